This is an optimization exercise on Yosys and OpenROAD, whose aim is small area, not a production implementation.
RTL that was checked went through simulation tests only; none was proved equivalent to the original.
The runs stand in the order in which they began. Some may have run side by side, so a run need not build on the results above it, and the first need not be the original design.
Some runs may be left out. An edit can pass the tests and still lose a function that they never use.
Only the layout flow was run in runs 3 to 5 and 9 to 12; the RTL was not checked for function there.
Power and IR drop assume default switching activity.

[design/flow/run.sh]
#!/bin/bash
# synth_recipe.tcl (not shown) runs the flow's synth.tcl, then flattens the netlist and writes it again
# the make line also repeats each setting of config.mk as NAME=value (left out here)
make -C /OpenROAD-flow-scripts/flow DESIGN_CONFIG=/design/flow/config.mk WORK_HOME=/design/flow/orfs CLKGATE_MAP_FILE= SYNTH_SCRIPT=/design/flow/synth_recipe.tcl finish
[design/flow/config.mk]
export PLATFORM = sky130hd
export DESIGN_NAME = miniCPU
export DESIGN_NICKNAME = miniCPU
export VERILOG_FILES = /design/flow/design.v
export SDC_FILE = /design/flow/constraint.sdc
export NUM_CORES = 4
export LEC_CHECK = 0
export CAP_MARGIN = 20
export CORE_MARGIN = 2
export CORE_UTILIZATION = 40
export SLEW_MARGIN = 20
[design/flow/constraint.sdc]
create_clock -name core_clock -period 20.0 [get_ports {clk}]
set_input_delay 4.0000 -clock core_clock [delete_from_list [all_inputs] [get_ports {clk}]]
set_output_delay 4.0000 -clock core_clock [all_outputs]
set_load 0.01 [all_outputs]
[design/flow/design.v]
module aluCPU(
    input [15:0] data1,  
    input [15:0] data2,  
    input [1:0] sel,  
    output reg [15:0] result
); 
    parameter [1:0] 
        SUM = 2'b00,
        SUB = 2'b01,
        MUL = 2'b10;
    reg [31:0] mul_full;  
    always @(*) begin
        case(sel)
            SUM: begin
                result = data1 + data2;
            end
            SUB: begin
                result = data1 - data2;
            end
            MUL: begin
                mul_full = $signed(data1) * $signed(data2);  
                result = mul_full[15:0];  
            end
            default: result = 16'd0;  
        endcase 
    end 
endmodule 
module memoryCPU (
    input clock,
    input reset,  
    input regWrite,               
    input [3:0] write_reg_addr,   
    input [15:0] write_data,      
    input [3:0] read_reg_addr_1, 
    input [3:0] read_reg_addr_2, 
    output [15:0] read_data_1,    
    output [15:0] read_data_2     
);
    reg [15:0] register [0:15];  
    integer i;
    always @ (posedge clock or negedge reset) begin
        if (~reset) begin
            for (i = 0; i < 16; i = i + 1) begin
                register[i] <= 16'd0;
            end
        end
        else if (regWrite) begin   
            register[write_reg_addr] <= write_data;
        end
    end
    assign read_data_1 = register[read_reg_addr_1]; 
    assign read_data_2 = register[read_reg_addr_2];
endmodule
module lcd_controller (
    input clk,
    input reset_n,           
    input rst_n,             
    input start,            
    input [2:0] opcode,     
    input [3:0] reg_idx,    
    input signed [15:0] value, 
    output reg [7:0] lcd_data,
    output reg lcd_rs,      
    output wire lcd_rw,      
    output reg lcd_en,      
    output wire lcd_on,     
    output wire lcd_blon    
);
    assign lcd_rw = 1'b0; 
    assign lcd_on   = (state != STATE_IDLE);
    assign lcd_blon = (state != STATE_IDLE);
    localparam STATE_IDLE = 0, STATE_INIT = 1, STATE_READY = 2, 
               STATE_WRITE_LINE1 = 3, STATE_LINE2_ADDR = 4, STATE_WRITE_LINE2 = 5;
    reg [3:0] state; 
    reg [5:0] char_index; 
    reg [19:0] counter;
    reg wait_flag;
    reg [2:0] op_store;
    reg [3:0] reg_store;
    reg signed [15:0] val_store;
    reg first_boot; 
    reg [15:0] unsigned_val;
    reg is_negative;
    reg [3:0] digit_10000, digit_1000, digit_100, digit_10, digit_1;
    reg prev_reset_n;        
    reg system_active;       
    function [7:0] init_cmds(input [5:0] idx);
        case(idx)
            6'd0: init_cmds = 8'h38;
            6'd1: init_cmds = 8'h38;
            6'd2: init_cmds = 8'h0C;
            6'd3: init_cmds = 8'h01;
            6'd4: init_cmds = 8'h06;
            default: init_cmds = 8'h00;
        endcase
    endfunction
    function [39:0] get_op_string(input [2:0] op);
        case(op)
            3'b000: get_op_string = "LOAD ";
            3'b001: get_op_string = "ADD  ";
            3'b010: get_op_string = "ADDI ";
            3'b011: get_op_string = "SUB  ";
            3'b100: get_op_string = "SUBI ";
            3'b101: get_op_string = "MUL  ";
            3'b110: get_op_string = "CLEAR";
            3'b111: get_op_string = "DPL  ";
            default: get_op_string = "ERR  ";
        endcase
    endfunction
    always @(posedge clk) begin
      if (!rst_n) begin
        system_active <= 0;
        prev_reset_n <= 1;
        state <= STATE_IDLE;
        lcd_en <= 0;
      end else begin
        prev_reset_n <= reset_n;
        if (prev_reset_n == 1'b1 && reset_n == 1'b0) begin
            system_active <= ~system_active; 
        end
        if (system_active == 1'b0) begin
            state <= STATE_IDLE;
            lcd_en <= 0;
            wait_flag <= 0;
            counter <= 0;
            char_index <= 0;
            first_boot <= 1;  
        end 
        else begin
            if (state == STATE_IDLE) begin
                state <= STATE_INIT;
                char_index <= 0;
                wait_flag <= 0;
                first_boot <= 1;
            end
            else if (wait_flag) begin
                if (counter < 20'd2000) begin 
                    counter <= counter + 1;
                    if (counter == 20'd40) lcd_en <= 0; 
                end else begin
                    wait_flag <= 0;
                    counter <= 0;
                end
            end else begin
                case (state)
                    STATE_INIT: begin
                        lcd_rs <= 0;
                        lcd_data <= init_cmds(char_index);
                        lcd_en <= 1; 
                        wait_flag <= 1;
                        if (char_index < 4) 
                            char_index <= char_index + 1;
                        else begin
                            char_index <= 0;
                            op_store <= 3'b000;
                            reg_store <= 4'b0000;
                            val_store <= 16'd0;
                            unsigned_val <= 16'd0;
                            is_negative <= 0;
                            state <= STATE_WRITE_LINE1; 
                        end
                    end
                    STATE_READY: begin
                        if (start) begin
                            op_store <= opcode;
                            reg_store <= reg_idx;
                            val_store <= value;
                            if (value < 0) begin
                                is_negative <= 1;
                                unsigned_val <= -value;
                            end else begin
                                is_negative <= 0;
                                unsigned_val <= value;
                            end
                            lcd_rs <= 0;
                            lcd_data <= 8'h01; 
                            lcd_en <= 1;
                            wait_flag <= 1;
                            state <= STATE_WRITE_LINE1;
                            char_index <= 0;
                        end
                    end
                    STATE_WRITE_LINE1: begin
                        digit_10000 <= (unsigned_val / 10000) % 10;
                        digit_1000  <= (unsigned_val / 1000) % 10;
                        digit_100   <= (unsigned_val / 100) % 10;
                        digit_10    <= (unsigned_val / 10) % 10;
                        digit_1     <= (unsigned_val) % 10;
                        lcd_rs <= 1;
                        lcd_en <= 1;
                        wait_flag <= 1;
                        if (char_index < 5) begin
                            if (first_boot)
                                lcd_data <= " "; 
                            else
                                lcd_data <= get_op_string(op_store) >> (8 * (4 - char_index));
                        end 
                        else begin
                            if (op_store == 3'b110 && !first_boot) begin
                                lcd_data <= " ";
                            end else begin
                                if (char_index == 5) lcd_data <= " ";
                                else if (char_index == 6) lcd_data <= "[";
                                else if (char_index >= 7 && char_index <= 10) 
                                    lcd_data <= reg_store[10 - char_index] ? "1" : "0";
                                else if (char_index == 11) lcd_data <= "]";
                            end
                        end
                        if (char_index < 11)
                            char_index <= char_index + 1;
                        else begin
                            char_index <= 0;
                            if (op_store == 3'b110 && !first_boot) begin
                                state <= STATE_READY;
                            end else begin
                                state <= STATE_LINE2_ADDR;
                            end
                        end
                    end
                    STATE_LINE2_ADDR: begin
                        lcd_rs <= 0;
                        lcd_data <= 8'hC0;
                        lcd_en <= 1;
                        wait_flag <= 1;
                        state <= STATE_WRITE_LINE2;
                    end
                    STATE_WRITE_LINE2: begin
                        lcd_rs <= 1;
                        lcd_en <= 1;
                        wait_flag <= 1;
                        case(char_index)
                            0: lcd_data <= is_negative ? "-" : "+";
                            1: lcd_data <= 8'h30 + digit_10000;
                            2: lcd_data <= 8'h30 + digit_1000;
                            3: lcd_data <= 8'h30 + digit_100;
                            4: lcd_data <= 8'h30 + digit_10;
                            5: lcd_data <= 8'h30 + digit_1;
                        endcase
                        if (char_index < 5)
                            char_index <= char_index + 1;
                        else begin
                            first_boot <= 0;
                            state <= STATE_READY;
                        end
                    end
                endcase
            end
        end
      end
    end
endmodule
module miniCPU (
    input [17:0] switches,  
    input ligar,       
    input enviar,      
    input clk,         
    input rst_n,       
    output [7:0] LCD_DATA,
    output LCD_RS,
    output LCD_RW,
    output LCD_EN,
    output LCD_ON,
    output LCD_BLON
);
    wire [2:0] opcode = switches [17:15];
    wire [3:0] reg_dest = switches [14:11];
    wire [3:0] reg_input1 = switches[10:7];
    wire [3:0] reg_input2 = switches [6:3];
    wire signal = switches[6];
    wire [15:0] imediato_module = {10'd0, switches[5:0]};
    wire [15:0] imediato = (signal) ? (-imediato_module) : imediato_module;
    wire [15:0] mem_read_data1;
    wire [15:0] mem_read_data2;
    wire [15:0] alu_result;
    reg write_enable;
    reg [15:0] mem_write;
    reg [1:0] alu_selector;
    reg [15:0] alu_input_2;
    reg soft_reset; 
    wire memory_reset_signal = ligar & ~soft_reset;  
    parameter [2:0] LOAD = 3'b000, ADD = 3'b001, ADDI = 3'b010, SUB = 3'b011,
                    SUBI = 3'b100, MUL = 3'b101, CLEAR = 3'b110, DISPLAY = 3'b111;                   
    memoryCPU Memo (
        .clock(clk),
        .reset(memory_reset_signal),
        .regWrite(write_enable),
        .write_reg_addr(reg_dest),
        .write_data(mem_write),
        .read_reg_addr_1(reg_input1),
        .read_reg_addr_2(reg_input2),
        .read_data_1(mem_read_data1),
        .read_data_2(mem_read_data2)
    );
    aluCPU ALU (
        .data1(mem_read_data1),
        .data2(alu_input_2),
        .sel(alu_selector),
        .result(alu_result)
    );
    reg lcd_start_signal;
    reg [15:0] lcd_value_reg;
    reg [3:0] lcd_reg_idx;
    wire [3:0] current_lcd_reg_idx = (opcode == DISPLAY) ? reg_input1 : reg_dest;
    reg [15:0] current_lcd_value;
    lcd_controller LCD (
        .clk(clk),
        .reset_n(ligar),
        .rst_n(rst_n),
        .start(lcd_start_signal),
        .opcode(opcode),
        .reg_idx(lcd_reg_idx),   
        .value(lcd_value_reg),  
        .lcd_data(LCD_DATA),
        .lcd_rs(LCD_RS),
        .lcd_rw(LCD_RW),
        .lcd_en(LCD_EN),
        .lcd_on(LCD_ON),
        .lcd_blon(LCD_BLON)
    );
    always @(*) begin
        if (opcode == LOAD)
            current_lcd_value = imediato;
        else if (opcode == DISPLAY)
            current_lcd_value = mem_read_data1;
        else
            current_lcd_value = alu_result;
    end
    reg [2:0] state;
    parameter [2:0] IDLE = 3'd0, EXECUTE = 3'd1, WRITE = 3'd2, WAIT_RELEASE = 3'd3;                 
    always @(posedge clk or negedge ligar) begin 
        if (~ligar) begin
            state <= IDLE;
            write_enable <= 0;
            soft_reset <= 0;
            lcd_start_signal <= 0;
        end
        else begin
            case(state)
                IDLE: begin  
                    write_enable <= 0;
                    soft_reset <= 0;
                    lcd_start_signal <= 0;  
                    if (!enviar) begin
                        state <= EXECUTE;
                    end
                end
                EXECUTE: begin  
                    state <= WRITE;
                end
                WRITE: begin  
                    lcd_start_signal <= 1;  
                    if (opcode == CLEAR) begin
                        soft_reset <= 1;
                        write_enable <= 0;
                    end
                    else if (opcode != DISPLAY) begin
                        write_enable <= 1;
                    end
                    state <= WAIT_RELEASE;
                end
                WAIT_RELEASE: begin  
                    write_enable <= 0;  
                    soft_reset <= 0;  
                    lcd_start_signal <= 0;  
                    if (enviar) begin  
                        state <= IDLE;  
                    end
                end
            endcase
        end
    end
    always @(posedge clk) begin
        if (state == EXECUTE) begin
            case(opcode)
                ADD: begin alu_selector <= 2'b00; alu_input_2 <= mem_read_data2; end
                ADDI: begin alu_selector <= 2'b00; alu_input_2 <= imediato; end
                SUB: begin alu_selector <= 2'b01; alu_input_2 <= mem_read_data2; end
                SUBI: begin alu_selector <= 2'b01; alu_input_2 <= imediato; end
                MUL: begin alu_selector <= 2'b10; alu_input_2 <= imediato; end
                default: begin alu_selector <= 2'b00; alu_input_2 <= 16'd0; end
            endcase
        end
        if (state == WRITE) begin
            lcd_reg_idx <= current_lcd_reg_idx;
            lcd_value_reg <= current_lcd_value;
            if (opcode != CLEAR && opcode != DISPLAY) begin
                if (opcode == LOAD)
                    mem_write <= imediato;
                else
                    mem_write <= alu_result;
            end
        end
    end
endmodule
==> metrics list, run 1 <==
* Row cnt: 108
* Flip-flop count of the largest register, all copies and words added: between 200 and 300
- Cell internal power dissipation: about 2.7 mW
* Die width: 300 µm
- The average instance in the mapped netlist occupies between 9 and 10 µm².
- The number of antenna diodes in the final layout is 0.
* Number of top-level design ports: 35
- The analysis attributes to net switching a power of about 2.1 mW.
* Final design utilization: 0.439
- Clk latency of the worst-skew pair: 630 ps
- The filler cells instantiated in the layout total 8398.
- Clock tree synthesis found a total of 419 sinks.
* Via count: between 30000 and 40000
- The share of total power dissipated in the clock network is 0.178.
- Area delta synth->final: 8.83%
- Sort of element at the start of the critical path: flip-flop
- Floorplan Core Area: 86900 µm²
* # DRC: 0
- In this design, the critical path's most frequently occurring cell is nand3_1.
* Status: no timing/DRC/antenna violations
* Synth top area cells: dfrtp_1, edfxtp_1, mux2_2
* Final setup slack of the worst path: about 8000 ps
- Total negative slack: 0 ps
- Cell type of the slowest stage on the worst timing path: and3_1
- Relative max-transition margin: 0.141
* Pin slew with the least headroom to its limit: around 1300 ps
- Global-route wire length before repair: between 150 and 200 mm
- Largest reg by FF count: Memo.register
- Buffers plus inverters on the worst setup path: 2
- Unrepaired setup endpoints after global routing: false
- Between clock sinks in the finished design, the worst skew comes to 49.7 ps.
* Minimum clock period after layout: ~12000 ps
* Ys flop type: dfrtp_1
- Pwr Total: ~4.8 mW
* Worst slack on hold paths: approximately 460 ps
- The count of nets left with antenna violations once routing finished came out at 0.
* Flop pwr share: 0.332
* Endpoints failing hold: 0
* Via density per instance: about 6.3
- Max-cap violations in this run came to 0.
* CTS tree: built
- On the critical path the largest part of the delay comes from compound AO/OA/AOI/OAI gates.
* Tightest Hold Check Type: flip-flop to flip-flop
- Commonest cells post-synth: nor2_1, nand2_1, mux2_2, dfrtp_1, a21oi_1
- Cell Area, Synth: 35100 µm²
* P per Cell Area: 126 nW/µm²
* Largest net degree at the start of global routing: 178
- Share of synthesized flip-flops with an asynchronous set or reset: 0.623
- The routed design has 117 mm of wire.
* Library cell used as clock root buffer: clkbuf_16
- In the final design database the tool counted about 4000 nets.
- Number of enable flip-flop cells after synthesis: 134
- The first detailed-routing pass ran for 9 iterations.
- Wire length per cell after detailed routing: ~23 µm
* Area enclosed by the die boundary: approximately 90000 µm²
- In the final layout, the share of cells above drive strength 1 is 0.143.
- Post-route cell area: ~38000 µm²
- Total grt overflow: 0
- Of the total power, combinational logic draws 0.490.
- In this run, CTS created clock tree buffers numbering between 40 and 50.
* Overall global routing resource usage: 0.254
* Netlist cell types: 131
- STA classifies the critical path endpoint as a flip-flop.
* Post-CTS Resized: 0
- IR Drop Worst-Case VDD: roughly 0.00017 V
- Of the post-synthesis cell area, the dominant cell type holds 0.186.
- Registers with the most flip-flops: Memo.register (256), LCD.counter (20)
- Data arrival time of the worst path: approximately 12000 ps
- Port buffering added 33 buffers.
* Maximum achievable frequency: about 0.083 GHz
- The setup path with the least slack is of type flip-flop to flip-flop.
- Initial antenna violation count: 2
* Detailed-placement wirelength estimate: just over 80 mm
- Via count of the first global-routing pass: between 30000 and 40000
- Of the synthesized area, sequential elements account for 0.315.
- In this design, the stage delay of the slowest critical-path cell is 820 ps.
- The clock passes through at most 3 buffers.
- In this run the static leakage power is ~15 nW.
- The number of setup buffers added after CTS is 0.
- Number of H-tree levels: 2
- The max-slew violation count came to 0.
- The number of placed instances, taps included, is approximately 4900.
- Worst EP required: a little over 20000 ps
- Effective utilization at floorplan: 0.404
* Yosys reg bits: 419
* Clock slew at the register clock pins of the worst setup and hold paths: 60 ps
- DRC marker count from the first detailed-route iteration: about 3700
- In this run the cell area measured after placement is 36700 µm².
- Switching portion of total power: 0.435
- The count of cells in the finished layout, fillers not included, comes to roughly 5000.
* Maximum fanout encountered on the critical timing path: 23
* Most common cell in the netlist: nor2_1
- Post-Synthesis Cells: between 3000 and 4000
- The largest total area in the synthesized netlist belongs to dfrtp_1.
- Of the available clock period, the critical path in the final layout requires 0.603.
- Post-placement worst setup slack: 7500 ps
- Measured along the y axis, the die boundary spans about 300 µm.
- Placer Congestion: between 0.9 and 1
- Yosys printed 5 warnings.
* Setup-violating endpoint count in the final report: 0
- For this design, the CTS-stage hold fixing added 0 buffers.
cell type report:
cell class	count	area (µm²)	share of cell area
multi-input combinational	3055	22500	0.589
sequential	419	11000	0.289
tap	1155	1450	0.0378
clock buffer	66	1310	0.0342
timing repair buffer	116	986	0.0258
inverter	190	713	0.0187
clock inverter	15	193	0.00505
power groups by stage:
stage | clock [mW] | sequential, mW | combinational, mW
2_1_floorplan | 0 | 1.39 | 1.86
3_3_place_gp | 0 | 1.59 | 2.30
3_5_place_dp | 0 | 1.59 | 2.34
4_1_cts | 0.868 | 1.58 | 2.35
5_1_grt | 0.903 | 1.63 | 2.63
6_report | 0.856 | 1.59 | 2.35
path summary, 6_finish.rpt:
path / startpoint / end / slack (ps) / cells after the start
setup / recovery: LCD.unsigned_val[14] / LCD.digit_10[3] / 7950 / 34
hold / removal: LCD.unsigned_val[0] / LCD.digit_1[0] / 460 / 0
setup reg to reg: LCD.unsigned_val[14] / LCD.digit_10[3] / 7950 / 34
hold reg to reg: LCD.unsigned_val[0] / LCD.digit_1[0] / 460 / 0
max in group asynchronous: ligar / Memo.register[13][10] / 14660 / 3
min in group asynchronous: soft_reset / Memo.register[4][15] / 580 / 2
cell usage in the layout (no fill, tap or decap), types with 81 or more instances in the layout:
master and count:
nor2_1 299, o21ai_0 181, a22oi_1 197, a21oi_1 242, dfrtp_1 261, nand2_1 288
mux2_2 264, xnor2_1 137, ha_1 112, nand3_1 102, and2_1 100, edfxtp_1 134
inv_1 180, buf_4 81
kinds of logic (layout without fill, tap and decap cells):
group           count (synthesis)  count (layout)  share of synthesized area
flops                         419             419                      0.315
fa+ha+maj                     208             208                     0.0903
compound gates               1122            1122                      0.226
xor+xnor                      190             190                     0.0483
other cells                     1              10                   0.000107
mux                           298             298                     0.0953
simple gates                 1227            1227                      0.176
buf+inv                       427             387                     0.0486
per-layer routing:
metal  wire (µm)  share of wire  GRT usage  vias up
met2       51300           0.44      0.394     1549
li1            -              -          -    14300
met5          29        0.00025          0        -
met3       10800          0.092     0.0520      391
met1       49800           0.43      0.349    15500
met4        5010          0.043     0.0945        4
worst register-to-register path: cells and delay by family, from the launching register on:
| family | cells | cell delay [ps] |
|---|---|---|
| XOR/XNOR | 2 | 320 |
| flip-flops | 1 | 360 |
| AND/OR/NAND/NOR | 13 | 4770 |
| buffers and inverters | 2 | 320 |
| AO/OA/AOI/OAI | 16 | 5640 |
| adder cells (fa/ha/maj) | 1 | 360 |
==> inputs of run 2 (changes only) <==
==> design/flow/design.v (replaced) <==
module aluCPU(
    input [15:0] data1,
    input [15:0] data2,
    input [1:0] sel,
    output [15:0] result
);
    wire mul = sel[1];
    wire sub = ~sel[1] & sel[0];
    wire [15:0] r0 = data1 & {16{~mul | data2[0]}};
    wire [15:0] r1 = mul ? ({data1[14:0], 1'b0} & {16{data2[1]}}) : (data2 ^ {16{sub}});
    wire [15:0] r2 = {data1[13:0], 2'b0} & {16{mul & data2[2]}};
    wire [15:0] r3 = {data1[12:0], 3'b0} & {16{mul & data2[3]}};
    wire [15:0] r4 = {data1[11:0], 4'b0} & {16{mul & data2[4]}};
    wire [15:0] r5 = {data1[10:0], 5'b0} & {16{mul & data2[5]}};
    wire neg = mul & data2[6];
    wire [15:0] r6 = {~data1[9:0] & {10{neg}}, 6'b0};
    wire [15:0] r7 = {9'd0, neg, 5'd0, sub};
    function [31:0] csa(input [15:0] a, input [15:0] b, input [15:0] c);
        reg [15:0] s, k;
        begin
            s = a ^ b ^ c;
            k = (a & b) | (a & c) | (b & c);
            csa = {k[14:0], 1'b0, s};
        end
    endfunction
    wire [31:0] l1a = csa(r0, r1, r2);
    wire [31:0] l1b = csa(r3, r4, r5);
    wire [31:0] l2a = csa(l1a[15:0], l1a[31:16], l1b[15:0]);
    wire [31:0] l2b = csa(l1b[31:16], r6, r7);
    wire [31:0] l3 = csa(l2a[15:0], l2a[31:16], l2b[15:0]);
    wire [31:0] l4 = csa(l3[15:0], l3[31:16], l2b[31:16]);
    wire [15:0] x = l4[15:0], y = l4[31:16];
    wire [16:0] c;
    assign c[0] = 1'b0;
    genvar g;
    generate
        for (g = 0; g < 16; g = g + 1) begin : rca
            assign result[g] = x[g] ^ y[g] ^ c[g];
            assign c[g+1] = (x[g] & y[g]) | (x[g] & c[g]) | (y[g] & c[g]);
        end
    endgenerate
endmodule
module memoryCPU (
    input clock,
    input clear,
    input regWrite,
    input [3:0] write_reg_addr,
    input [15:0] write_data,
    input [3:0] read_reg_addr,
    output reg [15:0] read_data
);
    reg [15:0] register [0:15];
    wire [15:0] wdata = write_data & {16{~clear}};
    integer i;
    always @(posedge clock) begin
        for (i = 0; i < 16; i = i + 1)
            if (clear | (regWrite & (write_reg_addr == i)))
                register[i] <= wdata;
    end
    always @(*) begin
        read_data = 16'd0;
        for (i = 0; i < 16; i = i + 1)
            read_data = read_data | (register[i] & {16{read_reg_addr == i}});
    end
endmodule
module lcd_controller (
    input clk,
    input reset_n,           
    input rst_n,             
    input start,
    input [2:0] opcode,
    input load,
    input [3:0] reg_idx,
    input [15:0] value,
    output reg [7:0] lcd_data,
    output reg lcd_rs,
    output wire lcd_rw,
    output reg lcd_en,
    output wire lcd_on,
    output wire lcd_blon
);
    localparam [2:0] STATE_IDLE = 0, STATE_INIT = 1, STATE_READY = 2,
                     STATE_WRITE_LINE1 = 3, STATE_LINE2_ADDR = 4, STATE_WRITE_LINE2 = 5;
    reg [2:0] state;
    reg [3:0] char_index;
    reg [10:0] counter;       
    reg wait_flag;
    reg [2:0] op_store;
    reg [3:0] reg_store;
    reg [15:0] val;           
    reg first_boot;
    reg prev_reset_n;
    reg system_active;
    assign lcd_rw = 1'b0;
    assign lcd_on = (state != STATE_IDLE);
    assign lcd_blon = (state != STATE_IDLE);
    function [7:0] init_cmds(input [3:0] idx);
        case (idx)
            4'd0: init_cmds = 8'h38;
            4'd1: init_cmds = 8'h38;
            4'd2: init_cmds = 8'h0C;
            4'd3: init_cmds = 8'h01;
            default: init_cmds = 8'h06;
        endcase
    endfunction
    function [39:0] get_op_string(input [2:0] op);
        case (op)
            3'b000: get_op_string = "LOAD ";
            3'b001: get_op_string = "ADD  ";
            3'b010: get_op_string = "ADDI ";
            3'b011: get_op_string = "SUB  ";
            3'b100: get_op_string = "SUBI ";
            3'b101: get_op_string = "MUL  ";
            3'b110: get_op_string = "CLEAR";
            default: get_op_string = "DPL  ";
        endcase
    endfunction
    wire val_neg = val[15];
    reg [15:0] step_k;
    always @(*) begin
        case ({val_neg, char_index[2:0]})
            4'b0001: step_k = -16'd10000;
            4'b0010: step_k = -16'd1000;
            4'b0011: step_k = -16'd100;
            4'b0100: step_k = -16'd10;
            4'b1001: step_k = 16'd10000;
            4'b1010: step_k = 16'd1000;
            4'b1011: step_k = 16'd100;
            4'b1100: step_k = 16'd10;
            4'b1101: step_k = 16'd1;
            default: step_k = -16'd1;
        endcase
    end
    wire [15:0] step_sum;
    wire [16:0] step_c;
    assign step_c[0] = 1'b0;
    genvar g;
    generate
        for (g = 0; g < 16; g = g + 1) begin : rca
            assign step_sum[g] = val[g] ^ step_k[g] ^ step_c[g];
            assign step_c[g+1] = (val[g] & step_k[g]) | (val[g] & step_c[g]) | (step_k[g] & step_c[g]);
        end
    endgenerate
    wire step_ok = val_neg ? (step_sum[15] | (step_sum == 16'd0)) : ~step_sum[15];
    wire extracting = (state == STATE_WRITE_LINE2) && wait_flag && !lcd_en && (char_index != 4'd0);
    wire is_clear = (op_store == 3'b110) && !first_boot;
    wire [39:0] op_str = get_op_string(op_store);
    always @(posedge clk) begin
        if (load && state == STATE_READY) begin
            reg_store <= reg_idx;
            val <= value;
        end else if (extracting && step_ok) begin
            val <= step_sum;
        end
        if (!rst_n) begin
            system_active <= 0;
            prev_reset_n <= 1;
            state <= STATE_IDLE;
            lcd_en <= 0;
        end else begin
            prev_reset_n <= reset_n;
            if (prev_reset_n == 1'b1 && reset_n == 1'b0)
                system_active <= ~system_active;
            if (system_active == 1'b0) begin
                state <= STATE_IDLE;
                lcd_en <= 0;
                wait_flag <= 0;
                counter <= 0;
                char_index <= 0;
                first_boot <= 1;
            end else if (state == STATE_IDLE) begin
                state <= STATE_INIT;
                char_index <= 0;
                wait_flag <= 0;
                first_boot <= 1;
            end else if (wait_flag) begin
                if (counter != 11'd935) begin
                    counter <= {counter[9:0], ~(counter[10] ^ counter[8])};
                    if (counter == 11'd1648) begin
                        lcd_en <= 0;
                        lcd_data[3:0] <= 4'd0;
                    end
                end else begin
                    wait_flag <= 0;
                    counter <= 0;
                end
                if (extracting && step_ok)
                    lcd_data[3:0] <= lcd_data[3:0] + 1'b1;
            end else begin
                case (state)
                    STATE_INIT: begin
                        lcd_rs <= 0;
                        lcd_data <= init_cmds(char_index);
                        lcd_en <= 1;
                        wait_flag <= 1;
                        if (char_index != 4'd4)
                            char_index <= char_index + 1'b1;
                        else begin
                            char_index <= 0;
                            state <= STATE_WRITE_LINE1;
                        end
                    end
                    STATE_READY: begin
                        if (start) begin
                            op_store <= opcode;
                            lcd_rs <= 0;
                            lcd_data <= 8'h01;
                            lcd_en <= 1;
                            wait_flag <= 1;
                            state <= STATE_WRITE_LINE1;
                            char_index <= 0;
                        end
                    end
                    STATE_WRITE_LINE1: begin
                        lcd_rs <= 1;
                        lcd_en <= 1;
                        wait_flag <= 1;
                        if (char_index < 5) begin
                            if (first_boot)
                                lcd_data <= " ";
                            else
                                lcd_data <= op_str >> (8 * (4 - char_index));
                        end else if (is_clear) begin
                            lcd_data <= " ";
                        end else begin
                            case (char_index)
                                4'd5: lcd_data <= " ";
                                4'd6: lcd_data <= "[";
                                4'd11: lcd_data <= "]";
                                default: lcd_data <= (reg_store[10 - char_index] && !first_boot) ? "1" : "0";
                            endcase
                        end
                        if (char_index != 4'd11)
                            char_index <= char_index + 1'b1;
                        else begin
                            char_index <= 0;
                            if (is_clear)
                                state <= STATE_READY;
                            else
                                state <= STATE_LINE2_ADDR;
                        end
                    end
                    STATE_LINE2_ADDR: begin
                        lcd_rs <= 0;
                        lcd_data <= 8'hC0;
                        lcd_en <= 1;
                        wait_flag <= 1;
                        state <= STATE_WRITE_LINE2;
                    end
                    STATE_WRITE_LINE2: begin
                        lcd_rs <= 1;
                        lcd_en <= 1;
                        wait_flag <= 1;
                        if (char_index == 4'd0)
                            lcd_data <= (val_neg && !first_boot) ? "-" : "+";
                        else
                            lcd_data <= {4'h3, first_boot ? 4'd0 : lcd_data[3:0]};
                        if (char_index != 4'd5)
                            char_index <= char_index + 1'b1;
                        else begin
                            first_boot <= 0;
                            state <= STATE_READY;
                        end
                    end
                    default: ;
                endcase
            end
        end
    end
endmodule
module miniCPU (
    input [17:0] switches,
    input ligar,
    input enviar,
    input clk,
    input rst_n,
    output [7:0] LCD_DATA,
    output LCD_RS,
    output LCD_RW,
    output LCD_EN,
    output LCD_ON,
    output LCD_BLON
);
    wire [2:0] opcode = switches[17:15];
    wire [3:0] reg_dest = switches[14:11];
    wire [3:0] reg_input1 = switches[10:7];
    wire [3:0] reg_input2 = switches[6:3];
    wire signal = switches[6];
    wire [15:0] imediato_module = {10'd0, switches[5:0]};
    wire [15:0] imediato = signal ? -imediato_module : imediato_module;
    localparam [2:0] LOAD = 3'b000, ADD = 3'b001, ADDI = 3'b010, SUB = 3'b011,
                     SUBI = 3'b100, MUL = 3'b101, CLEAR = 3'b110, DISPLAY = 3'b111;
    localparam [1:0] IDLE = 2'd0, EXECUTE = 2'd1, WRITE = 2'd2, WAIT_RELEASE = 2'd3;
    reg [1:0] state;
    reg write_enable;
    reg soft_reset;
    reg lcd_start_signal;
    reg [15:0] work;
    reg [1:0] alu_selector;
    wire [15:0] mem_read_data;
    wire [15:0] alu_result;
    reg ligar_high;
    always @(posedge clk or negedge ligar)
        if (~ligar) ligar_high <= 1'b0;
        else ligar_high <= 1'b1;
    wire memory_clear = ~ligar_high | soft_reset;
    wire [3:0] read_addr = (state == EXECUTE) ? reg_input2 : reg_input1;
    memoryCPU Memo (
        .clock(clk),
        .clear(memory_clear),
        .regWrite(write_enable),
        .write_reg_addr(reg_dest),
        .write_data(work),
        .read_reg_addr(read_addr),
        .read_data(mem_read_data)
    );
    aluCPU ALU (
        .data1(mem_read_data),
        .data2(work),
        .sel(alu_selector),
        .result(alu_result)
    );
    wire [3:0] current_lcd_reg_idx = (opcode == DISPLAY) ? reg_input1 : reg_dest;
    reg [15:0] current_lcd_value;
    always @(*) begin
        if (opcode == LOAD)
            current_lcd_value = imediato;
        else if (opcode == DISPLAY)
            current_lcd_value = mem_read_data;
        else
            current_lcd_value = alu_result;
    end
    lcd_controller LCD (
        .clk(clk),
        .reset_n(ligar),
        .rst_n(rst_n),
        .start(lcd_start_signal),
        .opcode(opcode),
        .load(state == WRITE),
        .reg_idx(current_lcd_reg_idx),
        .value(current_lcd_value),
        .lcd_data(LCD_DATA),
        .lcd_rs(LCD_RS),
        .lcd_rw(LCD_RW),
        .lcd_en(LCD_EN),
        .lcd_on(LCD_ON),
        .lcd_blon(LCD_BLON)
    );
    always @(posedge clk or negedge ligar) begin
        if (~ligar) begin
            state <= IDLE;
            write_enable <= 0;
            soft_reset <= 0;
            lcd_start_signal <= 0;
        end else begin
            case (state)
                IDLE: begin
                    write_enable <= 0;
                    soft_reset <= 0;
                    lcd_start_signal <= 0;
                    if (!enviar) state <= EXECUTE;
                end
                EXECUTE: state <= WRITE;
                WRITE: begin
                    lcd_start_signal <= 1;
                    if (opcode == CLEAR) begin
                        soft_reset <= 1;
                        write_enable <= 0;
                    end else if (opcode != DISPLAY) begin
                        write_enable <= 1;
                    end
                    state <= WAIT_RELEASE;
                end
                WAIT_RELEASE: begin
                    write_enable <= 0;
                    soft_reset <= 0;
                    lcd_start_signal <= 0;
                    if (enviar) state <= IDLE;
                end
            endcase
        end
    end
    always @(posedge clk) begin
        if (state == EXECUTE) begin
            case (opcode)
                ADD: begin alu_selector <= 2'b00; work <= mem_read_data; end
                ADDI: begin alu_selector <= 2'b00; work <= imediato; end
                SUB: begin alu_selector <= 2'b01; work <= mem_read_data; end
                SUBI: begin alu_selector <= 2'b01; work <= imediato; end
                MUL: begin alu_selector <= 2'b10; work <= imediato; end
                default: begin alu_selector <= 2'b00; work <= 16'd0; end
            endcase
        end else if (state == WRITE) begin
            work <= current_lcd_value;
        end
    end
endmodule
--- a/design/flow/config.mk
+++ b/design/flow/config.mk
@@ -7,2 +7,3 @@
 export LEC_CHECK = 0
+export ABC_AREA = 1
 export CAP_MARGIN = 20
==> metrics list, run 2 <==
- Library cell used as clock root buffer: clkbuf_16
- Via density per instance: 5.42 (-14%)
* Worst r2r src: LCD.char_index[0]
* Cell Area, Synth: 18500 µm² (-47%)
* Share of synthesized flip-flops with an asynchronous set or reset: 0.0179 (-0.605)
- In this run the worst hold path is classified as flip-flop to flip-flop.
- The summed negative setup slack over all endpoints is 0 ps (unchanged).
* Area delta synth->final: 11.8%
- The die extent in y came to 219 µm (-27%).
- Most common library cell in the layout ignoring fill and taps: nand2_1
- Netlist cell types: 58 (-56%)
- In the final layout, the registers with the most flip-flops are Memo.register (256), LCD.val (16), work (16).
* Longest Clk Path Bufs: 3 (unchanged)
* Minimum setup slack among reg-to-reg paths: 9020 ps (+1070 ps)
- IR Drop Worst-Case VDD: 0.000101 V (-39%)
- The row count was 78 (-28%).
- Startpoint-to-endpoint class of the critical path: input pin to flip-flop
* Final WL: 50.2 mm (-57%)
- The count of instances resized after the clock tree is built came to 0 (unchanged).
- P per Cell Area: 186 nW/µm² (+48%)
* DRC marker count from the first detailed-route iteration: 1252 (-66%)
- Sink of the worst hold path: LCD.system_active
* Effective utilization at floorplan: 0.406 (+0.00263)
- The horizontal die dimension is 219 µm (-27%).
- The per-instance average area after synthesis was 10.5 µm² (+17%).
- Endpoints failing hold: 0 (unchanged)
- Flip-flop count of the largest register, all copies and words added: 256 (unchanged)
* Nets: 1945 (-52%)
- Category of the worst setup path capture point: flip-flop
* Delay of the slowest critical-path stage: 700 ps (-120 ps)
* Max-slew violation total from the final report: 0 (unchanged)
- The length of the first detailed-routing pass in iterations came to 6 (-3).
- The clock-pin transition on the worst setup and hold timing paths is 60 ps (about the same).
- Number of top-level design ports: 35 (unchanged)
* RR Endpoint: LCD.val[9]
- Layout Skew: 35.8 ps (-13.9 ps)
- The clock latency at the later pin of the worst-skew pair is 560 ps (-70 ps).
- The wire length of the first global-routing pass is 76.5 mm (-58%).
- The area enclosed by the die boundary came to 48000 µm² (-47%).
- Post-placement worst setup slack: 6400 ps (-1100 ps)
* Number of warnings reported in the yosys synthesis log: 5 (unchanged)
- The highest net fanout along the worst path is 16 (-30%).
- Data arrival time of the worst path: 13360 ps (+980 ps)
- Clock network fraction of design power: 0.174 (-0.004)
- The worst hold path stage count came to 2 (+2).
- The quantity of I/O buffers inserted on ports is 33 (unchanged).
- Via count: 13200 (-59%)
- The core box area is 45600 µm² (-48%).
* Pin slew with the least headroom to its limit: 1110 ps (-176 ps)
* Post-Synthesis Cells: 1763 (-55%)
- Status: no timing/DRC/antenna violations
* Synth top area share: 0.524 (+0.337)
- CTS tree: built
* Antenna cells: 0 (unchanged)
- Sinks on the clock net: 335 (-20%)
- The number of global-route vias before repair was 12900 (-57%).
- Worst EP required: 20310 ps (about the same)
- Share of the clock period used by the worst path after layout: 0.652 (+0.0498)
- The number of levels the H-tree was split into is 2 (unchanged).
- The overall fraction of global-route tracks in use was 0.212 (-0.0421).
- Largest reg by FF count: Memo.register
- The number of setup violations in the final report is 0 (unchanged).
- The final routed DRC violation total is 0 (unchanged).
* Flop pwr share: 0.292 (-0.040)
- Sorting the synthesized cells by area gives the leading types as edfxtp_1, fa_1, nand2_1.
* Largest net degree at the start of global routing: 27 (-85%)
* Setup fix buffers added after clock tree synthesis: 0 (unchanged)
- Wire length per cell after detailed routing: 20.7 µm (-11%)
- Placer Congestion: 0.912 (-1.4%)
- Layout fillers: 4226 (-50%)
- Most common cell in the netlist: nand2_1
- The final worst hold slack was 475 ps (+19.3 ps).
* Antenna violation net count after detailed routing: 0 (unchanged)
- Switching Power: 1.72 mW (-17%)
* Max-cap violations: 0 (unchanged)
* Sort of element at the start of the critical path: input pin
* Commonest cells post-synth: nand2_1, edfxtp_1, inv_1, nor2_1, o21ai_0
- The worst setup slack after layout came to 6950 ps (-997 ps).
* Clock buffers created by TritonCTS: 38 (-14%)
- Minimum clock period after layout: 13050 ps (+997 ps)
* Yosys reg bits: 335 (-20%)
* Largest area contributor in the synthesized netlist: edfxtp_1
- The total chip power was 3.86 mW (-20%).
- Hold-fix buffers at CTS: 0 (unchanged)
* Ys flop type: edfxtp_1
- The overflow left after global routing is 0 (unchanged).
* Gate power share: 0.534 (+0.044)
- The critical path buffer and inverter count is 9 (+7).
- Most frequent cells in the layout: nand2_1, edfxtp_1, inv_1, nor2_1, a21oi_1
- Unrepaired setup endpoints after global routing: false
- Cell repeated most along the worst path: fa_1
* Switching portion of total power: 0.447 (+0.0118)
- The slowest stage of the critical path belongs to the cell clkdlybuf4s50_1.
- The cell count of the worst reg-to-reg path was 26 (-24%).
- The internal portion of total power is 2.14 mW (-21%).
* Fraction of layout cells with a size suffix above 1: 0.0941 (-0.0491)
* Top Family by Delay on Critical Path: adder cells
- The achievable frequency is 0.0766 GHz (-7.6%).
- Relative max-transition margin: 0.261 (+0.120)
- The half-perimeter wire length of the detailed placement result was 34.3 mm (-58%).
* Min-delay src: LCD.prev_reset_n
- The number of antenna violations at the first check in global routing came to 0 (-2).
- The sequential cell area fraction in the yosys report was 0.538 (+0.224).
- Number of enable flip-flop cells after synthesis: 323 (+140%)
* Multi-input combinational cell area: 7430 µm² (-67%)
- Sequential cell area: 9970 µm² (-9.7%)
- The static power due to leakage was 8.41 nW (-46%).
run 2: cell count changes after synthesis, sizes merged, moves of 67 or more:
cell,delta
mux2,-266
dfrtp,-255
a22oi,-190
edfxtp,+189
a21oi,-161
clkbuf,-158
xnor2,-139
nor2,-108
o21ai,-108
nand2,+102
and2,-101
nor3,-86
ha,-67
run 2: final cells by class:
type / instances / share of cell area
Clock buffer: 47 / 0.0475
Multi-Input combinational cell: 1130 / 0.359
Clock inverter: 20 / 0.00960
Inverter: 246 / 0.0448
Tap cell: 600 / 0.0362
Timing Repair Buffer: 49 / 0.0219
Sequential cell: 335 / 0.481
run 2: power groups by stage:
stage / sequential, mW / combinational, mW / clock [mW]
after floorplan: 1.11 / 1.36 / 0
after global placement: 1.14 / 2.01 / 0
after detailed placement: 1.14 / 2.04 / 0
after CTS: 1.13 / 2.05 / 0.678
after global routing: 1.14 / 2.30 / 0.706
final: 1.13 / 2.06 / 0.671
run 2: how the worst max path moves through the flow:
stage          cells after the start     endpoint        start  slack [ps]
2_1_floorplan                     46     work[15]  switches[6]        7740
3_3_place_gp                      47  LCD.val[15]  switches[6]        6640
3_5_place_dp                      47  LCD.val[15]  switches[6]        6400
4_1_cts                           47     work[15]  switches[6]        6980
5_1_grt                           47     work[15]  switches[6]        6260
6_report                          47     work[15]  switches[6]        6950
run 2: kinds of logic after synthesis:
group,Yosys count,share of synthesized area
buffers and inverters,298,0.0680
and+or+nand+nor,693,0.167
AOI/OAI and AO/OA,285,0.0984
adders and majority gates,123,0.115
DFF,335,0.538
muxes,14,0.00757
xor gates and xnor gates,13,0.00615
other,2,0.000405
run 2: per-stage QoR:
| step | cell area, µm² | instances | util |
|---|---|---|---|
| finish | 20700 | 2427 | 0.454 |
| floorplan | 18500 | 1763 | - |
| global route | 20700 | 2427 | 0.454 |
| CTS | 20700 | 2427 | 0.454 |
| detailed placement | 19500 | 2360 | 0.428 |
| global placement | 19500 | 2359 | 0.428 |
run 2: routing by layer:
layer / share of wire / track usage
met2: 0.48 / 0.354
met3: 0.067 / 0.0276
met4: 0.028 / 0.0658
met1: 0.43 / 0.288
met5: 0 / 0
run 2: tightest hold or removal path, stage by stage, from the launching register on:
cell and delay, ps:
dfxtp_1 300, nand2_1 70, a21oi_1 60
==> inputs of run 3 (changes only) <==
--- a/design/flow/design.v
+++ b/design/flow/design.v
@@ -3,9 +3,14 @@
     input [15:0] data2,
-    input [1:0] sel,
+    input [15:0] imm,
+    input pass,
+    input use_imm,
+    input add,
+    input sub,
+    input mul,
     output [15:0] result
 );
-    wire mul = sel[1];
-    wire sub = ~sel[1] & sel[0];
-    wire [15:0] r0 = data1 & {16{~mul | data2[0]}};
-    wire [15:0] r1 = mul ? ({data1[14:0], 1'b0} & {16{data2[1]}}) : (data2 ^ {16{sub}});
+    wire [15:0] r0 = data1 & {16{pass | add | sub | (mul & data2[0])}};
+    wire [15:0] r1 = (imm & {16{use_imm}})
+                   | ((data2 ^ {16{sub}}) & {16{add | sub}})
+                   | ({data1[14:0], 1'b0} & {16{mul & data2[1]}});
     wire [15:0] r2 = {data1[13:0], 2'b0} & {16{mul & data2[2]}};
@@ -293,2 +298,3 @@
     localparam [1:0] IDLE = 2'd0, EXECUTE = 2'd1, WRITE = 2'd2, WAIT_RELEASE = 2'd3;
+    localparam [1:0] SEL_ADD = 2'b00, SEL_SUB = 2'b01, SEL_MUL = 2'b10, SEL_PASS = 2'b11;
     reg [1:0] state;
@@ -306,3 +312,5 @@
     wire memory_clear = ~ligar_high | soft_reset;
-    wire [3:0] read_addr = (state == EXECUTE) ? reg_input2 : reg_input1;
+    wire executing = (state == EXECUTE);
+    wire writing = (state == WRITE);
+    wire [3:0] read_addr = executing ? reg_input2 : reg_input1;
     memoryCPU Memo (
@@ -316,2 +324,11 @@
     );
+    wire op_rr = (opcode == ADD) | (opcode == SUB);
+    wire w_load = (opcode == LOAD);
+    wire w_pass = (opcode == DISPLAY) | (alu_selector == SEL_PASS);
+    wire w_op = ~w_load & ~w_pass;
+    wire m_pass = executing ? op_rr : (~w_load & w_pass);
+    wire m_imm = executing ? ~op_rr : w_load;
+    wire m_add = ~executing & w_op & (alu_selector == SEL_ADD);
+    wire m_sub = ~executing & w_op & (alu_selector == SEL_SUB);
+    wire m_mul = ~executing & w_op & (alu_selector == SEL_MUL);
     aluCPU ALU (
@@ -319,3 +336,8 @@
         .data2(work),
-        .sel(alu_selector),
+        .imm(imediato),
+        .pass(m_pass),
+        .use_imm(m_imm),
+        .add(m_add),
+        .sub(m_sub),
+        .mul(m_mul),
         .result(alu_result)
@@ -323,11 +345,2 @@
     wire [3:0] current_lcd_reg_idx = (opcode == DISPLAY) ? reg_input1 : reg_dest;
-    reg [15:0] current_lcd_value;
-    always @(*) begin
-        if (opcode == LOAD)
-            current_lcd_value = imediato;
-        else if (opcode == DISPLAY)
-            current_lcd_value = mem_read_data;
-        else
-            current_lcd_value = alu_result;
-    end
     lcd_controller LCD (
@@ -338,5 +351,5 @@
         .opcode(opcode),
-        .load(state == WRITE),
+        .load(writing),
         .reg_idx(current_lcd_reg_idx),
-        .value(current_lcd_value),
+        .value(alu_result),
         .lcd_data(LCD_DATA),
@@ -383,14 +396,12 @@
     always @(posedge clk) begin
-        if (state == EXECUTE) begin
+        if (executing) begin
             case (opcode)
-                ADD: begin alu_selector <= 2'b00; work <= mem_read_data; end
-                ADDI: begin alu_selector <= 2'b00; work <= imediato; end
-                SUB: begin alu_selector <= 2'b01; work <= mem_read_data; end
-                SUBI: begin alu_selector <= 2'b01; work <= imediato; end
-                MUL: begin alu_selector <= 2'b10; work <= imediato; end
-                default: begin alu_selector <= 2'b00; work <= 16'd0; end
+                ADD, ADDI: alu_selector <= SEL_ADD;
+                SUB, SUBI: alu_selector <= SEL_SUB;
+                MUL: alu_selector <= SEL_MUL;
+                default: alu_selector <= SEL_PASS;
             endcase
-        end else if (state == WRITE) begin
-            work <= current_lcd_value;
         end
+        if (executing | writing)
+            work <= alu_result;
     end
==> design/flow/flow/run.sh (new file) <==
#!/bin/bash
# Standard synthesis, then a stronger ABC area pass over the combinational
# logic only (flip-flops, adders and tie cells are kept as they are, with
# their names), then the standard layout from that netlist.
set -euo pipefail
WORK=$(pwd)
R=$WORK/orfs/results/${FLOW_PLATFORM}/miniCPU/base
LIB=$FLOW_HOME/platforms/${FLOW_PLATFORM}/lib/sky130_fd_sc_hd__tt_025C_1v80.lib

bash standard.sh synth > synth_standard.log 2>&1
cp "$R/1_2_yosys.v" "$WORK/1_2_yosys.standard.v"

DU=$(sed -n '/DONT_USE_CELLS/,/^$/p' "$FLOW_HOME/platforms/${FLOW_PLATFORM}/config.mk" | tr -d '\\' \
     | grep -o 'sky130_fd_sc_hd__[a-z0-9_]*' | sed 's/^/-dont_use /' | tr '\n' ' ')
cp "$WORK/flow/reopt.abc" "$WORK/reopt.abc"
cat > "$WORK/reopt.ys" <<EOY
read_liberty -wb -ignore_miss_func $LIB
read_verilog $WORK/1_2_yosys.standard.v
hierarchy -top $FLOW_TOP
blackbox =sky130_fd_sc_hd__*df* =sky130_fd_sc_hd__fa_* =sky130_fd_sc_hd__ha_* =sky130_fd_sc_hd__conb_*
flatten -wb
opt_clean
abc -liberty $LIB $DU -script $WORK/reopt.abc
opt_clean -purge
read_liberty -lib -overwrite $LIB
hierarchy -top $FLOW_TOP
splitnets
opt_clean -purge
hilomap -singleton -hicell sky130_fd_sc_hd__conb_1 HI -locell sky130_fd_sc_hd__conb_1 LO
insbuf -buf sky130_fd_sc_hd__buf_4 A X
opt_clean -purge
check -assert -mapped
stat -liberty $LIB
write_verilog -noattr -nohex -nodec $WORK/1_2_yosys.reopt.v
EOY
yosys -s "$WORK/reopt.ys" > reopt.log 2>&1
cp "$WORK/1_2_yosys.reopt.v" "$R/1_2_yosys.v"
rm -f "$R/1_synth.odb" "$R/1_synth.sdc"
bash standard.sh finish > layout.log 2>&1
==> design/flow/flow/reopt.abc (new file) <==
strash;&get -n;&deepsyn -T 60;&put;&get -n;&dch -f;&nf -R 1000;&put
==> design/flow/standard.sh (new file) <==
#!/bin/bash
# synth_recipe.tcl (not shown) runs the flow's synth.tcl, then flattens the netlist and writes it again
# the make line also repeats each setting of config.mk as NAME=value (left out here)
make -C /OpenROAD-flow-scripts/flow DESIGN_CONFIG=/design/flow/config.mk WORK_HOME=/design/flow/orfs CLKGATE_MAP_FILE= SYNTH_SCRIPT=/design/flow/synth_recipe.tcl "${@:-finish}"
removed: design/flow/run.sh
==> metrics list, run 3 <==
- The flow ran to the end and the layout has no timing, DRC or antenna violations.
* Maximum achievable frequency: 0.0740 GHz (-3.5%)
- The cell count after placement came to 1831 (-22%).
- Clock buffers created by TritonCTS: 34 (-11%)
- The worst endpoint data arrival time was 13780 ps (+420 ps).
- P per Cell Area: 151 nW/µm² (-19%)
- Relative max-transition margin: 0.250 (-0.0112)
- By instance count, the cell type seen most on the critical path is fa_1.
- The area enclosed by the die boundary was 43200 µm² (-10%).
* Wire length per cell after detailed routing: 23.9 µm (+16%)
- The overflow left after global routing is 0 (unchanged).
- Post-CTS Resized: 0 (unchanged)
- The clock latency at the later pin of the worst-skew pair is 540 ps (-20 ps).
* Most common library cell in the layout ignoring fill and taps: edfxtp_1
* Sort of element at the start of the critical path: input pin
* Tightest Hold Check Type: flip-flop to flip-flop
- Maximum fanout encountered on the critical timing path: 16 (unchanged)
- Total negative slack: 0 ps (unchanged)
- Largest reg by FF count: Memo.register
- Flip-flop count of the largest register, all copies and words added: 256 (unchanged)
* Post-Synthesis Mean Instance Area: 13.5 µm² (+28%)
* Routing usage on met2: 0.348 (-0.00643)
- The largest stage delay on the critical path was 650 ps (-50 ps).
* Pre-Repair DR Iteration Count: 6 (unchanged)
- PortBufs: 33 (unchanged)
- Die width: 208 µm (-5.2%)
* Clock slew at the register clock pins of the worst setup and hold paths: 60 ps (about the same)
- The number of setup violations in the final report is 0 (unchanged).
- Effective utilization at floorplan: 0.406 (-0.000488)
- Worst EP required: 20260 ps (-50 ps)
- Antenna cells: 0 (unchanged)
- Placer Congestion: 0.955 (+4.7%)
- The critical path buffer and inverter count is 9 (unchanged).
- DRC marker count from the first detailed-route iteration: 1123 (-10%)
- Via density per instance: 5.89 (+8.6%)
- The final number of hold-violating endpoints came to 0 (unchanged).
- Number of H-tree levels: 2 (unchanged)
- Final design utilization: 0.463 (+0.00886)
- The overall routed net length was 45.2 mm (-9.8%).
* Number of warnings reported in the yosys synthesis log: 5 (unchanged)
* Sinks on the clock net: 335 (unchanged)
- Via count: 11100 (-15%)
- The static power due to leakage came to 6.46 nW (-23%).
- Clock tree synthesis selected as its root buffer the cell clkbuf_16.
* Nets: 1482 (-24%)
* Top Family by Delay on Critical Path: adder cells
- The maximum ir drop on the vdd rail came to 0.0000907 V (-9.9%).
* Area delta synth->final: 14.1%
- Overall global routing resource usage: 0.208 (-0.00356)
* Most frequent cells in the layout: edfxtp_1, clkinv_1, nand2_1, fa_1, nor2_1
* Category of the worst setup path capture point: flip-flop
- The max-capacitance violation count is 0 (unchanged).
- The fraction of final layout cells with drive strength greater than 1 is 0.0751 (-0.0191).
* Longest Clk Path Bufs: 3 (unchanged)
* CTS tree: built
- The number of global-route vias before repair was 11200 (-13%).
* Layout Skew: 22.0 ps (-13.9 ps)
- Post-placement worst setup slack: 5900 ps (-503 ps)
- Setup repair after global routing left no endpoint under its margin.
* Layout fillers: 3664 (-13%)
* Detailed-placement wirelength estimate: 29.7 mm (-13%)
- The worst setup slack after layout is 6480 ps (-469 ps).
- The mapped cell area was 16600 µm² (-10%).
* Floorplan Core Area: 40900 µm² (-10%)
* Number of top-level design ports: 35 (unchanged)
* Setup fix buffers added after clock tree synthesis: 0 (unchanged)
- The share of the clock period used by the worst path is 0.676 (+0.0234).
- The die extent in y came to 208 µm (-5.2%).
* Startpoint-to-endpoint class of the critical path: input pin to flip-flop
* Max-slew violation total from the final report: 0 (unchanged)
- Minimum clock period after layout: 13520 ps (+469 ps)
- The measured slew at the worst slew-check pin is 1130 ps (+16.9 ps).
* Row cnt: 74 (-5.1%)
- # DRC: 0 (unchanged)
* Antenna violation net count after detailed routing: 0 (unchanged)
- In this run the most used layer during global routing was met2.
* Post-Synthesis Cells: 1233 (-30%)
- Met1 Track Usage GR: 0.278 (-0.0104)
* Largest net degree at the start of global routing: 33 (+22%)
* Registers with the most flip-flops: Memo.register (256), LCD.val (16), work (16)
* Initial antenna violation count: 0 (unchanged)
- Count of non-filler cells in the finished layout: 1891 (-22%)
- Cell type of the slowest stage on the worst timing path: clkdlybuf4s50_1
* Hold-fix buffers at CTS: 0 (unchanged)
- The wire length of the first global-routing pass came to 68.4 mm (-11%).
- The final worst hold slack was 508 ps (+33.5 ps).
- Met3 track demand over resource in global routing: 0.0309 (+0.00328)
## run 3: worst paths after layout
check                                        from          endpoint  slack, ps  depth (start not counted)
worst max-delay path                  switches[6]       LCD.val[15]       6480                         39
worst min-delay path             lcd_start_signal  lcd_start_signal        510                          2
worst max register to register  LCD.char_index[0]   LCD.lcd_data[3]       9210                         26
worst min register to register   lcd_start_signal  lcd_start_signal        510                          2
max in group asynchronous                   ligar        soft_reset      15980                          1
min in group asynchronous                   ligar          state[0]       3750                          1
## run 3: through the flow
step | power, mW | cell area (µm²)
2_1_floorplan | 1.85 | 16600
5_1_grt | 3.04 | 19000
3_3_place_gp | 2.25 | 17900
3_5_place_dp | 2.27 | 17900
4_1_cts | 2.88 | 19000
6_report | 2.87 | 19000
## run 3: where the power goes
group	internal (mW)	switching, mW	total (mW)
Combinational	0.373	0.691	1.06
Sequential	1.10	0.0939	1.19
Clock	0.343	0.264	0.607
## run 3: worst reg2reg max path: stages (launching register included)
cell       delay [ps]
edfxtp_1          750
clkinv_1          500
ha_1              480
clkinv_1          130
ha_1              320
o22ai_1           140
a21oi_1           150
ha_1              160
clkinv_1           80
fa_1              430
fa_1              430
fa_1              430
fa_1              450
fa_1              440
fa_1              430
fa_1              430
fa_1              420
fa_1              420
fa_1              430
fa_1              430
fa_1              420
fa_1              420
fa_1              570
nand4b_1          110
nor4_1            610
o2111ai_1         370
a31oi_1           500
## run 3: layer usage
metal	vias to the layer above	wire, µm
met3	106	3410
met1	5628	18500
li1	4892	-
met4	0	1530
met2	511	21800
met5	-	0
## run 3: final cells by class
class | count | area (µm²) | share of cell area
clock buffers | 44 | 888 | 0.0468
clock inverters | 16 | 153 | 0.00805
inverters | 110 | 413 | 0.0218
multi-input cells | 783 | 6260 | 0.330
flip-flops and latches | 335 | 9970 | 0.526
well taps | 532 | 666 | 0.0351
repair buffers | 71 | 616 | 0.0325
==> inputs of run 4 (changes only) <==
--- a/design/flow/design.v
+++ b/design/flow/design.v
@@ -54,17 +54,40 @@
     input [3:0] read_reg_addr,
-    output reg [15:0] read_data
+    output [15:0] read_data
 );
-    reg [15:0] register [0:15];
-    wire [15:0] wdata = write_data & {16{~clear}};
+    reg phase;
+    reg write_d;
+    reg [3:0] addr_d;
+    reg clear_d;
+    reg [7:0] ring_a [0:15];
+    reg [7:0] ring_b [0:15];
+    always @(posedge clock) begin
+        phase <= ~phase;
+        write_d <= regWrite;
+        addr_d <= write_reg_addr;
+        clear_d <= clear;
+    end
+    wire clr = clear | clear_d;
+    wire [3:0] waddr = regWrite ? write_reg_addr : addr_d;
+    wire wen = regWrite | write_d;
+    wire [7:0] wbits = (phase ? write_data[7:0] : write_data[15:8]) & {8{~clr}};
     integer i;
     always @(posedge clock) begin
-        for (i = 0; i < 16; i = i + 1)
-            if (clear | (regWrite & (write_reg_addr == i)))
-                register[i] <= wdata;
+        for (i = 0; i < 16; i = i + 1) begin
+            ring_b[i] <= ring_a[i];
+            if (clr | (wen & (waddr == i)))
+                ring_a[i] <= wbits;
+            else
+                ring_a[i] <= ring_b[i];
+        end
     end
+    reg [7:0] rd_a, rd_b;
     always @(*) begin
-        read_data = 16'd0;
-        for (i = 0; i < 16; i = i + 1)
-            read_data = read_data | (register[i] & {16{read_reg_addr == i}});
+        rd_a = 8'd0;
+        rd_b = 8'd0;
+        for (i = 0; i < 16; i = i + 1) begin
+            rd_a = rd_a | (ring_a[i] & {8{read_reg_addr == i}});
+            rd_b = rd_b | (ring_b[i] & {8{read_reg_addr == i}});
+        end
     end
+    assign read_data = (phase ? {rd_a, rd_b} : {rd_b, rd_a}) & {16{~clear_d}};
 endmodule
@@ -80,3 +103,3 @@
     output reg [7:0] lcd_data,
-    output reg lcd_rs,
+    output wire lcd_rs,
     output wire lcd_rw,
@@ -89,3 +112,3 @@
     reg [2:0] state;
-    reg [3:0] char_index;
+    reg [3:0] char_index;     
     reg [10:0] counter;       
@@ -95,2 +118,3 @@
     reg [15:0] val;           
+    reg [3:0] digit;          
     reg first_boot;
@@ -101,11 +125,2 @@
     assign lcd_blon = (state != STATE_IDLE);
-    function [7:0] init_cmds(input [3:0] idx);
-        case (idx)
-            4'd0: init_cmds = 8'h38;
-            4'd1: init_cmds = 8'h38;
-            4'd2: init_cmds = 8'h0C;
-            4'd3: init_cmds = 8'h01;
-            default: init_cmds = 8'h06;
-        endcase
-    endfunction
     function [39:0] get_op_string(input [2:0] op);
@@ -149,5 +164,42 @@
     wire step_ok = val_neg ? (step_sum[15] | (step_sum == 16'd0)) : ~step_sum[15];
-    wire extracting = (state == STATE_WRITE_LINE2) && wait_flag && !lcd_en && (char_index != 4'd0);
+    wire extracting = (state == STATE_WRITE_LINE2) && wait_flag && !lcd_en &&
+                      (char_index != 4'd0) && !first_boot;
     wire is_clear = (op_store == 3'b110) && !first_boot;
     wire [39:0] op_str = get_op_string(op_store);
+    wire [3:0] ci_prev = char_index - 1'b1;
+    always @(*) begin
+        lcd_data = 8'hxx;
+        case (state)
+            STATE_INIT:
+                case (char_index)
+                    4'd1, 4'd2: lcd_data = 8'h38;
+                    4'd3: lcd_data = 8'h0C;
+                    default: lcd_data = 8'h01;
+                endcase
+            STATE_WRITE_LINE1:
+                if (char_index == 4'd0)
+                    lcd_data = first_boot ? 8'h06 : 8'h01;
+                else if (ci_prev < 5)
+                    lcd_data = first_boot ? " " : op_str >> (8 * (4 - ci_prev));
+                else if (is_clear || ci_prev == 4'd5)
+                    lcd_data = " ";
+                else if (ci_prev == 4'd6)
+                    lcd_data = "[";
+                else
+                    lcd_data = (reg_store[10 - ci_prev] && !first_boot) ? "1" : "0";
+            STATE_LINE2_ADDR:
+                lcd_data = "]";
+            STATE_WRITE_LINE2:
+                if (char_index == 4'd0)
+                    lcd_data = 8'hC0;
+                else if (char_index == 4'd1)
+                    lcd_data = (val_neg && !first_boot) ? "-" : "+";
+                else
+                    lcd_data = {4'h3, digit};
+            default:  
+                lcd_data = is_clear ? " " : {4'h3, digit};
+        endcase
+    end
+    assign lcd_rs = ((char_index != 4'd0) && (state == STATE_WRITE_LINE1 || state == STATE_WRITE_LINE2))
+                  || state == STATE_LINE2_ADDR || state == STATE_READY;
     always @(posedge clk) begin
@@ -185,3 +237,3 @@
                         lcd_en <= 0;
-                        lcd_data[3:0] <= 4'd0;
+                        digit <= 4'd0;
                     end
@@ -192,3 +244,3 @@
                 if (extracting && step_ok)
-                    lcd_data[3:0] <= lcd_data[3:0] + 1'b1;
+                    digit <= digit + 1'b1;
             end else begin
@@ -196,4 +248,2 @@
                     STATE_INIT: begin
-                        lcd_rs <= 0;
-                        lcd_data <= init_cmds(char_index);
                         lcd_en <= 1;
@@ -204,2 +254,3 @@
                             char_index <= 0;
+                            op_store <= 3'b000;
                             state <= STATE_WRITE_LINE1;
@@ -210,4 +261,2 @@
                             op_store <= opcode;
-                            lcd_rs <= 0;
-                            lcd_data <= 8'h01;
                             lcd_en <= 1;
@@ -219,20 +268,4 @@
                     STATE_WRITE_LINE1: begin
-                        lcd_rs <= 1;
                         lcd_en <= 1;
                         wait_flag <= 1;
-                        if (char_index < 5) begin
-                            if (first_boot)
-                                lcd_data <= " ";
-                            else
-                                lcd_data <= op_str >> (8 * (4 - char_index));
-                        end else if (is_clear) begin
-                            lcd_data <= " ";
-                        end else begin
-                            case (char_index)
-                                4'd5: lcd_data <= " ";
-                                4'd6: lcd_data <= "[";
-                                4'd11: lcd_data <= "]";
-                                default: lcd_data <= (reg_store[10 - char_index] && !first_boot) ? "1" : "0";
-                            endcase
-                        end
                         if (char_index != 4'd11)
@@ -248,4 +281,2 @@
                     STATE_LINE2_ADDR: begin
-                        lcd_rs <= 0;
-                        lcd_data <= 8'hC0;
                         lcd_en <= 1;
@@ -255,9 +286,4 @@
                     STATE_WRITE_LINE2: begin
-                        lcd_rs <= 1;
                         lcd_en <= 1;
                         wait_flag <= 1;
-                        if (char_index == 4'd0)
-                            lcd_data <= (val_neg && !first_boot) ? "-" : "+";
-                        else
-                            lcd_data <= {4'h3, first_boot ? 4'd0 : lcd_data[3:0]};
                         if (char_index != 4'd5)
==> design/flow/run.sh (new file) <==
#!/bin/bash
# synth_recipe.tcl (not shown) runs the flow's synth.tcl, then flattens the netlist and writes it again
# the make line also repeats each setting of config.mk as NAME=value (left out here)
make -C /OpenROAD-flow-scripts/flow DESIGN_CONFIG=/design/flow/config.mk WORK_HOME=/design/flow/orfs CLKGATE_MAP_FILE= SYNTH_SCRIPT=/design/flow/synth_recipe.tcl finish
--- a/design/flow/config.mk
+++ b/design/flow/config.mk
@@ -11,2 +11,4 @@
 export CORE_UTILIZATION = 40
+export CTS_CLUSTER_DIAMETER = 60
+export CTS_CLUSTER_SIZE = 20
 export SLEW_MARGIN = 20
removed: design/flow/flow/run.sh
removed: design/flow/flow/reopt.abc
removed: design/flow/standard.sh
==> metrics list, run 4 <==
- Status: no timing/DRC/antenna violations
- Most common library cell in the layout ignoring fill and taps: nand2_1
- Category of the worst setup path capture point: flip-flop
- Total grt overflow: 0 (unchanged)
* Number of top-level design ports: 35 (unchanged)
- Number of H-tree levels: 1 (-1)
* Post-Synth Simple-Gate Area: 0.250
- Worst EP required: 20350 ps (+90 ps)
- By instance count, the leading cell after synthesis is nand2_1.
* Portion of the post-synthesis area used by sequential elements: 0.431
* Delay of the slowest critical-path stage: 610 ps (-40 ps)
- Sort of element at the start of the critical path: input pin
- The final standard cell utilization of the core is 0.449 (-0.0139).
- Detailed-placement wirelength estimate: 39.6 mm (+33%)
- Clock slew at the register clock pins of the worst setup and hold paths: 80 ps (+20 ps)
* Yosys reg bits: between 300 and 400
- The maximum ir drop on the vdd rail was 0.0000688 V (-24%).
- The largest registers in the layout are Memo.ring_a (128), Memo.ring_b (128).
- Most frequent cells in the layout: nand2_1, dfxtp_1, inv_1, o21ai_0, nor2_1
- Layout fillers: 4243 (+16%)
- The area of all sequential standard cells came to 7400 µm² (-26%).
* Floorplan Core Area: 42100 µm² (+3.0%)
* Multi-input combinational cell area: 8430 µm² (+35%)
- The number of buffers created by CTS came to 28 (-18%).
* Row cnt: 75 (+1.4%)
- After synthesis, the share of cell area in mux cells is 0.000583.
* Tightest Hold Check Type: flip-flop to flip-flop
- Sinks on the clock net: 337 (+0.60%)
- Arithmetic-cell share of the synthesized area counting full adders, half adders and majority gates: 0.124
- By area, the combinational part of the netlist is dominated by simple AND/OR/NAND/NOR gates.
* Via count of the first global-routing pass: 13900 (+24%)
* Unrepaired setup endpoints after global routing: false
- For this design, the slowest cell found on the critical path is clkdlybuf4s50_1.
* Initial antenna violation count: 9 (+9)
- For this run, asynchronously set or reset flops after synthesis account for 0.0178.
- P per Cell Area: 134 nW/µm² (-11%)
- Static Leak: 8.15 nW (+26%)
- Relative to the synthesized area, the layout overhead comes to 10.3%.
* Compound-gate portion of the synthesized area: 0.100
- The setup path with the least slack is of type input pin to flip-flop.
- Pre-Repair DR Iteration Count: 5 (-1)
- The measured slew at the worst slew-check pin was 1120 ps (-6.22 ps).
- Ys flop type: dfxtp_1
- Max-slew violation total from the final report: 0 (unchanged)
- Nets: 2302 (+55%)
- The average via count per standard cell came to 5.14 (-13%).
* Layout Skew: 40.2 ps (+18.3 ps)
- The final routed DRC violation total was 0 (unchanged).
- CTS tree: built
* Global-route wire length before repair: 80.3 mm (+18%)
- The normalized max-slew margin came to 0.244 (-0.00532).
- Number of warnings reported in the yosys synthesis log: 6 (+1)
* Endpoints failing hold: 0 (unchanged)
- The largest net degree at the start of global routing came to 37 (+12%).
- PortBufs: 33 (unchanged)
- Die Y-Extent: 211 µm (+1.6%)
- The per-instance average area after synthesis is 8.01 µm² (-41%).
- The number of setup violations in the final report came to 0 (unchanged).
- Hold-fix buffers at CTS: 0 (unchanged)
- The final antenna-violating net count came to 0 (unchanged).
- The total chip power came to 2.54 mW (-11%).
- The netlist uses 58 different library cells.
* Wire length per cell after detailed routing: 18.9 µm (-21%)
- Number of enable flip-flop cells after synthesis: 62
* Library cell used as clock root buffer: clkbuf_16
- The worst endpoint data arrival time came to 13730 ps (-50 ps).
- Placer Congestion: 0.944 (-1.1%)
- Area enclosed by the die boundary: 44600 µm² (+3.3%)
* Fraction of layout cells with a size suffix above 1: 0.0584 (-0.0166)
- Longest Clk Path Bufs: 3 (unchanged)
- The worst slack after detailed placement came to 5960 ps (+66.0 ps).
- Of the total synthesized cell area, the portion taken by XOR and XNOR cells is 0.0133.
- The highest net fanout along the worst path was 16 (unchanged).
* Overall global routing resource usage: 0.234 (+0.0259)
* Commonest cells post-synth: nand2_1, dfxtp_1, inv_1, o21ai_0, nor2_1
- Effective utilization at floorplan: 0.407 (+0.00147)
- In the post-synthesis netlist, the biggest area contributors are dfxtp_1, nand2_1, edfxtp_1.
* Die width: 211 µm (+1.6%)
* Total negative slack: 0 ps (unchanged)
- Clk latency of the worst-skew pair: 610 ps (+70 ps)
- The max-capacitance violation count was 0 (unchanged).
* Minimum clock period after layout: 13380 ps (-132 ps)
- The worst setup slack after layout was 6620 ps (+132 ps).
- Share of the clock period used by the worst path after layout: 0.669 (-0.00661)
- The via count is 14000 (+25%).
- The achievable frequency was 0.0747 GHz (+0.99%).
* Post-Synthesis Cells: 2142 (+74%)
* DRC marker count from the first detailed-route iteration: 1170 (+4.2%)
- The mapped cell area was 17200 µm² (+3.3%).
* Synth top area share: 0.314
* Cell repeated most along the worst path: fa_1
- Setup fix buffers added after clock tree synthesis: 0 (unchanged)
* Worst slack on hold paths: 347 ps (-161 ps)
- The count of instances resized after the clock tree is built was 0 (unchanged).
- Largest area contributor in the synthesized netlist: dfxtp_1
- The overall routed net length came to 51.4 mm (+14%).
## run 4: cell types whose count changed in the layout (fill, tap and decap cells not counted), moves of 22 or more
| cell | before | now |
|---|---|---|
| a22oi_1 | 34 | 0 |
| a221oi_1 | 25 | 3 |
| o21ai_0 | 44 | 185 |
| a222oi_1 | 37 | 0 |
| dfxtp_1 | 6 | 269 |
| and2_0 | 36 | 0 |
| nand3_1 | 27 | 57 |
| nor2_1 | 78 | 180 |
| nor2b_1 | 28 | 0 |
| buf_4 | 38 | 15 |
| edfxtp_1 | 323 | 62 |
| nand2_1 | 101 | 669 |
| inv_1 | 0 | 261 |
| clkinv_1 | 115 | 2 |
## run 4: power breakdown
group	internal, mW	switching [mW]	total [mW]
Sequential	0.878	0.0951	0.973
Clock	0.292	0.294	0.586
Combinational	0.322	0.660	0.982
Total	1.49	1.05	2.54
## run 4: critical path, delay by kind of cell
kind | cells | cell delay (ps)
simple gates | 20 | 2240
fa+ha+maj | 16 | 6170
buf+inv | 7 | 990
compound gates | 1 | 330
## run 4: area by class of cell
class / count / area share
sequential: 337 / 0.391
timing repair buffer: 48 / 0.0234
tap: 539 / 0.0356
inverter: 269 / 0.0534
clock buffer: 31 / 0.0381
multi-input combinational: 1472 / 0.445
clock inverter: 17 / 0.0133
antenna: 4 / 0.000529
## run 4: layer usage
layer	wire length [µm]	GRT usage
met5	81	0
met4	1490	0.0622
met3	3070	0.0366
met2	23900	0.397
met1	22800	0.312
## run 4: kinds of logic after synthesis
group	Yosys count
buffers and inverters	333
adder cells (fa/ha/maj)	124
flip-flops	337
other	2
AND/OR/NAND/NOR	1014
AO/OA/AOI/OAI	305
multiplexers	1
XOR/XNOR	26
## run 4: stage by stage
step	instances	area, µm²
3_3_place_gp	2665	17900
2_1_floorplan	2142	17200
3_5_place_dp	2665	17900
6_report	2717	18900
5_1_grt	2714	18900
4_1_cts	2713	18900
## run 4: final timing paths
kind | startpoint | slack, ps | to | cells past startpoint
worst min register to register | Memo.ring_a[6][5] | 350 | Memo.ring_b[6][5] | 0
min in group asynchronous | ligar | 3720 | state[1] | 1
max in group asynchronous | ligar | 15960 | write_enable | 1
worst min-delay path | Memo.ring_a[6][5] | 350 | Memo.ring_b[6][5] | 0
worst max-delay path | switches[6] | 6620 | LCD.val[15] | 44
worst max register to register | LCD.char_index[0] | 9290 | LCD.digit[2] | 26
==> inputs of run 5 (changes only) <==
==> design/flow/flow/run.sh (new file) <==
#!/bin/bash
# Standard synthesis, then a stronger ABC area pass over the combinational
# logic only (flip-flops, adders and tie cells are kept as they are, with
# their names), then the standard layout from that netlist with the extra
# make settings in flow/params.sh (clock-tree and port-buffer options).
set -euo pipefail
WORK=$(pwd)
R=$WORK/orfs/results/${FLOW_PLATFORM}/miniCPU/base
LIB=$FLOW_HOME/platforms/${FLOW_PLATFORM}/lib/sky130_fd_sc_hd__tt_025C_1v80.lib
source "$WORK/flow/params.sh"

bash standard.sh synth > synth_standard.log 2>&1
cp "$R/1_2_yosys.v" "$WORK/1_2_yosys.standard.v"

DU=$(sed -n '/DONT_USE_CELLS/,/^$/p' "$FLOW_HOME/platforms/${FLOW_PLATFORM}/config.mk" | tr -d '\\' \
     | grep -o 'sky130_fd_sc_hd__[a-z0-9_]*' | sed 's/^/-dont_use /' | tr '\n' ' ')
cp "$WORK/flow/reopt.abc" "$WORK/reopt.abc"
cat > "$WORK/reopt.ys" <<EOY
read_liberty -wb -ignore_miss_func $LIB
read_verilog $WORK/1_2_yosys.standard.v
hierarchy -top $FLOW_TOP
blackbox =sky130_fd_sc_hd__*df* =sky130_fd_sc_hd__fa_* =sky130_fd_sc_hd__ha_* =sky130_fd_sc_hd__conb_*
flatten -wb
opt_clean
abc -liberty $LIB $DU -script $WORK/reopt.abc
opt_clean -purge
read_liberty -lib -overwrite $LIB
hierarchy -top $FLOW_TOP
splitnets
opt_clean -purge
hilomap -singleton -hicell sky130_fd_sc_hd__conb_1 HI -locell sky130_fd_sc_hd__conb_1 LO
insbuf -buf sky130_fd_sc_hd__buf_4 A X
opt_clean -purge
check -assert -mapped
stat -liberty $LIB
write_verilog -noattr -nohex -nodec $WORK/1_2_yosys.reopt.v
EOY
yosys -s "$WORK/reopt.ys" > reopt.log 2>&1
cp "$WORK/1_2_yosys.reopt.v" "$R/1_2_yosys.v"
rm -f "$R/1_synth.odb" "$R/1_synth.sdc"
bash standard.sh "${LAYOUT_VARS[@]}" finish > layout.log 2>&1
==> design/flow/flow/params.sh (new file) <==
# extra make settings for the layout steps
LAYOUT_VARS=(
  "CTS_ARGS=-sink_clustering_enable -repair_clock_nets -dont_use_dummy_load -sink_clustering_size 16 -sink_clustering_max_diameter 60"
  "BUFFER_PORTS_ARGS=-buffer_cell sky130_fd_sc_hd__buf_1"
)
==> design/flow/flow/reopt.abc (new file) <==
strash;&get -n;&deepsyn -T 60;&put;&get -n;&dch -f;&nf -R 1000;&put
==> design/flow/standard.sh (new file) <==
#!/bin/bash
# synth_recipe.tcl (not shown) runs the flow's synth.tcl, then flattens the netlist and writes it again
# the make line also repeats each setting of config.mk as NAME=value (left out here)
make -C /OpenROAD-flow-scripts/flow DESIGN_CONFIG=/design/flow/config.mk WORK_HOME=/design/flow/orfs CLKGATE_MAP_FILE= SYNTH_SCRIPT=/design/flow/synth_recipe.tcl "${@:-finish}"
--- a/design/flow/config.mk
+++ b/design/flow/config.mk
@@ -11,4 +11,2 @@
 export CORE_UTILIZATION = 40
-export CTS_CLUSTER_DIAMETER = 60
-export CTS_CLUSTER_SIZE = 20
 export SLEW_MARGIN = 20
removed: design/flow/run.sh
==> metrics list, run 5 <==
- The overall fraction of global-route tracks in use was 0.219 (-0.0151).
- Number of top-level design ports: 35 (unchanged)
- Post-Synthesis Cells: 1570 (-27%)
* Delay of the slowest critical-path stage: 500 ps (-110 ps)
- Crit path launch: switches[3]
* Cell Area, Synth: 15400 µm² (-10%)
* Via density per instance: 5.61 (+9.2%)
* Maximum achievable frequency: 0.0718 GHz (-4.0%)
- In this design, the critical path's most frequently occurring cell is fa_1.
- Sinks on the clock net: 337 (unchanged)
- Worst EP required: 20270 ps (-80 ps)
- The combinational fraction of design power was 0.355 (-0.031).
* Startpoint-to-endpoint class of the critical path: input pin to flip-flop
- The per-instance average area after synthesis is 9.83 µm² (+23%).
- Wire length per cell after detailed routing: 20.3 µm (+7.5%)
* Placer Congestion: 0.899 (-4.8%)
* Floorplan Core Area: 37800 µm² (-10%)
* CTS tree: built
- The initial core utilization was 0.408 (about the same).
- Registers with the most flip-flops: Memo.ring_a (128), Memo.ring_b (128)
* Hold-fix buffers at CTS: 0 (unchanged)
* Switching Power: 946 µW (-9.8%)
- The number of global-route vias before repair came to 12300 (-12%).
* Antenna violation net count after detailed routing: 0 (unchanged)
* Final WL: 44.2 mm (-14%)
- The clock-pin transition on the worst setup and hold timing paths came to 70 ps (about the same).
* Switching portion of total power: 0.389 (-0.0242)
- Flop pwr share: 0.444 (+0.061)
- The final routed DRC violation total came to 0 (unchanged).
- The summed negative setup slack over all endpoints was 0 ps (unchanged).
- PortBufs: 33 (unchanged)
- The largest net degree at the start of global routing was 23 (-38%).
- The count of instances resized after the clock tree is built was 0 (unchanged).
- Data arrival time of the worst path: 14210 ps (+480 ps)
* Longest Clk Path Bufs: 3 (unchanged)
- The length of the first detailed-routing pass in iterations was 6 (+1).
- The number of warnings printed during yosys synthesis came to 6 (unchanged).
- Initial antenna violation count: 0 (-9)
- DRC marker count from the first detailed-route iteration: 1436 (+23%)
- The post-CTS setup buffer count was 0 (unchanged).
- Worst hold stages: 0 (unchanged)
- Setup repair after global routing left no endpoint under its margin.
- The number of buffers created by CTS was 29 (+3.6%).
* Share of the clock period used by the worst path after layout: 0.697 (+0.0276)
- Maximum fanout encountered on the critical timing path: 16 (unchanged)
- From synthesis to final layout, the design area changed by 11.3%.
- Worst slack on hold paths: 307 ps (-40.1 ps)
- Cell internal power dissipation: 1.49 mW (-0.26%)
- Minimum setup slack among reg-to-reg paths: 8790 ps (-500 ps)
- Endpoints failing hold: 0 (unchanged)
- The worst register-to-register path begins at state[1].
- Cell type of the slowest stage on the worst timing path: fa_1
- Most frequent cells in the layout: dfxtp_1, nand2_1, nor2_1, clkinv_1, o21ai_0
- Die width: 200 µm (-5.1%)
- In this run the critical register-to-register path is captured at LCD.val[15].
- Pin slew with the least headroom to its limit: 1090 ps (-28.2 ps)
* Pwr Total: 2.43 mW (-4.2%)
* Most common library cell in the layout ignoring fill and taps: dfxtp_1
* Via count: 12200 (-13%)
* Clock network fraction of design power: 0.201 (-0.030)
- The antenna diode count is 0 (-4).
- The maximum ir drop on the vdd rail came to 0.0000861 V (+25%).
* Capturing element of the worst setup path: LCD.val[15]
- The wire length of the first global-routing pass came to 69.7 mm (-13%).
- The final-stage net count came to 1813 (-21%).
- Number of H-tree levels: 1 (unchanged)
- Max-cap violations: 0 (unchanged)
* Category of the worst setup path capture point: flip-flop
* Layout Skew: 78.8 ps (+38.6 ps)
* Die Y-Extent: 200 µm (-5.1%)
- The cell count of the worst reg-to-reg path was 40 (+54%).
- The tree is rooted in a clkbuf_16.
* Layout fillers: 3678 (-13%)
* Tightest Hold Check Type: flip-flop to flip-flop
- Max-slew violation total from the final report: 0 (unchanged)
* Sort of element at the start of the critical path: input pin
* Status: no timing/DRC/antenna violations
- The number of setup violations in the final report came to 0 (unchanged).
- The fraction of final layout cells with drive strength greater than 1 is 0.0384 (-0.0200).
- P per Cell Area: 142 nW/µm² (+5.7%)
* Clk latency of the worst-skew pair: 590 ps (-20 ps)
* Area enclosed by the die boundary: 40200 µm² (-9.9%)
* Row cnt: 71 (-5.3%)
- Relative max-transition margin: 0.265 (+0.0206)
- The clock period minus worst slack is 13940 ps (+551 ps).
- The half-perimeter wire length of the detailed placement result was 32.0 mm (-19%).
- The overflow left after global routing was 0 (unchanged).
- Static Leak: 6.35 nW (-22%)
[run 5: per-layer routing]
layer  global-route usage  vias to the layer above  wire length, µm
li1                     -                     5747                -
met1                0.295                     5967            19400
met2                0.354                      390            20200
met3               0.0292                      106             2650
met4               0.0966                        0             2070
met5                    0                        -                0
[run 5: power by group through the flow]
stage	Clock (mW)	Sequential (mW)	Combinational, mW
floorplan	0	1.03	0.568
global placement	0	1.09	0.847
detailed placement	0	1.09	0.861
CTS	0.497	1.08	0.863
global route	0.522	1.10	0.965
finish	0.489	1.08	0.865
[run 5: worst min path at each step]
stage | start | slack, ps | to
after floorplan | Memo.ring_a[10][1] | 330 | Memo.ring_b[10][1]
after global placement | Memo.ring_a[13][5] | 330 | Memo.ring_b[13][5]
after detailed placement | Memo.ring_a[1][6] | 340 | Memo.ring_b[1][6]
after CTS | Memo.ring_a[2][7] | 300 | Memo.ring_b[2][7]
after global routing | Memo.ring_a[2][7] | 320 | Memo.ring_b[2][7]
final | Memo.ring_a[2][7] | 310 | Memo.ring_b[2][7]
[run 5: cell type report]
class / instances / area, µm² / area share
sequential: 337 / 7400 / 0.431
multi-input combinational: 1108 / 7560 / 0.441
tap: 511 / 639 / 0.0372
timing repair buffer: 67 / 379 / 0.0221
inverter: 124 / 465 / 0.0271
clock buffer: 29 / 726 / 0.0423
[run 5: through the flow]
stage                     cells  cell area, µm²  worst slack, ps  utilization
after floorplan            1570           15400             6530            -
after global placement     2147           16400             5710        0.434
after detailed placement   2147           16400             5560        0.435
after CTS                  2176           17200             6130        0.454
after global routing       2176           17200             5560        0.454
final                      2176           17200             6060        0.454
[run 5: worst max-delay path: cells and delay by family]
kind	cells	cell delay [ps]
buffers and inverters	6	760
adders and majority gates	16	6150
xor gates and xnor gates	6	960
AOI/OAI and AO/OA	5	1560
and+or+nand+nor	6	760
==> inputs of run 6 (changes only) <==
--- a/design/flow/design.v
+++ b/design/flow/design.v
@@ -57,11 +57,12 @@
     reg phase;
-    reg write_d;
-    reg [3:0] addr_d;
+    reg pending;
+    reg [2:0] pair_d;
     reg clear_d;
-    reg [7:0] ring_a [0:15];
-    reg [7:0] ring_b [0:15];
+    reg [15:0] slot_p [0:7];
+    reg [15:0] slot_q [0:7];
+    wire write_now = regWrite & (write_reg_addr[0] != phase);
     always @(posedge clock) begin
         phase <= ~phase;
-        write_d <= regWrite;
-        addr_d <= write_reg_addr;
+        pending <= regWrite & (write_reg_addr[0] == phase);
+        pair_d <= write_reg_addr[3:1];
         clear_d <= clear;
@@ -69,25 +70,23 @@
     wire clr = clear | clear_d;
-    wire [3:0] waddr = regWrite ? write_reg_addr : addr_d;
-    wire wen = regWrite | write_d;
-    wire [7:0] wbits = (phase ? write_data[7:0] : write_data[15:8]) & {8{~clr}};
+    wire [15:0] wdata = write_data & {16{~clr}};
     integer i;
     always @(posedge clock) begin
-        for (i = 0; i < 16; i = i + 1) begin
-            ring_b[i] <= ring_a[i];
-            if (clr | (wen & (waddr == i)))
-                ring_a[i] <= wbits;
+        for (i = 0; i < 8; i = i + 1) begin
+            slot_q[i] <= slot_p[i];
+            if (clr | (write_now & (write_reg_addr[3:1] == i)) | (pending & (pair_d == i)))
+                slot_p[i] <= wdata;
             else
-                ring_a[i] <= ring_b[i];
+                slot_p[i] <= slot_q[i];
         end
     end
-    reg [7:0] rd_a, rd_b;
+    wire [3:0] slot = {read_reg_addr[3:1], read_reg_addr[0] ^ phase};  
+    reg [15:0] rd;
     always @(*) begin
-        rd_a = 8'd0;
-        rd_b = 8'd0;
-        for (i = 0; i < 16; i = i + 1) begin
-            rd_a = rd_a | (ring_a[i] & {8{read_reg_addr == i}});
-            rd_b = rd_b | (ring_b[i] & {8{read_reg_addr == i}});
+        rd = 16'd0;
+        for (i = 0; i < 8; i = i + 1) begin
+            rd = rd | (slot_p[i] & {16{slot == {i[2:0], 1'b0}}});
+            rd = rd | (slot_q[i] & {16{slot == {i[2:0], 1'b1}}});
         end
     end
-    assign read_data = (phase ? {rd_a, rd_b} : {rd_b, rd_a}) & {16{~clear_d}};
+    assign read_data = rd & {16{~clear_d}};
 endmodule
==> metrics list, run 6 <==
* Initial antenna violation count: 1 (+1)
- Worst hold stages: 0 (unchanged)
- The gate count after technology mapping is 1363 (-13%).
- The number of buffers created by CTS is 28 (-3.4%).
* Most common library cell in the layout ignoring fill and taps: dfxtp_1
- Total grt overflow: 0 (unchanged)
- Among cell families on the critical path, the largest total delay comes from adder cells.
* Buffers plus inverters on the worst setup path: 4 (-2)
* Floorplan Core Area: 37500 µm² (-0.94%)
* Max-cap violations: 0 (unchanged)
- Layout fillers: 3497 (-4.9%)
- Maximum fanout encountered on the critical timing path: 16 (unchanged)
- The worst slack after detailed placement was 5720 ps (+159 ps).
- The worst hold path terminates at Memo.slot_q[0][1].
- STA classifies the critical path startpoint as an input pin.
- Worst r2r src: state[1]
- Library cell used as clock root buffer: clkbuf_16
* Cell Area, Synth: 15100 µm² (-2.0%)
- Tightest Hold Check Type: flip-flop to flip-flop
- The maximum count of clock buffers along a single path is 3 (unchanged).
* Via count: 11700 (-4.6%)
* Final WL: 43.9 mm (-0.76%)
- Status: no timing/DRC/antenna violations
- The clock-pin transition on the worst setup and hold timing paths is 70 ps (about the same).
- The total chip power is 2.10 mW (-14%).
* Share of the clock period used by the worst path after layout: 0.687 (-0.00993)
- The count of instances resized after the clock tree is built was 0 (unchanged).
* Min-delay src: Memo.slot_p[0][1]
* Die Y-Extent: 198 µm (-0.99%)
- The clock period minus worst slack is 13740 ps (-199 ps).
* Final setup slack of the worst path: 6260 ps (+199 ps)
- DRC marker count from the first detailed-route iteration: 1387 (-3.4%)
* Path depth of the worst reg2reg path: 37 (-7.5%)
* Number of warnings reported in the yosys synthesis log: 6 (unchanged)
- Fraction of layout cells with a size suffix above 1: 0.0487 (+0.0103)
- The routability congestion estimate is 0.855 (-4.9%).
- Setup-violating endpoint count in the final report: 0 (unchanged)
* Total negative slack: 0 ps (unchanged)
* Largest net degree at the start of global routing: 23 (unchanged)
* Pin slew with the least headroom to its limit: 1110 ps (+15.0 ps)
- The post-route cell area is 16900 µm² (-1.7%).
- For this design, the slowest cell found on the critical path is fa_1.
- The normalized max-slew margin was 0.260 (-0.00505).
- The horizontal die dimension is 198 µm (-0.99%).
* Area enclosed by the die boundary: 39400 µm² (-2.0%)
- The average via count per standard cell was 5.92 (+5.4%).
- Setup repair after global routing left no endpoint under its margin.
- The number of global-route vias before repair was 11500 (-6.0%).
- The largest stage delay on the critical path was 510 ps (about the same).
- The number of placed I/O pins was 35 (unchanged).
* Cell repeated most along the worst path: fa_1
* PortBufs: 33 (unchanged)
- The total number of cells along the worst setup path was 36 (-7.7%).
* Hold-fix buffers at CTS: 0 (unchanged)
* Final design utilization: 0.450 (-0.00328)
- The top cell types in the final layout, fill and taps aside, are dfxtp_1, a22o_1, nand2_1, clkinv_1, nor2_1.
* Antenna violation net count after detailed routing: 0 (unchanged)
- Nets: 1607 (-11%)
- The required arrival time at the worst endpoint was 20220 ps (-50 ps).
- Maximum achievable frequency: 0.0728 GHz (+1.4%)
- Clk latency of the worst-skew pair: 610 ps (+20 ps)
* Wire length per cell after detailed routing: 22.3 µm (+9.7%)
* Category of the worst setup path capture point: flip-flop
- Layout Skew: 123 ps (+43.9 ps)
- Pre-Repair DR Iteration Count: 8 (+2)
- IR Drop Worst-Case VDD: 0.0000722 V (-16%)
- Number of H-tree levels: 1 (unchanged)
* Effective utilization at floorplan: 0.403 (-0.00438)
- The static power due to leakage is 6.08 nW (-4.2%).
* Detailed-placement wirelength estimate: 30.0 mm (-6.2%)
- The power density over cell area came to 124 nW/µm² (-12%).
* Startpoint-to-endpoint class of the critical path: input pin to flip-flop
- # DRC: 0 (unchanged)
- The slack of the worst reg-to-reg path is 8850 ps (+60 ps).
- The final number of hold-violating endpoints is 0 (unchanged).
- Area delta synth->final: 11.7%
- TritonCTS built the clock tree.
- RR Endpoint: LCD.val[15]
* Global-route wire length before repair: 68.4 mm (-1.9%)
- Registers with the most flip-flops: Memo.slot_p (128), Memo.slot_q (128)
- The overall fraction of global-route tracks in use came to 0.226 (+0.00694).
- The worst endpoint data arrival time is 13960 ps (-250 ps).
- The number of sinks driven by the clock tree came to 336 (-0.30%).
- Antenna cells: 0 (unchanged)
* Post-Synthesis Mean Instance Area: 11.1 µm² (+13%)
* Setup fix buffers added after clock tree synthesis: 0 (unchanged)
- Max-slew violation total from the final report: 0 (unchanged)
- The row count is 71 (unchanged).
- The cell area after placement was 16200 µm² (-1.6%).
## run 6: how the worst max path moves through the flow
stage	to	from	slack (ps)
final	LCD.val[15]	switches[3]	6260
after global routing	LCD.val[15]	switches[3]	5510
after CTS	LCD.val[15]	switches[3]	6240
after floorplan	LCD.val[15]	switches[3]	6390
after global placement	LCD.val[15]	switches[3]	5890
after detailed placement	LCD.val[15]	switches[3]	5720
## run 6: stage by stage
stage,instances,hold slack (ps)
floorplan,1363,330
global placement,1941,337
detailed placement,1941,336
CTS,1969,273
global route,1969,286
finish,1969,269
## run 6: final cells by class
class                   instances  area [µm²]  area share
multi-input cells             925        7400       0.438
inverters                     101         379      0.0225
clock buffers                  28         701      0.0415
flip-flops and latches        336        7380       0.437
well taps                     511         639      0.0379
repair buffers                 68         387      0.0229
## run 6: where the power goes
| group | switching, mW | internal, mW |
|---|---|---|
| sequential | 0.157 | 0.871 |
| clock | 0.232 | 0.244 |
| combinational | 0.374 | 0.221 |
## run 6: routing by layer
metal	GRT usage	vias to the layer above	wire length, µm
li1	-	5272	-
met1	0.333	5699	19700
met2	0.342	601	18900
met3	0.0390	76	4270
met4	0.0633	2	1000
met5	0	-	13
==> inputs of run 7 (changes only) <==
==> design/flow/flow/params.sh (replaced) <==
# extra make settings for the layout steps
LAYOUT_VARS=(
  "CTS_ARGS=-sink_clustering_enable -repair_clock_nets -dont_use_dummy_load -sink_clustering_size 24 -sink_clustering_max_diameter 80"
  "BUFFER_PORTS_ARGS=-buffer_cell sky130_fd_sc_hd__buf_1"
)
--- a/design/flow/config.mk
+++ b/design/flow/config.mk
@@ -10,3 +10,3 @@
 export CORE_MARGIN = 2
-export CORE_UTILIZATION = 40
+export CORE_UTILIZATION = 55
 export SLEW_MARGIN = 20
==> metrics list, run 7 <==
* Status: no timing/DRC/antenna violations
- Largest net degree at the start of global routing: 25 (+8.7%)
- The worst endpoint data arrival time came to 14010 ps (+50 ps).
- Most common library cell in the layout ignoring fill and taps: dfxtp_1
- Clock buffers created by TritonCTS: 19 (-32%)
- IR Drop Worst-Case VDD: 0.0000737 V (+2.1%)
- The core box area was 27000 µm² (-28%).
- The number of antenna violations at the first check in global routing was 0 (-1).
- Delay of the slowest critical-path stage: 470 ps (-40 ps)
* Die width: 170 µm (-14%)
- In this run the worst hold path is classified as flip-flop to flip-flop.
- The row count was 60 (-15%).
* Post-Synthesis Mean Instance Area: 11.1 µm² (unchanged)
- The top cell types in the final layout, fill and taps aside, are dfxtp_1, a22o_1, nand2_1, clkinv_1, nor2_1.
- Nets: 1599 (-0.50%)
- The number of sinks driven by the clock tree was 336 (unchanged).
* Worst EP required: 20270 ps (+50 ps)
* Final design utilization: 0.611 (+0.160)
- PortBufs: 33 (unchanged)
- The share of the clock period used by the worst path was 0.687 (about the same).
- Layout Skew: 51.2 ps (-71.5 ps)
- Relative max-transition margin: 0.267 (+0.00714)
- Global-route wire length before repair: 67.9 mm (-0.78%)
* P per Cell Area: 122 nW/µm² (-2.3%)
* Maximum fanout encountered on the critical timing path: 16 (unchanged)
- Effective utilization at floorplan: 0.561 (+0.158)
* Endpoints failing hold: 0 (unchanged)
- Clk latency of the worst-skew pair: 530 ps (-80 ps)
- The max-slew violation count was 0 (unchanged).
- Total grt overflow: 0 (unchanged)
- The max-capacitance violation count was 0 (unchanged).
- Detailed-placement wirelength estimate: 30.4 mm (+1.3%)
* Number of H-tree levels: 1 (unchanged)
- The via count is 11500 (-1.2%).
* Placer Congestion: 0.914 (+6.9%)
* Hold-fix buffers at CTS: 0 (unchanged)
* Total negative slack: 0 ps (unchanged)
* Category of the worst setup path capture point: flip-flop
- The maximum count of clock buffers along a single path is 3 (unchanged).
* Overall global routing resource usage: 0.309 (+0.0824)
- Die Y-Extent: 170 µm (-14%)
- Fraction of layout cells with a size suffix above 1: 0.0434 (-0.00525)
* Sort of element at the start of the critical path: input pin
- By startpoint and endpoint, the worst setup path is classified as input pin to flip-flop.
- The static power due to leakage came to 5.97 nW (-1.8%).
* Clock slew at the register clock pins of the worst setup and hold paths: 90 ps (+20 ps)
- Library cell used as clock root buffer: clkbuf_16
- The final antenna-violating net count came to 0 (unchanged).
- Area enclosed by the die boundary: 28800 µm² (-27%)
- The routed length per instance is 24.4 µm (+9.4%).
- The achievable frequency is 0.0728 GHz (about the same).
* # DRC: 0 (unchanged)
* Worst slack on hold paths: 333 ps (+64.1 ps)
* Cell type of the slowest stage on the worst timing path: fa_1
- Post-Synthesis Cells: 1363 (unchanged)
- The mapped cell area came to 15100 µm² (unchanged).
- From synthesis to final layout, the design area changed by 8.84%.
- The number of global-route vias before repair came to 11400 (-0.79%).
* Minimum clock period after layout: 13740 ps (+4.01 ps)
- Setup-violating endpoint count in the final report: 0 (unchanged)
- Pre-Repair DR Iteration Count: 6 (-2)
- Unrepaired setup endpoints after global routing: false
- Registers with the most flip-flops: Memo.slot_p (128), Memo.slot_q (128)
- Via density per instance: 6.42 (+8.5%)
- The count of instances resized after the clock tree is built came to 0 (unchanged).
- The post-CTS setup buffer count came to 0 (unchanged).
* Number of warnings reported in the yosys synthesis log: 6 (unchanged)
* Cell repeated most along the worst path: fa_1
- Final WL: 43.7 mm (-0.43%)
- DRC marker count from the first detailed-route iteration: 1315 (-5.2%)
- Number of top-level design ports: 35 (unchanged)
- The measured slew at the worst slew-check pin is 1100 ps (-10.7 ps).
- TritonCTS built the clock tree.
-- run 7: worst paths after layout --
path	startpoint	to	slack, ps	depth (start not counted)
setup / recovery	switches[3]	LCD.val[15]	6260	36
hold / removal	Memo.slot_p[3][2]	Memo.slot_q[3][2]	330	0
setup reg to reg	state[1]	LCD.val[15]	8920	37
hold reg to reg	Memo.slot_p[3][2]	Memo.slot_q[3][2]	330	0
max in group asynchronous	ligar	soft_reset	16300	1
min in group asynchronous	ligar	ligar_high	3380	1
-- run 7: power by group --
group / internal, mW / leakage [nW] / total [mW] / switching (mW)
Combinational: 0.219 / 2.88 / 0.586 / 0.367
Clock: 0.170 / 0.234 / 0.381 / 0.211
Sequential: 0.870 / 2.86 / 1.03 / 0.162
-- run 7: metal layers --
| layer | wire (µm) | vias up | track usage |
|---|---|---|---|
| met5 | 0 | - | 0 |
| met4 | 1530 | 0 | 0.0985 |
| met3 | 4160 | 92 | 0.0637 |
| met2 | 18800 | 532 | 0.464 |
| met1 | 19200 | 5643 | 0.448 |
| li1 | - | 5242 | - |
-- run 7: area by class of cell --
cell class,instances,area [µm²]
clock buffer,19,475
antenna,1,2.50
fill,2259,10500
timing repair buffer,69,394
multi-input combinational,925,7400
tap,341,427
inverter,101,379
sequential,336,7380
-- run 7: worst max-delay path: cells and delay by family --
kind / cells / cell delay [ps]
adder cells (fa/ha/maj): 16 / 6540
XOR/XNOR: 5 / 760
buffers and inverters: 5 / 650
AND/OR/NAND/NOR: 5 / 930
multiplexers: 1 / 180
AO/OA/AOI/OAI: 4 / 930
-- run 7: per-stage QoR --
stage	power (mW)	instance area [µm²]	cells	worst slack (ps)
2_1_floorplan	1.35	15100	1363	6390
3_3_place_gp	1.61	16000	1772	5940
3_5_place_dp	1.62	16000	1772	5690
4_1_cts	2.00	16500	1791	6260
5_1_grt	2.10	16500	1791	5540
6_report	2.00	16500	1792	6260
==> inputs of run 8 (changes only) <==
==> design/flow/flow/params.sh (replaced) <==
# extra make settings for the layout steps
LAYOUT_VARS=(
  "CTS_ARGS=-sink_clustering_enable -repair_clock_nets -dont_use_dummy_load -sink_clustering_size 12 -sink_clustering_max_diameter 50 -buf_list sky130_fd_sc_hd__clkbuf_8"
  "BUFFER_PORTS_ARGS=-buffer_cell sky130_fd_sc_hd__buf_1"
)
--- a/design/flow/config.mk
+++ b/design/flow/config.mk
@@ -10,3 +10,3 @@
 export CORE_MARGIN = 2
-export CORE_UTILIZATION = 55
+export CORE_UTILIZATION = 40
 export SLEW_MARGIN = 20
==> metrics list, run 8 <==
- Row cnt: 71 (+18%)
- The largest net degree at the start of global routing came to 23 (-8.0%).
* Cell Area, Synth: 15100 µm² (unchanged)
- Data arrival time of the worst path: 13930 ps (-80 ps)
- The achievable frequency was 0.0730 GHz (+0.28%).
- Area enclosed by the die boundary: 39400 µm² (+37%)
* Layout fillers: 3529 (+56%)
- The run finished with no timing, DRC or antenna violations.
- Setup-violating endpoint count in the final report: 0 (unchanged)
- The summed negative setup slack over all endpoints is 0 ps (unchanged).
* Post-CTS Resized: 0 (unchanged)
- Layout Skew: 87.1 ps (+35.9 ps)
- Post-placement worst setup slack: 5720 ps (+28.3 ps)
- Registers with the most flip-flops: Memo.slot_p (128), Memo.slot_q (128)
- Static Leak: 6.00 nW (+0.46%)
- The largest stage delay on the critical path was 460 ps (about the same).
* Placer Congestion: 0.855 (-6.5%)
- The overall fraction of global-route tracks in use came to 0.228 (-0.0807).
* Startpoint-to-endpoint class of the critical path: input pin to flip-flop
* Number of warnings reported in the yosys synthesis log: 6 (unchanged)
- Library cell used as clock root buffer: clkbuf_8
- The half-perimeter wire length of the detailed placement result was 30.0 mm (-1.3%).
- The number of placed I/O pins came to 35 (unchanged).
* Via count: 11700 (+1.6%)
* Wire length per cell after detailed routing: 22.2 µm (-8.8%)
* Setup fix buffers added after clock tree synthesis: 0 (unchanged)
- Effective utilization at floorplan: 0.403 (-0.158)
- The number of global-route vias before repair came to 11600 (+1.2%).
- Maximum fanout encountered on the critical timing path: 16 (unchanged)
- Worst slack on hold paths: 316 ps (-17.2 ps)
- The final number of hold-violating endpoints was 0 (unchanged).
- Longest Clk Path Bufs: 3 (unchanged)
- The clock latency at the later pin of the worst-skew pair is 580 ps (+50 ps).
* Share of the clock period used by the worst path after layout: 0.685 (-0.00192)
- IR Drop Worst-Case VDD: 0.0000470 V (-36%)
* PortBufs: 33 (unchanged)
- CTS tree: built
* # placed instances: 1941 (+9.5%)
- The startpoint identified for the worst register-to-register timing path is state[1].
- Among all stages on the critical path, the largest delay is contributed by fa_1.
- The gate count after technology mapping was 1363 (unchanged).
* Floorplan Core Area: 37500 µm² (+39%)
- The post-route cell area was 16700 µm² (+1.4%).
* Unrepaired setup endpoints after global routing: false
- The normalized max-slew margin was 0.231 (-0.0365).
* Area delta synth->final: 10.4%
- The number of levels the H-tree was split into came to 2 (+1).
* Max-slew violation total from the final report: 0 (unchanged)
* Most common library cell in the layout ignoring fill and taps: dfxtp_1
- The iteration-0 DRC count of the detailed router came to 1382 (+5.1%).
- The measured slew at the worst slew-check pin was 1150 ps (+54.6 ps).
- Fraction of layout cells with a size suffix above 1: 0.0545 (+0.0111)
* Tightest Hold Check Type: flip-flop to flip-flop
- Category of the worst setup path capture point: flip-flop
- The hold buffer count at cts is 0 (unchanged).
- The wire length of the first global-routing pass was 68.7 mm (+1.2%).
* Max-cap violations: 0 (unchanged)
- Count of non-filler cells in the finished layout: 1978 (+10%)
* # DRC: 0 (unchanged)
* Instance area at placement: 16200 µm² (+1.3%)
- Clock buffers created by TritonCTS: 37 (+18)
- The worst setup slack after layout came to 6300 ps (+38.3 ps).
- The area of combinational cells with multiple inputs came to 7400 µm² (unchanged).
- The number of sinks driven by the clock tree came to 336 (unchanged).
* Total grt overflow: 0 (unchanged)
* Antenna cells: 0 (-1)
- The clock-pin transition on the worst setup and hold timing paths came to 80 ps (about the same).
* Min-delay src: Memo.slot_p[0][1]
- Counting stages on the worst path, the most repeated cell is fa_1.
* P per Cell Area: 120 nW/µm² (-0.88%)
- The die extent in y came to 198 µm (+17%).
* Crit path launch: switches[3]
* Sequential cell area: 7380 µm² (unchanged)
- Pre-Repair DR Iteration Count: 6 (unchanged)
- The required arrival time at the worst endpoint came to 20230 ps (-40 ps).
- Sort of element at the start of the critical path: input pin
- The clock period minus worst slack is 13700 ps (-38.3 ps).
- Post-Synthesis Mean Instance Area: 11.1 µm² (unchanged)
- Die width: 198 µm (+17%)
* Final WL: 44.0 mm (+0.64%)
- Antenna violation net count after detailed routing: 0 (unchanged)
- Via density per instance: 5.91 (-7.9%)
- Nets: 1616 (+1.1%)
- Initial antenna violation count: 1 (+1)
- In the layout the commonest cells are dfxtp_1, a22o_1, nand2_1, clkinv_1, nor2_1.
==> run 8: cell type report <==
type | count | area share
Multi-Input combinational cell | 925 | 0.443
Sequential cell | 336 | 0.442
Tap cell | 511 | 0.0383
Clock buffer | 37 | 0.0305
Timing Repair Buffer | 68 | 0.0232
Inverter | 101 | 0.0227
==> run 8: final timing paths <==
check / cells past startpoint / end / slack [ps]
hold / removal: 0 / Memo.slot_q[0][1] / 320
max in group asynchronous: 1 / state[0] / 16300
hold reg to reg: 0 / Memo.slot_q[0][1] / 320
min in group asynchronous: 1 / soft_reset / 3370
setup / recovery: 36 / LCD.val[15] / 6300
setup reg to reg: 37 / LCD.val[15] / 8860
==> run 8: power by group <==
part | internal [mW] | leakage, nW | switching [mW]
clock | 0.165 | 0.266 | 0.224
sequential | 0.871 | 2.86 | 0.157
combinational | 0.221 | 2.87 | 0.373
total | 1.26 | 6.00 | 0.754
==> run 8: stage by stage <==
stage / power, mW / util
final: 2.01 / 0.445
after global routing: 2.12 / 0.445
after CTS: 2.01 / 0.445
after detailed placement: 1.62 / 0.432
after global placement: 1.62 / 0.432
after floorplan: 1.35 / -
==> run 8: critical path: cells and delay by family <==
kind | cells | cell delay (ps)
adder cells (fa/ha/maj) | 16 | 6520
XOR/XNOR | 5 | 720
buffers and inverters | 5 | 560
AO/OA/AOI/OAI | 4 | 970
AND/OR/NAND/NOR | 5 | 870
multiplexers | 1 | 270
==> run 8: per-layer routing <==
metal / vias up / GRT usage / routed length [µm]
met3: 84 / 0.0420 / 4190
met1: 5761 / 0.335 / 19800
met2: 570 / 0.341 / 19000
met4: 2 / 0.0663 / 1060
met5: - / 0 / 13
li1: 5279 / - / -
==> inputs of run 9 (changes only) <==
--- a/design/flow/design.v
+++ b/design/flow/design.v
@@ -4,2 +4,3 @@
     input [15:0] imm,
+    input imm_cin,
     input pass,
@@ -21,4 +22,4 @@
     wire [15:0] r6 = {~data1[9:0] & {10{neg}}, 6'b0};
-    wire [15:0] r7 = {9'd0, neg, 5'd0, sub};
-    function [31:0] csa(input [15:0] a, input [15:0] b, input [15:0] c);
+    wire [15:0] r7 = {9'd0, neg, 5'd0, sub | (use_imm & imm_cin)};
+    function [31:0] csa_n(input [15:0] a, input [15:0] b, input [15:0] c);
         reg [15:0] s, k;
@@ -27,14 +28,15 @@
             k = (a & b) | (a & c) | (b & c);
-            csa = {k[14:0], 1'b0, s};
+            csa_n = {k[14:0], 1'b1, s};
         end
     endfunction
-    wire [31:0] l1a = csa(r0, r1, r2);
-    wire [31:0] l1b = csa(r3, r4, r5);
-    wire [31:0] l2a = csa(l1a[15:0], l1a[31:16], l1b[15:0]);
-    wire [31:0] l2b = csa(l1b[31:16], r6, r7);
-    wire [31:0] l3 = csa(l2a[15:0], l2a[31:16], l2b[15:0]);
-    wire [31:0] l4 = csa(l3[15:0], l3[31:16], l2b[31:16]);
+    wire [31:0] l1a = csa_n(~r0, ~r1, ~r2);
+    wire [31:0] l1b = csa_n(~r3, ~r4, ~r5);
+    wire [31:0] l2a = csa_n(l1a[15:0], l1a[31:16], l1b[15:0]);
+    wire [31:0] l2b = csa_n(l1b[31:16], ~r6, ~r7);
+    wire [31:0] l3 = csa_n(l2a[15:0], l2a[31:16], l2b[15:0]);
+    wire [31:0] l4 = csa_n(l3[15:0], l3[31:16], l2b[31:16]);
     wire [15:0] x = l4[15:0], y = l4[31:16];
+    wire [15:0] result_n;
     wire [16:0] c;
-    assign c[0] = 1'b0;
+    assign c[0] = 1'b1;
     genvar g;
@@ -42,3 +44,3 @@
         for (g = 0; g < 16; g = g + 1) begin : rca
-            assign result[g] = x[g] ^ y[g] ^ c[g];
+            assign result_n[g] = x[g] ^ y[g] ^ c[g];
             assign c[g+1] = (x[g] & y[g]) | (x[g] & c[g]) | (y[g] & c[g]);
@@ -46,2 +48,3 @@
     endgenerate
+    assign result = ~result_n;
 endmodule
@@ -100,3 +103,6 @@
     input [3:0] reg_idx,
-    input [15:0] value,
+    input [15:0] value,      
+    input step_free,         
+    output [15:0] val_out,
+    output [15:0] step_out,
     output reg [7:0] lcd_data,
@@ -152,15 +158,8 @@
     end
-    wire [15:0] step_sum;
-    wire [16:0] step_c;
-    assign step_c[0] = 1'b0;
-    genvar g;
-    generate
-        for (g = 0; g < 16; g = g + 1) begin : rca
-            assign step_sum[g] = val[g] ^ step_k[g] ^ step_c[g];
-            assign step_c[g+1] = (val[g] & step_k[g]) | (val[g] & step_c[g]) | (step_k[g] & step_c[g]);
-        end
-    endgenerate
+    assign val_out = val;
+    assign step_out = step_k;
+    wire [15:0] step_sum = value;
     wire step_ok = val_neg ? (step_sum[15] | (step_sum == 16'd0)) : ~step_sum[15];
     wire extracting = (state == STATE_WRITE_LINE2) && wait_flag && !lcd_en &&
-                      (char_index != 4'd0) && !first_boot;
+                      (char_index != 4'd0) && !first_boot && step_free;
     wire is_clear = (op_store == 3'b110) && !first_boot;
@@ -318,12 +317,12 @@
     wire signal = switches[6];
-    wire [15:0] imediato_module = {10'd0, switches[5:0]};
-    wire [15:0] imediato = signal ? -imediato_module : imediato_module;
+    wire [15:0] imm_ones = {{10{signal}}, switches[5:0] ^ {6{signal}}};
     localparam [2:0] LOAD = 3'b000, ADD = 3'b001, ADDI = 3'b010, SUB = 3'b011,
                      SUBI = 3'b100, MUL = 3'b101, CLEAR = 3'b110, DISPLAY = 3'b111;
-    localparam [1:0] IDLE = 2'd0, EXECUTE = 2'd1, WRITE = 2'd2, WAIT_RELEASE = 2'd3;
+    localparam [2:0] IDLE = 3'b000, EXECUTE = 3'b001, WRITE = 3'b010, WAIT_MORE = 3'b011,
+                     W1_NONE = 3'b100, W1_WRITE = 3'b101, W1_CLEAR = 3'b110;
     localparam [1:0] SEL_ADD = 2'b00, SEL_SUB = 2'b01, SEL_MUL = 2'b10, SEL_PASS = 2'b11;
-    reg [1:0] state;
-    reg write_enable;
-    reg soft_reset;
-    reg lcd_start_signal;
+    reg [2:0] state;
+    wire lcd_start_signal = state[2];
+    wire write_enable = state[2] & state[0];
+    wire soft_reset = state[2] & state[1];
     reg [15:0] work;
@@ -353,11 +352,15 @@
     wire w_op = ~w_load & ~w_pass;
-    wire m_pass = executing ? op_rr : (~w_load & w_pass);
-    wire m_imm = executing ? ~op_rr : w_load;
-    wire m_add = ~executing & w_op & (alu_selector == SEL_ADD);
-    wire m_sub = ~executing & w_op & (alu_selector == SEL_SUB);
-    wire m_mul = ~executing & w_op & (alu_selector == SEL_MUL);
+    wire cpu_alu = executing | writing;
+    wire ext = ~cpu_alu;
+    wire m_pass = ext | (executing ? op_rr : (~w_load & w_pass));
+    wire m_imm = ext | (executing ? ~op_rr : w_load);
+    wire m_add = writing & w_op & (alu_selector == SEL_ADD);
+    wire m_sub = writing & w_op & (alu_selector == SEL_SUB);
+    wire m_mul = writing & w_op & (alu_selector == SEL_MUL);
+    wire [15:0] lcd_val, lcd_step;
     aluCPU ALU (
-        .data1(mem_read_data),
+        .data1(ext ? lcd_val : mem_read_data),
         .data2(work),
-        .imm(imediato),
+        .imm(ext ? lcd_step : imm_ones),
+        .imm_cin(~ext & signal),
         .pass(m_pass),
@@ -379,2 +382,5 @@
         .value(alu_result),
+        .step_free(ext),
+        .val_out(lcd_val),
+        .step_out(lcd_step),
         .lcd_data(LCD_DATA),
@@ -389,30 +395,17 @@
             state <= IDLE;
-            write_enable <= 0;
-            soft_reset <= 0;
-            lcd_start_signal <= 0;
         end else begin
             case (state)
-                IDLE: begin
-                    write_enable <= 0;
-                    soft_reset <= 0;
-                    lcd_start_signal <= 0;
-                    if (!enviar) state <= EXECUTE;
-                end
+                IDLE: if (!enviar) state <= EXECUTE;
                 EXECUTE: state <= WRITE;
                 WRITE: begin
-                    lcd_start_signal <= 1;
-                    if (opcode == CLEAR) begin
-                        soft_reset <= 1;
-                        write_enable <= 0;
-                    end else if (opcode != DISPLAY) begin
-                        write_enable <= 1;
-                    end
-                    state <= WAIT_RELEASE;
+                    if (opcode == CLEAR)
+                        state <= W1_CLEAR;
+                    else if (opcode == DISPLAY)
+                        state <= W1_NONE;
+                    else
+                        state <= W1_WRITE;
                 end
-                WAIT_RELEASE: begin
-                    write_enable <= 0;
-                    soft_reset <= 0;
-                    lcd_start_signal <= 0;
+                default:  
                     if (enviar) state <= IDLE;
-                end
+                    else state <= WAIT_MORE;
             endcase
==> design/flow/flow/params.sh (replaced) <==
# extra make settings for the layout steps
LAYOUT_VARS=(
  "CTS_ARGS=-sink_clustering_enable -repair_clock_nets -dont_use_dummy_load -sink_clustering_size 30 -sink_clustering_max_diameter 100"
  "BUFFER_PORTS_ARGS=-buffer_cell sky130_fd_sc_hd__buf_1"
)
--- a/design/flow/config.mk
+++ b/design/flow/config.mk
@@ -10,3 +10,3 @@
 export CORE_MARGIN = 2
-export CORE_UTILIZATION = 40
+export CORE_UTILIZATION = 55
 export SLEW_MARGIN = 20
==> metrics list, run 9 <==
- Leaving out fill and tap cells, the most frequent cell in the layout is dfxtp_1.
- The measured slew at the worst slew-check pin was 1150 ps (+2.08 ps).
- Setup fix buffers added after clock tree synthesis: 0 (unchanged)
- The gate count after technology mapping was 1287 (-5.6%).
* Clock slew at the register clock pins of the worst setup and hold paths: 110 ps (+30 ps)
* Antenna violation net count after detailed routing: 0 (unchanged)
* Relative max-transition margin: 0.229 (-0.00139)
- In this run the clock root is driven by a clkbuf_16.
- The worst endpoint data arrival time came to 15120 ps (+1190 ps).
- Layout Skew: 54.6 ps (-32.5 ps)
- STA classifies the critical path endpoint as a flip-flop.
* Minimum setup slack among reg-to-reg paths: 7720 ps (-1140 ps)
* Unrepaired setup endpoints after global routing: false
* Placer Congestion: 0.895 (+4.7%)
- The final worst hold slack was 358 ps (+41.9 ps).
- The number of antenna violations at the first check in global routing is 0 (-1).
- The number of cells in the finished layout apart from fillers is 1709 (-14%).
- Row cnt: 59 (-17%)
- In this design, the largest share of critical-path delay is due to adder cells.
- Post-CTS Resized: 0 (unchanged)
- CTS tree: built
- Via density per instance: 6.67 (+13%)
* Status: no timing/DRC/antenna violations
* P per Cell Area: 166 nW/µm² (+38%)
* # placed instances: 1694 (-13%)
* Delay of the slowest critical-path stage: 530 ps (+70 ps)
- # DRC: 0 (unchanged)
- Final setup slack of the worst path: 4970 ps (-1320 ps)
- The highest net fanout along the worst path was 16 (unchanged).
- The area growth from synthesis to layout is 8.81%.
- Number of top-level design ports: 35 (unchanged)
* Cell repeated most along the worst path: fa_1
- The wire length of the first global-routing pass was 69.2 mm (+0.71%).
* Total grt overflow: 0 (unchanged)
- The routed length per instance is 26.2 µm (+18%).
- Setup-violating endpoint count in the final report: 0 (unchanged)
* Pre-Repair DR Iteration Count: 10 (+4)
* Antenna cells: 0 (unchanged)
* Pwr Total: 2.61 mW (+30%)
- The max-capacitance violation count is 0 (unchanged).
- Startpoint-to-endpoint class of the critical path: input pin to flip-flop
* Post-Synthesis Mean Instance Area: 11.2 µm² (+1.4%)
- The overall fraction of global-route tracks in use is 0.324 (+0.0959).
- The mapped cell area was 14500 µm² (-4.3%).
- Area enclosed by the die boundary: 27600 µm² (-30%)
- Minimum clock period after layout: 15030 ps (+1320 ps)
* Largest net degree at the start of global routing: 34 (+48%)
- The hold buffer count at cts came to 0 (unchanged).
- Floorplan Core Area: 25900 µm² (-31%)
* Clk latency of the worst-skew pair: 510 ps (-70 ps)
- The number of buffers created by CTS came to 15 (-59%).
* Cell type of the slowest stage on the worst timing path: fa_1
* Nets: 1501 (-7.1%)
- The path class of the tightest hold or removal check is flip-flop to flip-flop.
- The max-slew violation count was 0 (unchanged).
- STA classifies the critical path startpoint as an input pin.
- The maximum ir drop on the vdd rail is 0.000146 V (+210%).
- In the layout the commonest cells are dfxtp_1, a22o_1, nand2_1, nor2_1, clkinv_1.
- Number of warnings reported in the yosys synthesis log: 6 (unchanged)
- The quantity of I/O buffers inserted on ports is 33 (unchanged).
- The horizontal die dimension was 166 µm (-16%).
- Total negative slack: 0 ps (unchanged)
* Via count: 11400 (-2.6%)
* Fraction of layout cells with a size suffix above 1: 0.0473 (-0.00723)
- Maximum achievable frequency: 0.0665 GHz (-8.8%)
- Registers with the most flip-flops: Memo.slot_p (128), Memo.slot_q (128)
- Sinks on the clock net: 334 (-0.60%)
- The required arrival time at the worst endpoint was 20100 ps (-130 ps).
* Final WL: 44.8 mm (+1.9%)
- Via count of the first global-routing pass: 11400 (-1.7%)
- The share of the clock period used by the worst path is 0.751 (+0.0662).
- Static Leak: 5.86 nW (-2.4%)
- DRC marker count from the first detailed-route iteration: 1615 (+17%)
- Effective utilization at floorplan: 0.559 (+0.155)
- Buffers plus inverters on the worst setup path: 4 (-1)
- The number of levels the H-tree was split into is 1 (-1).
- Endpoints failing hold: 0 (unchanged)
- The die extent in y came to 166 µm (-16%).
* Longest Clk Path Bufs: 3 (unchanged)
- The worst slack after detailed placement came to 4530 ps (-1190 ps).
- The half-perimeter wire length of the detailed placement result came to 29.8 mm (-0.67%).
==> run 9: report_power, final <==
group	leakage [nW]	internal [mW]	total (mW)	switching (mW)
registers	2.84	0.911	1.06	0.148
logic	2.83	0.455	1.22	0.762
clock network	0.185	0.136	0.337	0.201
==> run 9: final timing paths <==
check / from / end / cells after the start
min reg2reg: Memo.slot_p[3][11] / Memo.slot_q[3][11] / 0
max in group asynchronous: ligar / ligar_high / 1
max: switches[5] / LCD.digit[2] / 34
max reg2reg: state[2] / LCD.digit[2] / 36
min: Memo.slot_p[3][11] / Memo.slot_q[3][11] / 0
min in group asynchronous: ligar / state[1] / 1
==> run 9: per-layer routing <==
layer	track usage	routed length, µm	vias up
met5	0	0	-
met4	0.0956	1470	0
met3	0.0338	3670	112
met2	0.535	20600	575
met1	0.455	19000	5680
li1	-	-	5027
==> run 9: layout make-up <==
| class | count | area, µm² |
|---|---|---|
| multi-input cells | 879 | 6930 |
| flip-flops and latches | 334 | 7330 |
| clock buffers | 15 | 375 |
| repair buffers | 73 | 424 |
| fillers | 2235 | 10200 |
| inverters | 73 | 274 |
| well taps | 335 | 419 |
==> run 9: per-stage QoR <==
step	utilization	cell area [µm²]
global route	0.608	15700
floorplan	-	14500
global placement	0.593	15400
CTS	0.607	15700
detailed placement	0.593	15400
finish	0.608	15700
==> inputs of run 10 (changes only) <==
==> design/flow/flow/params.sh (replaced) <==
# extra make settings for the layout steps
LAYOUT_VARS=(
  "CTS_ARGS=-sink_clustering_enable -repair_clock_nets -dont_use_dummy_load -sink_clustering_size 24 -sink_clustering_max_diameter 80"
  "BUFFER_PORTS_ARGS=-buffer_cell sky130_fd_sc_hd__buf_1"
)
--- a/design/flow/config.mk
+++ b/design/flow/config.mk
@@ -8,5 +8,5 @@
 export ABC_AREA = 1
-export CAP_MARGIN = 20
+export CAP_MARGIN = 0
 export CORE_MARGIN = 2
-export CORE_UTILIZATION = 55
-export SLEW_MARGIN = 20
+export CORE_UTILIZATION = 65
+export SLEW_MARGIN = 0
==> metrics list, run 10 <==
- The die extent in y was 153 µm (-7.8%).
- Nets: 1503 (+0.13%)
* DRC marker count from the first detailed-route iteration: 1474 (-8.7%)
- The routed length per instance came to 26.0 µm (-0.85%).
* Antenna cells: 0 (unchanged)
* Post-CTS Resized: 0 (unchanged)
* Relative max-transition margin: 0.197 (-0.0317)
- The layout filler cell count was 1608 (-28%).
- The clock period minus worst slack was 14830 ps (-201 ps).
* Max-slew violation total from the final report: 0 (unchanged)
* Longest Clk Path Bufs: 3 (unchanged)
- The share of the clock period used by the worst path came to 0.741 (-0.0101).
- The post-route cell area was 15800 µm² (about the same).
* Fraction of layout cells with a size suffix above 1: 0.0472 (-0.0000688)
* Clock slew at the register clock pins of the worst setup and hold paths: 100 ps (about the same)
* Instance area at placement: 15300 µm² (-0.58%)
- Setup fix buffers added after clock tree synthesis: 0 (unchanged)
- The final number of hold-violating endpoints is 0 (unchanged).
* Tightest Hold Check Type: flip-flop to flip-flop
- Top Family by Delay on Critical Path: adder cells
- Registers with the most flip-flops: Memo.slot_p (128), Memo.slot_q (128)
- The horizontal die dimension was 153 µm (-7.8%).
* Startpoint-to-endpoint class of the critical path: input pin to flip-flop
- Setup repair after global routing left no endpoint under its margin.
* Area enclosed by the die boundary: 23500 µm² (-15%)
- Via count of the first global-routing pass: 11500 (+1.2%)
- The worst-case clock skew is 71.8 ps (+17.2 ps).
- Clk latency of the worst-skew pair: 530 ps (+20 ps)
* Sort of element at the start of the critical path: input pin
- The critical path buffer and inverter count is 4 (unchanged).
* Global-route wire length before repair: 66.5 mm (-3.9%)
- Cell type of the slowest stage on the worst timing path: nand2_1
- TritonCTS built the clock tree.
- The area added between synthesis and finish came to 8.83% (about the same).
- Status: no timing/DRC/antenna violations
- Maximum fanout encountered on the critical timing path: 16 (unchanged)
- The summed negative setup slack over all endpoints came to 0 ps (unchanged).
* Pre-Repair DR Iteration Count: 8 (-2)
- The library cell used most frequently in the layout, excluding fill and tap cells, is dfxtp_1.
- Cell Area, Synth: 14500 µm² (unchanged)
- The achievable frequency was 0.0675 GHz (+1.4%).
- Post-Synthesis Cells: 1287 (unchanged)
- Hold-fix buffers at CTS: 0 (unchanged)
- Library cell used as clock root buffer: clkbuf_16
- Overall global routing resource usage: 0.366 (+0.0422)
* Most frequent cells in the layout: dfxtp_1, a22o_1, nand2_1, nor2_1, clkinv_1
- Max-cap violations: 0 (unchanged)
- Setup-violating endpoint count in the final report: 0 (unchanged)
* Pin slew with the least headroom to its limit: 1200 ps (+49.3 ps)
- The number of placed I/O pins is 35 (unchanged).
- Delay of the slowest critical-path stage: 680 ps (+150 ps)
- Data arrival time of the worst path: 14920 ps (-200 ps)
- The static power due to leakage was 5.89 nW (+0.64%).
* Worst slack on hold paths: 302 ps (-55.5 ps)
- Final WL: 43.0 mm (-3.9%)
* Post-Synthesis Mean Instance Area: 11.2 µm² (unchanged)
- IR Drop Worst-Case VDD: 0.000170 V (+16%)
- The required arrival time at the worst endpoint came to 20090 ps (about the same).
- Category of the worst setup path capture point: flip-flop
- The slack of the worst reg-to-reg path came to 7250 ps (-470 ps).
- Effective utilization at floorplan: 0.663 (+0.105)
- The final routed DRC violation total was 0 (unchanged).
* Cell repeated most along the worst path: fa_1
* Via count: 11400 (+0.32%)
- Clock buffers created by TritonCTS: 19 (+4)
- Floorplan Core Area: 21800 µm² (-16%)
- Number of H-tree levels: 1 (unchanged)
* Via density per instance: 6.90 (+3.5%)
- Initial antenna violation count: 1 (+1)
- The half-perimeter wire length of the detailed placement result was 29.1 mm (-2.5%).
- Antenna violation net count after detailed routing: 0 (unchanged)
- The overflow left after global routing is 0 (unchanged).
* Largest net degree at the start of global routing: 34 (unchanged)
- The power density over cell area came to 167 nW/µm² (+0.62%).
- PortBufs: 33 (unchanged)
- Row cnt: 54 (-8.5%)
* Sinks on the clock net: 334 (unchanged)
* Number of warnings reported in the yosys synthesis log: 6 (unchanged)
- The routability congestion estimate was 0.997 (+11%).
run 10: cell count changes in the layout (fill, tap and decap cells not counted):
cell / delta
a311oi_2: +1
a311oi_4: -1
a41oi_1: +1
a41oi_2: -1
buf_4: -2
clkbuf_16: +4
nor3b_2: -1
nor3b_4: +1
o31a_1: +1
o31a_2: -1
run 10: final timing paths:
| path | from | endpoint | cells past startpoint |
|---|---|---|---|
| max | switches[6] | LCD.val[2] | 34 |
| min | Memo.slot_p[7][2] | Memo.slot_q[7][2] | 0 |
| max reg2reg | state[2] | LCD.val[2] | 34 |
| min reg2reg | Memo.slot_p[7][2] | Memo.slot_q[7][2] | 0 |
| max in group asynchronous | ligar | state[0] | 1 |
| min in group asynchronous | ligar | state[2] | 1 |
run 10: area by class of cell:
type                    count  area, µm²  area share
flip-flops and latches    334       7330       0.465
multi-input cells         879       6910       0.439
clock buffers              19        475      0.0302
repair buffers             71        409      0.0260
well taps                 280        350      0.0222
inverters                  73        274      0.0174
run 10: layer usage:
| metal | GRT usage | share of wire | routed length [µm] |
|---|---|---|---|
| met4 | 0.141 | 0.042 | 1810 |
| met2 | 0.596 | 0.46 | 19900 |
| met3 | 0.0655 | 0.099 | 4250 |
| met5 | 0 | 0.00028 | 12 |
| met1 | 0.492 | 0.40 | 17100 |
run 10: worst reg2reg max path: cells and delay by family, from the launching register on:
family	cells	cell delay (ps)
buf+inv	3	390
simple gates	10	3330
mux	1	220
compound gates	5	1800
xor+xnor	1	310
fa+ha+maj	14	5850
flops	1	460
run 10: per-stage QoR:
step / power [mW] / setup WS [ps] / std cells / util
after CTS: 2.60 / 5240 / 1656 / 0.722
after global routing: 2.78 / 4630 / 1656 / 0.722
after global placement: 2.19 / 5050 / 1637 / 0.700
after detailed placement: 2.22 / 4770 / 1637 / 0.700
final: 2.63 / 5170 / 1656 / 0.722
after floorplan: 1.79 / 5840 / 1287 / -
run 10: where the power goes:
group,internal (mW),switching (mW),total [mW]
Clock,0.170,0.206,0.376
Sequential,0.911,0.149,1.06
Combinational,0.447,0.745,1.19
==> inputs of run 11 (changes only) <==
==> design/flow/flow/params.sh (replaced) <==
# extra make settings for the layout steps
LAYOUT_VARS=(
  "CTS_ARGS=-sink_clustering_enable -repair_clock_nets -dont_use_dummy_load -sink_clustering_size 26 -sink_clustering_max_diameter 90"
  "BUFFER_PORTS_ARGS=-buffer_cell sky130_fd_sc_hd__buf_1"
)
--- a/design/flow/config.mk
+++ b/design/flow/config.mk
@@ -8,5 +8,6 @@
 export ABC_AREA = 1
-export CAP_MARGIN = 0
+export CAP_MARGIN = 20
 export CORE_MARGIN = 2
-export CORE_UTILIZATION = 65
-export SLEW_MARGIN = 0
+export CORE_UTILIZATION = 55
+export GPL_TIMING_DRIVEN = 0
+export SLEW_MARGIN = 20
==> metrics list, run 11 <==
* Number of top-level design ports: 35 (unchanged)
* Post-Synthesis Cells: 1287 (unchanged)
* Startpoint-to-endpoint class of the critical path: input pin to flip-flop
* Global-route wire length before repair: 67.6 mm (+1.7%)
* Cell type of the slowest stage on the worst timing path: a31oi_1
- Clk latency of the worst-skew pair: 530 ps (about the same)
* Sort of element at the start of the critical path: input pin
* Overall global routing resource usage: 0.318 (-0.0480)
- Antenna violation net count after detailed routing: 0 (unchanged)
- IR Drop Worst-Case VDD: 0.000181 V (+6.8%)
* Hold-fix buffers at CTS: 0 (unchanged)
* Category of the worst setup path capture point: flip-flop
- Status: no timing/DRC/antenna violations
- Detailed-placement wirelength estimate: 30.8 mm (+6.0%)
* Post-CTS Resized: 0 (unchanged)
- The number of warnings printed during yosys synthesis came to 6 (unchanged).
- The worst slack after detailed placement came to 3190 ps (-1580 ps).
- The maximum count of clock buffers along a single path came to 3 (unchanged).
- Placer Congestion: 0.892 (-11%)
- Most common library cell in the layout ignoring fill and taps: dfxtp_1
* Setup-violating endpoint count in the final report: 0 (unchanged)
- The iteration-0 DRC count of the detailed router was 1371 (-7.0%).
- Crit path launch: switches[6]
* Cell repeated most along the worst path: fa_1
* Fraction of layout cells with a size suffix above 1: 0.0566 (+0.00934)
- Setup repair after global routing left no endpoint under its margin.
* Cell Area, Synth: 14500 µm² (unchanged)
- Worst slack on hold paths: 319 ps (+17.1 ps)
- The overall routed net length was 44.2 mm (+2.8%).
* PortBufs: 33 (unchanged)
- Clock buffers created by TritonCTS: 17 (-2)
- Data arrival time of the worst path: 16570 ps (+1650 ps)
- The share of the clock period used by the worst path came to 0.823 (+0.0815).
- Relative max-transition margin: 0.209 (+0.0117)
- Delay of the slowest critical-path stage: 750 ps (+70 ps)
* Library cell used as clock root buffer: clkbuf_16
- Buffers plus inverters on the worst setup path: 4 (unchanged)
- Wire length per cell after detailed routing: 26.1 µm (+0.35%)
* Pre-Repair DR Iteration Count: 6 (-2)
- Area delta synth->final: 10.5%
- CTS tree: built
- Total grt overflow: 0 (unchanged)
- The die extent in y is 166 µm (+8.5%).
- Worst r2r src: state[2]
- The initial core utilization was 0.559 (-0.105).
- Floorplan Core Area: 25900 µm² (+19%)
- Worst EP required: 20110 ps (+20 ps)
- Min-delay src: Memo.slot_p[6][10]
- Static Leak: 5.85 nW (-0.69%)
- Layout Skew: 69.1 ps (-2.62 ps)
- The highest net fanout along the worst path is 16 (unchanged).
- Row cnt: 59 (+9.3%)
- Maximum achievable frequency: 0.0608 GHz (-9.9%)
- The final-stage net count is 1488 (-1.0%).
- The area enclosed by the die boundary came to 27600 µm² (+18%).
- The max-capacitance violation count was 0 (unchanged).
* Post-route cell area: 16000 µm² (+1.5%)
* Instance area at placement: 15600 µm² (+1.9%)
* Final setup slack of the worst path: 3550 ps (-1630 ps)
- The summed negative setup slack over all endpoints was 0 ps (unchanged).
* Tightest Hold Check Type: flip-flop to flip-flop
- Sinks on the clock net: 334 (unchanged)
- The number of global-route vias before repair came to 11100 (-3.3%).
- Endpoints failing hold: 0 (unchanged)
- # DRC: 0 (unchanged)
- Via density per instance: 6.71 (-2.7%)
- The per-instance average area after synthesis came to 11.2 µm² (unchanged).
- Number of H-tree levels: 1 (unchanged)
- Largest net degree at the start of global routing: 27 (-21%)
- The via count is 11400 (-0.37%).
- The final standard cell utilization of the core came to 0.617 (-0.105).
- Die width: 166 µm (+8.5%)
- Top Family by Delay on Critical Path: adder cells
- P per Cell Area: 167 nW/µm² (-0.25%)
- Max-slew violation total from the final report: 0 (unchanged)
* Registers with the most flip-flops: Memo.slot_p (128), Memo.slot_q (128)
* Pin slew with the least headroom to its limit: 1190 ps (-14.9 ps)
* Minimum clock period after layout: 16450 ps (+1630 ps)
* Clock slew at the register clock pins of the worst setup and hold paths: 100 ps (about the same)
* Antenna cells: 0 (unchanged)
- The library cells used most frequently in the layout, excluding fill and tap cells, are dfxtp_1, a22o_1, nand2_1, clkinv_1, nor2_1.
- Setup fix buffers added after clock tree synthesis: 0 (unchanged)
- Initial antenna violation count: 0 (-1)
## run 11: through the flow
| step | instances | power (mW) |
|---|---|---|
| finish | 1696 | 2.66 |
| global route | 1696 | 2.82 |
| CTS | 1696 | 2.66 |
| detailed placement | 1679 | 2.29 |
| global placement | 1655 | 2.23 |
| floorplan | 1287 | 1.79 |
## run 11: worst reg2reg max path: cells and delay by family, from the launching register on
kind            cells  cell delay [ps]
flops               1              480
buf+inv             2              160
compound gates      5             2160
mux                 1              320
xor+xnor            1              200
simple gates       11             3760
fa+ha+maj          14             6010
## run 11: where the power goes
| part | total (mW) | switching (mW) | internal [mW] |
|---|---|---|---|
| registers | 1.05 | 0.142 | 0.911 |
| logic | 1.25 | 0.784 | 0.468 |
| clock network | 0.359 | 0.205 | 0.153 |
| total | 2.66 | 1.13 | 1.53 |
## run 11: final cells by class
class,instances,area (µm²)
Fill cell,2171,9920
Clock buffer,17,425
Timing Repair Buffer,57,433
Tap cell,335,419
Multi-Input combinational cell,879,7100
Inverter,73,274
Sequential cell,334,7330
Buffer,1,7.51
## run 11: path summary, 6_finish.rpt
kind	endpoint	slack, ps	cells after the start
worst min-delay path	Memo.slot_q[6][10]	320	0
max in group asynchronous	state[0]	16310	1
worst max-delay path	LCD.digit[0]	3550	34
worst min register to register	Memo.slot_q[6][10]	320	0
worst max register to register	LCD.digit[0]	6540	34
min in group asynchronous	state[2]	3390	1
## run 11: metal layers
layer	global-route usage	wire, µm	up-vias
li1	-	-	5023
met5	0	0	-
met2	0.517	20300	583
met1	0.442	18700	5689
met3	0.0484	3840	93
met4	0.0990	1440	0
==> inputs of run 12 (changes only) <==
--- a/design/flow/flow/run.sh
+++ b/design/flow/flow/run.sh
@@ -31,3 +31,3 @@
 hilomap -singleton -hicell sky130_fd_sc_hd__conb_1 HI -locell sky130_fd_sc_hd__conb_1 LO
-insbuf -buf sky130_fd_sc_hd__buf_4 A X
+insbuf -buf sky130_fd_sc_hd__buf_1 A X
 opt_clean -purge
==> design/flow/flow/params.sh (replaced) <==
# extra make settings for the layout steps
LAYOUT_VARS=(
  "CTS_ARGS=-sink_clustering_enable -repair_clock_nets -dont_use_dummy_load -sink_clustering_size 26 -sink_clustering_max_diameter 90 -buf_list {sky130_fd_sc_hd__clkbuf_8 sky130_fd_sc_hd__clkbuf_16}"
  "BUFFER_PORTS_ARGS=-buffer_cell sky130_fd_sc_hd__buf_1"
)
--- a/design/flow/config.mk
+++ b/design/flow/config.mk
@@ -11,2 +11,3 @@
 export CORE_UTILIZATION = 55
+export GPL_ROUTABILITY_DRIVEN = 0
 export GPL_TIMING_DRIVEN = 0
==> metrics list, run 12 <==
- The post-CTS setup buffer count is 0 (unchanged).
- The number of setup violations in the final report came to 0 (unchanged).
- The number of buffers created by CTS is 17 (unchanged).
- Switching Power: 1.13 mW (+0.11%)
- The antenna diode count is 0 (unchanged).
* Via count of the first global-routing pass: 11300 (+1.3%)
- The number of cells in the finished layout apart from fillers came to 1701 (+0.29%).
- The clock share of power is 0.136 (about the same).
- Static Leak: 5.88 nW (+0.51%)
* Registers with the most flip-flops: Memo.slot_p (128), Memo.slot_q (128)
- Post-CTS Resized: 0 (unchanged)
- The initial core utilization came to 0.558 (about the same).
- The largest net degree at the start of global routing is 27 (unchanged).
- Post-Synthesis Cells: 1287 (unchanged)
- The worst endpoint data arrival time is 16110 ps (-460 ps).
- Minimum clock period after layout: 16000 ps (-454 ps)
- The share of the clock period used by the worst path came to 0.800 (-0.0227).
- The via count was 11400 (-0.14%).
* Flop pwr share: 0.395 (about the same)
* Worst EP required: 20110 ps (about the same)
* Wire length per cell after detailed routing: 26.3 µm (+0.82%)
* # placed instances: 1684 (+0.30%)
* Max-cap violations: 0 (unchanged)
- Switching portion of total power: 0.425 (about the same)
* Hold-fix buffers at CTS: 0 (unchanged)
* Total negative slack: 0 ps (unchanged)
* Gate power share: 0.469 (about the same)
- Unrepaired setup endpoints after global routing: false
* Number of H-tree levels: 1 (unchanged)
- Detailed-placement wirelength estimate: 31.4 mm (+2.0%)
- The mapped cell area is 14500 µm² (about the same).
- Die width: 166 µm (about the same)
- Die Y-Extent: 166 µm (about the same)
- The total chip power came to 2.67 mW (+0.15%).
- The slowest stage of the critical path belongs to the cell a31oi_1.
- The number of warnings printed during yosys synthesis is 6 (unchanged).
* Layout Skew: 80.2 ps (+11.1 ps)
- Cell repeated most along the worst path: fa_1
* Maximum fanout encountered on the critical timing path: 9 (-7)
* Top Family by Delay on Critical Path: adder cells
- Overall global routing resource usage: 0.321 (+0.00295)
* Sinks on the clock net: 334 (unchanged)
- Antenna violation net count after detailed routing: 0 (unchanged)
- Clock slew at the register clock pins of the worst setup and hold paths: 100 ps (about the same)
- Leaving out fill and tap cells, the most frequent cells in the layout are dfxtp_1, a22o_1, nand2_1, clkinv_1, nor2_1.
- The quantity of I/O buffers inserted on ports came to 33 (unchanged).
- The per-instance average area after synthesis was 11.2 µm² (about the same).
- The path class of the tightest hold or removal check is flip-flop to flip-flop.
- Most common library cell in the layout ignoring fill and taps: dfxtp_1
- Maximum achievable frequency: 0.0625 GHz (+2.8%)
- The row count is 59 (unchanged).
* Startpoint-to-endpoint class of the critical path: input pin to flip-flop
* Total grt overflow: 0 (unchanged)
* Via density per instance: 6.69 (-0.43%)
- Sort of element at the start of the critical path: input pin
- TritonCTS built the clock tree.
- Cell internal power dissipation: 1.53 mW (+0.18%)
- P per Cell Area: 166 nW/µm² (-0.15%)
- The largest stage delay on the critical path is 740 ps (about the same).
* Relative max-transition margin: 0.237 (+0.0279)
- The cell sitting at the root of the clock tree is a clkbuf_16.
* Pre-Repair DR Iteration Count: 6 (unchanged)
* Clk latency of the worst-skew pair: 540 ps (about the same)
* Number of top-level design ports: 35 (unchanged)
* Global-route wire length before repair: 68.2 mm (+0.89%)
- Endpoints failing hold: 0 (unchanged)
- Floorplan Core Area: 25900 µm² (unchanged)
- The layout filler cell count came to 2128 (-2.0%).
- Max-slew violation total from the final report: 0 (unchanged)
- The overall routed net length was 44.7 mm (+1.1%).
* Initial antenna violation count: 0 (unchanged)
- The final-stage net count came to 1493 (+0.34%).
* Area enclosed by the die boundary: 27600 µm² (about the same)
* DRC marker count from the first detailed-route iteration: 1584 (+16%)
- The area growth from synthesis to layout is 10.8%.
* Buffers plus inverters on the worst setup path: 5 (+1)
- The maximum count of clock buffers along a single path is 3 (unchanged).
- # DRC: 0 (unchanged)
- The run finished with no timing, DRC or antenna violations.
* Fraction of layout cells with a size suffix above 1: 0.0608 (+0.00419)
* IR Drop Worst-Case VDD: 0.000183 V (+0.78%)
- Category of the worst setup path capture point: flip-flop
* Pin slew with the least headroom to its limit: 1140 ps (-47.2 ps)
run 12: cell types whose count changed in the layout (fill, tap and decap cells not counted), sizes merged:
cell	change
buf	+5
run 12: metal layers:
| layer | wire, µm | up-vias | GRT usage |
|---|---|---|---|
| met4 | 1430 | 0 | 0.0941 |
| met5 | 0 | - | 0 |
| li1 | - | 5019 | - |
| met3 | 3650 | 105 | 0.0493 |
| met1 | 19000 | 5674 | 0.446 |
| met2 | 20600 | 574 | 0.524 |
run 12: final timing paths:
check / start / end / slack (ps) / cells past startpoint
min: Memo.slot_p[3][10] / Memo.slot_q[3][10] / 310 / 0
max in group asynchronous: ligar / ligar_high / 16330 / 1
min reg2reg: Memo.slot_p[3][10] / Memo.slot_q[3][10] / 310 / 0
min in group asynchronous: ligar / state[1] / 3390 / 1
max: switches[6] / LCD.digit[3] / 4000 / 33
max reg2reg: state[2] / LCD.digit[3] / 6590 / 34
run 12: layout make-up:
| class | count | area [µm²] | share of cell area |
|---|---|---|---|
| Tap cell | 335 | 419 | 0.0261 |
| Multi-Input combinational cell | 879 | 7090 | 0.442 |
| Sequential cell | 334 | 7330 | 0.457 |
| Buffer | 1 | 3.75 | 0.000234 |
| Inverter | 73 | 274 | 0.0171 |
| Clock buffer | 17 | 425 | 0.0265 |
| Timing Repair Buffer | 62 | 500 | 0.0312 |
run 12: per-stage QoR:
step / cell area [µm²] / util / worst slack, ps / hold slack, ps
floorplan: 14500 / - / 5840 / 330
global route: 16000 / 0.619 / 3540 / 327
global placement: 15000 / 0.579 / 2810 / 334
CTS: 16000 / 0.619 / 4020 / 318
finish: 16000 / 0.619 / 4000 / 314
detailed placement: 15600 / 0.602 / 3580 / 336
run 12: power by group through the flow:
stage               Combinational [mW]  Clock (mW)  Sequential (mW)
floorplan                        0.785           0             1.00
global placement                  1.17           0             1.06
detailed placement                1.23           0             1.06
CTS                               1.25       0.365             1.05
global route                      1.37       0.386             1.07
finish                            1.25       0.362             1.05
==> inputs of run 13 (changes only) <==
--- a/design/flow/design.v
+++ b/design/flow/design.v
@@ -89,7 +89,7 @@
         for (i = 0; i < 8; i = i + 1) begin
-            rd = rd | (slot_p[i] & {16{slot == {i[2:0], 1'b0}}});
-            rd = rd | (slot_q[i] & {16{slot == {i[2:0], 1'b1}}});
+            rd = rd | (slot_p[i] & {16{(slot == {i[2:0], 1'b0}) & ~clear_d}});
+            rd = rd | (slot_q[i] & {16{(slot == {i[2:0], 1'b1}) & ~clear_d}});
         end
     end
-    assign read_data = rd & {16{~clear_d}};
+    assign read_data = rd;
 endmodule
==> design/flow/flow/params.sh (replaced) <==
# extra make settings for the layout steps
LAYOUT_VARS=(
  "CTS_ARGS=-sink_clustering_enable -repair_clock_nets -dont_use_dummy_load -sink_clustering_size 28 -sink_clustering_max_diameter 100"
  "BUFFER_PORTS_ARGS=-buffer_cell sky130_fd_sc_hd__buf_1"
)
--- a/design/flow/config.mk
+++ b/design/flow/config.mk
@@ -11,4 +11,2 @@
 export CORE_UTILIZATION = 55
-export GPL_ROUTABILITY_DRIVEN = 0
-export GPL_TIMING_DRIVEN = 0
 export SLEW_MARGIN = 20
==> metrics list, run 13 <==
- Post-Synthesis Mean Instance Area: 11.2 µm² (-0.75%)
- The critical path buffer and inverter count was 4 (-1).
* Setup-violating endpoint count in the final report: 0 (unchanged)
- Initial antenna violation count: 0 (unchanged)
* Worst r2r src: state[2]
* # DRC: 0 (unchanged)
- Endpoints failing hold: 0 (unchanged)
- Top Family by Delay on Critical Path: adder cells
- By instance count, the cell type seen most on the critical path is fa_1.
* Overall global routing resource usage: 0.326 (+0.00474)
- Min-delay src: Memo.slot_p[0][1]
- Clock buffers created by TritonCTS: 17 (unchanged)
* Most common library cell in the layout ignoring fill and taps: dfxtp_1
* Tightest Hold Check Type: flip-flop to flip-flop
- Floorplan Core Area: 25900 µm² (unchanged)
- IR Drop Worst-Case VDD: 0.000143 V (-22%)
* Final setup slack of the worst path: 5320 ps (+1320 ps)
- Largest net degree at the start of global routing: 37 (+37%)
- The post-CTS setup buffer count is 0 (unchanged).
* Area enclosed by the die boundary: 27600 µm² (about the same)
* Post-placement worst setup slack: 4860 ps (+1290 ps)
- The layout filler cell count is 2159 (+1.5%).
* Relative max-transition margin: 0.372 (+0.135)
- The worst setup path is of the input pin to flip-flop kind.
* Share of the clock period used by the worst path after layout: 0.734 (-0.0661)
- Multi-input combinational cell area: 6870 µm² (-3.0%)
- The power density over cell area came to 174 nW/µm² (+4.7%).
- The final-stage net count is 1512 (+1.3%).
* Static Leak: 5.88 nW (about the same)
* Cell Area, Synth: 14500 µm² (about the same)
- Via density per instance: 6.59 (-1.4%)
* Effective utilization at floorplan: 0.558 (about the same)
- The half-perimeter wire length of the detailed placement result came to 30.0 mm (-4.6%).
* Longest Clk Path Bufs: 3 (unchanged)
* Fraction of layout cells with a size suffix above 1: 0.0469 (-0.0138)
- CTS tree: built
- The length of the first detailed-routing pass in iterations is 7 (+1).
* Global-route wire length before repair: 69.1 mm (+1.3%)
- The largest stage delay on the critical path came to 730 ps (about the same).
- Maximum fanout encountered on the critical timing path: 16 (+7)
- The worst endpoint data arrival time was 14700 ps (-1410 ps).
- Max-cap violations: 0 (unchanged)
* Category of the worst setup path capture point: flip-flop
- The via count is 11300 (-0.27%).
- The worst-case clock skew came to 85.5 ps (+5.33 ps).
- Hold-fix buffers at CTS: 0 (unchanged)
- Number of warnings reported in the yosys synthesis log: 6 (unchanged)
- The quantity of I/O buffers inserted on ports was 33 (unchanged).
- Total grt overflow: 0 (unchanged)
- Unrepaired setup endpoints after global routing: false
- DRC marker count from the first detailed-route iteration: 1267 (-20%)
- Die Y-Extent: 166 µm (about the same)
- Registers with the most flip-flops: Memo.slot_p (128), Memo.slot_q (128)
* Sinks on the clock net: 334 (unchanged)
- The library cells used most frequently in the layout, excluding fill and tap cells, are dfxtp_1, a22o_1, nand2_1, nor2_1, clkinv_1.
- Cell type of the slowest stage on the worst timing path: a21oi_1
* Antenna cells: 0 (unchanged)
- The row count was 59 (unchanged).
- The summed negative setup slack over all endpoints is 0 ps (unchanged).
- Pin slew with the least headroom to its limit: 942 ps (-197 ps)
- The number of global-route vias before repair is 11300 (+0.24%).
- The max-slew violation count was 0 (unchanged).
- Status: no timing/DRC/antenna violations
- Maximum achievable frequency: 0.0681 GHz (+9.0%)
- The gate count after technology mapping was 1296 (+0.70%).
- Clock slew at the register clock pins of the worst setup and hold paths: 110 ps (about the same)
- Compared with the post-synthesis result, the final layout area differs by 9.03%.
- Sequential cell area: 7330 µm² (unchanged)
- The final antenna-violating net count was 0 (unchanged).
- The worst setup path is launched from an input pin.
- The horizontal die dimension came to 166 µm (about the same).
- Routability-driven placement finished with a final weighted congestion of a little under 0.9.
- Clk latency of the worst-skew pair: 530 ps (about the same)
* Final WL: 45.2 mm (+1.1%)
- The count of instances resized after the clock tree is built is 0 (unchanged).
- The required arrival time at the worst endpoint came to 20020 ps (-90 ps).
* Crit path launch: switches[6]
- Minimum clock period after layout: 14680 ps (-1320 ps)
- The number of levels the H-tree was split into is 1 (unchanged).
- Wire length per cell after detailed routing: 26.3 µm (about the same)
* Number of top-level design ports: 35 (unchanged)
- In this run the clock root is driven by a clkbuf_16.
==> run 13: path summary, 6_finish.rpt <==
check	end	slack (ps)	cells past startpoint
max in group asynchronous	state[2]	16470	1
hold reg to reg	Memo.slot_q[0][1]	340	0
setup / recovery	LCD.val[15]	5320	36
min in group asynchronous	ligar_high	3320	1
hold / removal	Memo.slot_q[0][1]	340	0
setup reg to reg	LCD.val[15]	7930	37
==> run 13: cell type report <==
class                      count  area share
sequential                   334       0.465
inverter                      79      0.0188
multi-input combinational    882       0.436
timing repair buffer          73      0.0269
tap                          335      0.0266
clock buffer                  17      0.0270
==> run 13: layer usage <==
metal | GRT usage | up-vias | routed length (µm)
met2 | 0.542 | 518 | 21300
met5 | 0 | - | 0
li1 | - | 5066 | -
met1 | 0.430 | 5637 | 18700
met4 | 0.126 | 0 | 1910
met3 | 0.0510 | 120 | 3330
==> run 13: report_power, final <==
| part | switching (mW) | internal [mW] | leakage, nW | total [mW] |
|---|---|---|---|---|
| clock | 0.205 | 0.153 | 0.209 | 0.358 |
| sequential | 0.135 | 0.928 | 2.83 | 1.06 |
| combinational | 0.817 | 0.506 | 2.84 | 1.32 |
| total | 1.16 | 1.59 | 5.88 | 2.74 |
==> run 13: per-stage QoR <==
stage                     std cells  utilization  power (mW)  area, µm²  hold WS [ps]
after floorplan                1296            -        1.92      14500           330
after global placement         1703        0.592        2.36      15300           334
after detailed placement       1703        0.592        2.38      15300           336
after CTS                      1720        0.608        2.74      15800           340
after global routing           1720        0.608        2.94      15800           341
final                          1720        0.608        2.74      15800           336
==> inputs of run 14 (changes only) <==
==> design/flow/flow/params.sh (replaced) <==
# extra make settings for the layout steps
LAYOUT_VARS=(
  "CTS_ARGS=-sink_clustering_enable -repair_clock_nets -dont_use_dummy_load -sink_clustering_size 28 -sink_clustering_max_diameter 100"
  "BUFFER_PORTS_ARGS=-buffer_cell sky130_fd_sc_hd__buf_2"
)
==> metrics list, run 14 <==
* Antenna violation net count after detailed routing: 0 (unchanged)
* Max-slew violation total from the final report: 0 (unchanged)
- The worst-case clock skew is 65.6 ps (-19.9 ps).
- The mapped cell area is 14500 µm² (unchanged).
* Registers with the most flip-flops: Memo.slot_p (128), Memo.slot_q (128)
- The core box area came to 25900 µm² (unchanged).
* Min-delay src: Memo.slot_p[0][1]
* Worst r2r src: state[2]
- Via density per instance: 6.54 (-0.82%)
- The maximum ir drop on the vdd rail was 0.000169 V (+18%).
* Die width: 166 µm (unchanged)
- The hold buffer count at cts was 0 (unchanged).
- The normalized max-slew margin came to 0.351 (-0.0217).
- Area enclosed by the die boundary: 27600 µm² (unchanged)
* Area delta synth->final: 9.39%
- The worst register-to-register path ends at LCD.val[15].
- Post-Synthesis Cells: 1296 (unchanged)
- The final number of hold-violating endpoints is 0 (unchanged).
- The overall routed net length was 44.7 mm (-1.2%).
* Path depth of the worst reg2reg path: 37 (unchanged)
* Data arrival time of the worst path: 14660 ps (-40 ps)
* Effective utilization at floorplan: 0.558 (unchanged)
* Cell repeated most along the worst path: fa_1
- PortBufs: 33 (unchanged)
- The met1 usage came to 0.433 (+0.00215).
- The largest stage delay on the critical path came to 650 ps (-80 ps).
- The count of instances resized after the clock tree is built was 0 (unchanged).
- The total chip power is 2.77 mW (+0.89%).
- The number of buffers created by CTS is 17 (unchanged).
- Number of H-tree levels: 1 (unchanged)
- The global routing usage on met2 came to 0.532 (-0.00992).
- Overall global routing resource usage: 0.323 (-0.00257)
- The highest net fanout along the worst path came to 16 (unchanged).
- The slack of the worst reg-to-reg path was 7690 ps (-240 ps).
- The worst hold path stage count was 0 (unchanged).
- Library cell used as clock root buffer: clkbuf_16
- The area of combinational cells with multiple inputs is 6870 µm² (unchanged).
- The number of global-route vias before repair came to 11400 (+1.1%).
- Largest net degree at the start of global routing: 36 (-2.7%)
- The min-delay analysis places its worst path in the category flip-flop to flip-flop.
- The required arrival time at the worst endpoint is 20070 ps (+50 ps).
* Minimum clock period after layout: 14580 ps (-96.5 ps)
- Sequential cell area: 7330 µm² (unchanged)
* # DRC: 0 (unchanged)
* Pin slew with the least headroom to its limit: 974 ps (+32.6 ps)
- The routability congestion estimate was 0.898 (+2.2%).
* Met3 track demand over resource in global routing: 0.0408 (-0.0102)
- Static Leak: 5.99 nW (+1.8%)
* Longest Clk Path Bufs: 3 (unchanged)
- Clock slew at the register clock pins of the worst setup and hold paths: 100 ps (about the same)
- Cell type of the slowest stage on the worst timing path: nand2_1
- The number of antenna violations at the first check in global routing was 0 (unchanged).
- The length of the first detailed-routing pass in iterations is 9 (+2).
* Share of the clock period used by the worst path after layout: 0.729 (-0.00482)
* Post-Synthesis Mean Instance Area: 11.2 µm² (unchanged)
- STA classifies the critical path startpoint as an input pin.
* Status: no timing/DRC/antenna violations
* Layout fillers: 2173 (+0.65%)
* Sinks on the clock net: 334 (unchanged)
- Maximum achievable frequency: 0.0686 GHz (+0.66%)
- Setup fix buffers added after clock tree synthesis: 0 (unchanged)
- The library cell used most frequently in the layout, excluding fill and tap cells, is dfxtp_1.
- CTS tree: built
- Most frequent cells in the layout: dfxtp_1, a22o_1, nand2_1, nor2_1, clkinv_1
* Max-cap violations: 0 (unchanged)
- Nets: 1513 (+0.066%)
* Detailed-placement wirelength estimate: 30.3 mm (+1.0%)
- Total negative slack: 0 ps (unchanged)
* Sink of the worst hold path: Memo.slot_q[0][1]
- The iteration-0 DRC count of the detailed router was 1652 (+30%).
- The routed length per instance was 25.9 µm (-1.4%).
- Via count: 11300 (-0.71%)
- After global routing, the most crowded layer is met2.
- The worst setup path is captured at a flip-flop.
* Global-route wire length before repair: 68.7 mm (-0.57%)
- Setup repair after global routing left no endpoint under its margin.
* P per Cell Area: 175 nW/µm² (+0.56%)
* Clk latency of the worst-skew pair: 530 ps (about the same)
- The row count was 59 (unchanged).
- The fraction of final layout cells with drive strength greater than 1 is 0.0714 (+0.0245).
- Setup-violating endpoint count in the final report: 0 (unchanged)
- Startpoint-to-endpoint class of the critical path: input pin to flip-flop
- The number of warnings printed during yosys synthesis came to 6 (unchanged).
- Number of top-level design ports: 35 (unchanged)
- The overflow left after global routing came to 0 (unchanged).
* Die Y-Extent: 166 µm (unchanged)
run 14: layout make-up:
type / instances / share of cell area
diodes: 1 / 0.000158
well taps: 335 / 0.0265
clock buffers: 17 / 0.0269
flip-flops and latches: 334 / 0.463
multi-input cells: 882 / 0.435
inverters: 79 / 0.0187
repair buffers: 74 / 0.0299
run 14: how the worst max path moves through the flow:
stage	cells after the start	slack [ps]	start	end
after floorplan	36	6080	switches[6]	LCD.val[0]
after global placement	37	5160	switches[3]	LCD.val[11]
after detailed placement	37	4890	switches[3]	LCD.val[12]
after CTS	36	5380	switches[3]	LCD.val[10]
after global routing	38	4750	switches[3]	LCD.val[15]
final	37	5420	switches[3]	LCD.val[15]
run 14: per-layer routing:
metal / wire length [µm] / part of all wire
met2: 20500 / 0.46
met1: 18500 / 0.41
met3: 3430 / 0.077
met5: 0 / 0
met4: 2280 / 0.051
run 14: metrics by stage:
| stage | utilization | instance area, µm² | setup slack, ps | instances | hold slack (ps) |
|---|---|---|---|---|---|
| floorplan | - | 14500 | 6080 | 1296 | 330 |
| global placement | 0.594 | 15400 | 5160 | 1704 | 333 |
| detailed placement | 0.594 | 15400 | 4890 | 1704 | 336 |
| CTS | 0.610 | 15800 | 5380 | 1721 | 302 |
| global route | 0.610 | 15800 | 4750 | 1721 | 295 |
| finish | 0.610 | 15800 | 5420 | 1722 | 305 |
run 14: critical path: cells and delay by family:
family	cells	cell delay, ps
buf+inv	6	820
xor+xnor	7	1070
fa+ha+maj	14	5570
simple gates	6	1600
compound gates	3	1370
mux	1	180
run 14: power breakdown:
part           internal (mW)  switching, mW
registers              0.929          0.146
clock network          0.153          0.207
logic                  0.510          0.824
==> inputs of run 15 (changes only) <==
--- a/design/flow/design.v
+++ b/design/flow/design.v
@@ -202,2 +202,7 @@
                   || state == STATE_LINE2_ADDR || state == STATE_READY;
+    always @(posedge clk)
+        if (rst_n && system_active && state != STATE_IDLE && wait_flag && counter != 11'd935)
+            counter <= {counter[9:0], ~(counter[10] ^ counter[8])};
+        else
+            counter <= 11'd0;
     always @(posedge clk) begin
@@ -222,3 +227,2 @@
                 wait_flag <= 0;
-                counter <= 0;
                 char_index <= 0;
@@ -232,3 +236,2 @@
                 if (counter != 11'd935) begin
-                    counter <= {counter[9:0], ~(counter[10] ^ counter[8])};
                     if (counter == 11'd1648) begin
@@ -239,3 +242,2 @@
                     wait_flag <= 0;
-                    counter <= 0;
                 end
@@ -414,10 +416,8 @@
     always @(posedge clk) begin
-        if (executing) begin
-            case (opcode)
-                ADD, ADDI: alu_selector <= SEL_ADD;
-                SUB, SUBI: alu_selector <= SEL_SUB;
-                MUL: alu_selector <= SEL_MUL;
-                default: alu_selector <= SEL_PASS;
-            endcase
-        end
+        case (opcode)
+            ADD, ADDI: alu_selector <= SEL_ADD;
+            SUB, SUBI: alu_selector <= SEL_SUB;
+            MUL: alu_selector <= SEL_MUL;
+            default: alu_selector <= SEL_PASS;
+        endcase
         if (executing | writing)
--- a/design/flow/flow/run.sh
+++ b/design/flow/flow/run.sh
@@ -24,3 +24,3 @@
 opt_clean
-abc -liberty $LIB $DU -script $WORK/reopt.abc
+abc -D 20000 -liberty $LIB $DU -script $WORK/reopt.abc
 opt_clean -purge
==> design/flow/flow/params.sh (replaced) <==
# extra make settings for the layout steps
LAYOUT_VARS=(
  "CTS_ARGS=-sink_clustering_enable -repair_clock_nets -dont_use_dummy_load -sink_clustering_size 28 -sink_clustering_max_diameter 100"
  "BUFFER_PORTS_ARGS=-buffer_cell sky130_fd_sc_hd__buf_1"
)
==> design/flow/flow/reopt.abc (replaced) <==
strash;&get -n;&deepsyn -T 60;&put;&get -n;&dch -f;&nf -R 1000;&put;topo;stime -c;buffer -c -N 10;upsize -c;dnsize -c
==> metrics list, run 15 <==
- The horizontal die dimension was 167 µm (+0.59%).
* Startpoint-to-endpoint class of the critical path: input pin to flip-flop
- Leaving out fill and tap cells, the most frequent cell in the layout is dfxtp_1.
- The final antenna-violating net count was 0 (unchanged).
- The clock period minus worst slack was 13900 ps (-680 ps).
* Area enclosed by the die boundary: 27900 µm² (+1.2%)
* Number of top-level design ports: 35 (unchanged)
* Clock buffers created by TritonCTS: 16 (-1)
- Cell repeated most along the worst path: fa_1
- Status: no timing/DRC/antenna violations
* Data arrival time of the worst path: 14030 ps (-630 ps)
- Global-route wire length before repair: 68.9 mm (+0.36%)
* Hold-fix buffers at CTS: 0 (unchanged)
- The switching share of power was 0.431 (+0.00548).
- Tightest Hold Check Type: flip-flop to flip-flop
- For this design, the slowest cell found on the critical path is a31oi_1.
* Setup-violating endpoint count in the final report: 0 (unchanged)
* # DRC: 0 (unchanged)
- Via density per instance: 6.62 (+1.2%)
- The overall fraction of global-route tracks in use was 0.320 (-0.00326).
- Maximum fanout encountered on the critical timing path: 16 (unchanged)
- Total grt overflow: 0 (unchanged)
- The worst hold path begins at Memo.slot_p[2][2].
- The length of the first detailed-routing pass in iterations was 8 (-1).
- The required arrival time at the worst endpoint came to 20120 ps (+50 ps).
- Pin slew with the least headroom to its limit: 1140 ps (+170 ps)
- The most critical setup path has its startpoint at switches[3].
- The share of the clock period used by the worst path came to 0.695 (-0.0340).
- The antenna diode count came to 0 (-1).
- Static Leak: 6.20 nW (+3.6%)
* Area delta synth->final: 7.07%
- The number of warnings printed during yosys synthesis is 6 (unchanged).
- The clock latency at the later pin of the worst-skew pair is 510 ps (-20 ps).
* Gate power share: 0.490 (+0.008)
* DRC marker count from the first detailed-route iteration: 1424 (-14%)
- The layout filler cell count is 2208 (+1.6%).
- Nets: 1519 (+0.40%)
- The per-instance average area after synthesis is 10.8 µm² (-3.6%).
- The row count came to 59 (unchanged).
- The initial core utilization is 0.562 (+0.00361).
- Initial antenna violation count: 2 (+2)
- Largest net degree at the start of global routing: 41 (+14%)
- Setup repair after global routing left no endpoint under its margin.
- P per Cell Area: 179 nW/µm² (+2.0%)
- The die extent in y is 167 µm (+0.59%).
- Via count of the first global-routing pass: 11400 (+0.0088%)
* PortBufs: 33 (unchanged)
- Flop pwr share: 0.384 (-0.004)
- The number of levels the H-tree was split into came to 1 (unchanged).
* IR Drop Worst-Case VDD: 0.000195 V (+15%)
- The internal portion of total power was 1.59 mW (+0.14%).
* Registers with the most flip-flops: Memo.slot_p (128), Memo.slot_q (128)
- TritonCTS built the clock tree.
- The clock share of power was 0.126 (-0.004).
* Switching Power: 1.21 mW (+2.4%)
- The max-capacitance violation count came to 0 (unchanged).
* Max-slew violation total from the final report: 0 (unchanged)
- The core box area was 26100 µm² (+0.57%).
* Setup fix buffers added after clock tree synthesis: 0 (unchanged)
* Post-Synthesis Cells: 1361 (+5.0%)
* Total negative slack: 0 ps (unchanged)
- STA classifies the critical path startpoint as an input pin.
- Sinks on the clock net: 334 (unchanged)
* Detailed-placement wirelength estimate: 30.3 mm (-0.13%)
- The via count came to 11400 (+1.5%).
* Final design utilization: 0.601 (-0.00908)
- Cell Area, Synth: 14600 µm² (+1.2%)
- The maximum count of clock buffers along a single path came to 3 (unchanged).
- The routability congestion estimate was 0.903 (+0.58%).
- Layout Skew: 52.0 ps (-13.6 ps)
* Endpoints failing hold: 0 (unchanged)
* Worst r2r src: state[1]
- The largest stage delay on the critical path is 840 ps (+190 ps).
* Maximum achievable frequency: 0.0719 GHz (+4.9%)
- The count of instances resized after the clock tree is built is 0 (unchanged).
- Final WL: 45.0 mm (+0.65%)
- The routed length per instance was 26.0 µm (+0.36%).
* Relative max-transition margin: 0.234 (-0.117)
- Most frequent cells in the layout: dfxtp_1, a22o_1, nand2_1, nor2_1, inv_1
- Fraction of layout cells with a size suffix above 1: 0.0589 (-0.0125)
- The tree is rooted in a clkbuf_16.
- The clock-pin transition on the worst setup and hold timing paths was 100 ps (about the same).
* Category of the worst setup path capture point: flip-flop
-- run 15: layout make-up --
type	count	area, µm²	share of cell area
sequential	334	7200	0.459
multi-input combinational	897	6980	0.445
tap	335	419	0.0267
clock buffer	16	400	0.0255
timing repair buffer	69	394	0.0251
inverter	76	285	0.0182
-- run 15: stage by stage --
step,cells,hold WS [ps],setup slack (ps),total power [mW],instance area [µm²]
after detailed placement,1711,335,5600,2.44,15300
after CTS,1727,331,6100,2.79,15700
after global placement,1711,332,5750,2.42,15300
final,1727,332,6100,2.80,15700
after global routing,1727,334,5510,2.99,15700
after floorplan,1361,326,6700,1.94,14600
-- run 15: final timing paths --
path | endpoint | slack (ps) | depth (start not counted)
max | LCD.val[15] | 6100 | 35
min | Memo.slot_q[2][2] | 330 | 0
max reg2reg | LCD.val[15] | 8710 | 32
min reg2reg | Memo.slot_q[2][2] | 330 | 0
max in group asynchronous | state[1] | 16400 | 1
min in group asynchronous | state[2] | 3350 | 1
-- run 15: routing by layer --
layer  global-route usage  vias to the layer above  wire length (µm)
met2                0.521                      567             20600
met1                0.437                     5663             18800
li1                     -                     5075                 -
met4                0.127                        4              2020
met5                    0                        -                27
met3               0.0411                      122              3550
-- run 15: power by group through the flow --
stage               logic, mW  registers, mW  clock network [mW]
floorplan               0.918           1.02                   0
global placement         1.33           1.09                   0
detailed placement       1.36           1.08                   0
CTS                      1.37           1.07               0.355
global route             1.53           1.09               0.376
finish                   1.37           1.08               0.352
-- run 15: worst max-delay path: cells and delay by family --
| family | cells | cell delay [ps] |
|---|---|---|
| multiplexers | 2 | 330 |
| buffers and inverters | 6 | 660 |
| AND/OR/NAND/NOR | 8 | 1830 |
| adder cells (fa/ha/maj) | 13 | 5490 |
| XOR/XNOR | 1 | 150 |
| AO/OA/AOI/OAI | 5 | 1550 |
==> inputs of run 16 (changes only) <==
--- a/design/flow/flow/run.sh
+++ b/design/flow/flow/run.sh
@@ -24,3 +24,3 @@
 opt_clean
-abc -D 20000 -liberty $LIB $DU -script $WORK/reopt.abc
+abc -liberty $LIB $DU -script $WORK/reopt.abc
 opt_clean -purge
==> design/flow/flow/reopt.abc (replaced) <==
strash;&get -n;&deepsyn -T 60;&put;&get -n;&dch -f;&nf -R 1000;&put
==> metrics list, run 16 <==
- The worst endpoint data arrival time came to 14270 ps (+240 ps).
* Path depth of the worst reg2reg path: 28 (-13%)
- In this run the critical register-to-register path is captured at LCD.val[10].
* Via count: 11400 (-0.41%)
- The final routed DRC violation total came to 0 (unchanged).
- Worst hold stages: 0 (unchanged)
* Number of warnings reported in the yosys synthesis log: 6 (unchanged)
* Via density per instance: 6.59 (-0.41%)
- The final antenna-violating net count is 0 (unchanged).
- Flop pwr share: 0.382 (-0.002)
* P per Cell Area: 180 nW/µm² (+0.67%)
- The library cell used most frequently in the layout, excluding fill and tap cells, is dfxtp_1.
* Registers with the most flip-flops: Memo.slot_p (128), Memo.slot_q (128)
* Area enclosed by the die boundary: 27400 µm² (-1.8%)
- Fraction of layout cells with a size suffix above 1: 0.0445 (-0.0144)
- The normalized max-slew margin is 0.286 (+0.0527).
- The switching share of power came to 0.430 (-0.000504).
- Cell Area, Synth: 14400 µm² (-1.9%)
- Post-Synthesis Mean Instance Area: 11.0 µm² (+2.1%)
* Instance area at placement: 15200 µm² (-0.32%)
* Hold-fix buffers at CTS: 0 (unchanged)
- The summed negative setup slack over all endpoints is 0 ps (unchanged).
- Die Y-Extent: 166 µm (-0.92%)
* Antenna cells: 0 (unchanged)
- Worst EP required: 20140 ps (+20 ps)
- Startpoint-to-endpoint class of the critical path: input pin to flip-flop
- CTS tree: built
* Maximum fanout encountered on the critical timing path: 16 (unchanged)
* # placed instances: 1711 (unchanged)
- The iteration-0 DRC count of the detailed router was 1577 (+11%).
- Static Leak: 5.87 nW (-5.4%)
- The worst hold path terminates at Memo.slot_q[1][2].
- Total grt overflow: 0 (unchanged)
- The number of buffers created by CTS came to 16 (unchanged).
* Overall global routing resource usage: 0.329 (+0.00904)
- The number of cells in the finished layout apart from fillers is 1727 (unchanged).
- The horizontal die dimension was 166 µm (-0.92%).
- Status: no timing/DRC/antenna violations
- The final-stage net count came to 1519 (unchanged).
- Clock tree synthesis selected as its root buffer the cell clkbuf_16.
- Maximum achievable frequency: 0.0708 GHz (-1.6%)
- Tightest Hold Check Type: flip-flop to flip-flop
* Endpoints failing hold: 0 (unchanged)
- Clk latency of the worst-skew pair: 520 ps (about the same)
- Clock slew at the register clock pins of the worst setup and hold paths: 110 ps (about the same)
- The wire length of the first global-routing pass was 67.5 mm (-2.0%).
- Unrepaired setup endpoints after global routing: false
- The routed length per instance came to 25.6 µm (-1.5%).
- The maximum count of clock buffers along a single path came to 3 (unchanged).
- Switching Power: 1.21 mW (+0.24%)
- Max-slew violation total from the final report: 0 (unchanged)
- The routability congestion estimate is 0.950 (+5.2%).
- Max-cap violations: 0 (unchanged)
- Setup-violating endpoint count in the final report: 0 (unchanged)
* Cell repeated most along the worst path: fa_1
- Multi-input combinational cell area: 6930 µm² (-0.70%)
- Worst r2r src: state[1]
- Pin slew with the least headroom to its limit: 1070 ps (-78.6 ps)
- The largest net degree at the start of global routing came to 38 (-7.3%).
* PortBufs: 33 (unchanged)
* Clock network fraction of design power: 0.124 (-0.002)
- The core box area is 25800 µm² (-0.85%).
- Number of H-tree levels: 1 (unchanged)
- Compared with the post-synthesis result, the final layout area differs by 8.78%.
- Minimum clock period after layout: 14130 ps (+227 ps)
* Post-route cell area: 15600 µm² (-0.31%)
* Initial antenna violation count: 0 (-2)
- Pwr Total: 2.81 mW (+0.36%)
- Sinks on the clock net: 334 (unchanged)
- Share of the clock period used by the worst path after layout: 0.706 (+0.0113)
- The worst hold path begins at Memo.slot_p[1][2].
- Delay of the slowest critical-path stage: 760 ps (-80 ps)
- The area of all sequential standard cells was 7200 µm² (unchanged).
- On the critical path, the stage with the largest delay is an instance of and2_0.
* Layout Skew: 64.3 ps (+12.3 ps)
- Final WL: 44.3 mm (-1.5%)
- The combinational fraction of design power was 0.494 (+0.004).
* Via count of the first global-routing pass: 11300 (-1.0%)
- Layout fillers: 2230 (+1.0%)
- IR Drop Worst-Case VDD: 0.000185 V (-5.2%)
- Cell internal power dissipation: 1.60 mW (+0.44%)
- The worst setup path is captured at a flip-flop.
- The length of the first detailed-routing pass in iterations was 6 (-2).
- The gate count after technology mapping came to 1308 (-3.9%).
* Row cnt: 59 (unchanged)
- The half-perimeter wire length of the detailed placement result came to 29.8 mm (-1.6%).
- Number of top-level design ports: 35 (unchanged)
- The initial core utilization was 0.556 (-0.00584).
- The library cells used most frequently in the layout, excluding fill and tap cells, are dfxtp_1, a22o_1, nand2_1, nor2_1, clkinv_1.
- STA classifies the critical path startpoint as an input pin.
- Setup fix buffers added after clock tree synthesis: 0 (unchanged)
- Post-CTS Resized: 0 (unchanged)
- Minimum setup slack among reg-to-reg paths: 8460 ps (-250 ps)
==> run 16: layout make-up <==
| type | count | share of cell area |
|---|---|---|
| repair buffers | 69 | 0.0252 |
| clock buffers | 16 | 0.0256 |
| well taps | 335 | 0.0268 |
| flip-flops and latches | 334 | 0.461 |
| multi-input cells | 897 | 0.443 |
| inverters | 76 | 0.0183 |
==> run 16: per-layer routing <==
| metal | vias up | track usage | part of all wire |
|---|---|---|---|
| li1 | 5076 | - | - |
| met1 | 5589 | 0.461 | 0.43 |
| met2 | 600 | 0.518 | 0.45 |
| met3 | 119 | 0.0569 | 0.093 |
| met4 | 0 | 0.109 | 0.034 |
| met5 | - | 0 | 0 |
==> run 16: critical path, delay by kind of cell <==
family                   cells  cell delay (ps)
AND/OR/NAND/NOR              9             3700
buffers and inverters        4              400
multiplexers                 1              170
AO/OA/AOI/OAI                1              170
adder cells (fa/ha/maj)     14             5830
==> run 16: worst max path at each step <==
stage,startpoint,end,slack (ps),cells after the start
6_report,switches[17],LCD.val[10],5870,29
2_1_floorplan,switches[7],LCD.val[0],6540,32
5_1_grt,switches[3],LCD.val[10],5330,34
3_3_place_gp,switches[16],LCD.val[8],5260,29
4_1_cts,switches[3],LCD.val[10],5970,34
3_5_place_dp,switches[3],LCD.val[14],5460,34
==> run 16: per-stage QoR <==
step / hold slack (ps) / worst slack (ps) / utilization
2_1_floorplan: 326 / 6540 / -
3_3_place_gp: 333 / 5260 / 0.589
3_5_place_dp: 336 / 5460 / 0.589
4_1_cts: 341 / 5970 / 0.605
5_1_grt: 344 / 5330 / 0.605
6_report: 345 / 5870 / 0.605
==> run 16: power groups by stage <==
stage | Clock [mW] | Combinational [mW] | Sequential (mW)
after detailed placement | 0 | 1.38 | 1.08
after global routing | 0.376 | 1.55 | 1.09
after floorplan | 0 | 0.932 | 1.02
after CTS | 0.354 | 1.39 | 1.07
after global placement | 0 | 1.35 | 1.08
final | 0.349 | 1.39 | 1.07
==> inputs of run 17 (changes only) <==
--- a/design/flow/design.v
+++ b/design/flow/design.v
@@ -114,6 +114,5 @@
 );
-    localparam [2:0] STATE_IDLE = 0, STATE_INIT = 1, STATE_READY = 2,
-                     STATE_WRITE_LINE1 = 3, STATE_LINE2_ADDR = 4, STATE_WRITE_LINE2 = 5;
-    reg [2:0] state;
-    reg [3:0] char_index;     
+    localparam [1:0] STATE_IDLE = 2'd0, STATE_RUN = 2'd1, STATE_READY = 2'd2;
+    reg [1:0] state;
+    reg [4:0] pos;
     reg [10:0] counter;       
@@ -145,12 +144,12 @@
     always @(*) begin
-        case ({val_neg, char_index[2:0]})
-            4'b0001: step_k = -16'd10000;
-            4'b0010: step_k = -16'd1000;
-            4'b0011: step_k = -16'd100;
-            4'b0100: step_k = -16'd10;
-            4'b1001: step_k = 16'd10000;
-            4'b1010: step_k = 16'd1000;
-            4'b1011: step_k = 16'd100;
-            4'b1100: step_k = 16'd10;
-            4'b1101: step_k = 16'd1;
+        case ({val_neg, pos})
+            {1'b0, 5'd20}: step_k = -16'd10000;
+            {1'b0, 5'd21}: step_k = -16'd1000;
+            {1'b0, 5'd22}: step_k = -16'd100;
+            {1'b0, 5'd23}: step_k = -16'd10;
+            {1'b1, 5'd20}: step_k = 16'd10000;
+            {1'b1, 5'd21}: step_k = 16'd1000;
+            {1'b1, 5'd22}: step_k = 16'd100;
+            {1'b1, 5'd23}: step_k = 16'd10;
+            {1'b1, 5'd24}: step_k = 16'd1;
             default: step_k = -16'd1;
@@ -162,42 +161,41 @@
     wire step_ok = val_neg ? (step_sum[15] | (step_sum == 16'd0)) : ~step_sum[15];
-    wire extracting = (state == STATE_WRITE_LINE2) && wait_flag && !lcd_en &&
-                      (char_index != 4'd0) && !first_boot && step_free;
+    wire in_line2_digits = (pos >= 5'd20) && (pos <= 5'd24);
+    wire extracting = (state == STATE_RUN) && wait_flag && !lcd_en &&
+                      in_line2_digits && !first_boot && step_free;
     wire is_clear = (op_store == 3'b110) && !first_boot;
     wire [39:0] op_str = get_op_string(op_store);
-    wire [3:0] ci_prev = char_index - 1'b1;
+    wire [4:0] l1 = pos - 5'd7;    
     always @(*) begin
-        lcd_data = 8'hxx;
-        case (state)
-            STATE_INIT:
-                case (char_index)
-                    4'd1, 4'd2: lcd_data = 8'h38;
-                    4'd3: lcd_data = 8'h0C;
-                    default: lcd_data = 8'h01;
-                endcase
-            STATE_WRITE_LINE1:
-                if (char_index == 4'd0)
-                    lcd_data = first_boot ? 8'h06 : 8'h01;
-                else if (ci_prev < 5)
-                    lcd_data = first_boot ? " " : op_str >> (8 * (4 - ci_prev));
-                else if (is_clear || ci_prev == 4'd5)
-                    lcd_data = " ";
-                else if (ci_prev == 4'd6)
-                    lcd_data = "[";
-                else
-                    lcd_data = (reg_store[10 - ci_prev] && !first_boot) ? "1" : "0";
-            STATE_LINE2_ADDR:
+        lcd_data = 8'h00;
+        if (state == STATE_RUN) begin
+            if (pos == 5'd1 || pos == 5'd2)
+                lcd_data = 8'h38;
+            else if (pos == 5'd3)
+                lcd_data = 8'h0C;
+            else if (pos == 5'd4)
+                lcd_data = 8'h01;
+            else if (pos == 5'd6)
+                lcd_data = first_boot ? 8'h06 : 8'h01;
+            else if (pos <= 5'd11)
+                lcd_data = first_boot ? " " : op_str >> (8 * (4 - l1[2:0]));
+            else if (pos == 5'd12 || (is_clear && pos <= 5'd17))
+                lcd_data = " ";
+            else if (pos == 5'd13)
+                lcd_data = "[";
+            else if (pos <= 5'd17)
+                lcd_data = (reg_store[10 - l1[3:0]] && !first_boot) ? "1" : "0";
+            else if (pos == 5'd18)
                 lcd_data = "]";
-            STATE_WRITE_LINE2:
-                if (char_index == 4'd0)
-                    lcd_data = 8'hC0;
-                else if (char_index == 4'd1)
-                    lcd_data = (val_neg && !first_boot) ? "-" : "+";
-                else
-                    lcd_data = {4'h3, digit};
-            default:  
-                lcd_data = is_clear ? " " : {4'h3, digit};
-        endcase
+            else if (pos == 5'd19)
+                lcd_data = 8'hC0;
+            else if (pos == 5'd20)
+                lcd_data = (val_neg && !first_boot) ? "-" : "+";
+            else
+                lcd_data = {4'h3, digit};
+        end else begin  
+            lcd_data = is_clear ? " " : {4'h3, digit};
+        end
     end
-    assign lcd_rs = ((char_index != 4'd0) && (state == STATE_WRITE_LINE1 || state == STATE_WRITE_LINE2))
-                  || state == STATE_LINE2_ADDR || state == STATE_READY;
+    assign lcd_rs = (state != STATE_RUN) ||
+                    (pos >= 5'd7 && pos <= 5'd18) || (pos >= 5'd20);
     always @(posedge clk)
@@ -227,7 +225,7 @@
                 wait_flag <= 0;
-                char_index <= 0;
+                pos <= 0;
                 first_boot <= 1;
             end else if (state == STATE_IDLE) begin
-                state <= STATE_INIT;
-                char_index <= 0;
+                state <= STATE_RUN;
+                pos <= 0;
                 wait_flag <= 0;
@@ -245,54 +243,24 @@
                     digit <= digit + 1'b1;
-            end else begin
-                case (state)
-                    STATE_INIT: begin
-                        lcd_en <= 1;
-                        wait_flag <= 1;
-                        if (char_index != 4'd4)
-                            char_index <= char_index + 1'b1;
-                        else begin
-                            char_index <= 0;
-                            op_store <= 3'b000;
-                            state <= STATE_WRITE_LINE1;
-                        end
-                    end
-                    STATE_READY: begin
-                        if (start) begin
-                            op_store <= opcode;
-                            lcd_en <= 1;
-                            wait_flag <= 1;
-                            state <= STATE_WRITE_LINE1;
-                            char_index <= 0;
-                        end
-                    end
-                    STATE_WRITE_LINE1: begin
-                        lcd_en <= 1;
-                        wait_flag <= 1;
-                        if (char_index != 4'd11)
-                            char_index <= char_index + 1'b1;
-                        else begin
-                            char_index <= 0;
-                            if (is_clear)
-                                state <= STATE_READY;
-                            else
-                                state <= STATE_LINE2_ADDR;
-                        end
-                    end
-                    STATE_LINE2_ADDR: begin
-                        lcd_en <= 1;
-                        wait_flag <= 1;
-                        state <= STATE_WRITE_LINE2;
-                    end
-                    STATE_WRITE_LINE2: begin
-                        lcd_en <= 1;
-                        wait_flag <= 1;
-                        if (char_index != 4'd5)
-                            char_index <= char_index + 1'b1;
-                        else begin
-                            first_boot <= 0;
-                            state <= STATE_READY;
-                        end
-                    end
-                    default: ;
-                endcase
+            end else if (state == STATE_READY) begin
+                if (start) begin
+                    op_store <= opcode;
+                    lcd_en <= 1;
+                    wait_flag <= 1;
+                    state <= STATE_RUN;
+                    pos <= 5'd6;
+                end
+            end else begin  
+                lcd_en <= 1;
+                wait_flag <= 1;
+                if (pos == 5'd4) begin
+                    op_store <= 3'b000;
+                    pos <= 5'd6;
+                end else if (pos == 5'd17 && is_clear) begin
+                    state <= STATE_READY;
+                end else if (pos == 5'd24) begin
+                    first_boot <= 0;
+                    state <= STATE_READY;
+                end else begin
+                    pos <= pos + 1'b1;
+                end
             end
==> metrics list, run 17 <==
- The run finished with no timing, DRC or antenna violations.
- The number of buffers created by CTS was 16 (unchanged).
* Longest Clk Path Bufs: 3 (unchanged)
- Unrepaired setup endpoints after global routing: false
- The row count was 59 (unchanged).
* Final WL: 45.5 mm (+2.8%)
- Global-route wire length before repair: 68.6 mm (+1.6%)
* Relative max-transition margin: 0.309 (+0.0225)
* Post-CTS Resized: 0 (unchanged)
* Most frequent cells in the layout: dfxtp_1, a22o_1, nand2_1, nor2_1, clkinv_1
- Data arrival time of the worst path: 14990 ps (+720 ps)
- The worst-case clock skew is 59.3 ps (-5.00 ps).
- The hold buffer count at cts came to 0 (unchanged).
* Cell type of the slowest stage on the worst timing path: a31oi_1
- # DRC: 0 (unchanged)
- Tightest Hold Check Type: flip-flop to flip-flop
- The final-stage net count was 1512 (-0.46%).
* Antenna cells: 0 (unchanged)
- The power density over cell area is 193 nW/µm² (+7.2%).
* Total negative slack: 0 ps (unchanged)
* Instance area at placement: 15200 µm² (about the same)
- PortBufs: 33 (unchanged)
* Endpoints failing hold: 0 (unchanged)
* Via count of the first global-routing pass: 11100 (-2.1%)
- Placer Congestion: 0.896 (-5.8%)
* Via density per instance: 6.64 (+0.71%)
- The area added between synthesis and finish came to 8.87% (about the same).
* Gate power share: 0.518 (+0.024)
- The routed length per instance is 26.4 µm (+2.9%).
- Detailed-placement wirelength estimate: 30.5 mm (+2.4%)
* Sort of element at the start of the critical path: input pin
- The length of the first detailed-routing pass in iterations is 7 (+1).
- The clock share of power is 0.117 (-0.007).
- The maximum ir drop on the vdd rail is 0.000191 V (+3.2%).
- The via count is 11500 (+0.60%).
- The required arrival time at the worst endpoint was 20100 ps (-40 ps).
- Static Leak: 5.79 nW (-1.3%)
- CTS tree: built
* Cell Area, Synth: 14300 µm² (-0.14%)
* Overall global routing resource usage: 0.336 (+0.00728)
* Pin slew with the least headroom to its limit: 1040 ps (-29.4 ps)
* Minimum clock period after layout: 14890 ps (+765 ps)
- The fraction of final layout cells with drive strength greater than 1 is 0.0439 (-0.000655).
- The post-route cell area came to 15600 µm² (about the same).
- The number of warnings printed during yosys synthesis was 6 (unchanged).
- Die width: 165 µm (about the same)
- Leaving out fill and tap cells, the most frequent cell in the layout is dfxtp_1.
- The most numerous cell type found on the critical path is fa_1.
* Registers with the most flip-flops: Memo.slot_p (128), Memo.slot_q (128)
- Number of top-level design ports: 35 (unchanged)
- The tree is rooted in a clkbuf_16.
- The switching share of power was 0.439 (+0.00886).
* Total grt overflow: 0 (unchanged)
* Startpoint-to-endpoint class of the critical path: input pin to flip-flop
- Area enclosed by the die boundary: 27400 µm² (-0.14%)
- Post-Synthesis Cells: 1305 (-0.23%)
- Setup fix buffers added after clock tree synthesis: 0 (unchanged)
- Sinks on the clock net: 334 (unchanged)
- The share of the clock period used by the worst path came to 0.745 (+0.0382).
* Max-cap violations: 0 (unchanged)
- Max-slew violation total from the final report: 0 (unchanged)
* Category of the worst setup path capture point: flip-flop
* Largest net degree at the start of global routing: 36 (-5.3%)
- Cell internal power dissipation: 1.69 mW (+5.5%)
* Delay of the slowest critical-path stage: 680 ps (-80 ps)
- The number of levels the H-tree was split into was 1 (unchanged).
- The core box area is 25800 µm² (unchanged).
* Die Y-Extent: 165 µm (about the same)
- Switching Power: 1.32 mW (+9.4%)
- Post-Synthesis Mean Instance Area: 11.0 µm² (about the same)
* Setup-violating endpoint count in the final report: 0 (unchanged)
* Initial antenna violation count: 0 (unchanged)
- Maximum fanout encountered on the critical timing path: 16 (unchanged)
- Maximum achievable frequency: 0.0671 GHz (-5.1%)
* DRC marker count from the first detailed-route iteration: 1840 (+17%)
* Antenna violation net count after detailed routing: 0 (unchanged)
* Clk latency of the worst-skew pair: 520 ps (about the same)
* Clock slew at the register clock pins of the worst setup and hold paths: 100 ps (about the same)
* Flop pwr share: 0.365 (-0.017)
* Effective utilization at floorplan: 0.555 (-0.000775)
* Layout fillers: 2247 (+0.76%)
[run 17: critical path, delay by kind of cell]
kind	cells	cell delay, ps
simple gates	8	2900
fa+ha+maj	14	5840
compound gates	4	1270
buf+inv	5	700
mux	1	290
[run 17: through the flow]
stage          std cells  setup WS, ps  hold slack [ps]  power (mW)   util
3_5_place_dp        1709          4600              337        2.65  0.589
2_1_floorplan       1305          6130              330        2.10      -
5_1_grt             1725          4500              320        3.23  0.604
6_report            1725          5110              313        3.01  0.604
4_1_cts             1725          5150              311        3.00  0.604
3_3_place_gp        1709          4890              331        2.63  0.589
[run 17: path summary, 6_finish.rpt]
kind / start / to / slack [ps] / cells after the start
worst max-delay path: switches[6] / LCD.val[9] / 5110 / 32
worst min-delay path: Memo.slot_p[5][1] / Memo.slot_q[5][1] / 310 / 0
worst max register to register: state[2] / LCD.val[9] / 7660 / 32
worst min register to register: Memo.slot_p[5][1] / Memo.slot_q[5][1] / 310 / 0
max in group asynchronous: ligar / state[0] / 16470 / 1
min in group asynchronous: ligar / ligar_high / 3320 / 1
[run 17: area by class of cell]
class,instances,area (µm²),area share
inverters,76,285,0.0183
flip-flops and latches,334,7210,0.462
well taps,335,419,0.0268
clock buffers,16,400,0.0256
multi-input cells,894,6900,0.442
repair buffers,70,402,0.0257
[run 17: layer usage]
metal,global-route usage,up-vias,share of wire
met5,0,-,0
met4,0.115,0,0.038
met3,0.0465,127,0.084
met2,0.553,631,0.47
met1,0.458,5635,0.41
li1,-,5059,-
[run 17: power by group through the flow]
stage	clock network (mW)	registers (mW)	logic, mW
after floorplan	0	1.05	1.05
after global placement	0	1.11	1.52
after detailed placement	0	1.11	1.55
after CTS	0.354	1.09	1.55
after global routing	0.375	1.11	1.74
final	0.352	1.10	1.56
==> inputs of run 18 (changes only) <==
--- a/design/flow/flow/run.sh
+++ b/design/flow/flow/run.sh
@@ -2,3 +2,3 @@
 # Standard synthesis, then a stronger ABC area pass over the combinational
-# logic only (flip-flops, adders and tie cells are kept as they are, with
+# logic only (flip-flops, full adders and tie cells are kept as they are, with
 # their names), then the standard layout from that netlist with the extra
@@ -21,3 +21,3 @@
 hierarchy -top $FLOW_TOP
-blackbox =sky130_fd_sc_hd__*df* =sky130_fd_sc_hd__fa_* =sky130_fd_sc_hd__ha_* =sky130_fd_sc_hd__conb_*
+blackbox =sky130_fd_sc_hd__*df* =sky130_fd_sc_hd__fa_* =sky130_fd_sc_hd__conb_*
 flatten -wb
==> design/flow/flow/reopt.abc (replaced) <==
strash;&get -n;&deepsyn -T 60;&put;&get -n;&dch -f;&nf -R 1000;&put;&get -n;&dch -f;&nf -R 1000;&put
==> metrics list, run 18 <==
- The clock period minus worst slack is 14310 ps (-589 ps).
- The total chip power was 3.01 mW (about the same).
- The routability congestion estimate was 0.920 (+2.7%).
- The cell count after placement came to 1661 (-2.8%).
- Maximum fanout encountered on the critical timing path: 11 (-5)
- Gate power share: 0.513 (-0.005)
- TritonCTS built the clock tree.
- Total negative slack: 0 ps (unchanged)
- Setup-violating endpoint count in the final report: 0 (unchanged)
* Max-cap violations: 0 (unchanged)
- The row count is 58 (-1.7%).
- The number of global-route vias before repair is 10900 (-1.7%).
- Longest Clk Path Bufs: 3 (unchanged)
* Nets: 1435 (-5.1%)
- In the layout the commonest cells are dfxtp_1, a22o_1, nand2_1, nor2_1, fa_1.
- Delay of the slowest critical-path stage: 620 ps (-60 ps)
- The maximum ir drop on the vdd rail was 0.000234 V (+22%).
- The die extent in y was 163 µm (-1.5%).
* Library cell used as clock root buffer: clkbuf_16
- The run finished with no timing, DRC or antenna violations.
* Switching portion of total power: 0.433 (-0.00603)
* Final design utilization: 0.608 (+0.00365)
- Antenna cells: 0 (unchanged)
* Via density per instance: 6.62 (-0.21%)
- The quantity of I/O buffers inserted on ports came to 33 (unchanged).
* Unrepaired setup endpoints after global routing: false
* Post-Synthesis Cells: 1260 (-3.4%)
- Clock slew at the register clock pins of the worst setup and hold paths: 110 ps (about the same)
- Pre-Repair DR Iteration Count: 9 (+2)
- Detailed-placement wirelength estimate: 28.5 mm (-6.5%)
- The count of instances resized after the clock tree is built came to 0 (unchanged).
- Most common library cell in the layout ignoring fill and taps: dfxtp_1
- The final number of hold-violating endpoints came to 0 (unchanged).
- The largest registers in the layout are Memo.slot_p (128), Memo.slot_q (128).
- Via count: 11100 (-3.0%)
* Floorplan Core Area: 25000 µm² (-3.4%)
- Clk latency of the worst-skew pair: 520 ps (about the same)
- Wire length per cell after detailed routing: 25.5 µm (-3.2%)
* P per Cell Area: 198 nW/µm² (+2.8%)
- The share of the clock period used by the worst path came to 0.715 (-0.0295).
- Clock network fraction of design power: 0.117 (about the same)
- Clock buffers created by TritonCTS: 16 (unchanged)
- The internal portion of total power is 1.71 mW (+1.0%).
- Effective utilization at floorplan: 0.557 (+0.00183)
- The wire length of the first global-routing pass was 65.8 mm (-4.0%).
- The critical path buffer and inverter count was 5 (unchanged).
- Post-Synthesis Mean Instance Area: 11.0 µm² (+0.40%)
- Hold-fix buffers at CTS: 0 (unchanged)
* DRC marker count from the first detailed-route iteration: 1488 (-19%)
- The path class of the tightest hold or removal check is flip-flop to flip-flop.
* Sinks on the clock net: 334 (unchanged)
- The overall fraction of global-route tracks in use was 0.327 (-0.00906).
- Fraction of layout cells with a size suffix above 1: 0.0475 (+0.00363)
- The worst-case clock skew came to 50.8 ps (-8.43 ps).
- The number of warnings printed during yosys synthesis was 6 (unchanged).
* Static Leak: 5.42 nW (-6.4%)
* Relative max-transition margin: 0.300 (-0.00912)
- Cell Area, Synth: 13900 µm² (-3.1%)
* Count of non-filler cells in the finished layout: 1677 (-2.8%)
* Setup fix buffers added after clock tree synthesis: 0 (unchanged)
- The number of placed I/O pins is 35 (unchanged).
* Data arrival time of the worst path: 14420 ps (-570 ps)
- Final WL: 42.8 mm (-5.9%)
* Cell type of the slowest stage on the worst timing path: a21oi_1
* # DRC: 0 (unchanged)
- The required arrival time at the worst endpoint is 20120 ps (+20 ps).
- The overflow left after global routing is 0 (unchanged).
- By instance count, the cell type seen most on the critical path is fa_1.
- The switching component of the power came to 1.30 mW (-1.4%).
- Category of the worst setup path capture point: flip-flop
* Area delta synth->final: 9.17%
* Startpoint-to-endpoint class of the critical path: input pin to flip-flop
* Antenna violation net count after detailed routing: 0 (unchanged)
* Sort of element at the start of the critical path: input pin
- Top Family by Delay on Critical Path: adder cells
- The layout filler cell count came to 2191 (-2.5%).
* Flop pwr share: 0.370 (+0.005)
- The measured slew at the worst slew-check pin came to 1050 ps (+10.4 ps).
- Max-slew violation total from the final report: 0 (unchanged)
- The area enclosed by the die boundary came to 26600 µm² (-3.0%).
- Number of H-tree levels: 1 (unchanged)
- The number of antenna violations at the first check in global routing is 0 (unchanged).
* Maximum achievable frequency: 0.0699 GHz (+4.1%)
* Die width: 163 µm (-1.5%)
- The largest net degree at the start of global routing is 35 (-2.8%).
==> run 18: stage by stage <==
step / hold slack (ps) / cell area [µm²] / setup WS (ps)
finish: 341 / 15200 / 5690
global route: 359 / 15200 / 4940
CTS: 345 / 15200 / 5690
detailed placement: 335 / 14800 / 5210
global placement: 332 / 14800 / 5470
floorplan: 326 / 13900 / 6160
==> run 18: power groups by stage <==
stage          Combinational [mW]  Sequential [mW]  Clock [mW]
2_1_floorplan                1.09             1.06           0
3_3_place_gp                 1.52             1.12           0
3_5_place_dp                 1.54             1.12           0
4_1_cts                      1.55             1.11       0.353
5_1_grt                      1.74             1.13       0.374
6_report                     1.54             1.11       0.352
==> run 18: per-layer routing <==
layer  global-route usage  wire (µm)
met4                0.106       1440
met5                    0          0
met1                0.447      18100
met3               0.0504       3410
met2                0.537      19900
==> run 18: worst register-to-register path, delay by kind of cell (launching register included) <==
kind / cells / cell delay [ps]
compound gates: 5 / 1490
xor+xnor: 6 / 1100
fa+ha+maj: 13 / 5300
buf+inv: 4 / 600
flops: 1 / 470
mux: 1 / 180
simple gates: 8 / 2060
==> run 18: worst paths after layout <==
kind,end,startpoint,cells past startpoint,slack [ps]
worst min register to register,Memo.slot_q[7][0],Memo.slot_p[7][0],0,340
max in group asynchronous,state[2],ligar,1,16460
worst max register to register,LCD.digit[1],state[2],37,8420
worst min-delay path,Memo.slot_q[7][0],Memo.slot_p[7][0],0,340
worst max-delay path,LCD.digit[1],switches[5],36,5690
min in group asynchronous,state[1],ligar,1,3330
==> run 18: layout make-up <==
class | count | area [µm²] | share of cell area
inverters | 60 | 225 | 0.0148
clock buffers | 16 | 400 | 0.0264
multi-input cells | 865 | 6520 | 0.429
well taps | 330 | 413 | 0.0272
repair buffers | 72 | 417 | 0.0275
flip-flops and latches | 334 | 7210 | 0.475
==> inputs of run 19 (changes only) <==
==> design/flow/flow/params.sh (replaced) <==
# extra make settings for the layout steps
LAYOUT_VARS=(
  "CTS_ARGS=-sink_clustering_enable -repair_clock_nets -dont_use_dummy_load -sink_clustering_size 32 -sink_clustering_max_diameter 110"
  "BUFFER_PORTS_ARGS=-buffer_cell sky130_fd_sc_hd__buf_1"
)
--- a/design/flow/config.mk
+++ b/design/flow/config.mk
@@ -10,3 +10,3 @@
 export CORE_MARGIN = 2
-export CORE_UTILIZATION = 55
+export CORE_UTILIZATION = 60
 export SLEW_MARGIN = 20
==> metrics list, run 19 <==
- The run finished with no timing, DRC or antenna violations.
- The antenna diode count came to 0 (unchanged).
- Total negative slack: 0 ps (unchanged)
- The wire length of the first global-routing pass was 64.3 mm (-2.3%).
* Final setup slack of the worst path: 5960 ps (+261 ps)
- The number of setup violations in the final report came to 0 (unchanged).
* Initial antenna violation count: 0 (unchanged)
* Post-Synthesis Mean Instance Area: 11.0 µm² (unchanged)
* CTS tree: built
- The measured slew at the worst slew-check pin came to 1050 ps (+0.000656 ps).
- The worst slack after detailed placement was 5400 ps (+194 ps).
* Antenna violation net count after detailed routing: 0 (unchanged)
* Most frequent cells in the layout: dfxtp_1, a22o_1, nand2_1, nor2_1, fa_1
- The clock period minus worst slack was 14040 ps (-261 ps).
* Number of warnings reported in the yosys synthesis log: 6 (unchanged)
* Overall global routing resource usage: 0.347 (+0.0197)
- Row cnt: 55 (-5.2%)
- The static power due to leakage came to 5.40 nW (-0.38%).
- Among cell families on the critical path, the largest total delay comes from adder cells.
- The initial core utilization is 0.612 (+0.0553).
- Worst EP required: 20130 ps (about the same)
- The critical path buffer and inverter count is 4 (-1).
* Relative max-transition margin: 0.300 (unchanged)
- The horizontal die dimension was 156 µm (-4.2%).
- PortBufs: 33 (unchanged)
- Share of the clock period used by the worst path after layout: 0.702 (-0.0131)
- IR Drop Worst-Case VDD: 0.000222 V (-4.9%)
* Area enclosed by the die boundary: 24400 µm² (-8.1%)
* Count of non-filler cells in the finished layout: 1631 (-2.7%)
* Number of H-tree levels: 1 (unchanged)
- Setup fix buffers added after clock tree synthesis: 0 (unchanged)
- Max-slew violation total from the final report: 0 (unchanged)
- Delay of the slowest critical-path stage: 560 ps (-60 ps)
- The worst endpoint data arrival time was 14180 ps (-240 ps).
- Final WL: 41.3 mm (-3.5%)
- The number of sinks driven by the clock tree came to 334 (unchanged).
- Maximum fanout encountered on the critical timing path: 16 (+5)
* Tightest Hold Check Type: flip-flop to flip-flop
- The final-stage net count came to 1434 (-0.070%).
* Maximum achievable frequency: 0.0712 GHz (+1.9%)
- Via count of the first global-routing pass: 10900 (+0.52%)
* Clk latency of the worst-skew pair: 510 ps (about the same)
* Unrepaired setup endpoints after global routing: false
- Post-CTS Resized: 0 (unchanged)
* Layout fillers: 1850 (-16%)
- Clock buffers created by TritonCTS: 14 (-2)
- The half-perimeter wire length of the detailed placement result was 27.6 mm (-3.2%).
- The maximum count of clock buffers along a single path is 3 (unchanged).
- The area growth from synthesis to layout is 8.46%.
- Library cell used as clock root buffer: clkbuf_16
- Most common library cell in the layout ignoring fill and taps: dfxtp_1
- Cell Area, Synth: 13900 µm² (unchanged)
- Fraction of layout cells with a size suffix above 1: 0.0468 (-0.000708)
- Endpoints failing hold: 0 (unchanged)
- Sort of element at the start of the critical path: input pin
- In the final layout, the registers with the most flip-flops are Memo.slot_p (128), Memo.slot_q (128).
- The die extent in y was 156 µm (-4.2%).
- Via count: 11000 (-0.76%)
* Hold-fix buffers at CTS: 0 (unchanged)
- The final routed DRC violation total is 0 (unchanged).
- The worst-case clock skew came to 30.4 ps (-20.4 ps).
- The core box area came to 22700 µm² (-9.0%).
* Largest net degree at the start of global routing: 37 (+5.7%)
- Max-cap violations: 0 (unchanged)
- Cell repeated most along the worst path: fa_1
- Clock slew at the register clock pins of the worst setup and hold paths: 110 ps (about the same)
- Number of top-level design ports: 35 (unchanged)
* Cell type of the slowest stage on the worst timing path: a21boi_0
- The cell count after placement came to 1617 (-2.6%).
* P per Cell Area: 199 nW/µm² (+0.44%)
- Total grt overflow: 0 (unchanged)
- Category of the worst setup path capture point: flip-flop
* Post-Synthesis Cells: 1260 (unchanged)
- The routed length per instance came to 25.3 µm (-0.79%).
* DRC marker count from the first detailed-route iteration: 1411 (-5.2%)
- Placer Congestion: 0.903 (-1.8%)
- Via density per instance: 6.76 (+2.0%)
* Startpoint-to-endpoint class of the critical path: input pin to flip-flop
- The length of the first detailed-routing pass in iterations came to 6 (-3).
-- run 19: power by group --
group,total (mW),switching [mW],internal (mW)
Sequential,1.11,0.144,0.969
Combinational,1.56,0.969,0.595
Clock,0.326,0.198,0.128
Total,3.00,1.31,1.69
-- run 19: per-layer routing --
metal | vias to the layer above | track usage | wire, µm
met1 | 5424 | 0.467 | 16900
met2 | 548 | 0.567 | 18900
met5 | - | 0 | 0
met4 | 0 | 0.134 | 1700
li1 | 4936 | - | -
met3 | 118 | 0.0562 | 3810
-- run 19: worst register-to-register path, delay by kind of cell (launching register included) --
family / cells / cell delay [ps]
AOI/OAI and AO/OA: 5 / 1240
xor gates and xnor gates: 7 / 1400
and+or+nand+nor: 8 / 1680
buffers and inverters: 6 / 1050
adders and majority gates: 13 / 5240
DFF: 1 / 490
-- run 19: area by class of cell --
cell class	instances	area (µm²)	share of cell area
Sequential cell	334	7210	0.478
Multi-Input combinational cell	865	6520	0.432
Timing Repair Buffer	73	424	0.0281
Tap cell	285	357	0.0236
Clock buffer	14	350	0.0232
Inverter	60	225	0.0149
-- run 19: final timing paths --
check,from,slack [ps],endpoint,cells past startpoint
setup / recovery,switches[3],5960,LCD.digit[0],41
hold / removal,Memo.slot_p[6][2],350,Memo.slot_q[6][2],0
setup reg to reg,state[2],8520,LCD.digit[0],39
hold reg to reg,Memo.slot_p[6][2],350,Memo.slot_q[6][2],0
max in group asynchronous,ligar,16430,state[2],1
min in group asynchronous,ligar,3330,state[0],1
-- run 19: per-stage QoR --
step | cell area (µm²) | util | hold slack (ps) | total power, mW
after CTS | 15100 | 0.664 | 344 | 2.99
after detailed placement | 14700 | 0.649 | 337 | 2.67
after floorplan | 13900 | - | 326 | 2.16
after global routing | 15100 | 0.664 | 357 | 3.24
final | 15100 | 0.664 | 346 | 3.00
after global placement | 14700 | 0.649 | 333 | 2.65
==> inputs of run 20 (changes only) <==
--- a/design/flow/flow/run.sh
+++ b/design/flow/flow/run.sh
@@ -3,3 +3,4 @@
 # logic only (flip-flops, full adders and tie cells are kept as they are, with
-# their names), then the standard layout from that netlist with the extra
+# their names), a larger drive strength for the drivers of high-fanout nets,
+# then the standard layout from that netlist with the extra
 # make settings in flow/params.sh (clock-tree and port-buffer options).
@@ -38,3 +39,4 @@
 yosys -s "$WORK/reopt.ys" > reopt.log 2>&1
-cp "$WORK/1_2_yosys.reopt.v" "$R/1_2_yosys.v"
+python3 "$WORK/flow/upsize.py" "$LIB" "$WORK/1_2_yosys.reopt.v" "$WORK/1_2_yosys.upsized.v" 14 $DU > upsize.log 2>&1
+cp "$WORK/1_2_yosys.upsized.v" "$R/1_2_yosys.v"
 rm -f "$R/1_synth.odb" "$R/1_synth.sdc"
==> design/flow/flow/params.sh (replaced) <==
# extra make settings for the layout steps
LAYOUT_VARS=(
  "CTS_ARGS=-sink_clustering_enable -repair_clock_nets -dont_use_dummy_load -sink_clustering_size 28 -sink_clustering_max_diameter 100"
  "BUFFER_PORTS_ARGS=-buffer_cell sky130_fd_sc_hd__buf_1"
)
==> design/flow/flow/upsize.py (new file) <==
#!/usr/bin/env python3
"""Give the combinational drivers of high-fanout nets the next drive strength
(X_0/X_1 -> X_2, same pins), so that placement repair needs fewer buffers.
usage: upsize.py liberty netlist_in netlist_out min_fanout"""
import re, sys

lib, src, dst, min_fanout = sys.argv[1], sys.argv[2], sys.argv[3], int(sys.argv[4])
cells = set(re.findall(r'^\s*cell\s*\(\s*"?(sky130_fd_sc_hd__\w+)"?\s*\)', open(lib).read(), re.M))
dont_use = set(sys.argv[5:])
txt = open(src).read()
inst = re.compile(r'(sky130_fd_sc_hd__\w+)(\s+\S+\s*\()(.*?)(\);)', re.S)
outs = ('X', 'Y')
fanout, driver = {}, {}
for m in inst.finditer(txt):
    for p, n in re.findall(r'\.(\w+)\(([^)]*)\)', m.group(3)):
        n = n.strip()
        if p in outs:
            driver[n] = m.group(1)
        else:
            fanout[n] = fanout.get(n, 0) + 1
big = {n for n, f in fanout.items() if f >= min_fanout}

def repl(m):
    typ, body = m.group(1), m.group(3)
    if re.search(r'__(df|edf|sdf|dl|fa_|ha_|conb)', typ):
        return m.group(0)
    pins = dict(re.findall(r'\.(\w+)\(([^)]*)\)', body))
    o = [pins[p].strip() for p in outs if p in pins]
    base = re.match(r'(sky130_fd_sc_hd__\w+?)_(\d+)$', typ)
    if o and o[0] in big and base and int(base.group(2)) < 2:
        new = base.group(1) + '_2'
        if new in cells and new not in dont_use:
            return new + m.group(2) + body + m.group(4)
    return m.group(0)

open(dst, 'w').write(inst.sub(repl, txt))
--- a/design/flow/config.mk
+++ b/design/flow/config.mk
@@ -10,3 +10,3 @@
 export CORE_MARGIN = 2
-export CORE_UTILIZATION = 60
+export CORE_UTILIZATION = 55
 export SLEW_MARGIN = 20
==> metrics list, run 20 <==
- The run finished with no timing, DRC or antenna violations.
- The setup path with the least slack is of type input pin to flip-flop.
- The cell count after placement came to 1647 (+1.9%).
- The library cell used most frequently in the layout, excluding fill and tap cells, is dfxtp_1.
- The initial core utilization was 0.559 (-0.0535).
- Antenna cells: 0 (unchanged)
* Top Family by Delay on Critical Path: adder cells
- The normalized max-slew margin came to 0.210 (-0.0902).
- The largest net degree at the start of global routing is 37 (unchanged).
* Delay of the slowest critical-path stage: 910 ps (+350 ps)
- Maximum fanout encountered on the critical timing path: 16 (unchanged)
- Most frequent cells in the layout: dfxtp_1, a22o_1, nand2_1, nor2_1, fa_1
* Sort of element at the start of the critical path: input pin
- Setup fix buffers added after clock tree synthesis: 0 (unchanged)
- Sink of the worst hold path: Memo.slot_q[1][3]
- The worst slack after detailed placement came to 4890 ps (-505 ps).
* Buffers plus inverters on the worst setup path: 3 (-1)
* Registers with the most flip-flops: Memo.slot_p (128), Memo.slot_q (128)
- The number of setup violations in the final report is 0 (unchanged).
- Post-Synthesis Mean Instance Area: 11.1 µm² (+0.90%)
- Data arrival time of the worst path: 14820 ps (+640 ps)
- The routability congestion estimate is 0.931 (+3.1%).
* Minimum setup slack among reg-to-reg paths: 8050 ps (-470 ps)
- Switching portion of total power: 0.436 (-0.00101)
- Number of warnings reported in the yosys synthesis log: 6 (unchanged)
- Hold-fix buffers at CTS: 0 (unchanged)
- Overall global routing resource usage: 0.329 (-0.0180)
- The static power due to leakage was 5.36 nW (-0.68%).
- The routed length per instance came to 26.2 µm (+3.5%).
- The cell area after placement came to 14800 µm² (+0.21%).
- The mapped cell area is 14000 µm² (+0.90%).
- Clock network fraction of design power: 0.115 (+0.006)
* Post-route cell area: 15200 µm² (+0.57%)
* IR Drop Worst-Case VDD: 0.000234 V (+5.3%)
- Max-slew violation total from the final report: 0 (unchanged)
- The cell count of the worst reg-to-reg path came to 40 (+2.6%).
- Flop pwr share: 0.367 (-0.004)
* Clock buffers created by TritonCTS: 16 (+2)
* # DRC: 0 (unchanged)
- The number of cells in the finished layout apart from fillers came to 1663 (+2.0%).
- Number of top-level design ports: 35 (unchanged)
* Clk latency of the worst-skew pair: 510 ps (about the same)
- Pre-Repair DR Iteration Count: 7 (+1)
- The switching component of the power came to 1.32 mW (+0.92%).
* Initial antenna violation count: 0 (unchanged)
- Detailed-placement wirelength estimate: 28.5 mm (+3.2%)
- Post-CTS Resized: 0 (unchanged)
- Antenna violation net count after detailed routing: 0 (unchanged)
- Tightest Hold Check Type: flip-flop to flip-flop
- Category of the worst setup path capture point: flip-flop
- The fraction of final layout cells with drive strength greater than 1 came to 0.0623 (+0.0155).
- The required arrival time at the worst endpoint came to 20100 ps (-30 ps).
- Die width: 164 µm (+4.8%)
- Unrepaired setup endpoints after global routing: false
- Library cell used as clock root buffer: clkbuf_16
- Worst hold stages: 0 (unchanged)
- Worst r2r src: state[2]
- Endpoints failing hold: 0 (unchanged)
- The total chip power came to 3.04 mW (+1.2%).
- RR Endpoint: LCD.digit[0]
* Share of the clock period used by the worst path after layout: 0.736 (+0.0337)
- The layout filler cell count was 2154 (+16%).
- Longest Clk Path Bufs: 3 (unchanged)
- The internal portion of total power was 1.71 mW (+1.3%).
- Sinks on the clock net: 334 (unchanged)
- The final-stage net count was 1421 (-0.91%).
- Clock slew at the register clock pins of the worst setup and hold paths: 110 ps (about the same)
- Final setup slack of the worst path: 5280 ps (-674 ps)
- Gate power share: 0.518 (-0.003)
- Row cnt: 58 (+5.5%)
* Cell repeated most along the worst path: fa_1
* Total negative slack: 0 ps (unchanged)
* Total grt overflow: 0 (unchanged)
- Layout Skew: 55.8 ps (+25.4 ps)
- The achievable frequency came to 0.0679 GHz (-4.6%).
- The via count came to 11200 (+1.4%).
- CTS tree: built
* Area delta synth->final: 8.11%
- Min-delay src: Memo.slot_p[1][3]
- The die extent in y came to 164 µm (+4.8%).
- Post-Synthesis Cells: 1260 (unchanged)
- The core box area is 25100 µm² (+11%).
- The average via count per standard cell came to 6.72 (-0.56%).
- The quantity of I/O buffers inserted on ports was 33 (unchanged).
- The power density over cell area came to 200 nW/µm² (+0.58%).
- The area enclosed by the die boundary was 26800 µm² (+9.8%).
- Max-cap violations: 0 (unchanged)
* DRC marker count from the first detailed-route iteration: 1344 (-4.7%)
- Via count of the first global-routing pass: 11000 (+0.57%)
* Cell type of the slowest stage on the worst timing path: nor2_2
- Final WL: 43.6 mm (+5.5%)
- The number of levels the H-tree was split into came to 1 (unchanged).
* Minimum clock period after layout: 14720 ps (+674 ps)
- Pin slew with the least headroom to its limit: 1180 ps (+138 ps)
- Global-route wire length before repair: 66.3 mm (+3.1%)
[run 20: cell count changes in the layout (fill, tap and decap cells not counted), sizes merged]
cell,before,now
buf,73,58
clkbuf,14,16
[run 20: worst max-delay path by stage]
| stage | slack [ps] | to | startpoint | cells past startpoint |
|---|---|---|---|---|
| finish | 5280 | LCD.digit[0] | switches[4] | 39 |
| CTS | 5280 | LCD.digit[0] | switches[4] | 39 |
| floorplan | 6520 | LCD.digit[0] | switches[7] | 39 |
| global placement | 5160 | LCD.digit[0] | switches[3] | 40 |
| global route | 4610 | LCD.digit[3] | switches[3] | 40 |
| detailed placement | 4890 | LCD.digit[0] | switches[4] | 39 |
[run 20: layout make-up]
| type | count | area (µm²) | area share |
|---|---|---|---|
| well taps | 330 | 413 | 0.0272 |
| repair buffers | 58 | 312 | 0.0205 |
| flip-flops and latches | 334 | 7210 | 0.475 |
| clock buffers | 16 | 400 | 0.0264 |
| multi-input cells | 865 | 6610 | 0.436 |
| inverters | 60 | 226 | 0.0149 |
[run 20: stage by stage]
step / util / hold slack (ps)
2_1_floorplan: - / 326
3_3_place_gp: 0.588 / 333
3_5_place_dp: 0.588 / 336
4_1_cts: 0.604 / 352
5_1_grt: 0.604 / 361
6_report: 0.604 / 340
[run 20: power groups by stage]
stage               logic (mW)  clock network, mW  registers [mW]
global route              1.76              0.373            1.13
detailed placement        1.57                  0            1.12
CTS                       1.58              0.350            1.11
floorplan                 1.10                  0            1.06
finish                    1.57              0.349            1.11
global placement          1.53                  0            1.12
[run 20: routing by layer]
layer / global-route usage / share of wire
met1: 0.438 / 0.41
met2: 0.544 / 0.46
met3: 0.0535 / 0.081
met4: 0.120 / 0.046
met5: 0 / 0
==> inputs of run 21 (changes only) <==
--- a/design/flow/design.v
+++ b/design/flow/design.v
@@ -22,3 +22,4 @@
     wire [15:0] r6 = {~data1[9:0] & {10{neg}}, 6'b0};
-    wire [15:0] r7 = {9'd0, neg, 5'd0, sub | (use_imm & imm_cin)};
+    wire [15:0] r7 = {9'd0, neg, 6'd0};
+    wire cin = sub | (use_imm & imm_cin);    
     function [31:0] csa_n(input [15:0] a, input [15:0] b, input [15:0] c);
@@ -40,3 +41,3 @@
     wire [16:0] c;
-    assign c[0] = 1'b1;
+    assign c[0] = ~cin;
     genvar g;
==> design/flow/flow/params.sh (replaced) <==
# extra make settings for the layout steps
LAYOUT_VARS=(
  "CTS_ARGS=-sink_clustering_enable -repair_clock_nets -dont_use_dummy_load -sink_clustering_size 30 -sink_clustering_max_diameter 105"
  "BUFFER_PORTS_ARGS=-buffer_cell sky130_fd_sc_hd__buf_1"
)
--- a/design/flow/config.mk
+++ b/design/flow/config.mk
@@ -10,3 +10,3 @@
 export CORE_MARGIN = 2
-export CORE_UTILIZATION = 55
+export CORE_UTILIZATION = 60
 export SLEW_MARGIN = 20
==> metrics list, run 21 <==
- Post-Synthesis Mean Instance Area: 11.2 µm² (+0.24%)
- The quantity of I/O buffers inserted on ports was 33 (unchanged).
- The static power due to leakage came to 5.41 nW (+0.79%).
* Longest Clk Path Bufs: 3 (unchanged)
- Buffers plus inverters on the worst setup path: 4 (+1)
* Via count: 11100 (-1.1%)
- IR Drop Worst-Case VDD: 0.000168 V (-28%)
- The clock latency at the later pin of the worst-skew pair is 520 ps (about the same).
- The final worst hold slack was 341 ps (+1.32 ps).
- The mapped cell area came to 14000 µm² (-0.31%).
- Final WL: 42.4 mm (-2.9%)
- Antenna violation net count after detailed routing: 0 (unchanged)
* Via count of the first global-routing pass: 11000 (+0.036%)
- Tightest Hold Check Type: flip-flop to flip-flop
- CTS tree: built
* Row cnt: 55 (-5.2%)
* P per Cell Area: 200 nW/µm² (-0.19%)
* Number of H-tree levels: 1 (unchanged)
* Max-slew violation total from the final report: 0 (unchanged)
* Total negative slack: 0 ps (unchanged)
- Effective utilization at floorplan: 0.614 (+0.0552)
- The path with the worst hold slack has its endpoint at Memo.slot_q[1][13].
* Min-delay src: Memo.slot_p[1][13]
- The largest registers in the layout are Memo.slot_p (128), Memo.slot_q (128).
* Overall global routing resource usage: 0.350 (+0.0209)
- Clock slew at the register clock pins of the worst setup and hold paths: 120 ps (about the same)
- The horizontal die dimension is 157 µm (-4.3%).
- Clock network fraction of design power: 0.112 (-0.003)
* Area enclosed by the die boundary: 24500 µm² (-8.4%)
- Post-CTS Resized: 0 (unchanged)
- The final routed DRC violation total is 0 (unchanged).
* Final setup slack of the worst path: 5110 ps (-169 ps)
- Final design utilization: 0.664 (+0.0600)
- The max-capacitance violation count is 0 (unchanged).
* Switching Power: 1.32 mW (-0.41%)
- The cell sitting at the root of the clock tree is a clkbuf_16.
- Minimum setup slack among reg-to-reg paths: 7750 ps (-300 ps)
- Data arrival time of the worst path: 15010 ps (+190 ps)
- The routability congestion estimate is 0.891 (-4.4%).
* Total grt overflow: 0 (unchanged)
- The run finished with no timing, DRC or antenna violations.
- The total chip power came to 3.02 mW (-0.47%).
- The achievable frequency is 0.0672 GHz (-1.1%).
- DRC marker count from the first detailed-route iteration: 1491 (+11%)
- Minimum clock period after layout: 14890 ps (+169 ps)
- The number of cells in the finished layout apart from fillers is 1643 (-1.2%).
- STA classifies the critical path endpoint as a flip-flop.
* Sort of element at the start of the critical path: input pin
- The cell family contributing the most delay on the critical path is adder cells.
- Crit path launch: switches[6]
* Layout Skew: 47.2 ps (-8.67 ps)
* Pin slew with the least headroom to its limit: 1220 ps (+31.7 ps)
* Hold-fix buffers at CTS: 0 (unchanged)
- Pre-Repair DR Iteration Count: 8 (+1)
- Delay of the slowest critical-path stage: 680 ps (-230 ps)
* Cell type of the slowest stage on the worst timing path: a21oi_1
- Via density per instance: 6.73 (+0.10%)
- The core box area is 22800 µm² (-9.3%).
- The cell count of the worst reg-to-reg path came to 35 (-13%).
* Post-route cell area: 15100 µm² (-0.27%)
* Post-Synthesis Cells: 1253 (-0.56%)
- Largest net degree at the start of global routing: 38 (+2.7%)
* Startpoint-to-endpoint class of the critical path: input pin to flip-flop
- Initial antenna violation count: 0 (unchanged)
* Die Y-Extent: 157 µm (-4.3%)
* RR Endpoint: LCD.digit[0]
- Fraction of layout cells with a size suffix above 1: 0.0647 (+0.00240)
- Most common library cell in the layout ignoring fill and taps: dfxtp_1
- Cell internal power dissipation: 1.71 mW (-0.51%)
- Setup repair after global routing left no endpoint under its margin.
- The cell count after placement was 1627 (-1.2%).
- The number of setup violations in the final report came to 0 (unchanged).
- The cell area after placement was 14700 µm² (-0.21%).
- The area added between synthesis and finish was 8.15% (about the same).
* Cell repeated most along the worst path: fa_1
- Switching portion of total power: 0.436 (about the same)
- The highest net fanout along the worst path is 16 (unchanged).
* Endpoints failing hold: 0 (unchanged)
- Sinks on the clock net: 334 (unchanged)
- Global-route wire length before repair: 64.9 mm (-2.1%)
- Number of warnings reported in the yosys synthesis log: 6 (unchanged)
* Worst EP required: 20130 ps (+30 ps)
* Flop pwr share: 0.367 (about the same)
- Nets: 1418 (-0.21%)
* Wire length per cell after detailed routing: 25.8 µm (-1.7%)
- The share of the clock period used by the worst path came to 0.744 (+0.00844).
* Worst r2r src: state[2]
* Relative max-transition margin: 0.188 (-0.0211)
- The worst hold path stage count is 0 (unchanged).
- The number of buffers created by CTS is 15 (-1).
- The combinational fraction of design power came to 0.521 (+0.003).
- Post-placement worst setup slack: 4760 ps (-137 ps)
* Setup fix buffers added after clock tree synthesis: 0 (unchanged)
- Most frequent cells in the layout: dfxtp_1, a22o_1, nand2_1, nor2_1, fa_1
* Detailed-placement wirelength estimate: 27.6 mm (-3.0%)
- The antenna diode count was 0 (unchanged).
- The number of placed I/O pins was 35 (unchanged).
## run 21: area by class of cell
class,count,area [µm²]
clock buffer,15,375
multi-input combinational,866,6580
timing repair buffer,63,372
inverter,52,196
tap,313,392
sequential,334,7210
fill,1836,7650
## run 21: worst reg2reg max path, delay by kind of cell (launching register included)
family          cells  cell delay, ps
fa+ha+maj          13            5420
compound gates      8            2960
simple gates       10            2330
buf+inv             3             510
flops               1             500
xor+xnor            1             220
## run 21: worst max path at each step
stage / endpoint / slack [ps] / cells past startpoint
2_1_floorplan: LCD.digit[0] / 5800 / 35
3_3_place_gp: LCD.digit[1] / 4970 / 35
3_5_place_dp: LCD.digit[3] / 4760 / 35
4_1_cts: LCD.digit[0] / 5240 / 35
5_1_grt: LCD.digit[0] / 4490 / 35
6_report: LCD.digit[0] / 5110 / 34
## run 21: power by group through the flow
stage / Clock [mW] / Combinational [mW] / Sequential [mW]
finish: 0.337 / 1.58 / 1.11
global route: 0.362 / 1.74 / 1.13
floorplan: 0 / 1.09 / 1.06
CTS: 0.339 / 1.56 / 1.10
global placement: 0 / 1.51 / 1.12
detailed placement: 0 / 1.55 / 1.12
## run 21: routing by layer
metal,up-vias,track usage,wire length (µm),part of all wire
met4,0,0.121,1600,0.038
li1,4906,-,-,-
met2,614,0.591,19900,0.47
met1,5409,0.467,17200,0.41
met5,-,0,0,0
met3,127,0.0435,3690,0.087
==> inputs of run 22 (changes only) <==
--- a/design/flow/config.mk
+++ b/design/flow/config.mk
@@ -10,3 +10,3 @@
 export CORE_MARGIN = 2
-export CORE_UTILIZATION = 60
+export CORE_UTILIZATION = 70
 export SLEW_MARGIN = 20
==> metrics list, run 22 <==
- Startpoint-to-endpoint class of the critical path: input pin to flip-flop
- The power density over cell area was 202 nW/µm² (+1.3%).
- Number of warnings reported in the yosys synthesis log: 6 (unchanged)
- Placer Congestion: 0.972 (+9.1%)
- The max-slew violation count was 0 (unchanged).
- The number of antenna violations at the first check in global routing was 0 (unchanged).
- Count of non-filler cells in the finished layout: 1591 (-3.2%)
- The share of the clock period used by the worst path came to 0.745 (+0.000827).
- The tree is rooted in a clkbuf_16.
* Via count of the first global-routing pass: 11100 (+0.95%)
* Met3 track demand over resource in global routing: 0.0674 (+0.0239)
- Most frequent cells in the layout: dfxtp_1, a22o_1, nand2_1, nor2_1, fa_1
- The global routing usage on met2 was 0.614 (+0.0231).
- The final-stage net count was 1414 (-0.28%).
* Antenna cells: 0 (unchanged)
- The final worst hold slack was 300 ps (-41.2 ps).
- The total chip power was 3.04 mW (+0.49%).
- Wire length per cell after detailed routing: 25.8 µm (+0.13%)
* Number of H-tree levels: 1 (unchanged)
- Pin slew with the least headroom to its limit: 1230 ps (+9.55 ps)
- Layout Skew: 63.2 ps (+16.1 ps)
* Clock buffers created by TritonCTS: 15 (unchanged)
* Clock slew at the register clock pins of the worst setup and hold paths: 110 ps (about the same)
- DRC marker count from the first detailed-route iteration: 1588 (+6.5%)
* Relative max-transition margin: 0.182 (-0.00637)
* Worst hold stages: 0 (unchanged)
- Largest net degree at the start of global routing: 38 (unchanged)
- The overflow left after global routing came to 0 (unchanged).
- Area enclosed by the die boundary: 21100 µm² (-14%)
- The half-perimeter wire length of the detailed placement result came to 26.8 mm (-3.1%).
- TritonCTS built the clock tree.
- Hold-fix buffers at CTS: 0 (unchanged)
- The max-capacitance violation count is 0 (unchanged).
* Global route hottest layer: met2
- The row count was 51 (-7.3%).
- The cell that appears most often on the critical path is fa_1.
- Post-CTS Resized: 0 (unchanged)
- Static Leak: 5.38 nW (-0.52%)
- The cell count after placement is 1576 (-3.1%).
* Buffers plus inverters on the worst setup path: 4 (unchanged)
* Floorplan Core Area: 19500 µm² (-14%)
- Sinks on the clock net: 334 (unchanged)
- Fraction of layout cells with a size suffix above 1: 0.0618 (-0.00282)
* Worst r2r src: state[2]
- Setup repair after global routing left no endpoint under its margin.
- The post-CTS setup buffer count is 0 (unchanged).
- The clock period minus worst slack was 14900 ps (+16.5 ps).
- The highest net fanout along the worst path came to 16 (unchanged).
- The final antenna-violating net count was 0 (unchanged).
* Tightest Hold Check Type: flip-flop to flip-flop
- Cell Area, Synth: 14000 µm² (unchanged)
- The horizontal die dimension is 145 µm (-7.2%).
* # DRC: 0 (unchanged)
- Via count: 11300 (+2.2%)
- Cell type of the slowest stage on the worst timing path: nor2_2
- Maximum achievable frequency: 0.0671 GHz (-0.11%)
- STA classifies the critical path startpoint as an input pin.
* Post-Synthesis Mean Instance Area: 11.2 µm² (unchanged)
- The largest registers in the layout are Memo.slot_p (128), Memo.slot_q (128).
- Post-route cell area: 15000 µm² (-0.78%)
- RR Endpoint: LCD.digit[3]
* Endpoints failing hold: 0 (unchanged)
- The maximum count of clock buffers along a single path is 3 (unchanged).
- Most common library cell in the layout ignoring fill and taps: dfxtp_1
- The gate count after technology mapping is 1253 (unchanged).
- Min-delay src: Memo.slot_p[4][2]
* Setup-violating endpoint count in the final report: 0 (unchanged)
- The number of placed I/O pins is 35 (unchanged).
- The slack of the worst reg-to-reg path was 7800 ps (+50 ps).
- The required arrival time at the worst endpoint came to 20100 ps (-30 ps).
* Die Y-Extent: 145 µm (-7.2%)
* Global-route wire length before repair: 63.7 mm (-1.8%)
* Instance area at placement: 14600 µm² (-0.66%)
- PortBufs: 33 (unchanged)
* Sink of the worst hold path: Memo.slot_q[4][2]
- The overall fraction of global-route tracks in use came to 0.385 (+0.0358).
* Effective utilization at floorplan: 0.716 (+0.102)
* Clk latency of the worst-skew pair: 520 ps (about the same)
- Grouping stages by cell kind, the critical path spends the most delay in adder cells.
- STA classifies the critical path endpoint as a flip-flop.
- The summed negative setup slack over all endpoints was 0 ps (unchanged).
* Area delta synth->final: 7.31%
* Status: no timing/DRC/antenna violations
- Data arrival time of the worst path: 15000 ps (about the same)
- The average via count per standard cell was 7.10 (+5.5%).
- Path depth of the worst reg2reg path: 36 (+2.9%)
- The largest stage delay on the critical path was 890 ps (+210 ps).
- IR Drop Worst-Case VDD: 0.000229 V (+36%)
- The length of the first detailed-routing pass in iterations is 8 (unchanged).
- Met1 Track Usage GR: 0.524 (+0.0578)
* Final WL: 41.1 mm (-3.0%)
## run 22: cell count changes in the layout (fill, tap and decap cells not counted), sizes merged
cell	delta
buf	-4
## run 22: layout make-up
class	count	area, µm²
clock buffers	15	375
fillers	1372	4520
inverters	52	196
multi-input cells	866	6580
flip-flops and latches	334	7210
well taps	265	332
repair buffers	59	319
## run 22: per-layer routing
metal  up-vias  wire (µm)  share of wire
li1       4894          -              -
met2       791      18700           0.46
met5         -          0              0
met3       167       4870           0.12
met1      5448      15300           0.37
met4         0       2160          0.052
## run 22: worst max path at each step
stage,slack (ps),depth (start not counted),from,to
finish,5100,34,switches[3],LCD.digit[3]
global route,4370,37,switches[6],LCD.digit[3]
CTS,5210,34,switches[3],LCD.digit[3]
detailed placement,4760,35,switches[6],LCD.digit[3]
global placement,5050,40,switches[5],LCD.digit[0]
floorplan,5800,35,switches[10],LCD.digit[0]
## run 22: power breakdown
part / leakage, nW / switching, mW / internal [mW]
clock: 0.185 / 0.197 / 0.136
combinational: 2.39 / 0.992 / 0.603
sequential: 2.80 / 0.144 / 0.966
total: 5.38 / 1.33 / 1.71
## run 22: metrics by stage
step                      utilization  worst slack, ps
after detailed placement        0.749             4760
after global routing            0.768             4370
after CTS                       0.768             5210
final                           0.768             5100
after global placement          0.749             5050
after floorplan                     -             5800
==> inputs of run 23 (changes only) <==
--- a/design/flow/config.mk
+++ b/design/flow/config.mk
@@ -10,3 +10,4 @@
 export CORE_MARGIN = 2
-export CORE_UTILIZATION = 70
+export CORE_UTILIZATION = 60
+export PLACE_DENSITY = 0.8
 export SLEW_MARGIN = 20
==> metrics list, run 23 <==
- The post-CTS setup buffer count is 0 (unchanged).
- The mapped cell area was 14000 µm² (unchanged).
- Nets: 1411 (-0.21%)
- Via count of the first global-routing pass: 10900 (-1.6%)
* Cell repeated most along the worst path: fa_1
- Effective utilization at floorplan: 0.614 (-0.102)
* Largest net degree at the start of global routing: 38 (unchanged)
- The root buffer cell chosen for the clock tree is clkbuf_16.
* Most frequent cells in the layout: dfxtp_1, a22o_1, nand2_1, nor2_1, fa_1
- Endpoints failing hold: 0 (unchanged)
- Share of the clock period used by the worst path after layout: 0.776 (+0.0308)
* Cell type of the slowest stage on the worst timing path: nor2_2
* Setup-violating endpoint count in the final report: 0 (unchanged)
- Number of H-tree levels: 1 (unchanged)
- The gate count after technology mapping came to 1253 (unchanged).
- Min-delay src: Memo.slot_p[0][7]
- DRC marker count from the first detailed-route iteration: 1618 (+1.9%)
* RR Endpoint: LCD.digit[1]
- The hold buffer count at cts came to 0 (unchanged).
* Detailed-placement wirelength estimate: 26.4 mm (-1.2%)
- Antenna violation net count after detailed routing: 0 (unchanged)
- Minimum setup slack among reg-to-reg paths: 7140 ps (-660 ps)
* Via density per instance: 6.87 (-3.2%)
- The number of warnings printed during yosys synthesis was 6 (unchanged).
- Buffers plus inverters on the worst setup path: 4 (unchanged)
- The largest registers in the layout are Memo.slot_p (128), Memo.slot_q (128).
- The final routed DRC violation total came to 0 (unchanged).
* Most common library cell in the layout ignoring fill and taps: dfxtp_1
- Row cnt: 55 (+7.8%)
- The via count came to 11200 (-0.50%).
- Post-Synthesis Mean Instance Area: 11.2 µm² (unchanged)
* Worst hold stages: 0 (unchanged)
* Post-CTS Resized: 0 (unchanged)
* Tightest Hold Check Type: flip-flop to flip-flop
- Clk latency of the worst-skew pair: 520 ps (about the same)
- The area of combinational cells with multiple inputs was 6580 µm² (unchanged).
- The area of all sequential standard cells came to 7210 µm² (unchanged).
- The overflow left after global routing came to 0 (unchanged).
* Final design utilization: 0.660 (-0.108)
- Relative max-transition margin: 0.172 (-0.0103)
* Pin slew with the least headroom to its limit: 1240 ps (+15.5 ps)
* Maximum fanout encountered on the critical timing path: 16 (unchanged)
- Overall global routing resource usage: 0.333 (-0.0523)
- Floorplan Core Area: 22800 µm² (+17%)
- The max-capacitance violation count came to 0 (unchanged).
- Global-route wire length before repair: 62.8 mm (-1.5%)
* Startpoint-to-endpoint class of the critical path: input pin to flip-flop
- The achievable frequency is 0.0644 GHz (-4.0%).
* Status: no timing/DRC/antenna violations
- Sort of element at the start of the critical path: input pin
* PortBufs: 33 (unchanged)
- Layout fillers: 1766 (+29%)
- Static Leak: 5.36 nW (-0.28%)
- Total negative slack: 0 ps (unchanged)
- IR Drop Worst-Case VDD: 0.000151 V (-34%)
- Relative to the synthesized area, the layout overhead comes to 7.58%.
* Antenna cells: 0 (unchanged)
* Placer Congestion: 0.938 (-3.5%)
- The area enclosed by the die boundary is 24500 µm² (+16%).
- The number of placed I/O pins was 35 (unchanged).
* Sink of the worst hold path: Memo.slot_q[0][7]
- The fraction of final layout cells with drive strength greater than 1 came to 0.0597 (-0.00213).
- The number of sinks driven by the clock tree was 334 (unchanged).
- Initial antenna violation count: 1 (+1)
- Category of the worst setup path capture point: flip-flop
- Worst EP required: 20090 ps (about the same)
* Wire length per cell after detailed routing: 24.8 µm (-4.1%)
* Clock slew at the register clock pins of the worst setup and hold paths: 110 ps (about the same)
- Die Y-Extent: 157 µm (+7.8%)
- The worst endpoint data arrival time is 15610 ps (+610 ps).
* Max-slew violation total from the final report: 0 (unchanged)
- Layout Skew: 73.5 ps (+10.2 ps)
* Worst r2r src: state[2]
* Final WL: 40.5 mm (-1.4%)
- Top Family by Delay on Critical Path: adder cells
* Path depth of the worst reg2reg path: 35 (-2.8%)
- The length of the first detailed-routing pass in iterations came to 7 (-1).
- The largest stage delay on the critical path is 910 ps (+20 ps).
- Unrepaired setup endpoints after global routing: false
* Post-placement worst setup slack: 4210 ps (-554 ps)
* CTS tree: built
* Die width: 157 µm (+7.8%)
- The power density over cell area is 200 nW/µm² (-1.2%).
- Pwr Total: 3.01 mW (-0.92%)
* Clock buffers created by TritonCTS: 15 (unchanged)
* Final setup slack of the worst path: 4480 ps (-615 ps)
- The maximum count of clock buffers along a single path is 3 (unchanged).
* Minimum clock period after layout: 15520 ps (+615 ps)
==> run 23: cell types whose count changed in the layout (fill, tap and decap cells not counted) <==
cell / previous run / this run
buf_4: 26 / 23
==> run 23: power by group <==
part | total (mW) | leakage [nW] | internal, mW | switching (mW)
Clock | 0.337 | 0.185 | 0.136 | 0.201
Combinational | 1.56 | 2.38 | 0.596 | 0.969
Sequential | 1.11 | 2.80 | 0.966 | 0.143
==> run 23: area by class of cell <==
cell class | count | area share
tap | 313 | 0.0260
multi-input combinational | 866 | 0.437
inverter | 52 | 0.0131
timing repair buffer | 56 | 0.0197
sequential | 334 | 0.479
clock buffer | 15 | 0.0250
==> run 23: per-layer routing <==
layer,global-route usage,part of all wire,vias to the layer above
li1,-,-,4898
met1,0.446,0.39,5459
met2,0.525,0.44,724
met3,0.0629,0.12,163
met4,0.159,0.053,0
met5,0,0,-
==> run 23: worst max path at each step <==
| stage | start | end | slack (ps) | depth (start not counted) |
|---|---|---|---|---|
| after floorplan | switches[10] | LCD.digit[0] | 5800 | 35 |
| after global placement | switches[6] | LCD.val[6] | 4620 | 34 |
| after detailed placement | switches[6] | LCD.digit[1] | 4210 | 34 |
| after CTS | switches[6] | LCD.digit[1] | 4660 | 34 |
| after global routing | switches[6] | LCD.digit[1] | 3790 | 37 |
| final | switches[6] | LCD.digit[1] | 4480 | 34 |
==> run 23: metrics by stage <==
| stage | hold WS (ps) | area, µm² | instances |
|---|---|---|---|
| floorplan | 326 | 14000 | 1253 |
| CTS | 341 | 15000 | 1636 |
| global route | 354 | 15000 | 1636 |
| finish | 333 | 15000 | 1636 |
| detailed placement | 337 | 14700 | 1621 |
| global placement | 332 | 14700 | 1621 |
==> inputs of run 24 (changes only) <==
--- a/design/flow/config.mk
+++ b/design/flow/config.mk
@@ -10,4 +10,4 @@
 export CORE_MARGIN = 2
-export CORE_UTILIZATION = 60
-export PLACE_DENSITY = 0.8
+export CORE_UTILIZATION = 70
+export PLACE_DENSITY = 0.85
 export SLEW_MARGIN = 20
==> metrics list, run 24 <==
- The final antenna-violating net count is 0 (unchanged).
- Data arrival time of the worst path: 15370 ps (-240 ps)
- The iteration-0 DRC count of the detailed router came to 1663 (+2.8%).
* Status: no timing/DRC/antenna violations
- The number of antenna violations at the first check in global routing was 0 (-1).
* Overall global routing resource usage: 0.387 (+0.0539)
- The number of warnings printed during yosys synthesis came to 6 (unchanged).
- Setup-violating endpoint count in the final report: 0 (unchanged)
* Share of the clock period used by the worst path after layout: 0.764 (-0.0123)
- The largest registers in the layout are Memo.slot_p (128), Memo.slot_q (128).
* # DRC: 0 (unchanged)
- Gate power share: 0.522 (+0.002)
* Final setup slack of the worst path: 4730 ps (+247 ps)
- The final number of hold-violating endpoints came to 0 (unchanged).
- The clock latency at the later pin of the worst-skew pair is 520 ps (about the same).
- Via density per instance: 7.14 (+3.9%)
- The clock-pin transition on the worst setup and hold timing paths is 110 ps (about the same).
- The clock period minus worst slack is 15270 ps (-247 ps).
- Relative max-transition margin: 0.180 (+0.00781)
* Effective utilization at floorplan: 0.716 (+0.102)
- The max-slew violation count came to 0 (unchanged).
- The largest individual stage delay along the critical path comes from the cell nor2_2.
* Delay of the slowest critical-path stage: 910 ps (about the same)
- The quantity of I/O buffers inserted on ports is 33 (unchanged).
- Pin slew with the least headroom to its limit: 1230 ps (-11.7 ps)
- Via count: 11300 (+0.84%)
* Worst EP required: 20100 ps (about the same)
- STA classifies the critical path startpoint as an input pin.
* Unrepaired setup endpoints after global routing: false
* Longest Clk Path Bufs: 3 (unchanged)
- Area enclosed by the die boundary: 21100 µm² (-14%)
* Maximum fanout encountered on the critical timing path: 16 (unchanged)
- Nets: 1411 (unchanged)
- The max-capacitance violation count came to 0 (unchanged).
* Antenna cells: 0 (unchanged)
* Floorplan Core Area: 19500 µm² (-14%)
- Flop pwr share: 0.367 (about the same)
- Maximum achievable frequency: 0.0655 GHz (+1.6%)
* Number of top-level design ports: 35 (unchanged)
- The power density over cell area was 202 nW/µm² (+1.0%).
- The tree is rooted in a clkbuf_16.
* Post-Synthesis Cells: 1253 (unchanged)
- Switching Power: 1.32 mW (+0.94%)
- The count of instances resized after the clock tree is built is 0 (unchanged).
- Global-route wire length before repair: 64.4 mm (+2.7%)
- Largest net degree at the start of global routing: 38 (unchanged)
- The number of sinks driven by the clock tree was 334 (unchanged).
* Clock network fraction of design power: 0.111 (about the same)
* Via count of the first global-routing pass: 11500 (+5.6%)
- The layout filler cell count came to 1352 (-23%).
- The number of levels the H-tree was split into was 1 (unchanged).
- Cell internal power dissipation: 1.71 mW (+0.42%)
- The per-instance average area after synthesis came to 11.2 µm² (unchanged).
* Hold-fix buffers at CTS: 0 (unchanged)
* Startpoint-to-endpoint class of the critical path: input pin to flip-flop
* Layout Skew: 70.3 ps (-3.17 ps)
* Switching portion of total power: 0.437 (+0.00126)
- Category of the worst setup path capture point: flip-flop
* Row cnt: 51 (-7.3%)
* Static Leak: 5.36 nW (about the same)
- The routed length per instance came to 25.8 µm (+4.1%).
- The summed negative setup slack over all endpoints came to 0 ps (unchanged).
- The mapped cell area was 14000 µm² (unchanged).
- The length of the first detailed-routing pass in iterations came to 6 (-1).
- Most common library cell in the layout ignoring fill and taps: dfxtp_1
* Die width: 145 µm (-7.2%)
- The worst hold path belongs to the class flip-flop to flip-flop.
- The total chip power was 3.03 mW (+0.65%).
- Fraction of layout cells with a size suffix above 1: 0.0597 (unchanged)
* Area delta synth->final: 7.18%
- Die Y-Extent: 145 µm (-7.2%)
* Setup fix buffers added after clock tree synthesis: 0 (unchanged)
* Placer Congestion: 0.963 (+2.6%)
* Final WL: 41.0 mm (+1.1%)
* Total grt overflow: 0 (unchanged)
* Most frequent cells in the layout: dfxtp_1, a22o_1, nand2_1, nor2_1, fa_1
* Detailed-placement wirelength estimate: 26.7 mm (+0.91%)
* Clock buffers created by TritonCTS: 15 (unchanged)
- CTS tree: built
* Post-placement worst setup slack: 4430 ps (+227 ps)
- The final worst hold slack is 336 ps (+2.72 ps).
- Among the stages of the critical path, the cell type that occurs most often is fa_1.
- The maximum ir drop on the vdd rail was 0.000154 V (+2.0%).
run 24: cell types whose count changed in the layout (fill, tap and decap cells not counted):
cell,before,now
nor2_4,0,1
nor2_2,25,24
run 24: worst paths after layout:
| check | cells past startpoint | to | from | slack, ps |
|---|---|---|---|---|
| worst max-delay path | 38 | LCD.digit[3] | switches[10] | 4730 |
| worst min-delay path | 0 | Memo.slot_q[5][7] | Memo.slot_p[5][7] | 340 |
| worst max register to register | 39 | LCD.digit[3] | state[2] | 7490 |
| worst min register to register | 0 | Memo.slot_q[5][7] | Memo.slot_p[5][7] | 340 |
| max in group asynchronous | 1 | ligar_high | ligar | 16400 |
| min in group asynchronous | 1 | state[1] | ligar | 3370 |
run 24: final cells by class:
class / count / area, µm² / area share
multi-input cells: 866 / 6580 / 0.439
repair buffers: 56 / 297 / 0.0198
clock buffers: 15 / 375 / 0.0250
inverters: 52 / 196 / 0.0131
well taps: 265 / 332 / 0.0221
flip-flops and latches: 334 / 7210 / 0.481
run 24: stage by stage:
stage / std cells / utilization / area (µm²)
CTS: 1588 / 0.767 / 15000
global route: 1588 / 0.768 / 15000
finish: 1588 / 0.768 / 15000
floorplan: 1253 / - / 14000
global placement: 1573 / 0.748 / 14600
detailed placement: 1573 / 0.748 / 14600
run 24: power by group through the flow:
stage	Sequential [mW]	Clock [mW]	Combinational (mW)
after floorplan	1.06	0	1.09
after global placement	1.11	0	1.47
after detailed placement	1.12	0	1.53
after CTS	1.11	0.333	1.56
after global routing	1.13	0.355	1.72
final	1.11	0.336	1.58
run 24: layer usage:
layer  vias to the layer above  global-route usage  wire length, µm
li1                       4884                   -                -
met1                      5432               0.499            15000
met2                       828               0.632            18800
met3                       195              0.0812             4950
met4                         0               0.180             2170
met5                         -                   0                0
run 24: worst max-delay path: cells and delay by family:
kind	cells	cell delay, ps
adder cells (fa/ha/maj)	13	5210
AND/OR/NAND/NOR	14	3640
AO/OA/AOI/OAI	8	2280
buffers and inverters	3	250
==> inputs of run 25 (changes only) <==
--- a/design/flow/config.mk
+++ b/design/flow/config.mk
@@ -10,4 +10,4 @@
 export CORE_MARGIN = 2
-export CORE_UTILIZATION = 70
-export PLACE_DENSITY = 0.85
+export CORE_UTILIZATION = 60
+export PLACE_DENSITY = 0.92
 export SLEW_MARGIN = 20
==> metrics list, run 25 <==
- Status: no timing/DRC/antenna violations
- Sinks on the clock net: 334 (unchanged)
- Initial antenna violation count: 1 (+1)
- The number of levels the H-tree was split into came to 1 (unchanged).
* Number of warnings reported in the yosys synthesis log: 6 (unchanged)
- Max-cap violations: 0 (unchanged)
- Tightest Hold Check Type: flip-flop to flip-flop
* Clock buffers created by TritonCTS: 15 (unchanged)
- The row count came to 55 (+7.8%).
- TritonCTS built the clock tree.
* Share of the clock period used by the worst path after layout: 0.781 (+0.0171)
* Delay of the slowest critical-path stage: 1010 ps (+100 ps)
- The measured slew at the worst slew-check pin came to 1240 ps (+6.89 ps).
- Path depth of the worst reg2reg path: 35 (-10%)
- The wire length of the first global-routing pass came to 63.7 mm (-1.1%).
- The core box area was 22800 µm² (+17%).
- The max-slew violation count came to 0 (unchanged).
* Setup-violating endpoint count in the final report: 0 (unchanged)
* Relative max-transition margin: 0.175 (-0.00460)
- The cell area after placement was 14600 µm² (+0.26%).
- The largest net degree at the start of global routing is 38 (unchanged).
- From synthesis to final layout, the design area changed by 7.53%.
* Sort of element at the start of the critical path: input pin
- The tree is rooted in a clkbuf_16.
- Detailed-placement wirelength estimate: 26.6 mm (-0.22%)
* Antenna cells: 0 (unchanged)
- In this run the top signal layer used is met4.
- The worst setup path is captured at a flip-flop.
- The maximum count of clock buffers along a single path is 3 (unchanged).
* Met3 wire length: 5.37 mm (+8.5%)
- The post-CTS setup buffer count is 0 (unchanged).
* M1 WL: 14.8 mm (-1.6%)
* Effective utilization at floorplan: 0.614 (-0.102)
* Data arrival time of the worst path: 15700 ps (+330 ps)
* Minimum clock period after layout: 15610 ps (+342 ps)
* Most frequent cells in the layout: dfxtp_1, a22o_1, nand2_1, nor2_1, fa_1
- Cell repeated most along the worst path: fa_1
- Clock slew at the register clock pins of the worst setup and hold paths: 110 ps (about the same)
* Worst slack on hold paths: 316 ps (-19.8 ps)
- The area enclosed by the die boundary came to 24500 µm² (+16%).
- The worst register-to-register path ends at LCD.digit[0].
- Post-Synthesis Cells: 1253 (unchanged)
- Clk latency of the worst-skew pair: 520 ps (about the same)
- The post-route cell area came to 15000 µm² (+0.33%).
- Min-delay src: Memo.slot_p[5][7]
- Die width: 157 µm (+7.8%)
* Overall global routing resource usage: 0.336 (-0.0510)
- Total grt overflow: 0 (unchanged)
* Antenna violation net count after detailed routing: 0 (unchanged)
- The startpoint identified for the worst register-to-register timing path is state[2].
- The count of instances resized after the clock tree is built was 0 (unchanged).
- Endpoints failing hold: 0 (unchanged)
- The hold buffer count at cts came to 0 (unchanged).
* Via count of the first global-routing pass: 11500 (-0.52%)
* Total met2 wirelength after detailed routing: 18.4 mm (-2.2%)
- Sink of the worst hold path: Memo.slot_q[5][7]
- The required arrival time at the worst endpoint was 20090 ps (about the same).
* Cell Area, Synth: 14000 µm² (unchanged)
- The static power due to leakage came to 5.35 nW (-0.19%).
* Final WL: 41.4 mm (+1.0%)
* Die Y-Extent: 157 µm (+7.8%)
* Maximum achievable frequency: 0.0640 GHz (-2.2%)
- Maximum fanout encountered on the critical timing path: 16 (unchanged)
- Registers with the most flip-flops: Memo.slot_p (128), Memo.slot_q (128)
- The worst-case clock skew is 76.0 ps (+5.72 ps).
* Cell type of the slowest stage on the worst timing path: nor2_2
- Unrepaired setup endpoints after global routing: false
- The length of the first detailed-routing pass in iterations is 7 (+1).
* Post-Synthesis Mean Instance Area: 11.2 µm² (unchanged)
- PortBufs: 33 (unchanged)
- The final-stage net count came to 1409 (-0.14%).
- Placer Congestion: 0.962 (about the same)
* Worst hold stages: 0 (unchanged)
- Via density per instance: 7.06 (-1.1%)
- The layout filler cell count is 1679 (+24%).
- The summed negative setup slack over all endpoints was 0 ps (unchanged).
- The number of placed I/O pins came to 35 (unchanged).
- The via count is 11500 (+1.7%).
* IR Drop Worst-Case VDD: 0.000144 V (-6.8%)
- Minimum setup slack among reg-to-reg paths: 7110 ps (-380 ps)
- Fraction of layout cells with a size suffix above 1: 0.0583 (-0.00142)
* Startpoint-to-endpoint class of the critical path: input pin to flip-flop
* # DRC: 0 (unchanged)
- Wire length per cell after detailed routing: 25.3 µm (-1.8%)
* DRC marker count from the first detailed-route iteration: 1638 (-1.5%)
- The power density over cell area came to 201 nW/µm² (-0.37%).
- Leaving out fill and tap cells, the most frequent cell in the layout is dfxtp_1.
## run 25: final cells by class
| cell class | instances | area [µm²] | share of cell area |
|---|---|---|---|
| Clock buffer | 15 | 375 | 0.0250 |
| Inverter | 52 | 196 | 0.0131 |
| Multi-Input combinational cell | 866 | 6580 | 0.438 |
| Sequential cell | 334 | 7210 | 0.479 |
| Tap cell | 313 | 392 | 0.0260 |
| Timing Repair Buffer | 54 | 285 | 0.0190 |
## run 25: stage by stage
step	instances	util	setup slack (ps)	power (mW)
finish	1634	0.660	4390	3.03
global placement	1618	0.643	4630	2.56
floorplan	1253	-	5800	2.15
CTS	1633	0.659	4630	2.98
global route	1634	0.660	3780	3.21
detailed placement	1618	0.643	4200	2.64
## run 25: worst max path at each step
stage,startpoint,endpoint,slack [ps],cells after the start
2_1_floorplan,switches[10],LCD.digit[0],5800,35
3_3_place_gp,switches[6],LCD.digit[0],4630,34
3_5_place_dp,switches[6],LCD.digit[3],4200,37
4_1_cts,switches[6],LCD.digit[3],4630,34
5_1_grt,switches[6],LCD.digit[0],3780,37
6_report,switches[10],LCD.digit[0],4390,35
## run 25: power by group
group          leakage, nW  switching (mW)  internal [mW]  total [mW]
logic                 2.37           0.978          0.599        1.58
registers             2.80           0.149          0.966        1.11
clock network        0.185           0.200          0.136       0.336
## run 25: metal layers
metal	GRT usage	vias to the layer above
met2	0.527	927
met5	0	-
met4	0.187	0
met1	0.435	5474
met3	0.0714	245
li1	-	4889
## run 25: worst max-delay path: cells and delay by family
kind	cells	cell delay, ps
compound gates	6	2090
simple gates	11	3390
xor+xnor	1	290
fa+ha+maj	13	5590
buf+inv	4	320
==> inputs of run 26 (changes only) <==
==> design/flow/flow/params.sh (replaced) <==
# extra make settings for the layout steps
LAYOUT_VARS=(
  "CTS_ARGS=-sink_clustering_enable -repair_clock_nets -dont_use_dummy_load -sink_clustering_size 16 -sink_clustering_max_diameter 60 -buf_list sky130_fd_sc_hd__clkbuf_8"
  "BUFFER_PORTS_ARGS=-buffer_cell sky130_fd_sc_hd__buf_1"
)
==> metrics list, run 26 <==
- Status: no timing/DRC/antenna violations
- The clock latency at the later pin of the worst-skew pair is 610 ps (+90 ps).
- Most frequent cells in the layout: dfxtp_1, a22o_1, nand2_1, nor2_1, fa_1
- The number of placed I/O pins is 35 (unchanged).
- Die Y-Extent: 157 µm (unchanged)
* Pre-Repair DR Iteration Count: 7 (unchanged)
- TritonCTS built the clock tree.
- The maximum ir drop on the vdd rail came to 0.000140 V (-2.9%).
* Sort of element at the start of the critical path: input pin
- The wire length of the first global-routing pass came to 63.6 mm (-0.19%).
* Cell internal power dissipation: 1.68 mW (-1.1%)
- The total chip power was 3.02 mW (-0.35%).
- Total negative slack: 0 ps (unchanged)
- The area enclosed by the die boundary is 24500 µm² (unchanged).
* Clock network fraction of design power: 0.107 (-0.004)
* Maximum fanout encountered on the critical timing path: 16 (unchanged)
- The power density over cell area is 201 nW/µm² (-0.12%).
* Maximum achievable frequency: 0.0643 GHz (+0.41%)
* Via density per instance: 7.03 (-0.42%)
- Endpoints failing hold: 0 (unchanged)
- The iteration-0 DRC count of the detailed router is 1831 (+12%).
- The worst-case clock skew is 91.5 ps (+15.5 ps).
- Switching portion of total power: 0.442 (+0.00416)
- Final setup slack of the worst path: 4450 ps (+63.1 ps)
- The antenna diode count was 0 (unchanged).
- Flop pwr share: 0.369 (about the same)
* Switching Power: 1.33 mW (+0.60%)
* Clock buffers created by TritonCTS: 26 (+11)
- The row count was 55 (unchanged).
- The horizontal die dimension was 157 µm (unchanged).
- Cell Area, Synth: 14000 µm² (unchanged)
- The measured slew at the worst slew-check pin came to 1190 ps (-50.1 ps).
* Via count of the first global-routing pass: 11700 (+1.8%)
- The maximum count of clock buffers along a single path is 3 (unchanged).
- The post-route cell area is 15000 µm² (-0.22%).
- The count of instances resized after the clock tree is built came to 0 (unchanged).
* Instance area at placement: 14600 µm² (unchanged)
- The half-perimeter wire length of the detailed placement result came to 26.6 mm (unchanged).
- Count of non-filler cells in the finished layout: 1644 (+0.61%)
- STA classifies the critical path endpoint as a flip-flop.
- Library cell used as clock root buffer: clkbuf_8
* Startpoint-to-endpoint class of the critical path: input pin to flip-flop
- Leaving out fill and tap cells, the most frequent cell in the layout is dfxtp_1.
- Clock slew at the register clock pins of the worst setup and hold paths: 100 ps (about the same)
- Gate power share: 0.524 (+0.003)
- The final-stage net count was 1419 (+0.71%).
* PortBufs: 33 (unchanged)
- Wire length per cell after detailed routing: 25.1 µm (-0.89%)
- Delay of the slowest critical-path stage: 960 ps (-50 ps)
- Tightest Hold Check Type: flip-flop to flip-flop
- The static power due to leakage is 5.35 nW (about the same).
- Number of H-tree levels: 1 (unchanged)
- Post-placement worst setup slack: 4200 ps (unchanged)
* Largest net degree at the start of global routing: 38 (unchanged)
- The initial core utilization came to 0.614 (unchanged).
- Setup fix buffers added after clock tree synthesis: 0 (unchanged)
- The normalized max-slew margin is 0.208 (+0.0334).
- The overall routed net length came to 41.3 mm (-0.28%).
- Cell repeated most along the worst path: fa_1
- The share of the clock period used by the worst path is 0.778 (-0.00316).
* # placed instances: 1618 (unchanged)
- The overflow left after global routing came to 0 (unchanged).
- The number of setup violations in the final report is 0 (unchanged).
* Hold-fix buffers at CTS: 0 (unchanged)
- Max-slew violation total from the final report: 0 (unchanged)
- Area delta synth->final: 7.29%
- Number of warnings reported in the yosys synthesis log: 6 (unchanged)
- The number of antenna violations at the first check in global routing came to 0 (-1).
* Data arrival time of the worst path: 15700 ps (about the same)
- Unrepaired setup endpoints after global routing: false
- The required arrival time at the worst endpoint is 20150 ps (+60 ps).
- Via count: 11600 (+0.19%)
- Overall global routing resource usage: 0.336 (+0.000341)
- The gate count after technology mapping came to 1253 (unchanged).
- The max-capacitance violation count came to 0 (unchanged).
- The number of sinks driven by the clock tree is 334 (unchanged).
- Placer Congestion: 0.962 (unchanged)
* Post-Synthesis Mean Instance Area: 11.2 µm² (unchanged)
- The largest registers in the layout are Memo.slot_p (128), Memo.slot_q (128).
- The final antenna-violating net count came to 0 (unchanged).
- Fraction of layout cells with a size suffix above 1: 0.0654 (+0.00708)
* Minimum clock period after layout: 15550 ps (-63.1 ps)
- # DRC: 0 (unchanged)
* Floorplan Core Area: 22800 µm² (unchanged)
- Cell type of the slowest stage on the worst timing path: nor2_2
## run 26: final timing paths
check,start,slack [ps],depth (start not counted),endpoint
min in group asynchronous,ligar,3280,1,state[2]
worst min register to register,Memo.slot_p[2][1],300,0,Memo.slot_q[2][1]
worst min-delay path,Memo.slot_p[2][1],300,0,Memo.slot_q[2][1]
worst max register to register,state[2],7040,34,LCD.digit[3]
worst max-delay path,switches[10],4450,35,LCD.digit[3]
max in group asynchronous,ligar,16490,1,ligar_high
## run 26: final cells by class
type | instances | area, µm²
repair buffers | 53 | 274
fillers | 1688 | 7770
multi-input cells | 866 | 6580
clock buffers | 26 | 358
flip-flops and latches | 334 | 7210
well taps | 313 | 392
inverters | 52 | 196
## run 26: per-stage QoR
stage / hold slack [ps] / utilization
detailed placement: 337 / 0.643
floorplan: 326 / -
global route: 286 / 0.659
CTS: 284 / 0.659
finish: 303 / 0.659
global placement: 331 / 0.643
## run 26: critical path, delay by kind of cell
kind            cells  cell delay [ps]
fa+ha+maj          13             5550
xor+xnor            1              250
simple gates       11             3450
compound gates      6             2070
buf+inv             4              320
## run 26: power by group through the flow
stage               clock network, mW  registers [mW]  logic [mW]
floorplan                           0            1.06        1.09
global placement                    0            1.11        1.45
detailed placement                  0            1.12        1.52
CTS                             0.319            1.11        1.54
global route                    0.344            1.13        1.73
finish                          0.323            1.11        1.58
## run 26: routing by layer
layer	track usage	part of all wire
met5	0	0
met4	0.186	0.064
met3	0.0789	0.12
met2	0.532	0.45
met1	0.427	0.37
==> inputs of run 27 (changes only) <==
==> design/flow/flow/params.sh (replaced) <==
# extra make settings for the layout steps
LAYOUT_VARS=(
  "CTS_ARGS=-sink_clustering_enable -repair_clock_nets -dont_use_dummy_load -sink_clustering_size 10 -sink_clustering_max_diameter 40 -buf_list sky130_fd_sc_hd__clkbuf_4"
  "BUFFER_PORTS_ARGS=-buffer_cell sky130_fd_sc_hd__buf_1"
)
==> metrics list, run 27 <==
* Status: no timing/DRC/antenna violations
- P per Cell Area: 200 nW/µm² (-0.57%)
* Endpoints failing hold: 0 (unchanged)
- Number of warnings reported in the yosys synthesis log: 6 (unchanged)
- Hold-fix buffers at CTS: 0 (unchanged)
* Share of the clock period used by the worst path after layout: 0.770 (-0.00754)
- Pre-Repair DR Iteration Count: 10 (+3)
* Number of H-tree levels: 2 (+1)
- Number of top-level design ports: 35 (unchanged)
- Data arrival time of the worst path: 15660 ps (-40 ps)
- The sequential power share is 0.371 (+0.002).
- In the final layout, the registers with the most flip-flops are Memo.slot_p (128), Memo.slot_q (128).
- The max-capacitance violation count was 0 (unchanged).
* Floorplan Core Area: 22800 µm² (unchanged)
- Clock buffers created by TritonCTS: 42 (+62%)
* Cell type of the slowest stage on the worst timing path: nor2_2
* Fraction of layout cells with a size suffix above 1: 0.0765 (+0.0111)
- Startpoint-to-endpoint class of the critical path: input pin to flip-flop
- The required arrival time at the worst endpoint came to 20260 ps (+110 ps).
* Final design utilization: 0.657 (-0.00176)
* Crit path launch: switches[6]
- The achievable frequency was 0.0649 GHz (+0.98%).
- Library cell used as clock root buffer: clkbuf_4
- The cell count of the worst reg-to-reg path came to 38 (+12%).
- The cell that appears most often on the critical path is fa_1.
- TritonCTS built the clock tree.
* Via count of the first global-routing pass: 11700 (+0.54%)
* RR Endpoint: LCD.digit[3]
* Overall global routing resource usage: 0.336 (about the same)
- Minimum clock period after layout: 15400 ps (-151 ps)
- The row count came to 55 (unchanged).
- Area delta synth->final: 7.01%
- Final WL: 41.1 mm (-0.47%)
- The maximum count of clock buffers along a single path came to 3 (unchanged).
* Most common library cell in the layout ignoring fill and taps: dfxtp_1
* Worst r2r src: state[2]
- The largest net degree at the start of global routing is 38 (unchanged).
- The switching share of power is 0.445 (+0.00264).
* Wire length per cell after detailed routing: 24.7 µm (-1.5%)
- The largest stage delay on the critical path came to 880 ps (-80 ps).
* Static Leak: 5.36 nW (+0.12%)
- The post-CTS setup buffer count came to 0 (unchanged).
* Maximum fanout encountered on the critical timing path: 16 (unchanged)
- The maximum ir drop on the vdd rail is 0.000132 V (-5.9%).
- The routability congestion estimate is 0.962 (unchanged).
- The wire length of the first global-routing pass was 63.4 mm (-0.28%).
* Detailed-placement wirelength estimate: 26.6 mm (unchanged)
* Switching Power: 1.33 mW (-0.24%)
- The clock-pin transition on the worst setup and hold timing paths came to 110 ps (about the same).
- Layout fillers: 1698 (+0.59%)
* DRC marker count from the first detailed-route iteration: 1728 (-5.6%)
- The internal portion of total power came to 1.66 mW (-1.3%).
- Area enclosed by the die boundary: 24500 µm² (unchanged)
* Die width: 157 µm (unchanged)
- The quantity of I/O buffers inserted on ports came to 33 (unchanged).
* Post-CTS Resized: 0 (unchanged)
- The summed negative setup slack over all endpoints was 0 ps (unchanged).
- Worst hold stages: 0 (unchanged)
- Via count: 11500 (-0.16%)
* Nets: 1435 (+1.1%)
- The final routed DRC violation total was 0 (unchanged).
- Max-slew violation total from the final report: 0 (unchanged)
- The worst setup path is captured at a flip-flop.
- Sort of element at the start of the critical path: input pin
- Die Y-Extent: 157 µm (unchanged)
- Via density per instance: 6.95 (-1.2%)
- Capturing element of the worst setup path: LCD.digit[3]
* Clk latency of the worst-skew pair: 740 ps (+130 ps)
- The worst-case clock skew is 151 ps (+59.6 ps).
- Pin slew with the least headroom to its limit: 1260 ps (+69.3 ps)
- The final worst hold slack is 233 ps (-70.6 ps).
* Unrepaired setup endpoints after global routing: false
- The clock share of power was 0.103 (-0.004).
- Tightest Hold Check Type: flip-flop to flip-flop
- Gate power share: 0.526 (+0.002)
- The initial core utilization is 0.614 (unchanged).
- Post-Synthesis Mean Instance Area: 11.2 µm² (unchanged)
- Most frequent cells in the layout: dfxtp_1, a22o_1, nand2_1, nor2_1, fa_1
* Relative max-transition margin: 0.162 (-0.0463)
- Setup-violating endpoint count in the final report: 0 (unchanged)
- Post-Synthesis Cells: 1253 (unchanged)
- Sinks on the clock net: 334 (unchanged)
- The overflow left after global routing was 0 (unchanged).
- The slack of the worst reg-to-reg path is 7070 ps (+30 ps).
- Initial antenna violation count: 1 (+1)
- The final antenna-violating net count is 0 (unchanged).
- Cell Area, Synth: 14000 µm² (unchanged)
==> run 27: layout make-up <==
| class | instances | area (µm²) | area share |
|---|---|---|---|
| antenna | 1 | 2.50 | 0.000167 |
| inverter | 52 | 196 | 0.0131 |
| multi-input combinational | 866 | 6580 | 0.440 |
| sequential | 334 | 7210 | 0.482 |
| timing repair buffer | 53 | 274 | 0.0183 |
| clock buffer | 42 | 315 | 0.0211 |
| tap | 313 | 392 | 0.0262 |
==> run 27: worst min-delay path by stage <==
stage,from,endpoint,slack [ps]
after floorplan,Memo.slot_p[0][1],Memo.slot_q[0][1],330
after global placement,Memo.slot_p[6][14],Memo.slot_q[6][14],330
after detailed placement,Memo.slot_p[5][7],Memo.slot_q[5][7],340
after CTS,Memo.slot_p[5][7],Memo.slot_q[5][7],250
after global routing,Memo.slot_p[5][7],Memo.slot_q[5][7],220
final,Memo.slot_p[1][7],Memo.slot_q[1][7],230
==> run 27: routing by layer <==
layer	GRT usage	share of wire
met5	0	0
met4	0.200	0.065
met2	0.525	0.44
met1	0.423	0.37
met3	0.0856	0.13
==> run 27: power by group through the flow <==
| stage | Combinational (mW) | Sequential (mW) | Clock, mW |
|---|---|---|---|
| after floorplan | 1.09 | 1.06 | 0 |
| after global placement | 1.45 | 1.11 | 0 |
| after detailed placement | 1.52 | 1.12 | 0 |
| after CTS | 1.53 | 1.10 | 0.303 |
| after global routing | 1.72 | 1.12 | 0.331 |
| final | 1.57 | 1.11 | 0.308 |
==> run 27: metrics by stage <==
stage | power, mW | instance area (µm²) | setup WS (ps) | instances
final | 2.99 | 15000 | 4600 | 1661
after global routing | 3.18 | 15000 | 3900 | 1661
after CTS | 2.94 | 15000 | 4800 | 1660
after detailed placement | 2.64 | 14600 | 4200 | 1618
after global placement | 2.56 | 14600 | 4630 | 1618
after floorplan | 2.15 | 14000 | 5800 | 1253
==> run 27: critical path, delay by kind of cell <==
family | cells | cell delay (ps)
fa+ha+maj | 13 | 5170
buf+inv | 3 | 330
compound gates | 10 | 3160
simple gates | 11 | 2990

[what the ideal ports hide]
The flow's constraints put no driver on any port. The routed layouts listed below were extracted and timed again, unchanged, in two steps.
Step 1 (the two cells are an assumption about what drives the block):
set clk [get_ports {clk}]
set_driving_cell -lib_cell sky130_fd_sc_hd__clkbuf_16 $clk
set_driving_cell -lib_cell sky130_fd_sc_hd__buf_2 [delete_from_list [all_inputs] $clk]
Step 2 moves the port delays by t, midway between the first and last clock arrival at a register: inputs arrive t later, outputs are due t later. That takes back most of the time a late clock gives input paths.
Three values: ideal ports, drivers, drivers and shift; two values: the first two.
run | t, ns | slack for setup (ns) | clock arrival spread, ns | worst slew at a driven data input, ns | pins driven straight from the clock port
run 1 | 0.670 | 7.949 / 7.943 / 7.273 | 0.052 / 0.052 | 0.13 | 1
run 2 | 0.597 | 6.952 / 6.942 / 6.346 | 0.037 / 0.037 | 0.06 | 1
run 3 | 0.574 | 6.483 / 6.487 / 5.914 | 0.023 / 0.023 | 0.06 | 1
run 4 | 0.649 | 6.616 / 6.588 / 5.940 | 0.041 / 0.041 | 0.09 | 1
run 5 | 0.611 | 6.064 / 6.063 / 5.453 | 0.079 / 0.079 | 0.08 | 1
run 6 | 0.604 | 6.263 / 6.238 / 5.634 | 0.122 / 0.123 | 0.14 | 1
run 7 | 0.553 | 6.259 / 6.281 / 5.727 | 0.052 / 0.051 | 0.08 | 1
run 8 | 0.590 | 6.297 / 6.266 / 5.677 | 0.087 / 0.087 | 0.14 | 1
run 9 | 0.534 | 4.973 / 4.992 / 4.457 | 0.055 / 0.055 | 0.04 | 1
run 10 | 0.548 | 5.174 / 5.201 / 4.652 | 0.072 / 0.071 | 0.06 | 1
run 11 | 0.542 | 3.545 / 3.575 / 3.032 | 0.069 / 0.069 | 0.03 | 1
run 12 | 0.546 | 3.999 / 4.020 / 3.474 | 0.081 / 0.081 | 0.03 | 1
run 13 | 0.536 | 5.320 / 5.348 / 4.811 | 0.086 / 0.085 | 0.03 | 1
run 14 | 0.554 | 5.417 / 5.450 / 4.895 | 0.069 / 0.069 | 0.06 | 1
run 15 | 0.539 | 6.097 / 6.125 / 5.586 | 0.064 / 0.064 | 0.04 | 1
run 16 | 0.535 | 5.870 / 5.899 / 5.364 | 0.064 / 0.065 | 0.04 | 1
run 17 | 0.547 | 5.106 / 5.136 / 4.589 | 0.059 / 0.059 | 0.04 | 1
run 18 | 0.550 | 5.695 / 5.724 / 5.174 | 0.051 / 0.051 | 0.04 | 1
run 19 | 0.544 | 5.956 / 5.983 / 5.438 | 0.030 / 0.031 | 0.04 | 1
run 20 | 0.537 | 5.282 / 5.304 / 4.767 | 0.056 / 0.056 | 0.06 | 1
run 21 | 0.548 | 5.113 / 5.128 / 4.579 | 0.049 / 0.049 | 0.04 | 1
run 22 | 0.535 | 5.097 / 5.122 / 4.587 | 0.064 / 0.064 | 0.04 | 1
run 23 | 0.529 | 4.482 / 4.499 / 3.970 | 0.074 / 0.074 | 0.04 | 1
run 24 | 0.535 | 4.729 / 4.756 / 4.221 | 0.070 / 0.070 | 0.04 | 1
run 25 | 0.528 | 4.387 / 4.410 / 3.882 | 0.076 / 0.076 | 0.04 | 1
run 26 | 0.602 | 4.450 / 4.470 / 3.868 | 0.092 / 0.092 | 0.03 | 1
run 27 | 0.707 | 4.601 / 4.622 / 3.916 | 0.151 / 0.151 | 0.03 | 1
After both steps every run listed still meets setup and hold. For run 27, which loses most, drivers alone change the setup slack by +0.021 ns; drivers and shift together by -0.685 ns.
